Source: an optimization exercise on an open RTL-to-GDS flow (aim: small area). Production flows keep margins and buffers that such runs may drop. Where RTL was checked, it was by simulation tests only, not by an equivalence proof against the original. Runs are listed by start time; runs that overlapped did not see each other's results, and the first one shown may already differ from the original design. Not every run is shown, and edits may drop behaviour that the tests do not exercise. For run 21, only the layout was checked, not whether the RTL still works. No driver is modelled on the clock port, so clocking that relies on it looks cheaper here than on a real chip.

--- design/flow/config.mk ---
export PLATFORM = sky130hd
export DESIGN_NAME = ddc_frontend
export DESIGN_NICKNAME = ddc_frontend
export VERILOG_FILES = /design/flow/design.v
export SDC_FILE = /design/flow/constraint.sdc
export NUM_CORES = 4
export LEC_CHECK = 0
export CAP_MARGIN = 20
export CORE_MARGIN = 2
export CORE_UTILIZATION = 40
export SLEW_MARGIN = 20
--- design/flow/constraint.sdc ---
create_clock -name core_clock -period 16.0 [get_ports {clock}]
set_input_delay 3.2000 -clock core_clock [delete_from_list [all_inputs] [get_ports {clock}]]
set_output_delay 3.2000 -clock core_clock [all_outputs]
set_load 0.01 [all_outputs]
--- design/flow/design.v ---
module cordic( clock, reset, frequency, in_data, out_data_I, out_data_Q );
parameter IN_WIDTH   = 12;  
parameter EXTRA_BITS = 5;   
localparam WR =  IN_WIDTH + EXTRA_BITS + 1;  
localparam OUT_WIDTH = WR;                   
localparam WZ =  IN_WIDTH + EXTRA_BITS - 1;  
localparam STG = IN_WIDTH + EXTRA_BITS - 2;  
localparam WO = OUT_WIDTH;
localparam WF = 32;  
localparam WP = WF;  
input clock;
input reset;
input signed [WF-1:0] frequency;
input signed [IN_WIDTH-1:0] in_data;
output signed [WO-1:0] out_data_I;
output signed [WO-1:0] out_data_Q;
localparam WT = 32;
wire signed [WT-1:0] atan_table [1:WT-1];
assign atan_table[01] = 32'b00100101110010000000101000111011;  
assign atan_table[02] = 32'b00010011111101100111000010110111;  
assign atan_table[03] = 32'b00001010001000100010001110101000;  
assign atan_table[04] = 32'b00000101000101100001101010000110;  
assign atan_table[05] = 32'b00000010100010111010111111000011;  
assign atan_table[06] = 32'b00000001010001011110110000111101;  
assign atan_table[07] = 32'b00000000101000101111100010101010;  
assign atan_table[08] = 32'b00000000010100010111110010100111;  
assign atan_table[09] = 32'b00000000001010001011111001011101;  
assign atan_table[10] = 32'b00000000000101000101111100110000;  
assign atan_table[11] = 32'b00000000000010100010111110011000;  
assign atan_table[12] = 32'b00000000000001010001011111001100;  
assign atan_table[13] = 32'b00000000000000101000101111100110;  
assign atan_table[14] = 32'b00000000000000010100010111110011;  
assign atan_table[15] = 32'b00000000000000001010001011111010;  
assign atan_table[16] = 32'b00000000000000000101000101111101;  
assign atan_table[17] = 32'b00000000000000000010100010111110;  
assign atan_table[18] = 32'b00000000000000000001010001011111;  
assign atan_table[19] = 32'b00000000000000000000101000110000;  
assign atan_table[20] = 32'b00000000000000000000010100011000;  
assign atan_table[21] = 32'b00000000000000000000001010001100;  
assign atan_table[22] = 32'b00000000000000000000000101000110;  
assign atan_table[23] = 32'b00000000000000000000000010100011;  
assign atan_table[24] = 32'b00000000000000000000000001010001;  
assign atan_table[25] = 32'b00000000000000000000000000101001;  
assign atan_table[26] = 32'b00000000000000000000000000010100;  
assign atan_table[27] = 32'b00000000000000000000000000001010;  
assign atan_table[28] = 32'b00000000000000000000000000000101;  
assign atan_table[29] = 32'b00000000000000000000000000000011;  
assign atan_table[30] = 32'b00000000000000000000000000000001;  
assign atan_table[31] = 32'b00000000000000000000000000000001;  
reg [WP-1:0] phase;
reg signed [WR-1:0] X [0:STG-1];
reg signed [WR-1:0] Y [0:STG-1];
reg signed [WZ-1:0] Z [0:STG-1];
wire signed [WR-1:0] in_data_ext = {in_data[IN_WIDTH-1], in_data, {EXTRA_BITS{1'b0}}};
wire [1:0] quadrant = phase[WP-1:WP-2];
always @(posedge clock)
  begin
  case (quadrant)
    0: begin X[0] <=  in_data_ext;   Y[0] <=  in_data_ext; end
    1: begin X[0] <= -in_data_ext;   Y[0] <=  in_data_ext; end
    2: begin X[0] <= -in_data_ext;   Y[0] <= -in_data_ext; end
    3: begin X[0] <=  in_data_ext;   Y[0] <= -in_data_ext; end
  endcase
  Z[0] <= {~phase[WP-3], ~phase[WP-3], phase[WP-4:WP-WZ-1]};
  if (reset) phase <= 0;
  else phase <= phase + frequency;
  end
genvar n;
generate
  for (n=0; n<=(STG-2); n=n+1)
    begin : stages
    wire signed [WR-1:0] X_shr = {{(n+1){X[n][WR-1]}}, X[n][WR-1:n+1]};
    wire signed [WR-1:0] Y_shr = {{(n+1){Y[n][WR-1]}}, Y[n][WR-1:n+1]};
    wire [WZ-2-n:0] atan = atan_table[n+1][WT-2-n:WT-WZ] + atan_table[n+1][WT-WZ-1];
    wire Z_sign = Z[n][WZ-1-n];
    always @(posedge clock)
      begin
      X[n+1] <= Z_sign ? X[n] + Y_shr + Y[n][n] : X[n] - Y_shr - Y[n][n];
      Y[n+1] <= Z_sign ? Y[n] - X_shr - X[n][n] : Y[n] + X_shr + X[n][n];
      if (n < STG-2)
        begin : angles
        Z[n+1][WZ-2-n:0] <= Z_sign ? Z[n][WZ-2-n:0] + atan : Z[n][WZ-2-n:0] - atan;
        end
      end
    end
endgenerate
generate
  if (OUT_WIDTH == WR)
    begin
    assign out_data_I = X[STG-1];
    assign out_data_Q = Y[STG-1];
    end
  else
    begin
    reg signed [WO-1:0] rounded_I;
    reg signed [WO-1:0] rounded_Q;
    always @(posedge clock)
      begin
      rounded_I <= X[STG-1][WR-1 : WR-WO] + X[STG-1][WR-1-WO];
      rounded_Q <= Y[STG-1][WR-1 : WR-WO] + Y[STG-1][WR-1-WO];
      end
    assign out_data_I = rounded_I;
    assign out_data_Q = rounded_Q;
    end
endgenerate
endmodule
module cic( clock, reset, in_strobe, out_strobe, in_data, out_data );
parameter STAGES = 3;
parameter DECIMATION = 16;  
parameter IN_WIDTH = 18;
parameter ACC_WIDTH = IN_WIDTH  + 12;
parameter OUT_WIDTH = IN_WIDTH  + 2;
input clock;
input reset;
input in_strobe;
output reg out_strobe;
input signed [IN_WIDTH-1:0] in_data;
output signed [OUT_WIDTH-1:0] out_data;
reg [15:0] sample_no;
always @(posedge clock)
  if (reset)
    begin
    sample_no <= 0;
    out_strobe <= 0;
    end
  else if (in_strobe)
    begin
    if (sample_no == (DECIMATION-1))
      begin
      sample_no <= 0;
      out_strobe <= 1;
      end
    else
      begin
      sample_no <= sample_no + 8'd1;
      out_strobe <= 0;
      end
    end
  else
    out_strobe <= 0;
wire signed [ACC_WIDTH-1:0] integrator_data [0:STAGES];
wire signed [ACC_WIDTH-1:0] comb_data [0:STAGES];
assign integrator_data[0] = in_data;
assign comb_data[0] = integrator_data[STAGES];
genvar i;
generate
  for (i=0; i<STAGES; i=i+1)
    begin : cic_stages
    cic_integrator #(ACC_WIDTH) cic_integrator_inst(
      .clock(clock),
      .strobe(in_strobe),
      .in_data(integrator_data[i]),
      .out_data(integrator_data[i+1])
      );
    cic_comb #(ACC_WIDTH) cic_comb_inst(
      .clock(clock),
      .strobe(out_strobe),
      .in_data(comb_data[i]),
      .out_data(comb_data[i+1])
      );
    end
endgenerate
assign out_data = comb_data[STAGES][ACC_WIDTH-1:ACC_WIDTH-OUT_WIDTH] +
  {{(OUT_WIDTH-1){1'b0}}, comb_data[STAGES][ACC_WIDTH-OUT_WIDTH-1]};
endmodule
module cic_comb( clock, strobe,  in_data,  out_data );
parameter WIDTH = 64;
input clock;
input strobe;
input signed [WIDTH-1:0] in_data;
output reg signed [WIDTH-1:0] out_data;
reg signed [WIDTH-1:0] prev_data;
always @(posedge clock)  
  if (strobe) 
    begin
    out_data <= in_data - prev_data;
    prev_data <= in_data;
    end
endmodule
module cic_integrator( clock, strobe, in_data,  out_data );
parameter WIDTH = 64;
input clock;
input strobe;
input signed [WIDTH-1:0] in_data;
output reg signed [WIDTH-1:0] out_data;
always @(posedge clock)
  if (strobe) out_data <= out_data + in_data;
endmodule
module varcic(decimation, clock, reset, in_strobe,  out_strobe, in_data, out_data );
  parameter STAGES = 5;
  parameter IN_WIDTH = 18;
  parameter ACC_WIDTH = 45;
  parameter OUT_WIDTH = 18;
  input [5:0] decimation; 
  input clock;
  input reset;
  input in_strobe;
  output reg out_strobe;
  input signed [IN_WIDTH-1:0] in_data;
  output reg signed [OUT_WIDTH-1:0] out_data;
reg [15:0] sample_no;
always @(posedge clock)
  if (reset)
    begin
    sample_no <= 0;
    out_strobe <= 0;
    end
  else if (in_strobe)
    begin
    if (sample_no == (decimation - 1))
      begin
      sample_no <= 0;
      out_strobe <= 1;
      end
    else
      begin
      sample_no <= sample_no + 8'd1;
      out_strobe <= 0;
      end
    end
  else
    out_strobe <= 0;
wire signed [ACC_WIDTH-1:0] integrator_data [0:STAGES];
wire signed [ACC_WIDTH-1:0] comb_data [0:STAGES];
assign integrator_data[0] = in_data;
assign comb_data[0] = integrator_data[STAGES];
genvar i;
generate
  for (i=0; i<STAGES; i=i+1)
    begin : cic_stages
    cic_integrator #(ACC_WIDTH) cic_integrator_inst(
      .clock(clock),
      .strobe(in_strobe),
      .in_data(integrator_data[i]),
      .out_data(integrator_data[i+1])
      );
    cic_comb #(ACC_WIDTH) cic_comb_inst(
      .clock(clock),
      .strobe(out_strobe),
      .in_data(comb_data[i]),
      .out_data(comb_data[i+1])
      );
    end
endgenerate
localparam GROWTH2  =  5;
localparam GROWTH4  = 10;
localparam GROWTH5  = 12;
localparam GROWTH8  = 15;
localparam GROWTH10 = 17;
localparam GROWTH20 = 22;
localparam GROWTH40 = 27;
localparam MSB2  =  (IN_WIDTH + GROWTH2)  - 1;            
localparam LSB2  =  (IN_WIDTH + GROWTH2)  - OUT_WIDTH;    
localparam MSB4  =  (IN_WIDTH + GROWTH4)  - 1;            
localparam LSB4  =  (IN_WIDTH + GROWTH4)  - OUT_WIDTH;    
localparam MSB5  =  (IN_WIDTH + GROWTH5)  - 1;            
localparam LSB5  =  (IN_WIDTH + GROWTH5)  - OUT_WIDTH;    
localparam MSB8  =  (IN_WIDTH + GROWTH8)  - 1;            
localparam LSB8  =  (IN_WIDTH + GROWTH8)  - OUT_WIDTH;    
localparam MSB10 =  (IN_WIDTH + GROWTH10) - 1;            
localparam LSB10 =  (IN_WIDTH + GROWTH10) - OUT_WIDTH;    
localparam MSB20 =  (IN_WIDTH + GROWTH20) - 1;    			 
localparam LSB20 =  (IN_WIDTH + GROWTH20) - OUT_WIDTH;    
localparam MSB40 =  (IN_WIDTH + GROWTH40) - 1;     		 
localparam LSB40 =  (IN_WIDTH + GROWTH40) - OUT_WIDTH;    
always @(posedge clock)
  case (decimation)
	   2: out_data <= comb_data[STAGES][MSB2:LSB2] 	 + comb_data[STAGES][LSB2-1];
	   4: out_data <= comb_data[STAGES][MSB4:LSB4]   + comb_data[STAGES][LSB4-1];
	   5: out_data <= comb_data[STAGES][MSB5:LSB5]   + comb_data[STAGES][LSB5-1];
	   8: out_data <= comb_data[STAGES][MSB8:LSB8]   + comb_data[STAGES][LSB8-1];
	  10: out_data <= comb_data[STAGES][MSB10:LSB10] + comb_data[STAGES][LSB10-1];
	  20: out_data <= comb_data[STAGES][MSB20:LSB20] + comb_data[STAGES][LSB20-1];
	  40: out_data <= comb_data[STAGES][MSB40:LSB40] + comb_data[STAGES][LSB40-1];
  endcase
endmodule
module ddc_frontend(
  input clock,                   
  input reset,                   
  input [31:0] frequency,        
  input signed [11:0] adc_data,  
  output out_strobe,             
  output signed [17:0] out_i,
  output signed [17:0] out_q
  );
    reg signed [11:0] temp_ADC;
    always @ (posedge clock) temp_ADC <= adc_data;
       localparam M2 = 32'd2345624805;   
       localparam M3 = 32'd16777216;    
       wire [63:0] ratio = frequency * M2 + M3;
       wire [31:0] rx_tune_phase = ratio[56:25];
wire signed [17:0] cordic_outdata_I;
wire signed [17:0] cordic_outdata_Q;
cordic rx_cordic (
    .clock(clock),
    .reset(reset),
    .in_data(temp_ADC),
    .frequency(rx_tune_phase),   
    .out_data_I(cordic_outdata_I),
    .out_data_Q(cordic_outdata_Q)
    );
wire cic_outstrobe_1;
wire signed [17:0] cic_outdata_I1;
wire signed [17:0] cic_outdata_Q1;
cic #(.STAGES(3), .DECIMATION(16), .IN_WIDTH(18), .ACC_WIDTH(27), .OUT_WIDTH(18))
  cic_inst_I1(
    .clock(clock),
    .reset(reset),
    .in_strobe(1'b1),
    .out_strobe(cic_outstrobe_1),
    .in_data(cordic_outdata_I),
    .out_data(cic_outdata_I1)
    );
cic #(.STAGES(3), .DECIMATION(16), .IN_WIDTH(18), .ACC_WIDTH(27), .OUT_WIDTH(18))
  cic_inst_Q1(
    .clock(clock),
    .reset(reset),
    .in_strobe(1'b1),
    .out_strobe(),
    .in_data(cordic_outdata_Q),
    .out_data(cic_outdata_Q1)
    );
varcic #(.STAGES(5), .IN_WIDTH(18), .ACC_WIDTH(45), .OUT_WIDTH(18))
  varcic_inst_I2(
    .clock(clock),
    .reset(reset),
    .in_strobe(cic_outstrobe_1),
    .decimation(6'd10),
    .out_strobe(out_strobe),
    .in_data(cic_outdata_I1),
    .out_data(out_i)
    );
varcic #(.STAGES(5), .IN_WIDTH(18), .ACC_WIDTH(45), .OUT_WIDTH(18))
  varcic_inst_Q2(
    .clock(clock),
    .reset(reset),
    .in_strobe(cic_outstrobe_1),
    .decimation(6'd10),
    .out_strobe(),
    .in_data(cic_outdata_Q1),
    .out_data(out_q)
    );
endmodule
--- design/flow/run.sh ---
#!/bin/bash
# synth_recipe.tcl (not shown) runs the flow's synth.tcl, then flattens the netlist and writes it again
# the make line also repeats each setting of config.mk as NAME=value (left out here)
make -C /OpenROAD-flow-scripts/flow DESIGN_CONFIG=/design/flow/config.mk WORK_HOME=/design/flow/orfs CLKGATE_MAP_FILE= SYNTH_SCRIPT=/design/flow/synth_recipe.tcl finish
==> results.yml, run 1 <==
layout:
  layout_common_cells: "inv_1 (3102), ha_1 (2790), a21oi_1 (1434), xnor2_1 (1333), edfxtp_1 (1326)"
  utilization_pct: 44.0
  layout_commonest_cell: "inv_1"
  drive_above_1_share_pct: 3.39
  finalNetCount: 22400
  fillers: 42800
  area_growth_pct: 9.64
synthesis:
  synth_area_sq_um: 178000
  yosys.area_share.adder_pct: 25.5
  synth.net_count: 22100
  synth_compound_gate_area_share_pct: 15.5
  syn_avg_cell_area_sq_um: 9.52
  synth_xor_area_share_pct: 8.93
  synthCells: 18700
  synth_ff_type: "edfxtp_1"
  yosys.area_share.simple_pct: 9.81
  synth_top_area_share_pct: 22.3
  synth_top_area_cell: "edfxtp_1"
  synth.distinct_cells: 95
  synth_top_family_by_area: "adder cells"
  synth_mux_area_share_pct: 0.459
  synth_area_leaders: "edfxtp_1 (22%), ha_1 (20%), dfxtp_1 (11%), xnor2_1 (6.5%), inv_1 (6.5%)"
  synth-seq-cells: 2281
  ys_warn_count: 11
  seq_area_frac_synth_pct: 33.0
  async_reset_ff_share_pct: 0
  synth_edf_count: 1326
sta:
  finalCriticalPeriod_ns: 13.54
  hold_viol: 0
  rsz0062_at_grt: "false"
  fin_crit_sh_pct: 84.6
  timing.fmax_mhz: 73.9
  setup_viol: 0
  maxSlewHeadroom_pct: 17.5
  finalMaxSlewViolations: 0
  worst_slew_pin_slew_ns: 1.24
  fin_ws_ns: 2.46
  fin_tns_setup_ns: 0
  skew_ns: 0.0741
setup_path:
  startpoint_type: "primary input"
  cp_slowest_stage_delay_ns: 0.91
  endpoint_kind: "register"
  cp_common_cell: "fa_1"
  worstSetupPathType: "primary input to register"
  path_max_fanout: 9
  cp.required_ns: 16.76
  timing.reg2reg.setup_slack_ns: 10.76
  arrival_ns: 14.30
  slowest_stage: "clkdlybuf4s50_1"
place:
  io_buffers: 82
  hpwl_mm: 289
  pre_cts_ws_ns: 1.60
  gp_congestion: 0.891
floorplan:
  initial_core_util_pct: 40.1
  dieHeight_um: 672
  rows: 245
  die_width_um: 672
  core-area_sq_um: 445000
  die_area_sq_um: 451000
  ios: 83
drt:
  drc: 0
  ant_nets: 0
  dr.first_iter.drc_count: 5481
  firstDrtPassIters: 5
  num_vias: 125000
  avgViaCountPerCell: 4.98
  route.detailed.wl_per_inst_um: 14.6
  routed_wl_mm: 367
cts:
  cts_tree: "yes"
  postCtsHoldBufs: 0
  cts.repair.resized: 0
  root_buffer: "clkbuf_16"
  htreeDepth: 5
  clk_transition_reported_paths_ns: 0.06
  clock_latency_ns: 0.93
  postCtsSetupBuffers: 0
  cts_sinks: 2281
  clk_path_buf_depth: 4
  cts_buffers: 281
global_routing:
  track_usage_pct: 16.0
  grt_overflow: 0
  grt_max_degree: 185
  grt_antenna_before_repair: 4
  grt_first_pass_wirelength_mm: 609
  grt_pass1_vias: 124000
hold_path:
  hold_path.class: "register to register"
flow_run:
  cap_violations: 0
run_status:
  status: "timing/DRC/antenna clean"
worst paths after layout:
check,end,depth (start not counted),startpoint
worst min-delay path,rx_cordic.Z[5][1]$_DFF_P_,0,rx_cordic.Z[4][1]$_DFF_P_
worst max register to register,register,19,register
worst max-delay path,rx_cordic.phase[29]$_SDFF_PP0_,41,frequency[16]
worst min register to register,rx_cordic.Z[5][1]$_DFF_P_,0,rx_cordic.Z[4][1]$_DFF_P_
cell usage after synthesis, drive strengths merged, types with 61 or more instances:
cell type / instances
a211oi: 94
a21boi: 103
a21o: 551
a21oi: 1437
a31oi: 129
and2: 61
and3: 156
clkbuf: 110
dfxtp: 955
edfxtp: 1326
fa: 525
ha: 2790
inv: 3102
nand2: 715
nand2b: 253
nand3: 299
nand4: 113
nor2: 1158
nor2b: 203
nor3: 301
o21a: 211
o21ai: 925
o21bai: 253
o31ai: 94
or3: 135
xnor2: 1334
xor2: 486
per-layer routing:
metal	up-vias	global-route usage [%]	routed length (um)
li1	65200	-	-
met1	58300	20.1	169000
met2	1237	28.9	179000
met3	482	1.88	10700
met4	0	3.84	8400
met5	-	0	0
logic make-up (layout without fill, tap and decap cells):
logic type / after synthesis / after routing
AOI/OAI and AO/OA: 4379 / 4379
xor gates and xnor gates: 1820 / 1820
adders and majority gates: 3315 / 3315
buffers and inverters: 3240 / 3741
DFF: 2281 / 2281
muxes: 77 / 77
other: 0 / 3
and+or+nand+nor: 3622 / 3622
final cells by class:
type	instances	area, sq um	share of cell area (%)
Multi-Input combinational cell	13200	107000	54.9
Tap cell	5928	7420	3.79
Sequential cell	2281	59000	30.1
Inverter	3106	11700	5.96
Clock buffer	373	7750	3.96
Timing Repair Buffer	135	1260	0.643
Clock inverter	127	1220	0.623
Antenna cell	3	7.51	0.00384
worst max-delay path, delay by kind of cell:
family | cells | cell delay, ns
adders and majority gates | 10 | 4.53
AOI/OAI and AO/OA | 15 | 3.72
buffers and inverters | 8 | 1.67
and+or+nand+nor | 6 | 0.64
muxes | 1 | 0.34
xor gates and xnor gates | 1 | 0.15
stage by stage:
stage	hold slack (ns)	cell area [sq um]	std cells
6_report	0.325	196000	25200
5_1_grt	0.330	196000	25200
4_1_cts	0.326	196000	25200
3_5_place_dp	0.312	187000	24700
3_3_place_gp	0.314	187000	24700
2_1_floorplan	0.310	178000	18700
sequential cells by signal, summed over array words and instances, names as in the netlist, 12 cells and up:
name / cells
varcic_inst_I2.cic_stages.cic_comb_inst.out_data: 159
rx_cordic.X: 256
varcic_inst_Q2.cic_stages.cic_comb_inst.prev_data: 175
temp_ADC: 12
cic_inst_Q1.cic_stages.cic_comb_inst.prev_data: 81
cic_inst_Q1.cic_stages.cic_integrator_inst.out_data: 81
varcic_inst_I2.cic_stages.cic_comb_inst.prev_data: 175
cic_inst_I1.cic_stages.cic_integrator_inst.out_data: 81
varcic_inst_Q2.out_data: 18
varcic_inst_Q2.cic_stages.cic_integrator_inst.out_data: 175
varcic_inst_I2.out_data: 18
varcic_inst_Q2.cic_stages.cic_comb_inst.out_data: 159
cic_inst_I1.cic_stages.cic_comb_inst.prev_data: 81
rx_cordic.Y: 259
cic_inst_I1.sample_no: 16
rx_cordic.Z: 130
varcic_inst_Q2.sample_no: 16
varcic_inst_I2.cic_stages.cic_integrator_inst.out_data: 175
varcic_inst_I2.sample_no: 16
rx_cordic.phase: 32
cic_inst_Q1.cic_stages.cic_comb_inst.out_data: 73
cic_inst_Q1.sample_no: 16
cic_inst_I1.cic_stages.cic_comb_inst.out_data: 73
Power of run 1 is left out: the tool's default activity adds up to more than one toggle a clock period on the data nets, which glitch-free logic cannot reach.
==> inputs of run 2 (changes only) <==
==> design/flow/design.v (replaced) <==
module rca #(parameter W = 8) (
  input  [W-1:0] a,
  input  [W-1:0] b,
  input          ci,
  output [W-1:0] s
  );
wire [W:0] c;
assign c[0] = ci;
genvar i;
generate
  for (i = 0; i < W; i = i + 1)
    begin : bits
    assign s[i]   = a[i] ^ b[i] ^ c[i];
    assign c[i+1] = (a[i] & b[i]) | (c[i] & (a[i] ^ b[i]));
    end
endgenerate
endmodule
module cordic_pipe #(parameter [13:0] CUT = 14'b00100100100100) (
  input         clock,
  input  [11:0] adc,
  input  [31:0] ph,
  output [17:0] xo,
  output [17:0] yo
  );
localparam [14*15-1:0] ATAN = {
  15'd1, 15'd3, 15'd5, 15'd10, 15'd20, 15'd41, 15'd81,
  15'd163, 15'd326, 15'd652, 15'd1302, 15'd2594, 15'd5110, 15'd9672};
wire [17:0] X [0:14];
wire [17:0] Y [0:14];
wire [15:0] Z [0:14];
wire [17:0] a  = {adc[11], adc, 5'b0};
wire [12:0] na13;
rca #(13) neg (.a(~{adc[11], adc}), .b(13'd0), .ci(1'b1), .s(na13));
wire [17:0] na = {na13, 5'b0};
assign X[0] = (ph[31] ^ ph[30]) ? na : a;
assign Y[0] = ph[31] ? na : a;
assign Z[0] = {~ph[29], ~ph[29], ph[28:15]};
genvar n;
generate
  for (n = 0; n < 14; n = n + 1)
    begin : stages
    wire d = Z[n][15-n];
    wire [17:0] ysh = {{(n+1){Y[n][17]}}, Y[n][17:n+1]};
    wire [17:0] xsh = {{(n+1){X[n][17]}}, X[n][17:n+1]};
    wire ry = Y[n][n];
    wire rx = X[n][n];
    wire [17:0] xn, yn;
    rca #(18) ax (.a(X[n]), .b(d ? ysh : ~ysh), .ci(d ? ry : ~ry), .s(xn));
    rca #(18) ay (.a(Y[n]), .b(d ? ~xsh : xsh), .ci(d ? ~rx : rx), .s(yn));
    wire [15:0] zn;
    if (n < 13)
      begin : zs
      wire [14-n:0] at = ATAN[n*15 +: 15-n];
      wire [14-n:0] zs = Z[n][14-n:0] + (d ? at : ~at + 1'b1);
      assign zn = zs;
      end
    else
      begin : zz
      assign zn = 16'd0;
      end
    if (CUT[n])
      begin : r
      reg [17:0] xr, yr;
      reg [14-n:0] zr;
      always @(posedge clock)
        begin
        xr <= xn;
        yr <= yn;
        zr <= zn[14-n:0];
        end
      assign X[n+1] = xr;
      assign Y[n+1] = yr;
      assign Z[n+1] = zr;
      end
    else
      begin : w
      assign X[n+1] = xn;
      assign Y[n+1] = yn;
      assign Z[n+1] = zn;
      end
    end
endgenerate
assign xo = X[14];
assign yo = Y[14];
endmodule
module csa_add #(parameter W = 16, parameter LOW = 8) (
  input  [W-1:0] a,
  input  [W-1:0] b,
  input          ci,
  output [W-1:0] s
  );
wire [LOW:0] cl;
wire [W-LOW:0] c0, c1;
wire [W-LOW-1:0] s0, s1;
assign cl[0] = ci;
assign c0[0] = 1'b0;
assign c1[0] = 1'b1;
genvar i;
generate
  for (i = 0; i < LOW; i = i + 1)
    begin : lo
    assign s[i]    = a[i] ^ b[i] ^ cl[i];
    assign cl[i+1] = (a[i] & b[i]) | (cl[i] & (a[i] ^ b[i]));
    end
  for (i = 0; i < W-LOW; i = i + 1)
    begin : hi
    assign s0[i]   = a[LOW+i] ^ b[LOW+i] ^ c0[i];
    assign c0[i+1] = (a[LOW+i] & b[LOW+i]) | (c0[i] & (a[LOW+i] ^ b[LOW+i]));
    assign s1[i]   = a[LOW+i] ^ b[LOW+i] ^ c1[i];
    assign c1[i+1] = (a[LOW+i] & b[LOW+i]) | (c1[i] & (a[LOW+i] ^ b[LOW+i]));
    assign s[LOW+i] = (cl[LOW] & s1[i]) | (~cl[LOW] & s0[i]);
    end
endgenerate
endmodule
module cic1 (
  input         clock,
  input         ev,
  input  [17:0] x,
  output reg [18:0] r1
  );
reg [26:0] i1, i2, i3;
reg [26:0] c0, c1, c2;
wire [26:0] s1, s2, s3;
rca #(27) ai1 (.a(i1), .b({{9{x[17]}}, x}), .ci(1'b0), .s(s1));
rca #(27) ai2 (.a(i2), .b(i1), .ci(1'b0), .s(s2));
rca #(27) ai3 (.a(i3), .b(i2), .ci(1'b0), .s(s3));
wire [26:0] a1, a2, a3;
rca #(27) ac1 (.a(i3), .b(~c0), .ci(1'b1), .s(a1));
rca #(27) ac2 (.a(a1), .b(~c1), .ci(1'b1), .s(a2));
rca #(27) ac3 (.a(a2), .b(~c2), .ci(1'b1), .s(a3));
always @(posedge clock)
  begin
  i1 <= s1;
  i2 <= s2;
  i3 <= s3;
  if (ev)
    begin
    c0 <= i3;
    c1 <= a1;
    c2 <= a2;
    r1 <= a3[26:8];
    end
  end
endmodule
module cic2 (
  input         clock,
  input  [3:0]  r10,        
  input         iact,       
  input         cact,       
  input  [18:0] xi,         
  input  [18:0] xq,
  output reg [17:0] out_i,
  output reg [17:0] out_q
  );
reg [349:0] ir;
reg [539:0] cr;
reg [34:0]  t;
wire [34:0] iw0 = ir[34:0];
wire [34:0] iw1 = ir[69:35];
wire sel_i = (r10 == 4'd4);
wire sel_q = (r10 == 4'd9);
wire [18:0] xs = sel_i ? xi : xq;
wire xu = xs[18] | (&xs[17:0]);
wire [34:0] xin = {{17{xu}}, xs[18:1]};
wire [34:0] op = (sel_i | sel_q) ? xin : iw1;
wire [34:0] iw;
csa_add #(35, 17) ai (.a(iw0), .b(iact ? op : 35'd0), .ci(iact & (sel_i | sel_q) & xs[0]), .s(iw));
always @(posedge clock)
  ir <= {iw, ir[349:35]};
wire [34:0] cw0 = cr[34:0];
wire [18:0] ow0 = cr[53:35];
wire [18:0] ow1 = cr[107:89];
wire first = (r10 == 4'd0) | (r10 == 4'd5);
wire last  = (r10 == 4'd4) | (r10 == 4'd9);
wire [34:0] src = first ? iw0 : t;
wire [34:0] dif;
csa_add #(35, 17) ac (.a(src), .b(~cw0), .ci(1'b1), .s(dif));
wire [34:0] cn = cact ? src : cw0;
wire [18:0] on = cact ? (last ? dif[34:16] : ow1) : ow0;
wire [17:0] rnd;
rca #(18) ar (.a(ow0[18:1]), .b(18'd0), .ci(ow0[0]), .s(rnd));
always @(posedge clock)
  begin
  cr <= {on, cn, cr[539:54]};
  t <= dif;
  if (cact & (r10 == 4'd0)) out_i <= rnd;
  if (cact & (r10 == 4'd5)) out_q <= rnd;
  end
endmodule
module nco_step(input [31:0] f, input [31:0] p, output [31:0] pn);
  wire w1 = f[22] ^ f[20];
  wire w2 = f[22] & f[20];
  wire w3 = f[23] ^ f[21];
  wire w4 = f[23] & f[21];
  wire w5 = f[24] ^ f[22] ^ ~f[19];
  wire w6 = (f[24] & f[22]) | (~f[19] & (f[24] ^ f[22]));
  wire w7 = f[25] ^ f[23] ^ ~f[20];
  wire w8 = (f[25] & f[23]) | (~f[20] & (f[25] ^ f[23]));
  wire w9 = f[26] ^ f[24] ^ ~f[21];
  wire w10 = (f[26] & f[24]) | (~f[21] & (f[26] ^ f[24]));
  wire w11 = f[18] ^ f[16];
  wire w12 = f[18] & f[16];
  wire w13 = f[27] ^ f[25] ^ ~f[22];
  wire w14 = (f[27] & f[25]) | (~f[22] & (f[27] ^ f[25]));
  wire w15 = f[19] ^ f[17];
  wire w16 = f[19] & f[17];
  wire w17 = f[28] ^ f[26] ^ ~f[23];
  wire w18 = (f[28] & f[26]) | (~f[23] & (f[28] ^ f[26]));
  wire w19 = f[20] ^ f[18] ^ ~f[15];
  wire w20 = (f[20] & f[18]) | (~f[15] & (f[20] ^ f[18]));
  wire w21 = f[29] ^ f[27] ^ ~f[24];
  wire w22 = (f[29] & f[27]) | (~f[24] & (f[29] ^ f[27]));
  wire w23 = f[21] ^ f[19] ^ ~f[16];
  wire w24 = (f[21] & f[19]) | (~f[16] & (f[21] ^ f[19]));
  wire w25 = f[30] ^ f[28] ^ ~f[25];
  wire w26 = (f[30] & f[28]) | (~f[25] & (f[30] ^ f[28]));
  wire w27 = f[22] ^ f[20] ^ ~f[17];
  wire w28 = (f[22] & f[20]) | (~f[17] & (f[22] ^ f[20]));
  wire w29 = f[31] ^ f[29] ^ ~f[26];
  wire w30 = (f[31] & f[29]) | (~f[26] & (f[31] ^ f[29]));
  wire w31 = f[23] ^ f[21] ^ ~f[18];
  wire w32 = (f[23] & f[21]) | (~f[18] & (f[23] ^ f[21]));
  wire w33 = f[30] ^ ~f[27] ^ f[24];
  wire w34 = (f[30] & ~f[27]) | (f[24] & (f[30] ^ ~f[27]));
  wire w35 = f[22] ^ ~f[19] ^ ~f[17];
  wire w36 = (f[22] & ~f[19]) | (~f[17] & (f[22] ^ ~f[19]));
  wire w37 = f[31] ^ ~f[28] ^ f[25];
  wire w38 = (f[31] & ~f[28]) | (f[25] & (f[31] ^ ~f[28]));
  wire w39 = f[23] ^ ~f[20] ^ ~f[18];
  wire w40 = (f[23] & ~f[20]) | (~f[18] & (f[23] ^ ~f[20]));
  wire w41 = ~f[29] ^ f[26] ^ f[24];
  wire w42 = (~f[29] & f[26]) | (f[24] & (~f[29] ^ f[26]));
  wire w43 = ~f[21] ^ ~f[19];
  wire w44 = ~f[21] & ~f[19];
  wire w45 = ~f[30] ^ f[27] ^ f[25];
  wire w46 = (~f[30] & f[27]) | (f[25] & (~f[30] ^ f[27]));
  wire w47 = ~f[22] ^ ~f[20];
  wire w48 = ~f[22] & ~f[20];
  wire w49 = ~f[31] ^ f[28] ^ f[26];
  wire w50 = (~f[31] & f[28]) | (f[26] & (~f[31] ^ f[28]));
  wire w51 = ~f[23] ^ ~f[21];
  wire w52 = ~f[23] & ~f[21];
  wire w53 = f[29] ^ f[27] ^ ~f[24];
  wire w54 = (f[29] & f[27]) | (~f[24] & (f[29] ^ f[27]));
  wire w55 = ~f[22] ^ f[17];
  wire w56 = ~f[22] & f[17];
  wire w57 = f[30] ^ f[28] ^ ~f[25];
  wire w58 = (f[30] & f[28]) | (~f[25] & (f[30] ^ f[28]));
  wire w59 = ~f[23] ^ f[18];
  wire w60 = ~f[23] & f[18];
  wire w61 = f[31] ^ f[29] ^ ~f[26];
  wire w62 = (f[31] & f[29]) | (~f[26] & (f[31] ^ f[29]));
  wire w63 = ~f[24] ^ f[19];
  wire w64 = ~f[24] & f[19];
  wire w65 = f[30] ^ ~f[27] ^ ~f[25];
  wire w66 = (f[30] & ~f[27]) | (~f[25] & (f[30] ^ ~f[27]));
  wire w67 = f[31] ^ ~f[28] ^ ~f[26];
  wire w68 = (f[31] & ~f[28]) | (~f[26] & (f[31] ^ ~f[28]));
  wire w69 = ~f[29] ^ ~f[27];
  wire w70 = ~f[29] & ~f[27];
  wire w71 = ~f[30] ^ ~f[28];
  wire w72 = ~f[30] & ~f[28];
  wire w73 = ~f[31] ^ ~f[29];
  wire w74 = ~f[31] & ~f[29];
  wire w75 = f[13] ^ f[11];
  wire w76 = f[13] & f[11];
  wire w77 = f[14] ^ f[12];
  wire w78 = f[14] & f[12];
  wire w79 = f[15] ^ f[13] ^ ~f[10];
  wire w80 = (f[15] & f[13]) | (~f[10] & (f[15] ^ f[13]));
  wire w81 = f[16] ^ f[14] ^ ~f[11];
  wire w82 = (f[16] & f[14]) | (~f[11] & (f[16] ^ f[14]));
  wire w83 = f[17] ^ f[15] ^ ~f[12];
  wire w84 = (f[17] & f[15]) | (~f[12] & (f[17] ^ f[15]));
  wire w85 = f[18] ^ f[16] ^ ~f[13];
  wire w86 = (f[18] & f[16]) | (~f[13] & (f[18] ^ f[16]));
  wire w87 = f[19] ^ f[17] ^ ~f[14];
  wire w88 = (f[19] & f[17]) | (~f[14] & (f[19] ^ f[17]));
  wire w89 = f[20] ^ f[18] ^ ~f[15];
  wire w90 = (f[20] & f[18]) | (~f[15] & (f[20] ^ f[18]));
  wire w91 = f[21] ^ f[19] ^ ~f[16];
  wire w92 = (f[21] & f[19]) | (~f[16] & (f[21] ^ f[19]));
  wire w93 = w1 ^ ~f[17] ^ f[14];
  wire w94 = (w1 & ~f[17]) | (f[14] & (w1 ^ ~f[17]));
  wire w95 = f[12] ^ ~f[9];
  wire w96 = f[12] & ~f[9];
  wire w97 = w3 ^ ~f[18] ^ f[15];
  wire w98 = (w3 & ~f[18]) | (f[15] & (w3 ^ ~f[18]));
  wire w99 = f[13] ^ ~f[10] ^ ~f[8];
  wire w100 = (f[13] & ~f[10]) | (~f[8] & (f[13] ^ ~f[10]));
  wire w101 = w5 ^ f[16] ^ f[14];
  wire w102 = (w5 & f[16]) | (f[14] & (w5 ^ f[16]));
  wire w103 = ~f[11] ^ ~f[9] ^ f[4];
  wire w104 = (~f[11] & ~f[9]) | (f[4] & (~f[11] ^ ~f[9]));
  wire w105 = w7 ^ f[17] ^ f[15];
  wire w106 = (w7 & f[17]) | (f[15] & (w7 ^ f[17]));
  wire w107 = ~f[12] ^ ~f[10] ^ f[5];
  wire w108 = (~f[12] & ~f[10]) | (f[5] & (~f[12] ^ ~f[10]));
  wire w109 = w9 ^ w11 ^ ~f[13];
  wire w110 = (w9 & w11) | (~f[13] & (w9 ^ w11));
  wire w111 = ~f[11] ^ f[6] ^ ~f[4];
  wire w112 = (~f[11] & f[6]) | (~f[4] & (~f[11] ^ f[6]));
  wire w113 = w13 ^ w15 ^ ~f[14];
  wire w114 = (w13 & w15) | (~f[14] & (w13 ^ w15));
  wire w115 = ~f[12] ^ f[7] ^ ~f[5];
  wire w116 = (~f[12] & f[7]) | (~f[5] & (~f[12] ^ f[7]));
  wire w117 = w17 ^ w19 ^ ~f[13];
  wire w118 = (w17 & w19) | (~f[13] & (w17 ^ w19));
  wire w119 = f[8] ^ ~f[6] ^ ~f[2];
  wire w120 = (f[8] & ~f[6]) | (~f[2] & (f[8] ^ ~f[6]));
  wire w121 = w21 ^ w23 ^ ~f[14];
  wire w122 = (w21 & w23) | (~f[14] & (w21 ^ w23));
  wire w123 = f[9] ^ ~f[7] ^ ~f[3];
  wire w124 = (f[9] & ~f[7]) | (~f[3] & (f[9] ^ ~f[7]));
  wire w125 = w25 ^ w27 ^ ~f[15];
  wire w126 = (w25 & w27) | (~f[15] & (w25 ^ w27));
  wire w127 = f[10] ^ ~f[8] ^ ~f[4];
  wire w128 = (f[10] & ~f[8]) | (~f[4] & (f[10] ^ ~f[8]));
  wire w129 = w29 ^ w31 ^ ~f[16];
  wire w130 = (w29 & w31) | (~f[16] & (w29 ^ w31));
  wire w131 = f[11] ^ ~f[9] ^ ~f[5];
  wire w132 = (f[11] & ~f[9]) | (~f[5] & (f[11] ^ ~f[9]));
  wire w133 = f[3] ^ f[0];
  wire w134 = f[3] & f[0];
  wire w135 = w33 ^ w35 ^ f[12];
  wire w136 = (w33 & w35) | (f[12] & (w33 ^ w35));
  wire w137 = ~f[10] ^ ~f[6] ^ f[4];
  wire w138 = (~f[10] & ~f[6]) | (f[4] & (~f[10] ^ ~f[6]));
  wire w139 = f[1] ^ p[7];
  wire w140 = f[1] & p[7];
  wire w141 = w37 ^ w39 ^ f[13];
  wire w142 = (w37 & w39) | (f[13] & (w37 ^ w39));
  wire w143 = ~f[11] ^ ~f[7] ^ f[5];
  wire w144 = (~f[11] & ~f[7]) | (f[5] & (~f[11] ^ ~f[7]));
  wire w145 = f[2] ^ p[8];
  wire w146 = f[2] & p[8];
  wire w147 = w41 ^ w43 ^ f[14];
  wire w148 = (w41 & w43) | (f[14] & (w41 ^ w43));
  wire w149 = ~f[12] ^ ~f[8] ^ f[6];
  wire w150 = (~f[12] & ~f[8]) | (f[6] & (~f[12] ^ ~f[8]));
  wire w151 = f[3] ^ p[9];
  wire w152 = f[3] & p[9];
  wire w153 = w45 ^ w47 ^ f[15];
  wire w154 = (w45 & w47) | (f[15] & (w45 ^ w47));
  wire w155 = ~f[13] ^ ~f[9] ^ f[7];
  wire w156 = (~f[13] & ~f[9]) | (f[7] & (~f[13] ^ ~f[9]));
  wire w157 = f[4] ^ p[10];
  wire w158 = f[4] & p[10];
  wire w159 = w49 ^ w51 ^ f[16];
  wire w160 = (w49 & w51) | (f[16] & (w49 ^ w51));
  wire w161 = ~f[14] ^ ~f[10] ^ f[8];
  wire w162 = (~f[14] & ~f[10]) | (f[8] & (~f[14] ^ ~f[10]));
  wire w163 = f[5] ^ p[11];
  wire w164 = f[5] & p[11];
  wire w165 = w53 ^ w55 ^ ~f[15];
  wire w166 = (w53 & w55) | (~f[15] & (w53 ^ w55));
  wire w167 = ~f[11] ^ f[9] ^ f[6];
  wire w168 = (~f[11] & f[9]) | (f[6] & (~f[11] ^ f[9]));
  wire w169 = p[12] ^ 1'b1;
  wire w170 = p[12] & 1'b1;
  wire w171 = w57 ^ w59 ^ ~f[16];
  wire w172 = (w57 & w59) | (~f[16] & (w57 ^ w59));
  wire w173 = ~f[12] ^ f[10] ^ f[7];
  wire w174 = (~f[12] & f[10]) | (f[7] & (~f[12] ^ f[10]));
  wire w175 = p[13] ^ 1'b1;
  wire w176 = p[13] & 1'b1;
  wire w177 = w61 ^ w63 ^ ~f[17];
  wire w178 = (w61 & w63) | (~f[17] & (w61 ^ w63));
  wire w179 = ~f[13] ^ f[11] ^ f[8];
  wire w180 = (~f[13] & f[11]) | (f[8] & (~f[13] ^ f[11]));
  wire w181 = p[14] ^ 1'b1;
  wire w182 = p[14] & 1'b1;
  wire w183 = w65 ^ f[20] ^ ~f[18];
  wire w184 = (w65 & f[20]) | (~f[18] & (w65 ^ f[20]));
  wire w185 = ~f[14] ^ f[12] ^ f[9];
  wire w186 = (~f[14] & f[12]) | (f[9] & (~f[14] ^ f[12]));
  wire w187 = p[15] ^ 1'b1;
  wire w188 = p[15] & 1'b1;
  wire w189 = w67 ^ f[21] ^ ~f[19];
  wire w190 = (w67 & f[21]) | (~f[19] & (w67 ^ f[21]));
  wire w191 = ~f[15] ^ f[13] ^ f[10];
  wire w192 = (~f[15] & f[13]) | (f[10] & (~f[15] ^ f[13]));
  wire w193 = w69 ^ f[22] ^ ~f[20];
  wire w194 = (w69 & f[22]) | (~f[20] & (w69 ^ f[22]));
  wire w195 = ~f[16] ^ f[14] ^ f[11];
  wire w196 = (~f[16] & f[14]) | (f[11] & (~f[16] ^ f[14]));
  wire w197 = w71 ^ f[23] ^ ~f[21];
  wire w198 = (w71 & f[23]) | (~f[21] & (w71 ^ f[23]));
  wire w199 = ~f[17] ^ f[15] ^ f[12];
  wire w200 = (~f[17] & f[15]) | (f[12] & (~f[17] ^ f[15]));
  wire w201 = w73 ^ f[24] ^ ~f[22];
  wire w202 = (w73 & f[24]) | (~f[22] & (w73 ^ f[24]));
  wire w203 = ~f[18] ^ f[16] ^ f[13];
  wire w204 = (~f[18] & f[16]) | (f[13] & (~f[18] ^ f[16]));
  wire w205 = ~f[30] ^ f[25] ^ ~f[23];
  wire w206 = (~f[30] & f[25]) | (~f[23] & (~f[30] ^ f[25]));
  wire w207 = ~f[19] ^ f[17];
  wire w208 = ~f[19] & f[17];
  wire w209 = ~f[31] ^ f[26] ^ ~f[24];
  wire w210 = (~f[31] & f[26]) | (~f[24] & (~f[31] ^ f[26]));
  wire w211 = ~f[20] ^ f[18];
  wire w212 = ~f[20] & f[18];
  wire w213 = f[27] ^ ~f[25] ^ ~f[21];
  wire w214 = (f[27] & ~f[25]) | (~f[21] & (f[27] ^ ~f[25]));
  wire w215 = f[28] ^ ~f[26] ^ ~f[22];
  wire w216 = (f[28] & ~f[26]) | (~f[22] & (f[28] ^ ~f[26]));
  wire w217 = f[29] ^ ~f[27] ^ ~f[23];
  wire w218 = (f[29] & ~f[27]) | (~f[23] & (f[29] ^ ~f[27]));
  wire w219 = f[30] ^ ~f[28] ^ ~f[24];
  wire w220 = (f[30] & ~f[28]) | (~f[24] & (f[30] ^ ~f[28]));
  wire w221 = f[31] ^ ~f[29] ^ ~f[25];
  wire w222 = (f[31] & ~f[29]) | (~f[25] & (f[31] ^ ~f[29]));
  wire w223 = ~f[30] ^ ~f[26];
  wire w224 = ~f[30] & ~f[26];
  wire w225 = ~f[31] ^ ~f[27];
  wire w226 = ~f[31] & ~f[27];
  wire w227 = f[10] ^ f[8];
  wire w228 = f[10] & f[8];
  wire w229 = f[11] ^ f[9] ^ ~f[6];
  wire w230 = (f[11] & f[9]) | (~f[6] & (f[11] ^ f[9]));
  wire w231 = f[12] ^ f[10] ^ ~f[7];
  wire w232 = (f[12] & f[10]) | (~f[7] & (f[12] ^ f[10]));
  wire w233 = w75 ^ ~f[8] ^ f[5];
  wire w234 = (w75 & ~f[8]) | (f[5] & (w75 ^ ~f[8]));
  wire w235 = w77 ^ ~f[9] ^ f[6];
  wire w236 = (w77 & ~f[9]) | (f[6] & (w77 ^ ~f[9]));
  wire w237 = w79 ^ f[7] ^ f[5];
  wire w238 = (w79 & f[7]) | (f[5] & (w79 ^ f[7]));
  wire w239 = ~f[2] ^ ~f[0];
  wire w240 = ~f[2] & ~f[0];
  wire w241 = w81 ^ f[8] ^ f[6];
  wire w242 = (w81 & f[8]) | (f[6] & (w81 ^ f[8]));
  wire w243 = ~f[3] ^ ~f[1];
  wire w244 = ~f[3] & ~f[1];
  wire w245 = w83 ^ f[9] ^ f[7];
  wire w246 = (w83 & f[9]) | (f[7] & (w83 ^ f[9]));
  wire w247 = ~f[4] ^ ~f[2];
  wire w248 = ~f[4] & ~f[2];
  wire w249 = w85 ^ f[10] ^ f[8];
  wire w250 = (w85 & f[10]) | (f[8] & (w85 ^ f[10]));
  wire w251 = ~f[5] ^ ~f[3];
  wire w252 = ~f[5] & ~f[3];
  wire w253 = w87 ^ f[11] ^ f[9];
  wire w254 = (w87 & f[11]) | (f[9] & (w87 ^ f[11]));
  wire w255 = ~f[6] ^ ~f[4];
  wire w256 = ~f[6] & ~f[4];
  wire w257 = w89 ^ f[12] ^ f[10];
  wire w258 = (w89 & f[12]) | (f[10] & (w89 ^ f[12]));
  wire w259 = ~f[7] ^ ~f[5] ^ f[0];
  wire w260 = (~f[7] & ~f[5]) | (f[0] & (~f[7] ^ ~f[5]));
  wire w261 = w91 ^ f[13] ^ f[11];
  wire w262 = (w91 & f[13]) | (f[11] & (w91 ^ f[13]));
  wire w263 = ~f[8] ^ ~f[6] ^ f[1];
  wire w264 = (~f[8] & ~f[6]) | (f[1] & (~f[8] ^ ~f[6]));
  wire w265 = w93 ^ w95 ^ ~f[7];
  wire w266 = (w93 & w95) | (~f[7] & (w93 ^ w95));
  wire w267 = f[2] ^ ~f[0] ^ 1'b1;
  wire w268 = (f[2] & ~f[0]) | (1'b1 & (f[2] ^ ~f[0]));
  wire w269 = w97 ^ w99 ^ f[3];
  wire w270 = (w97 & w99) | (f[3] & (w97 ^ w99));
  wire w271 = ~f[1] ^ w2 ^ w94;
  wire w272 = (~f[1] & w2) | (w94 & (~f[1] ^ w2));
  wire w273 = w101 ^ w103 ^ ~f[2];
  wire w274 = (w101 & w103) | (~f[2] & (w101 ^ w103));
  wire w275 = 1'b1 ^ w4 ^ w98;
  wire w276 = (1'b1 & w4) | (w98 & (1'b1 ^ w4));
  wire w277 = w105 ^ w107 ^ ~f[3];
  wire w278 = (w105 & w107) | (~f[3] & (w105 ^ w107));
  wire w279 = p[0] ^ w6 ^ w102;
  wire w280 = (p[0] & w6) | (w102 & (p[0] ^ w6));
  wire w281 = w109 ^ w111 ^ ~f[0];
  wire w282 = (w109 & w111) | (~f[0] & (w109 ^ w111));
  wire w283 = p[1] ^ 1'b1 ^ w8;
  wire w284 = (p[1] & 1'b1) | (w8 & (p[1] ^ 1'b1));
  wire w285 = w113 ^ w115 ^ ~f[1];
  wire w286 = (w113 & w115) | (~f[1] & (w113 ^ w115));
  wire w287 = p[2] ^ w10 ^ w12;
  wire w288 = (p[2] & w10) | (w12 & (p[2] ^ w10));
  wire w289 = w117 ^ w119 ^ f[0];
  wire w290 = (w117 & w119) | (f[0] & (w117 ^ w119));
  wire w291 = p[3] ^ w14 ^ w16;
  wire w292 = (p[3] & w14) | (w16 & (p[3] ^ w14));
  wire w293 = w121 ^ w123 ^ f[1];
  wire w294 = (w121 & w123) | (f[1] & (w121 ^ w123));
  wire w295 = p[4] ^ w18 ^ w20;
  wire w296 = (p[4] & w18) | (w20 & (p[4] ^ w18));
  wire w297 = w125 ^ w127 ^ f[2];
  wire w298 = (w125 & w127) | (f[2] & (w125 ^ w127));
  wire w299 = p[5] ^ w22 ^ w24;
  wire w300 = (p[5] & w22) | (w24 & (p[5] ^ w22));
  wire w301 = w129 ^ w131 ^ w133;
  wire w302 = (w129 & w131) | (w133 & (w129 ^ w131));
  wire w303 = p[6] ^ w26 ^ w28;
  wire w304 = (p[6] & w26) | (w28 & (p[6] ^ w26));
  wire w305 = w135 ^ w137 ^ w139;
  wire w306 = (w135 & w137) | (w139 & (w135 ^ w137));
  wire w307 = w30 ^ w32 ^ w130;
  wire w308 = (w30 & w32) | (w130 & (w30 ^ w32));
  wire w309 = w141 ^ w143 ^ w145;
  wire w310 = (w141 & w143) | (w145 & (w141 ^ w143));
  wire w311 = w34 ^ w36 ^ w136;
  wire w312 = (w34 & w36) | (w136 & (w34 ^ w36));
  wire w313 = w147 ^ w149 ^ w151;
  wire w314 = (w147 & w149) | (w151 & (w147 ^ w149));
  wire w315 = w38 ^ w40 ^ w142;
  wire w316 = (w38 & w40) | (w142 & (w38 ^ w40));
  wire w317 = w153 ^ w155 ^ w157;
  wire w318 = (w153 & w155) | (w157 & (w153 ^ w155));
  wire w319 = w42 ^ w44 ^ w148;
  wire w320 = (w42 & w44) | (w148 & (w42 ^ w44));
  wire w321 = w159 ^ w161 ^ w163;
  wire w322 = (w159 & w161) | (w163 & (w159 ^ w161));
  wire w323 = w46 ^ w48 ^ w154;
  wire w324 = (w46 & w48) | (w154 & (w46 ^ w48));
  wire w325 = w165 ^ w167 ^ w169;
  wire w326 = (w165 & w167) | (w169 & (w165 ^ w167));
  wire w327 = w50 ^ w52 ^ w160;
  wire w328 = (w50 & w52) | (w160 & (w50 ^ w52));
  wire w329 = w171 ^ w173 ^ w175;
  wire w330 = (w171 & w173) | (w175 & (w171 ^ w173));
  wire w331 = w54 ^ w56 ^ w166;
  wire w332 = (w54 & w56) | (w166 & (w54 ^ w56));
  wire w333 = w177 ^ w179 ^ w181;
  wire w334 = (w177 & w179) | (w181 & (w177 ^ w179));
  wire w335 = w58 ^ w60 ^ w172;
  wire w336 = (w58 & w60) | (w172 & (w58 ^ w60));
  wire w337 = w183 ^ w185 ^ w187;
  wire w338 = (w183 & w185) | (w187 & (w183 ^ w185));
  wire w339 = w62 ^ w64 ^ w178;
  wire w340 = (w62 & w64) | (w178 & (w62 ^ w64));
  wire w341 = w189 ^ w191 ^ p[16];
  wire w342 = (w189 & w191) | (p[16] & (w189 ^ w191));
  wire w343 = 1'b1 ^ w66 ^ w184;
  wire w344 = (1'b1 & w66) | (w184 & (1'b1 ^ w66));
  wire w345 = w193 ^ w195 ^ p[17];
  wire w346 = (w193 & w195) | (p[17] & (w193 ^ w195));
  wire w347 = 1'b1 ^ w68 ^ w190;
  wire w348 = (1'b1 & w68) | (w190 & (1'b1 ^ w68));
  wire w349 = w197 ^ w199 ^ p[18];
  wire w350 = (w197 & w199) | (p[18] & (w197 ^ w199));
  wire w351 = 1'b1 ^ w70 ^ w194;
  wire w352 = (1'b1 & w70) | (w194 & (1'b1 ^ w70));
  wire w353 = w201 ^ w203 ^ p[19];
  wire w354 = (w201 & w203) | (p[19] & (w201 ^ w203));
  wire w355 = 1'b1 ^ w72 ^ w198;
  wire w356 = (1'b1 & w72) | (w198 & (1'b1 ^ w72));
  wire w357 = w205 ^ w207 ^ f[14];
  wire w358 = (w205 & w207) | (f[14] & (w205 ^ w207));
  wire w359 = p[20] ^ w74 ^ w202;
  wire w360 = (p[20] & w74) | (w202 & (p[20] ^ w74));
  wire w361 = w209 ^ w211 ^ f[15];
  wire w362 = (w209 & w211) | (f[15] & (w209 ^ w211));
  wire w363 = p[21] ^ 1'b1 ^ w206;
  wire w364 = (p[21] & 1'b1) | (w206 & (p[21] ^ 1'b1));
  wire w365 = w213 ^ f[19] ^ f[16];
  wire w366 = (w213 & f[19]) | (f[16] & (w213 ^ f[19]));
  wire w367 = p[22] ^ w210;
  wire w368 = p[22] & w210;
  wire w369 = w215 ^ f[20] ^ f[17];
  wire w370 = (w215 & f[20]) | (f[17] & (w215 ^ f[20]));
  wire w371 = p[23] ^ 1'b1;
  wire w372 = p[23] & 1'b1;
  wire w373 = w217 ^ f[21] ^ f[18];
  wire w374 = (w217 & f[21]) | (f[18] & (w217 ^ f[21]));
  wire w375 = p[24] ^ 1'b1;
  wire w376 = p[24] & 1'b1;
  wire w377 = w219 ^ f[22] ^ f[19];
  wire w378 = (w219 & f[22]) | (f[19] & (w219 ^ f[22]));
  wire w379 = p[25] ^ 1'b1;
  wire w380 = p[25] & 1'b1;
  wire w381 = w221 ^ f[23] ^ f[20];
  wire w382 = (w221 & f[23]) | (f[20] & (w221 ^ f[23]));
  wire w383 = p[26] ^ 1'b1;
  wire w384 = p[26] & 1'b1;
  wire w385 = w223 ^ f[24] ^ f[21];
  wire w386 = (w223 & f[24]) | (f[21] & (w223 ^ f[24]));
  wire w387 = p[27] ^ 1'b1;
  wire w388 = p[27] & 1'b1;
  wire w389 = w225 ^ f[25] ^ f[22];
  wire w390 = (w225 & f[25]) | (f[22] & (w225 ^ f[25]));
  wire w391 = p[28] ^ 1'b1;
  wire w392 = p[28] & 1'b1;
  wire w393 = ~f[28] ^ f[26] ^ f[23];
  wire w394 = (~f[28] & f[26]) | (f[23] & (~f[28] ^ f[26]));
  wire w395 = ~f[29] ^ f[27] ^ f[24];
  wire w396 = (~f[29] & f[27]) | (f[24] & (~f[29] ^ f[27]));
  wire w397 = ~f[30] ^ f[28] ^ f[25];
  wire w398 = (~f[30] & f[28]) | (f[25] & (~f[30] ^ f[28]));
  wire w399 = f[5] ^ f[3];
  wire w400 = f[5] & f[3];
  wire w401 = f[6] ^ f[4];
  wire w402 = f[6] & f[4];
  wire w403 = f[7] ^ f[5];
  wire w404 = f[7] & f[5];
  wire w405 = f[8] ^ f[6] ^ ~f[3];
  wire w406 = (f[8] & f[6]) | (~f[3] & (f[8] ^ f[6]));
  wire w407 = f[9] ^ f[7] ^ ~f[4];
  wire w408 = (f[9] & f[7]) | (~f[4] & (f[9] ^ f[7]));
  wire w409 = w227 ^ ~f[5] ^ f[2];
  wire w410 = (w227 & ~f[5]) | (f[2] & (w227 ^ ~f[5]));
  wire w411 = w229 ^ f[3] ^ f[1];
  wire w412 = (w229 & f[3]) | (f[1] & (w229 ^ f[3]));
  wire w413 = w231 ^ f[4] ^ f[2];
  wire w414 = (w231 & f[4]) | (f[2] & (w231 ^ f[4]));
  wire w415 = w233 ^ f[3] ^ ~f[0];
  wire w416 = (w233 & f[3]) | (~f[0] & (w233 ^ f[3]));
  wire w417 = w235 ^ f[4] ^ ~f[1];
  wire w418 = (w235 & f[4]) | (~f[1] & (w235 ^ f[4]));
  wire w419 = w237 ^ w239 ^ 1'b1;
  wire w420 = (w237 & w239) | (1'b1 & (w237 ^ w239));
  wire w421 = w241 ^ w243 ^ w80;
  wire w422 = (w241 & w243) | (w80 & (w241 ^ w243));
  wire w423 = w245 ^ w247 ^ w82;
  wire w424 = (w245 & w247) | (w82 & (w245 ^ w247));
  wire w425 = w249 ^ w251 ^ w84;
  wire w426 = (w249 & w251) | (w84 & (w249 ^ w251));
  wire w427 = w253 ^ w255 ^ w86;
  wire w428 = (w253 & w255) | (w86 & (w253 ^ w255));
  wire w429 = w257 ^ w259 ^ w88;
  wire w430 = (w257 & w259) | (w88 & (w257 ^ w259));
  wire w431 = w261 ^ w263 ^ w90;
  wire w432 = (w261 & w263) | (w90 & (w261 ^ w263));
  wire w433 = w265 ^ w267 ^ w92;
  wire w434 = (w265 & w267) | (w92 & (w265 ^ w267));
  wire w435 = w269 ^ w271 ^ w96;
  wire w436 = (w269 & w271) | (w96 & (w269 ^ w271));
  wire w437 = w273 ^ w275 ^ w100;
  wire w438 = (w273 & w275) | (w100 & (w273 ^ w275));
  wire w439 = w277 ^ w279 ^ w104;
  wire w440 = (w277 & w279) | (w104 & (w277 ^ w279));
  wire w441 = w281 ^ w283 ^ w106;
  wire w442 = (w281 & w283) | (w106 & (w281 ^ w283));
  wire w443 = w108 ^ w278;
  wire w444 = w108 & w278;
  wire w445 = w285 ^ w287 ^ w110;
  wire w446 = (w285 & w287) | (w110 & (w285 ^ w287));
  wire w447 = w112 ^ w282 ^ w284;
  wire w448 = (w112 & w282) | (w284 & (w112 ^ w282));
  wire w449 = w289 ^ w291 ^ w114;
  wire w450 = (w289 & w291) | (w114 & (w289 ^ w291));
  wire w451 = w116 ^ w286 ^ w288;
  wire w452 = (w116 & w286) | (w288 & (w116 ^ w286));
  wire w453 = w293 ^ w295 ^ w118;
  wire w454 = (w293 & w295) | (w118 & (w293 ^ w295));
  wire w455 = w120 ^ w290 ^ w292;
  wire w456 = (w120 & w290) | (w292 & (w120 ^ w290));
  wire w457 = w297 ^ w299 ^ w122;
  wire w458 = (w297 & w299) | (w122 & (w297 ^ w299));
  wire w459 = w124 ^ w294 ^ w296;
  wire w460 = (w124 & w294) | (w296 & (w124 ^ w294));
  wire w461 = w301 ^ w303 ^ w126;
  wire w462 = (w301 & w303) | (w126 & (w301 ^ w303));
  wire w463 = w128 ^ w298 ^ w300;
  wire w464 = (w128 & w298) | (w300 & (w128 ^ w298));
  wire w465 = w305 ^ w307 ^ w132;
  wire w466 = (w305 & w307) | (w132 & (w305 ^ w307));
  wire w467 = w134 ^ w302 ^ w304;
  wire w468 = (w134 & w302) | (w304 & (w134 ^ w302));
  wire w469 = w309 ^ w311 ^ w138;
  wire w470 = (w309 & w311) | (w138 & (w309 ^ w311));
  wire w471 = w140 ^ w306 ^ w308;
  wire w472 = (w140 & w306) | (w308 & (w140 ^ w306));
  wire w473 = w313 ^ w315 ^ w144;
  wire w474 = (w313 & w315) | (w144 & (w313 ^ w315));
  wire w475 = w146 ^ w310 ^ w312;
  wire w476 = (w146 & w310) | (w312 & (w146 ^ w310));
  wire w477 = w317 ^ w319 ^ w150;
  wire w478 = (w317 & w319) | (w150 & (w317 ^ w319));
  wire w479 = w152 ^ w314 ^ w316;
  wire w480 = (w152 & w314) | (w316 & (w152 ^ w314));
  wire w481 = w321 ^ w323 ^ w156;
  wire w482 = (w321 & w323) | (w156 & (w321 ^ w323));
  wire w483 = w158 ^ w318 ^ w320;
  wire w484 = (w158 & w318) | (w320 & (w158 ^ w318));
  wire w485 = w325 ^ w327 ^ w162;
  wire w486 = (w325 & w327) | (w162 & (w325 ^ w327));
  wire w487 = w164 ^ w322 ^ w324;
  wire w488 = (w164 & w322) | (w324 & (w164 ^ w322));
  wire w489 = w329 ^ w331 ^ w168;
  wire w490 = (w329 & w331) | (w168 & (w329 ^ w331));
  wire w491 = w170 ^ w326 ^ w328;
  wire w492 = (w170 & w326) | (w328 & (w170 ^ w326));
  wire w493 = w333 ^ w335 ^ w174;
  wire w494 = (w333 & w335) | (w174 & (w333 ^ w335));
  wire w495 = w176 ^ w330 ^ w332;
  wire w496 = (w176 & w330) | (w332 & (w176 ^ w330));
  wire w497 = w337 ^ w339 ^ w180;
  wire w498 = (w337 & w339) | (w180 & (w337 ^ w339));
  wire w499 = w182 ^ w334 ^ w336;
  wire w500 = (w182 & w334) | (w336 & (w182 ^ w334));
  wire w501 = w341 ^ w343 ^ w186;
  wire w502 = (w341 & w343) | (w186 & (w341 ^ w343));
  wire w503 = w188 ^ w338 ^ w340;
  wire w504 = (w188 & w338) | (w340 & (w188 ^ w338));
  wire w505 = w345 ^ w347 ^ w192;
  wire w506 = (w345 & w347) | (w192 & (w345 ^ w347));
  wire w507 = w342 ^ w344;
  wire w508 = w342 & w344;
  wire w509 = w349 ^ w351 ^ w196;
  wire w510 = (w349 & w351) | (w196 & (w349 ^ w351));
  wire w511 = w346 ^ w348;
  wire w512 = w346 & w348;
  wire w513 = w353 ^ w355 ^ w200;
  wire w514 = (w353 & w355) | (w200 & (w353 ^ w355));
  wire w515 = w350 ^ w352;
  wire w516 = w350 & w352;
  wire w517 = w357 ^ w359 ^ w204;
  wire w518 = (w357 & w359) | (w204 & (w357 ^ w359));
  wire w519 = w354 ^ w356;
  wire w520 = w354 & w356;
  wire w521 = w361 ^ w363 ^ w208;
  wire w522 = (w361 & w363) | (w208 & (w361 ^ w363));
  wire w523 = w358 ^ w360;
  wire w524 = w358 & w360;
  wire w525 = w365 ^ w367 ^ w212;
  wire w526 = (w365 & w367) | (w212 & (w365 ^ w367));
  wire w527 = w362 ^ w364;
  wire w528 = w362 & w364;
  wire w529 = w369 ^ w371 ^ w214;
  wire w530 = (w369 & w371) | (w214 & (w369 ^ w371));
  wire w531 = w366 ^ w368;
  wire w532 = w366 & w368;
  wire w533 = w373 ^ w375 ^ w216;
  wire w534 = (w373 & w375) | (w216 & (w373 ^ w375));
  wire w535 = w370 ^ w372;
  wire w536 = w370 & w372;
  wire w537 = w377 ^ w379 ^ w218;
  wire w538 = (w377 & w379) | (w218 & (w377 ^ w379));
  wire w539 = w374 ^ w376;
  wire w540 = w374 & w376;
  wire w541 = w381 ^ w383 ^ w220;
  wire w542 = (w381 & w383) | (w220 & (w381 ^ w383));
  wire w543 = w378 ^ w380;
  wire w544 = w378 & w380;
  wire w545 = w385 ^ w387 ^ w222;
  wire w546 = (w385 & w387) | (w222 & (w385 ^ w387));
  wire w547 = w382 ^ w384;
  wire w548 = w382 & w384;
  wire w549 = w389 ^ w391 ^ w224;
  wire w550 = (w389 & w391) | (w224 & (w389 ^ w391));
  wire w551 = w386 ^ w388;
  wire w552 = w386 & w388;
  wire w553 = w393 ^ p[29] ^ w226;
  wire w554 = (w393 & p[29]) | (w226 & (w393 ^ p[29]));
  wire w555 = w390 ^ w392;
  wire w556 = w390 & w392;
  wire w557 = w395 ^ p[30] ^ 1'b1;
  wire w558 = (w395 & p[30]) | (1'b1 & (w395 ^ p[30]));
  wire w559 = w397 ^ p[31] ^ 1'b1;
  wire w560 = (w397 & p[31]) | (1'b1 & (w397 ^ p[31]));
  wire w561 = w399 ^ ~f[0];
  wire w562 = w399 & ~f[0];
  wire w563 = w401 ^ ~f[1] ^ w400;
  wire w564 = (w401 & ~f[1]) | (w400 & (w401 ^ ~f[1]));
  wire w565 = w403 ^ ~f[2] ^ w402;
  wire w566 = (w403 & ~f[2]) | (w402 & (w403 ^ ~f[2]));
  wire w567 = w405 ^ f[0] ^ w404;
  wire w568 = (w405 & f[0]) | (w404 & (w405 ^ f[0]));
  wire w569 = w407 ^ f[1] ^ w406;
  wire w570 = (w407 & f[1]) | (w406 & (w407 ^ f[1]));
  wire w571 = w409 ^ f[0] ^ w408;
  wire w572 = (w409 & f[0]) | (w408 & (w409 ^ f[0]));
  wire w573 = w411 ^ w228 ^ w410;
  wire w574 = (w411 & w228) | (w410 & (w411 ^ w228));
  wire w575 = w413 ^ w230 ^ w412;
  wire w576 = (w413 & w230) | (w412 & (w413 ^ w230));
  wire w577 = w415 ^ 1'b1 ^ w232;
  wire w578 = (w415 & 1'b1) | (w232 & (w415 ^ 1'b1));
  wire w579 = w417 ^ w76 ^ w234;
  wire w580 = (w417 & w76) | (w234 & (w417 ^ w76));
  wire w581 = w419 ^ w78 ^ w236;
  wire w582 = (w419 & w78) | (w236 & (w419 ^ w78));
  wire w583 = w421 ^ w238 ^ w240;
  wire w584 = (w421 & w238) | (w240 & (w421 ^ w238));
  wire w585 = w423 ^ w242 ^ w244;
  wire w586 = (w423 & w242) | (w244 & (w423 ^ w242));
  wire w587 = w425 ^ w246 ^ w248;
  wire w588 = (w425 & w246) | (w248 & (w425 ^ w246));
  wire w589 = w427 ^ w250 ^ w252;
  wire w590 = (w427 & w250) | (w252 & (w427 ^ w250));
  wire w591 = w429 ^ w254 ^ w256;
  wire w592 = (w429 & w254) | (w256 & (w429 ^ w254));
  wire w593 = w431 ^ w258 ^ w260;
  wire w594 = (w431 & w258) | (w260 & (w431 ^ w258));
  wire w595 = w433 ^ w262 ^ w264;
  wire w596 = (w433 & w262) | (w264 & (w433 ^ w262));
  wire w597 = w435 ^ w266 ^ w268;
  wire w598 = (w435 & w266) | (w268 & (w435 ^ w266));
  wire w599 = w437 ^ w270 ^ w272;
  wire w600 = (w437 & w270) | (w272 & (w437 ^ w270));
  wire w601 = w439 ^ w274 ^ w276;
  wire w602 = (w439 & w274) | (w276 & (w439 ^ w274));
  wire w603 = w441 ^ w443 ^ w280;
  wire w604 = (w441 & w443) | (w280 & (w441 ^ w443));
  wire w605 = w445 ^ w447 ^ w442;
  wire w606 = (w445 & w447) | (w442 & (w445 ^ w447));
  wire w607 = w449 ^ w451 ^ w446;
  wire w608 = (w449 & w451) | (w446 & (w449 ^ w451));
  wire w609 = w453 ^ w455 ^ w450;
  wire w610 = (w453 & w455) | (w450 & (w453 ^ w455));
  wire w611 = w457 ^ w459 ^ w454;
  wire w612 = (w457 & w459) | (w454 & (w457 ^ w459));
  wire w613 = w461 ^ w463 ^ w458;
  wire w614 = (w461 & w463) | (w458 & (w461 ^ w463));
  wire w615 = w465 ^ w467 ^ w462;
  wire w616 = (w465 & w467) | (w462 & (w465 ^ w467));
  wire w617 = w469 ^ w471 ^ w466;
  wire w618 = (w469 & w471) | (w466 & (w469 ^ w471));
  wire w619 = w473 ^ w475 ^ w470;
  wire w620 = (w473 & w475) | (w470 & (w473 ^ w475));
  wire w621 = w477 ^ w479 ^ w474;
  wire w622 = (w477 & w479) | (w474 & (w477 ^ w479));
  wire w623 = w481 ^ w483 ^ w478;
  wire w624 = (w481 & w483) | (w478 & (w481 ^ w483));
  wire w625 = w485 ^ w487 ^ w482;
  wire w626 = (w485 & w487) | (w482 & (w485 ^ w487));
  wire w627 = w489 ^ w491 ^ w486;
  wire w628 = (w489 & w491) | (w486 & (w489 ^ w491));
  wire w629 = w493 ^ w495 ^ w490;
  wire w630 = (w493 & w495) | (w490 & (w493 ^ w495));
  wire w631 = w497 ^ w499 ^ w494;
  wire w632 = (w497 & w499) | (w494 & (w497 ^ w499));
  wire w633 = w501 ^ w503 ^ w498;
  wire w634 = (w501 & w503) | (w498 & (w501 ^ w503));
  wire w635 = w505 ^ w507 ^ w502;
  wire w636 = (w505 & w507) | (w502 & (w505 ^ w507));
  wire w637 = w509 ^ w511 ^ w506;
  wire w638 = (w509 & w511) | (w506 & (w509 ^ w511));
  wire w639 = w513 ^ w515 ^ w510;
  wire w640 = (w513 & w515) | (w510 & (w513 ^ w515));
  wire w641 = w517 ^ w519 ^ w514;
  wire w642 = (w517 & w519) | (w514 & (w517 ^ w519));
  wire w643 = w521 ^ w523 ^ w518;
  wire w644 = (w521 & w523) | (w518 & (w521 ^ w523));
  wire w645 = w525 ^ w527 ^ w522;
  wire w646 = (w525 & w527) | (w522 & (w525 ^ w527));
  wire w647 = w529 ^ w531 ^ w526;
  wire w648 = (w529 & w531) | (w526 & (w529 ^ w531));
  wire w649 = w533 ^ w535 ^ w530;
  wire w650 = (w533 & w535) | (w530 & (w533 ^ w535));
  wire w651 = w537 ^ w539 ^ w534;
  wire w652 = (w537 & w539) | (w534 & (w537 ^ w539));
  wire w653 = w541 ^ w543 ^ w538;
  wire w654 = (w541 & w543) | (w538 & (w541 ^ w543));
  wire w655 = w545 ^ w547 ^ w542;
  wire w656 = (w545 & w547) | (w542 & (w545 ^ w547));
  wire w657 = w549 ^ w551 ^ w546;
  wire w658 = (w549 & w551) | (w546 & (w549 ^ w551));
  wire w659 = w553 ^ w555 ^ w550;
  wire w660 = (w553 & w555) | (w550 & (w553 ^ w555));
  wire w661 = w557 ^ w394 ^ w554;
  wire w662 = (w557 & w394) | (w554 & (w557 ^ w394));
  wire w663 = w559 ^ w396 ^ w558;
  wire w664 = (w559 & w396) | (w558 & (w559 ^ w396));
  wire w665 = w577 ^ w414;
  wire w666 = w577 & w414;
  wire w667 = w579 ^ w416 ^ w578;
  wire w668 = (w579 & w416) | (w578 & (w579 ^ w416));
  wire w669 = w581 ^ w418 ^ w580;
  wire w670 = (w581 & w418) | (w580 & (w581 ^ w418));
  wire w671 = w583 ^ w420 ^ w582;
  wire w672 = (w583 & w420) | (w582 & (w583 ^ w420));
  wire w673 = w585 ^ w422 ^ w584;
  wire w674 = (w585 & w422) | (w584 & (w585 ^ w422));
  wire w675 = w587 ^ w424 ^ w586;
  wire w676 = (w587 & w424) | (w586 & (w587 ^ w424));
  wire w677 = w589 ^ w426 ^ w588;
  wire w678 = (w589 & w426) | (w588 & (w589 ^ w426));
  wire w679 = w591 ^ w428 ^ w590;
  wire w680 = (w591 & w428) | (w590 & (w591 ^ w428));
  wire w681 = w593 ^ w430 ^ w592;
  wire w682 = (w593 & w430) | (w592 & (w593 ^ w430));
  wire w683 = w595 ^ w432 ^ w594;
  wire w684 = (w595 & w432) | (w594 & (w595 ^ w432));
  wire w685 = w597 ^ w434 ^ w596;
  wire w686 = (w597 & w434) | (w596 & (w597 ^ w434));
  wire w687 = w599 ^ w436 ^ w598;
  wire w688 = (w599 & w436) | (w598 & (w599 ^ w436));
  wire w689 = w601 ^ w438 ^ w600;
  wire w690 = (w601 & w438) | (w600 & (w601 ^ w438));
  wire w691 = w603 ^ w440 ^ w602;
  wire w692 = (w603 & w440) | (w602 & (w603 ^ w440));
  wire w693 = w605 ^ w444 ^ w604;
  wire w694 = (w605 & w444) | (w604 & (w605 ^ w444));
  wire w695 = w607 ^ w448 ^ w606;
  wire w696 = (w607 & w448) | (w606 & (w607 ^ w448));
  wire w697 = w609 ^ w452 ^ w608;
  wire w698 = (w609 & w452) | (w608 & (w609 ^ w452));
  wire w699 = w611 ^ w456 ^ w610;
  wire w700 = (w611 & w456) | (w610 & (w611 ^ w456));
  wire w701 = w613 ^ w460 ^ w612;
  wire w702 = (w613 & w460) | (w612 & (w613 ^ w460));
  wire w703 = w615 ^ w464 ^ w614;
  wire w704 = (w615 & w464) | (w614 & (w615 ^ w464));
  wire w705 = w617 ^ w468 ^ w616;
  wire w706 = (w617 & w468) | (w616 & (w617 ^ w468));
  wire w707 = w619 ^ w472 ^ w618;
  wire w708 = (w619 & w472) | (w618 & (w619 ^ w472));
  wire w709 = w621 ^ w476 ^ w620;
  wire w710 = (w621 & w476) | (w620 & (w621 ^ w476));
  wire w711 = w623 ^ w480 ^ w622;
  wire w712 = (w623 & w480) | (w622 & (w623 ^ w480));
  wire w713 = w625 ^ w484 ^ w624;
  wire w714 = (w625 & w484) | (w624 & (w625 ^ w484));
  wire w715 = w627 ^ w488 ^ w626;
  wire w716 = (w627 & w488) | (w626 & (w627 ^ w488));
  wire w717 = w629 ^ w492 ^ w628;
  wire w718 = (w629 & w492) | (w628 & (w629 ^ w492));
  wire w719 = w631 ^ w496 ^ w630;
  wire w720 = (w631 & w496) | (w630 & (w631 ^ w496));
  wire w721 = w633 ^ w500 ^ w632;
  wire w722 = (w633 & w500) | (w632 & (w633 ^ w500));
  wire w723 = w635 ^ w504 ^ w634;
  wire w724 = (w635 & w504) | (w634 & (w635 ^ w504));
  wire w725 = w637 ^ w508 ^ w636;
  wire w726 = (w637 & w508) | (w636 & (w637 ^ w508));
  wire w727 = w639 ^ w512 ^ w638;
  wire w728 = (w639 & w512) | (w638 & (w639 ^ w512));
  wire w729 = w641 ^ w516 ^ w640;
  wire w730 = (w641 & w516) | (w640 & (w641 ^ w516));
  wire w731 = w643 ^ w520 ^ w642;
  wire w732 = (w643 & w520) | (w642 & (w643 ^ w520));
  wire w733 = w645 ^ w524 ^ w644;
  wire w734 = (w645 & w524) | (w644 & (w645 ^ w524));
  wire w735 = w647 ^ w528 ^ w646;
  wire w736 = (w647 & w528) | (w646 & (w647 ^ w528));
  wire w737 = w649 ^ w532 ^ w648;
  wire w738 = (w649 & w532) | (w648 & (w649 ^ w532));
  wire w739 = w651 ^ w536 ^ w650;
  wire w740 = (w651 & w536) | (w650 & (w651 ^ w536));
  wire w741 = w653 ^ w540 ^ w652;
  wire w742 = (w653 & w540) | (w652 & (w653 ^ w540));
  wire w743 = w655 ^ w544 ^ w654;
  wire w744 = (w655 & w544) | (w654 & (w655 ^ w544));
  wire w745 = w657 ^ w548 ^ w656;
  wire w746 = (w657 & w548) | (w656 & (w657 ^ w548));
  wire w747 = w659 ^ w552 ^ w658;
  wire w748 = (w659 & w552) | (w658 & (w659 ^ w552));
  wire w749 = w661 ^ w556 ^ w660;
  wire w750 = (w661 & w556) | (w660 & (w661 ^ w556));
  wire w751 = w663 ^ w662;
  wire w752 = w663 & w662;
  wire w753 = (f[0] & 1'b0) | (1'b0 & (f[0] ^ 1'b0));
  wire w754 = (f[1] & 1'b0) | (w753 & (f[1] ^ 1'b0));
  wire w755 = (f[2] & f[0]) | (w754 & (f[2] ^ f[0]));
  wire w756 = (f[3] & f[1]) | (w755 & (f[3] ^ f[1]));
  wire w757 = (f[4] & f[2]) | (w756 & (f[4] ^ f[2]));
  wire w758 = (w561 & 1'b1) | (w757 & (w561 ^ 1'b1));
  wire w759 = (w563 & w562) | (w758 & (w563 ^ w562));
  wire w760 = (w565 & w564) | (w759 & (w565 ^ w564));
  wire w761 = (w567 & w566) | (w760 & (w567 ^ w566));
  wire w762 = (w569 & w568) | (w761 & (w569 ^ w568));
  wire w763 = (w571 & w570) | (w762 & (w571 ^ w570));
  wire w764 = (w573 & w572) | (w763 & (w573 ^ w572));
  wire w765 = (w575 & w574) | (w764 & (w575 ^ w574));
  wire w766 = (w665 & w576) | (1'b0 & (w665 ^ w576));
  wire w767 = (w667 & w666) | (w766 & (w667 ^ w666));
  wire w768 = (w669 & w668) | (w767 & (w669 ^ w668));
  wire w769 = (w671 & w670) | (w768 & (w671 ^ w670));
  wire w770 = (w673 & w672) | (w769 & (w673 ^ w672));
  wire w771 = (w675 & w674) | (w770 & (w675 ^ w674));
  wire w772 = (w677 & w676) | (w771 & (w677 ^ w676));
  wire w773 = (w679 & w678) | (w772 & (w679 ^ w678));
  wire w774 = (w681 & w680) | (w773 & (w681 ^ w680));
  wire w775 = (w683 & w682) | (w774 & (w683 ^ w682));
  wire w776 = (w685 & w684) | (w775 & (w685 ^ w684));
  wire w777 = (w687 & w686) | (w776 & (w687 ^ w686));
  wire w778 = (w665 & w576) | (1'b1 & (w665 ^ w576));
  wire w779 = (w667 & w666) | (w778 & (w667 ^ w666));
  wire w780 = (w669 & w668) | (w779 & (w669 ^ w668));
  wire w781 = (w671 & w670) | (w780 & (w671 ^ w670));
  wire w782 = (w673 & w672) | (w781 & (w673 ^ w672));
  wire w783 = (w675 & w674) | (w782 & (w675 ^ w674));
  wire w784 = (w677 & w676) | (w783 & (w677 ^ w676));
  wire w785 = (w679 & w678) | (w784 & (w679 ^ w678));
  wire w786 = (w681 & w680) | (w785 & (w681 ^ w680));
  wire w787 = (w683 & w682) | (w786 & (w683 ^ w682));
  wire w788 = (w685 & w684) | (w787 & (w685 ^ w684));
  wire w789 = (w687 & w686) | (w788 & (w687 ^ w686));
  wire w790 = (w765 & w789) | (~w765 & w777);
  wire w791 = w689 ^ w688 ^ 1'b0;
  wire w792 = (w689 & w688) | (1'b0 & (w689 ^ w688));
  wire w793 = w691 ^ w690 ^ w792;
  wire w794 = (w691 & w690) | (w792 & (w691 ^ w690));
  wire w795 = w693 ^ w692 ^ w794;
  wire w796 = (w693 & w692) | (w794 & (w693 ^ w692));
  wire w797 = w695 ^ w694 ^ w796;
  wire w798 = (w695 & w694) | (w796 & (w695 ^ w694));
  wire w799 = w697 ^ w696 ^ w798;
  wire w800 = (w697 & w696) | (w798 & (w697 ^ w696));
  wire w801 = w699 ^ w698 ^ w800;
  wire w802 = (w699 & w698) | (w800 & (w699 ^ w698));
  wire w803 = w701 ^ w700 ^ w802;
  wire w804 = (w701 & w700) | (w802 & (w701 ^ w700));
  wire w805 = w703 ^ w702 ^ w804;
  wire w806 = (w703 & w702) | (w804 & (w703 ^ w702));
  wire w807 = w705 ^ w704 ^ w806;
  wire w808 = (w705 & w704) | (w806 & (w705 ^ w704));
  wire w809 = w707 ^ w706 ^ w808;
  wire w810 = (w707 & w706) | (w808 & (w707 ^ w706));
  wire w811 = w709 ^ w708 ^ w810;
  wire w812 = (w709 & w708) | (w810 & (w709 ^ w708));
  wire w813 = w711 ^ w710 ^ w812;
  wire w814 = (w711 & w710) | (w812 & (w711 ^ w710));
  wire w815 = w713 ^ w712 ^ w814;
  wire w816 = (w713 & w712) | (w814 & (w713 ^ w712));
  wire w817 = w715 ^ w714 ^ w816;
  wire w818 = (w715 & w714) | (w816 & (w715 ^ w714));
  wire w819 = w717 ^ w716 ^ w818;
  wire w820 = (w717 & w716) | (w818 & (w717 ^ w716));
  wire w821 = w719 ^ w718 ^ w820;
  wire w822 = (w719 & w718) | (w820 & (w719 ^ w718));
  wire w823 = w689 ^ w688 ^ 1'b1;
  wire w824 = (w689 & w688) | (1'b1 & (w689 ^ w688));
  wire w825 = w691 ^ w690 ^ w824;
  wire w826 = (w691 & w690) | (w824 & (w691 ^ w690));
  wire w827 = w693 ^ w692 ^ w826;
  wire w828 = (w693 & w692) | (w826 & (w693 ^ w692));
  wire w829 = w695 ^ w694 ^ w828;
  wire w830 = (w695 & w694) | (w828 & (w695 ^ w694));
  wire w831 = w697 ^ w696 ^ w830;
  wire w832 = (w697 & w696) | (w830 & (w697 ^ w696));
  wire w833 = w699 ^ w698 ^ w832;
  wire w834 = (w699 & w698) | (w832 & (w699 ^ w698));
  wire w835 = w701 ^ w700 ^ w834;
  wire w836 = (w701 & w700) | (w834 & (w701 ^ w700));
  wire w837 = w703 ^ w702 ^ w836;
  wire w838 = (w703 & w702) | (w836 & (w703 ^ w702));
  wire w839 = w705 ^ w704 ^ w838;
  wire w840 = (w705 & w704) | (w838 & (w705 ^ w704));
  wire w841 = w707 ^ w706 ^ w840;
  wire w842 = (w707 & w706) | (w840 & (w707 ^ w706));
  wire w843 = w709 ^ w708 ^ w842;
  wire w844 = (w709 & w708) | (w842 & (w709 ^ w708));
  wire w845 = w711 ^ w710 ^ w844;
  wire w846 = (w711 & w710) | (w844 & (w711 ^ w710));
  wire w847 = w713 ^ w712 ^ w846;
  wire w848 = (w713 & w712) | (w846 & (w713 ^ w712));
  wire w849 = w715 ^ w714 ^ w848;
  wire w850 = (w715 & w714) | (w848 & (w715 ^ w714));
  wire w851 = w717 ^ w716 ^ w850;
  wire w852 = (w717 & w716) | (w850 & (w717 ^ w716));
  wire w853 = w719 ^ w718 ^ w852;
  wire w854 = (w719 & w718) | (w852 & (w719 ^ w718));
  wire w855 = (w790 & w854) | (~w790 & w822);
  wire w856 = w721 ^ w720 ^ 1'b0;
  wire w857 = (w721 & w720) | (1'b0 & (w721 ^ w720));
  wire w858 = w723 ^ w722 ^ w857;
  wire w859 = (w723 & w722) | (w857 & (w723 ^ w722));
  wire w860 = w725 ^ w724 ^ w859;
  wire w861 = (w725 & w724) | (w859 & (w725 ^ w724));
  wire w862 = w727 ^ w726 ^ w861;
  wire w863 = (w727 & w726) | (w861 & (w727 ^ w726));
  wire w864 = w729 ^ w728 ^ w863;
  wire w865 = (w729 & w728) | (w863 & (w729 ^ w728));
  wire w866 = w731 ^ w730 ^ w865;
  wire w867 = (w731 & w730) | (w865 & (w731 ^ w730));
  wire w868 = w733 ^ w732 ^ w867;
  wire w869 = (w733 & w732) | (w867 & (w733 ^ w732));
  wire w870 = w735 ^ w734 ^ w869;
  wire w871 = (w735 & w734) | (w869 & (w735 ^ w734));
  wire w872 = w737 ^ w736 ^ w871;
  wire w873 = (w737 & w736) | (w871 & (w737 ^ w736));
  wire w874 = w739 ^ w738 ^ w873;
  wire w875 = (w739 & w738) | (w873 & (w739 ^ w738));
  wire w876 = w741 ^ w740 ^ w875;
  wire w877 = (w741 & w740) | (w875 & (w741 ^ w740));
  wire w878 = w743 ^ w742 ^ w877;
  wire w879 = (w743 & w742) | (w877 & (w743 ^ w742));
  wire w880 = w745 ^ w744 ^ w879;
  wire w881 = (w745 & w744) | (w879 & (w745 ^ w744));
  wire w882 = w747 ^ w746 ^ w881;
  wire w883 = (w747 & w746) | (w881 & (w747 ^ w746));
  wire w884 = w749 ^ w748 ^ w883;
  wire w885 = (w749 & w748) | (w883 & (w749 ^ w748));
  wire w886 = w751 ^ w750 ^ w885;
  wire w887 = (w751 & w750) | (w885 & (w751 ^ w750));
  wire w888 = w721 ^ w720 ^ 1'b1;
  wire w889 = (w721 & w720) | (1'b1 & (w721 ^ w720));
  wire w890 = w723 ^ w722 ^ w889;
  wire w891 = (w723 & w722) | (w889 & (w723 ^ w722));
  wire w892 = w725 ^ w724 ^ w891;
  wire w893 = (w725 & w724) | (w891 & (w725 ^ w724));
  wire w894 = w727 ^ w726 ^ w893;
  wire w895 = (w727 & w726) | (w893 & (w727 ^ w726));
  wire w896 = w729 ^ w728 ^ w895;
  wire w897 = (w729 & w728) | (w895 & (w729 ^ w728));
  wire w898 = w731 ^ w730 ^ w897;
  wire w899 = (w731 & w730) | (w897 & (w731 ^ w730));
  wire w900 = w733 ^ w732 ^ w899;
  wire w901 = (w733 & w732) | (w899 & (w733 ^ w732));
  wire w902 = w735 ^ w734 ^ w901;
  wire w903 = (w735 & w734) | (w901 & (w735 ^ w734));
  wire w904 = w737 ^ w736 ^ w903;
  wire w905 = (w737 & w736) | (w903 & (w737 ^ w736));
  wire w906 = w739 ^ w738 ^ w905;
  wire w907 = (w739 & w738) | (w905 & (w739 ^ w738));
  wire w908 = w741 ^ w740 ^ w907;
  wire w909 = (w741 & w740) | (w907 & (w741 ^ w740));
  wire w910 = w743 ^ w742 ^ w909;
  wire w911 = (w743 & w742) | (w909 & (w743 ^ w742));
  wire w912 = w745 ^ w744 ^ w911;
  wire w913 = (w745 & w744) | (w911 & (w745 ^ w744));
  wire w914 = w747 ^ w746 ^ w913;
  wire w915 = (w747 & w746) | (w913 & (w747 ^ w746));
  wire w916 = w749 ^ w748 ^ w915;
  wire w917 = (w749 & w748) | (w915 & (w749 ^ w748));
  wire w918 = w751 ^ w750 ^ w917;
  wire w919 = (w751 & w750) | (w917 & (w751 ^ w750));
  wire w920 = (w855 & w919) | (~w855 & w887);
  assign pn[0] = ((w790 & w823) | (~w790 & w791));
  assign pn[1] = ((w790 & w825) | (~w790 & w793));
  assign pn[2] = ((w790 & w827) | (~w790 & w795));
  assign pn[3] = ((w790 & w829) | (~w790 & w797));
  assign pn[4] = ((w790 & w831) | (~w790 & w799));
  assign pn[5] = ((w790 & w833) | (~w790 & w801));
  assign pn[6] = ((w790 & w835) | (~w790 & w803));
  assign pn[7] = ((w790 & w837) | (~w790 & w805));
  assign pn[8] = ((w790 & w839) | (~w790 & w807));
  assign pn[9] = ((w790 & w841) | (~w790 & w809));
  assign pn[10] = ((w790 & w843) | (~w790 & w811));
  assign pn[11] = ((w790 & w845) | (~w790 & w813));
  assign pn[12] = ((w790 & w847) | (~w790 & w815));
  assign pn[13] = ((w790 & w849) | (~w790 & w817));
  assign pn[14] = ((w790 & w851) | (~w790 & w819));
  assign pn[15] = ((w790 & w853) | (~w790 & w821));
  assign pn[16] = ((w855 & w888) | (~w855 & w856));
  assign pn[17] = ((w855 & w890) | (~w855 & w858));
  assign pn[18] = ((w855 & w892) | (~w855 & w860));
  assign pn[19] = ((w855 & w894) | (~w855 & w862));
  assign pn[20] = ((w855 & w896) | (~w855 & w864));
  assign pn[21] = ((w855 & w898) | (~w855 & w866));
  assign pn[22] = ((w855 & w900) | (~w855 & w868));
  assign pn[23] = ((w855 & w902) | (~w855 & w870));
  assign pn[24] = ((w855 & w904) | (~w855 & w872));
  assign pn[25] = ((w855 & w906) | (~w855 & w874));
  assign pn[26] = ((w855 & w908) | (~w855 & w876));
  assign pn[27] = ((w855 & w910) | (~w855 & w878));
  assign pn[28] = ((w855 & w912) | (~w855 & w880));
  assign pn[29] = ((w855 & w914) | (~w855 & w882));
  assign pn[30] = ((w855 & w916) | (~w855 & w884));
  assign pn[31] = ((w855 & w918) | (~w855 & w886));
endmodule
module ddc_frontend(
  input clock,                   
  input reset,                   
  input [31:0] frequency,        
  input signed [11:0] adc_data,  
  output out_strobe,             
  output signed [17:0] out_i,
  output signed [17:0] out_q
  );
localparam [13:0] CUT = 14'b11010101001000;   
localparam integer L = 6;                     
localparam [3:0] R16 = (2 - L + 32) % 16;     
localparam integer Q1 = (R16 + 1 + L - 3) / 16;
localparam [3:0] RK = 4'd0;                   
localparam [3:0] KC = (RK + 7 + Q1) % 10;     
localparam [3:0] R16M = (R16 + 15) % 16;      
localparam [3:0] RKM  = (R16 == 0) ? (RK + 9) % 10 : RK;    
reg [3:0] c16;     
reg [3:0] k10;     
reg [3:0] r10;     
reg armed, strobe, iact_r, cact_r;
wire c16_wrap = (c16 == 4'd15);
wire ev1 = (c16 == 4'd3);
wire istart = (r10 == 4'd0) & (c16 <= 4'd9);
wire iact = istart | (iact_r & (r10 != 4'd0));
wire cstart = istart & (k10 == KC);
wire cact = cstart | (cact_r & (r10 != 4'd0));
always @(posedge clock)
  begin
  iact_r <= iact;
  cact_r <= cact;
  if (reset)
    begin
    c16 <= R16;
    k10 <= RK;
    r10 <= 4'd0;
    armed <= 1'b0;
    strobe <= 1'b0;
    end
  else
    begin
    c16 <= c16 + 4'd1;
    if (c16_wrap) k10 <= (k10 == 4'd9) ? 4'd0 : k10 + 4'd1;
    r10 <= (r10 == 4'd9) ? 4'd0 : r10 + 4'd1;
    if ((c16 == R16M) & (k10 == RKM)) armed <= 1'b1;
    strobe <= armed & (c16 == R16) & (k10 == RK);
    end
  end
assign out_strobe = strobe;
reg [11:0] adc_r;
reg [31:0] phase;
wire [31:0] phase_n;
nco_step nco (.f(frequency), .p(phase), .pn(phase_n));
always @(posedge clock)
  begin
  adc_r <= adc_data;
  phase <= reset ? 32'd0 : phase_n;
  end
wire [17:0] cordic_i, cordic_q;
cordic_pipe #(.CUT(CUT)) rx_cordic (
  .clock(clock), .adc(adc_r), .ph(phase), .xo(cordic_i), .yo(cordic_q));
wire [18:0] r1_i, r1_q;
cic1 cic1_i (.clock(clock), .ev(ev1), .x(cordic_i), .r1(r1_i));
cic1 cic1_q (.clock(clock), .ev(ev1), .x(cordic_q), .r1(r1_q));
cic2 cic2_iq (
  .clock(clock), .r10(r10), .iact(iact), .cact(cact),
  .xi(r1_i), .xq(r1_q), .out_i(out_i), .out_q(out_q));
endmodule
==> results.yml, run 2 <==
run_status:
  status: "timing/DRC/antenna clean"
synthesis:
  synthTopCellsByCount: "dfxtp_1 (1397), fa_1 (1198), inv_1 (955)"
  synth.net_count: 6824
  synth_area_sq_um: 74700
  synth_mux_area_share_pct: 1.53
  yosys.area_share.adder_pct: 36.2
  synth.distinct_cells: 56
  seq_area_frac_synth_pct: 46.9
  synth_compound_gate_area_share_pct: 2.52
  synthCells: 5335
  synth_edf_count: 236
  synth-seq-cells: 1633
  synth_area_leaders: "dfxtp_1 (37%), fa_1 (32%), edfxtp_1 (9.5%), inv_1 (4.8%), ha_1 (4.1%)"
  synth_top_area_share_pct: 37.4
  yosysMostFrequentCell: "dfxtp_1"
  syn_avg_cell_area_sq_um: 14.0
  synth_top_family_by_area: "adder cells"
  yosys.area_share.simple_pct: 1.96
  synth_top_area_cell: "dfxtp_1"
  async_reset_ff_share_pct: 0
  ys_warn_count: 4
  synth_ff_type: "dfxtp_1"
  synth_xor_area_share_pct: 5.61
layout:
  reg.largest.list: "cic2_iq.cr (540), cic2_iq.ir (350)"
  layout_commonest_cell: "dfxtp_1"
  largest_reg_flops: 540
  fillers: 16700
  drive_above_1_share_pct: 6.21
  finalNetCount: 7044
  regMostFlops: "cic2_iq.cr"
  area_growth_pct: 13.0
  layout_common_cells: "dfxtp_1 (1396), fa_1 (1198), inv_1 (955), xnor2_1 (332), ha_1 (245)"
drt:
  routed_wl_mm: 120
  dr.first_iter.drc_count: 1395
  firstDrtPassIters: 5
  route.detailed.wl_per_inst_um: 14.7
  ant_nets: 0
  avgViaCountPerCell: 4.25
  num_vias: 34700
  drc: 0
setup_path:
  cp-startpoint: "rx_cordic.stages[3].r.zr[11]$_DFF_P_"
  slowest_stage: "xnor2_1"
  cp.required_ns: 16.64
  worstSetupPathType: "register to register"
  endpoint_kind: "register"
  cp_common_cell: "fa_1"
  timing.reg2reg.setup_slack_ns: 1.35
  cp_slowest_stage_delay_ns: 0.79
  r2r-start: "rx_cordic.stages[3].r.zr[11]$_DFF_P_"
  arrival_ns: 15.29
  path_max_fanout: 10
  startpoint_type: "register"
cts:
  postCtsSetupBuffers: 0
  clock_latency_ns: 0.78
  root_buffer: "clkbuf_16"
  clk_transition_reported_paths_ns: 0.06
  cts_buffers: 162
  postCtsHoldBufs: 0
  cts.repair.resized: 0
  cts_sinks: 1633
  htreeDepth: 4
  cts_tree: "yes"
  clk_path_buf_depth: 3
sta:
  hold_viol: 0
  maxSlewHeadroom_pct: 25.6
  fin_crit_sh_pct: 91.5
  rsz0062_at_grt: "false"
  finalMaxSlewViolations: 0
  worst_slew_pin_slew_ns: 1.12
  timing.fmax_mhz: 68.3
  skew_ns: 0.0417
  setup_viol: 0
  fin_tns_setup_ns: 0
  finalCriticalPeriod_ns: 14.65
global_routing:
  track_usage_pct: 13.5
  grt_overflow: 0
  grt_antenna_before_repair: 3
  grt_pass1_vias: 39700
  grt_max_degree: 176
  grt_first_pass_wirelength_mm: 206
hold_path:
  hold_path.class: "register to register"
  hp-start: "cic2_iq.ir[341]$_DFF_P_"
floorplan:
  rows: 158
  initial_core_util_pct: 40.3
  die_area_sq_um: 190000
  die_width_um: 436
  dieHeight_um: 436
  ios: 83
  core-area_sq_um: 185000
place:
  io_buffers: 82
  hpwl_mm: 94.4
  gp_congestion: 0.871
flow_run:
  cap_violations: 0
[run 2: cell count changes in the layout (fill, tap and decap cells not counted), sizes merged, moves of 527 or more]
cell,delta
nor2,-998
inv,-2150
nand2,-621
a21o,-527
ha,-2545
edfxtp,-1090
o21ai,-890
a21oi,-1317
xnor2,-988
fa,+673
[run 2: worst paths after layout]
kind	endpoint	cells after the start
setup / recovery	rx_cordic.stages[6].r.xr[17]$_DFF_P_	39
hold / removal	cic2_iq.ir[306]$_DFF_P_	0
setup reg to reg	rx_cordic.stages[6].r.xr[17]$_DFF_P_	39
hold reg to reg	cic2_iq.ir[306]$_DFF_P_	0
[run 2: worst max-delay path: cells and delay by family, from the launching register on]
family,cells,cell delay [ns]
buf+inv,4,0.32
xor+xnor,4,1.31
flops,1,0.47
fa+ha+maj,31,12.44
[run 2: routing by layer]
layer  wire (um)  vias to the layer above  track usage (%)
li1            -                    16700                -
met1       55900                    17400             18.2
met2       57800                      372             22.3
met3        4330                      166             2.60
met4        2350                        0             3.56
met5           0                        -                0
[run 2: kinds of logic after synthesis]
family | count (synthesis)
compound gates | 297
simple gates | 336
fa+ha+maj | 1443
xor+xnor | 475
mux | 112
buf+inv | 1039
flops | 1633
[run 2: cell type report]
class	count	area, sq um	share of cell area (%)
Inverter	957	3590	4.26
Multi-Input combinational cell	2663	35900	42.5
Tap cell	2480	3100	3.68
Clock inverter	57	733	0.869
Sequential cell	1633	35100	41.6
Antenna cell	2	5.00	0.00593
Clock buffer	238	4730	5.61
Timing Repair Buffer	138	1250	1.48
[run 2: through the flow]
step / setup slack [ns] / instance area (sq um) / util [%] / instances / hold slack (ns)
detailed placement: 0.988 / 78900 / 42.5 / 7871 / 0.312
floorplan: 0.965 / 74700 / - / 5335 / 0.310
global placement: 1.14 / 78900 / 42.5 / 7871 / 0.310
CTS: 1.20 / 84300 / 45.5 / 8166 / 0.292
global route: 0.637 / 84400 / 45.5 / 8167 / 0.297
finish: 1.35 / 84400 / 45.5 / 8168 / 0.292
Power of run 2 is left out for the same reason.
==> inputs of run 3 (changes only) <==
--- a/design/flow/design.v
+++ b/design/flow/design.v
@@ -119,13 +119,12 @@
   output reg [18:0] r1
   );
-reg [26:0] i1, i2, i3;
-reg [26:0] c0, c1, c2;
-wire [26:0] s1, s2, s3;
+reg [26:0] i1, i2, acc;
+reg [26:0] c1, c2;
+wire [26:0] s1, s2, sa;
 rca #(27) ai1 (.a(i1), .b({{9{x[17]}}, x}), .ci(1'b0), .s(s1));
 rca #(27) ai2 (.a(i2), .b(i1), .ci(1'b0), .s(s2));
-rca #(27) ai3 (.a(i3), .b(i2), .ci(1'b0), .s(s3));
-wire [26:0] a1, a2, a3;
-rca #(27) ac1 (.a(i3), .b(~c0), .ci(1'b1), .s(a1));
-rca #(27) ac2 (.a(a1), .b(~c1), .ci(1'b1), .s(a2));
+rca #(27) ai3 (.a(ev ? 27'd0 : acc), .b(i2), .ci(1'b0), .s(sa));
+wire [26:0] a2, a3;
+rca #(27) ac2 (.a(acc), .b(~c1), .ci(1'b1), .s(a2));
 rca #(27) ac3 (.a(a2), .b(~c2), .ci(1'b1), .s(a3));
 always @(posedge clock)
@@ -133,9 +132,8 @@
   i1 <= s1;
   i2 <= s2;
-  i3 <= s3;
+  acc <= sa;
   if (ev)
     begin
-    c0 <= i3;
-    c1 <= a1;
+    c1 <= acc;
     c2 <= a2;
     r1 <= a3[26:8];
@@ -154,5 +152,6 @@
   );
 reg [349:0] ir;
-reg [539:0] cr;
+reg [279:0] cr;
+reg [179:0] orr;
 reg [34:0]  t;
 wire [34:0] iw0 = ir[34:0];
@@ -160,4 +159,5 @@
 wire sel_i = (r10 == 4'd4);
 wire sel_q = (r10 == 4'd9);
+wire dump = cact & ((r10 == 4'd0) | (r10 == 4'd5));
 wire [18:0] xs = sel_i ? xi : xq;
 wire xu = xs[18] | (&xs[17:0]);
@@ -165,25 +165,27 @@
 wire [34:0] op = (sel_i | sel_q) ? xin : iw1;
 wire [34:0] iw;
-csa_add #(35, 17) ai (.a(iw0), .b(iact ? op : 35'd0), .ci(iact & (sel_i | sel_q) & xs[0]), .s(iw));
+csa_add #(35, 17) ai (.a(dump ? 35'd0 : iw0), .b(iact ? op : 35'd0),
+  .ci(iact & (sel_i | sel_q) & xs[0]), .s(iw));
 always @(posedge clock)
   ir <= {iw, ir[349:35]};
+wire cstep = cact & ~r10[3];                  
 wire [34:0] cw0 = cr[34:0];
-wire [18:0] ow0 = cr[53:35];
-wire [18:0] ow1 = cr[107:89];
-wire first = (r10 == 4'd0) | (r10 == 4'd5);
-wire last  = (r10 == 4'd4) | (r10 == 4'd9);
-wire [34:0] src = first ? iw0 : t;
+wire [34:0] src = (r10 == 4'd0) ? iw0 : (r10 == 4'd4) ? iw1 : t;
 wire [34:0] dif;
-csa_add #(35, 17) ac (.a(src), .b(~cw0), .ci(1'b1), .s(dif));
-wire [34:0] cn = cact ? src : cw0;
-wire [18:0] on = cact ? (last ? dif[34:16] : ow1) : ow0;
+csa_add #(35, 17) ac (.a(src), .b(cstep ? ~cw0 : 35'd0), .ci(cstep), .s(dif));
+wire [34:0] cn = cstep ? src : cw0;
 wire [17:0] rnd;
-rca #(18) ar (.a(ow0[18:1]), .b(18'd0), .ci(ow0[0]), .s(rnd));
+rca #(18) ar (.a(t[34:17]), .b(18'd0), .ci(t[16]), .s(rnd));
+wire [17:0] ow0 = orr[17:0];
+wire [17:0] ow1 = orr[35:18];
+wire olast = (r10 == 4'd4) | (r10 == 4'd9);
+wire [17:0] on = cact ? (olast ? rnd : ow1) : ow0;
 always @(posedge clock)
   begin
-  cr <= {on, cn, cr[539:54]};
+  cr <= {cn, cr[279:35]};
+  orr <= {on, orr[179:18]};
   t <= dif;
-  if (cact & (r10 == 4'd0)) out_i <= rnd;
-  if (cact & (r10 == 4'd5)) out_q <= rnd;
+  if (cact & (r10 == 4'd0)) out_i <= ow0;
+  if (cact & (r10 == 4'd5)) out_q <= ow0;
   end
 endmodule
--- a/design/flow/config.mk
+++ b/design/flow/config.mk
@@ -6,6 +6,10 @@
 export NUM_CORES = 4
 export LEC_CHECK = 0
+export ABC_AREA = 1
 export CAP_MARGIN = 20
 export CORE_MARGIN = 2
 export CORE_UTILIZATION = 40
+export CTS_BUF_LIST = sky130_fd_sc_hd__clkbuf_8
+export CTS_CLUSTER_DIAMETER = 60
+export CTS_CLUSTER_SIZE = 16
 export SLEW_MARGIN = 20
==> results.yml, run 3 <==
run_status:
  status: "timing/DRC/antenna clean"
sta:
  fin_crit_sh_pct: 94.0
  worst_slew_pin_slew_ns: 0.990
  fin_tns_setup_ns: 0
  timing.fmax_mhz: 66.5
  hold_viol: 0
  skew_ns: 0.0700
  finalCriticalPeriod_ns: 15.03
  maxSlewHeadroom_pct: 33.9
  rsz0062_at_grt: "false"
  setup_viol: 0
  finalMaxSlewViolations: 0
flow_run:
  cap_violations: 0
setup_path:
  worstSetupPathType: "register to register"
  cp_common_cell: "fa_1"
  slowest_stage: "fa_1"
  path_max_fanout: 25
  cp.required_ns: 16.75
  arrival_ns: 15.78
  startpoint_type: "register"
  cp_slowest_stage_delay_ns: 0.49
  endpoint_kind: "register"
floorplan:
  die_area_sq_um: 182000
  dieHeight_um: 427
  core-area_sq_um: 178000
  ios: 83
  initial_core_util_pct: 40.2
  rows: 155
  die_width_um: 427
synthesis:
  synth_ff_type: "dfxtp_1"
  yosys.area_share.adder_pct: 36.4
  yosys.area_share.simple_pct: 4.65
  seq_area_frac_synth_pct: 44.5
  synth_edf_count: 182
  synth_xor_area_share_pct: 5.85
  synth_area_sq_um: 71600
  synth.net_count: 7070
  synth_compound_gate_area_share_pct: 2.56
  synth_top_family_by_area: "adder cells"
  async_reset_ff_share_pct: 0
  ys_warn_count: 4
  synth_top_area_share_pct: 36.8
  synthTopCellsByCount: "dfxtp_1 (1317), fa_1 (1149), inv_1 (992)"
  syn_avg_cell_area_sq_um: 12.7
  synth.distinct_cells: 59
  synthCells: 5633
  yosysMostFrequentCell: "dfxtp_1"
  synth_area_leaders: "dfxtp_1 (37%), fa_1 (32%), edfxtp_1 (7.6%), inv_1 (5.2%), ha_1 (4.2%)"
  synth_mux_area_share_pct: 0.210
  synth_top_area_cell: "dfxtp_1"
  synth-seq-cells: 1499
global_routing:
  grt_overflow: 0
  grt_antenna_before_repair: 2
  grt_pass1_vias: 39100
  grt_first_pass_wirelength_mm: 207
  grt_max_degree: 69
  track_usage_pct: 14.3
layout:
  regArea_sq_um: 31800
  layout_common_cells: "dfxtp_1 (1316), fa_1 (1149), inv_1 (1016), nand2_1 (480), xor2_1 (290)"
  drive_above_1_share_pct: 4.56
  fillers: 16400
  multiInputGateArea_sq_um: 35600
  largest_reg_flops: 350
  reg.largest.list: "cic2_iq.ir (350), cic2_iq.cr (280), cic2_iq.orr (180)"
  layout_commonest_cell: "dfxtp_1"
  area_growth_pct: 8.74
  finalNetCount: 7217
  regMostFlops: "cic2_iq.ir"
drt:
  firstDrtPassIters: 5
  avgViaCountPerCell: 4.32
  ant_nets: 0
  routed_wl_mm: 123
  drc: 0
  dr.first_iter.drc_count: 1475
  route.detailed.wl_per_inst_um: 15.0
  num_vias: 35500
place:
  gp_congestion: 0.893
  hpwl_mm: 97.5
  io_buffers: 82
cts:
  htreeDepth: 3
  cts_tree: "yes"
  cts_buffers: 120
  clk_transition_reported_paths_ns: 0.10
  clock_latency_ns: 0.91
  clk_path_buf_depth: 3
  cts_sinks: 1499
  root_buffer: "clkbuf_8"
hold_path:
  hold_path.class: "register to register"
[run 3: changes by cell type in the layout (fill, tap and decap cells not counted), moves of 49 or more]
cell | before | now
edfxtp_1 | 236 | 182
dfxtp_1 | 1396 | 1316
xnor2_1 | 332 | 158
nand2_1 | 94 | 480
inv_1 | 955 | 1016
fa_1 | 1198 | 1149
mux2i_1 | 93 | 15
nor2_1 | 160 | 245
clkbuf_16 | 169 | 0
xor2_1 | 125 | 290
clkbuf_8 | 24 | 127
o21ai_0 | 33 | 115
[run 3: critical path: cells and delay by family, from the launching register on]
family / cells / cell delay [ns]
adders and majority gates: 32 / 13.06
xor gates and xnor gates: 4 / 0.92
buffers and inverters: 2 / 0.49
DFF: 1 / 0.46
[run 3: metrics by stage]
step / utilization [%] / std cells / instance area (sq um) / setup WS, ns / hold WS, ns
6_report: 43.7 / 8207 / 77800 / 0.967 / 0.286
3_5_place_dp: 42.3 / 8013 / 75300 / 0.570 / 0.312
3_3_place_gp: 42.3 / 8013 / 75300 / 0.760 / 0.310
4_1_cts: 43.7 / 8206 / 77800 / 0.576 / 0.277
2_1_floorplan: - / 5633 / 71600 / 0.672 / 0.310
5_1_grt: 43.7 / 8207 / 77800 / 0.319 / 0.281
[run 3: kinds of logic (layout without fill, tap and decap cells)]
| family | count (synthesis) | count (layout) |
|---|---|---|
| multiplexers | 15 | 15 |
| adder cells (fa/ha/maj) | 1391 | 1391 |
| XOR/XNOR | 466 | 466 |
| AND/OR/NAND/NOR | 826 | 826 |
| other | 0 | 1 |
| AO/OA/AOI/OAI | 332 | 332 |
| buffers and inverters | 1104 | 1322 |
| flip-flops | 1499 | 1499 |
[run 3: metal layers]
layer / GRT usage, % / up-vias / routed length (um)
li1: - / 17100 / -
met1: 18.4 / 17700 / 53700
met2: 25.2 / 466 / 62400
met3: 2.12 / 202 / 3990
met4: 3.89 / 0 / 3180
met5: 0 / - / 0
[run 3: timing repair]
| item | CTS | global route |
|---|---|---|
| setup endpoints to repair | 0 | 2 |
| resized for setup | 0 | 2 |
| hold buffers | 0 | 0 |
| setup buffers | 0 | 0 |
[run 3: path summary, 6_finish.rpt]
| path | startpoint | cells past startpoint | slack [ns] | end |
|---|---|---|---|---|
| max | rx_cordic.stages[3].r.zr[11]$_DFF_P_ | 38 | 0.97 | rx_cordic.stages[6].r.yr[17]$_DFF_P_ |
| min | cic2_iq.cr[53]$_DFF_P_ | 0 | 0.29 | cic2_iq.cr[18]$_DFF_P_ |
| max reg2reg | rx_cordic.stages[3].r.zr[11]$_DFF_P_ | 38 | 0.97 | rx_cordic.stages[6].r.yr[17]$_DFF_P_ |
| min reg2reg | cic2_iq.cr[53]$_DFF_P_ | 0 | 0.29 | cic2_iq.cr[18]$_DFF_P_ |
[run 3: final cells by class]
type / count / area share, %
antenna: 1 / 0.00322
clock buffer: 127 / 2.25
clock inverter: 66 / 0.944
inverter: 1004 / 4.85
multi-input combinational: 3030 / 45.8
sequential: 1499 / 40.9
tap: 2355 / 3.79
timing repair buffer: 125 / 1.47
Power of run 3 is left out for the same reason.
==> inputs of run 4 (changes only) <==
--- a/design/flow/config.mk
+++ b/design/flow/config.mk
@@ -10,6 +10,3 @@
 export CORE_MARGIN = 2
 export CORE_UTILIZATION = 40
-export CTS_BUF_LIST = sky130_fd_sc_hd__clkbuf_8
-export CTS_CLUSTER_DIAMETER = 60
-export CTS_CLUSTER_SIZE = 16
 export SLEW_MARGIN = 20
==> results.yml, run 4 <==
run_status:
  status: "timing/DRC/antenna clean"
layout:
  fillers: 16100
  drive_above_1_share_pct: 5.96
  layout_commonest_cell: "dfxtp_1"
  finalNetCount: 7249
  layout_common_cells: "dfxtp_1 (1316), fa_1 (1149), inv_1 (991), nand2_1 (480), xor2_1 (290)"
  reg.largest.list: "cic2_iq.ir (350), cic2_iq.cr (280), cic2_iq.orr (180)"
  multiInputGateArea_sq_um: 35600
  largest_reg_flops: 350
  regMostFlops: "cic2_iq.ir"
  area_growth_pct: 13.0
  antenna_cells: 0
  regArea_sq_um: 31800
cts:
  postCtsSetupBuffers: 0
  clk_transition_reported_paths_ns: 0.06
  cts.repair.resized: 0
  cts_tree: "yes"
  clk_path_buf_depth: 3
  htreeDepth: 4
  cts_sinks: 1499
  postCtsHoldBufs: 0
  root_buffer: "clkbuf_16"
  clock_latency_ns: 0.80
  cts_buffers: 152
drt:
  drc: 0
  routed_wl_mm: 125
  firstDrtPassIters: 5
  dr.first_iter.drc_count: 1404
  num_vias: 35900
  avgViaCountPerCell: 4.33
  ant_nets: 0
  route.detailed.wl_per_inst_um: 15.1
sta:
  finalCriticalPeriod_ns: 15.03
  worst_slew_pin_slew_ns: 0.990
  rsz0062_at_grt: "false"
  fin_tns_setup_ns: 0
  setup_viol: 0
  timing.fmax_mhz: 66.5
  maxSlewHeadroom_pct: 33.9
  finalMaxSlewViolations: 0
  fin_crit_sh_pct: 93.9
  skew_ns: 0.0881
  hold_viol: 0
floorplan:
  initial_core_util_pct: 40.2
  rows: 155
  die_width_um: 427
  dieHeight_um: 427
  die_area_sq_um: 182000
  core-area_sq_um: 178000
  ios: 83
place:
  gp_congestion: 0.893
  hpwl_mm: 97.5
  io_buffers: 82
global_routing:
  grt_first_pass_wirelength_mm: 210
  grt_overflow: 0
  grt_max_degree: 69
  grt_antenna_before_repair: 0
  grt_pass1_vias: 39700
  track_usage_pct: 14.5
synthesis:
  async_reset_ff_share_pct: 0
  seq_area_frac_synth_pct: 44.5
  synth.distinct_cells: 59
  synth_edf_count: 182
  synth.net_count: 7070
  synth_area_leaders: "dfxtp_1 (37%), fa_1 (32%), edfxtp_1 (7.6%), inv_1 (5.2%), ha_1 (4.2%)"
  syn_avg_cell_area_sq_um: 12.7
  synth_ff_type: "dfxtp_1"
  yosysMostFrequentCell: "dfxtp_1"
  synth-seq-cells: 1499
  synthTopCellsByCount: "dfxtp_1 (1317), fa_1 (1149), inv_1 (992)"
  ys_warn_count: 4
  synth_area_sq_um: 71600
  synth_top_area_share_pct: 36.8
  synth_top_area_cell: "dfxtp_1"
  synthCells: 5633
flow_run:
  cap_violations: 0
setup_path:
  cp.required_ns: 16.62
  endpoint_kind: "register"
  path_max_fanout: 10
  cp_common_cell: "fa_1"
  slowest_stage: "xor2_2"
  arrival_ns: 15.66
  worstSetupPathType: "register to register"
  crit_buf_inv: 4
  cp_slowest_stage_delay_ns: 0.55
  startpoint_type: "register"
  crit_family: "adder cells"
hold_path:
  hold_path.class: "register to register"
-- run 4: cell counts after synthesis --
Identical to the previous run, type by type.
-- run 4: worst paths after layout --
path                                                to  slack [ns]  cells past startpoint                            startpoint
hold / removal                 cic2_iq.cr[119]$_DFF_P_        0.26                      0               cic2_iq.cr[154]$_DFF_P_
hold reg to reg                cic2_iq.cr[119]$_DFF_P_        0.26                      0               cic2_iq.cr[154]$_DFF_P_
setup / recovery  rx_cordic.stages[6].r.xr[17]$_DFF_P_        0.97                     40  rx_cordic.stages[3].r.zr[11]$_DFF_P_
setup reg to reg  rx_cordic.stages[6].r.xr[17]$_DFF_P_        0.97                     40  rx_cordic.stages[3].r.zr[11]$_DFF_P_
-- run 4: layer usage --
| layer | global-route usage [%] | wire length (um) | up-vias |
|---|---|---|---|
| met4 | 4.07 | 3120 | 0 |
| met1 | 18.5 | 54600 | 17900 |
| met3 | 2.43 | 4170 | 221 |
| met2 | 25.4 | 63200 | 516 |
| met5 | 0 | 0 | - |
| li1 | - | - | 17300 |
-- run 4: final cells by class --
class,instances,area share (%)
clock buffer,208,5.49
timing repair buffer,125,1.41
clock inverter,72,1.32
tap,2355,3.65
inverter,1004,4.67
sequential,1499,39.4
multi-input combinational,3030,44.1
-- run 4: through the flow --
step / worst slack (ns) / instances / area (sq um) / utilization [%] / hold WS [ns]
after floorplan: 0.672 / 5633 / 71600 / - / 0.310
after CTS: 0.571 / 8293 / 80800 / 45.4 / 0.250
after global placement: 0.760 / 8013 / 75300 / 42.3 / 0.310
after detailed placement: 0.570 / 8013 / 75300 / 42.3 / 0.312
final: 0.969 / 8293 / 80800 / 45.4 / 0.256
after global routing: 0.291 / 8293 / 80800 / 45.4 / 0.251
-- run 4: cells by family after synthesis --
group           after synthesis  synth area share (%)
fa+ha+maj                  1391                  36.4
simple gates                826                  4.65
buf+inv                    1104                  5.88
xor+xnor                    466                  5.85
compound gates              332                  2.56
flops                      1499                  44.5
mux                          15                 0.210
-- run 4: worst reg2reg max path: cells and delay by family (launching register included) --
family,cells,cell delay (ns)
XOR/XNOR,5,1.50
flip-flops,1,0.45
buffers and inverters,4,0.34
adder cells (fa/ha/maj),31,12.66
Power of run 4 is left out for the same reason.
==> inputs of run 5 (changes only) <==
--- a/design/flow/design.v
+++ b/design/flow/design.v
@@ -1153,6 +1153,6 @@
   output signed [17:0] out_q
   );
-localparam [13:0] CUT = 14'b11010101001000;   
-localparam integer L = 6;                     
+localparam [13:0] CUT = 14'b01010101001000;   
+localparam integer L = 5;                     
 localparam [3:0] R16 = (2 - L + 32) % 16;     
 localparam integer Q1 = (R16 + 1 + L - 3) / 16;
--- a/design/flow/config.mk
+++ b/design/flow/config.mk
@@ -6,7 +6,9 @@
 export NUM_CORES = 4
 export LEC_CHECK = 0
-export ABC_AREA = 1
 export CAP_MARGIN = 20
 export CORE_MARGIN = 2
 export CORE_UTILIZATION = 40
+export CTS_BUF_LIST = sky130_fd_sc_hd__clkbuf_8
+export CTS_CLUSTER_DIAMETER = 60
+export CTS_CLUSTER_SIZE = 16
 export SLEW_MARGIN = 20
==> results.yml, run 5 <==
place:
  io_buffers: 82
  hpwl_mm: 91.9
  gp_congestion: 0.839
setup_path:
  cp.depth: 38
  slowest_stage: "xnor2_1"
  arrival_ns: 15.61
  timing.reg2reg.setup_slack_ns: 1.13
  path_max_fanout: 32
  cp-startpoint: "rx_cordic.stages[3].r.zr[11]$_DFF_P_"
  startpoint_type: "register"
  crit_buf_inv: 4
  cp_slowest_stage_delay_ns: 0.81
  cp_common_cell: "fa_1"
  endpoint_kind: "register"
  crit_family: "adder cells"
  rr_worst_depth: 38
  cp.required_ns: 16.74
  worstSetupPathType: "register to register"
  reg2reg_to: "rx_cordic.stages[6].r.xr[17]$_DFF_P_"
  endpoint: "rx_cordic.stages[6].r.xr[17]$_DFF_P_"
  r2r-start: "rx_cordic.stages[3].r.zr[11]$_DFF_P_"
sta:
  setup_viol: 0
  timing.fmax_mhz: 67.3
  fin_crit_sh_pct: 92.9
  maxSlewHeadroom_pct: 31.3
  fin_tns_setup_ns: 0
  rsz0062_at_grt: "false"
  finalCriticalPeriod_ns: 14.87
  finalMaxSlewViolations: 0
  skew_ns: 0.0468
  worst_slew_pin_slew_ns: 1.03
  hold_viol: 0
floorplan:
  dieHeight_um: 424
  ios: 83
  die_width_um: 424
  core-area_sq_um: 176000
  initial_core_util_pct: 40.1
  die_area_sq_um: 179000
  rows: 154
hold_path:
  hold_path.class: "register to register"
synthesis:
  seq_area_frac_synth_pct: 44.2
  synth.distinct_cells: 55
  synthCells: 5169
  synth_area_leaders: "dfxtp_1 (36%), fa_1 (33%), edfxtp_1 (7.8%), inv_1 (4.6%), ha_1 (4.3%)"
  synthTopCellsByCount: "dfxtp_1 (1281), fa_1 (1149), inv_1 (865)"
  yosysMostFrequentCell: "dfxtp_1"
  syn_avg_cell_area_sq_um: 13.6
  synth_edf_count: 182
  synth.net_count: 6606
  synth_area_sq_um: 70400
  ys_warn_count: 4
  async_reset_ff_share_pct: 0
  synth_ff_type: "dfxtp_1"
  synth_top_area_share_pct: 36.4
  synth-seq-cells: 1463
  synth_top_area_cell: "dfxtp_1"
drt:
  routed_wl_mm: 116
  firstDrtPassIters: 7
  num_vias: 33600
  avgViaCountPerCell: 4.34
  route.detailed.wl_per_inst_um: 15.0
  ant_nets: 0
  dr.first_iter.drc_count: 1196
  drc: 0
layout:
  finalNetCount: 6762
  drive_above_1_share_pct: 5.51
  reg.largest.list: "cic2_iq.ir (350), cic2_iq.cr (280), cic2_iq.orr (180)"
  area_growth_pct: 8.85
  layout_commonest_cell: "dfxtp_1"
  regMostFlops: "cic2_iq.ir"
  fillers: 15900
  largest_reg_flops: 350
  layout_common_cells: "dfxtp_1 (1280), fa_1 (1148), inv_1 (890), xnor2_1 (315), ha_1 (242)"
cts:
  postCtsHoldBufs: 0
  clock_latency_ns: 0.88
  cts_buffers: 116
  cts.repair.resized: 0
  root_buffer: "clkbuf_8"
  postCtsSetupBuffers: 0
  cts_sinks: 1463
  htreeDepth: 3
  clk_transition_reported_paths_ns: 0.10
  cts_tree: "yes"
  clk_path_buf_depth: 3
global_routing:
  met3_usage_pct: 2.39
  grt-busiest-layer: "met2"
  grt_pass1_vias: 37700
  track_usage_pct: 13.7
  grt_first_pass_wirelength_mm: 198
  grtUsageMet2_pct: 22.8
  met1_usage_pct: 18.6
  grt_antenna_before_repair: 3
  grt_max_degree: 56
  grt_overflow: 0
flow_run:
  cap_violations: 0
run_status:
  status: "timing/DRC/antenna clean"
==> run 5: kinds of logic (layout without fill, tap and decap cells) <==
| group | Yosys count | after routing | synth area share (%) |
|---|---|---|---|
| XOR/XNOR | 472 | 472 | 5.92 |
| flip-flops | 1463 | 1463 | 44.2 |
| adder cells (fa/ha/maj) | 1391 | 1391 | 37.0 |
| buffers and inverters | 963 | 1184 | 5.16 |
| multiplexers | 168 | 168 | 2.47 |
| AO/OA/AOI/OAI | 296 | 296 | 2.54 |
| other | 0 | 2 | 0 |
| AND/OR/NAND/NOR | 416 | 416 | 2.77 |
==> run 5: final cells by class <==
class / instances / area, sq um / share of cell area (%)
Antenna cell: 2 / 5.00 / 0.00653
Clock buffer: 123 / 1690 / 2.21
Clock inverter: 60 / 543 / 0.708
Inverter: 866 / 3260 / 4.25
Multi-Input combinational cell: 2743 / 35900 / 46.8
Sequential cell: 1463 / 31100 / 40.6
Tap cell: 2340 / 2930 / 3.82
Timing Repair Buffer: 135 / 1210 / 1.58
==> run 5: worst min path at each step <==
stage,cells past startpoint,end,from
global route,0,cic2_iq.ir[112]$_DFF_P_,cic2_iq.ir[147]$_DFF_P_
detailed placement,0,cic2_iq.ir[58]$_DFF_P_,cic2_iq.ir[93]$_DFF_P_
finish,0,cic2_iq.ir[84]$_DFF_P_,cic2_iq.ir[119]$_DFF_P_
CTS,0,cic2_iq.orr[88]$_DFF_P_,cic2_iq.orr[106]$_DFF_P_
floorplan,0,cic2_iq.cr[0]$_DFF_P_,cic2_iq.cr[35]$_DFF_P_
global placement,0,cic2_iq.cr[17]$_DFF_P_,cic2_iq.cr[52]$_DFF_P_
==> run 5: metal layers <==
metal	vias up	wire length, um
li1	16000	-
met3	169	3670
met1	17000	54600
met2	322	55200
met5	-	0
met4	0	2840
==> run 5: through the flow <==
step           util (%)  hold slack (ns)  setup slack (ns)  std cells  area, sq um
3_3_place_gp       42.4            0.310              1.21       7547        74400
5_1_grt            43.7            0.319             0.408       7732        76700
2_1_floorplan         -            0.310             0.532       5169        70400
4_1_cts            43.6            0.314              1.00       7730        76600
3_5_place_dp       42.4            0.312             0.997       7547        74400
6_report           43.7            0.312              1.13       7732        76700
Power of run 5 is left out for the same reason.
==> inputs of run 6 (changes only) <==
--- a/design/flow/config.mk
+++ b/design/flow/config.mk
@@ -10,5 +10,5 @@
 export CORE_UTILIZATION = 40
 export CTS_BUF_LIST = sky130_fd_sc_hd__clkbuf_8
-export CTS_CLUSTER_DIAMETER = 60
-export CTS_CLUSTER_SIZE = 16
+export CTS_CLUSTER_DIAMETER = 35
+export CTS_CLUSTER_SIZE = 20
 export SLEW_MARGIN = 20
==> results.yml, run 6 <==
run_status:
  status: "timing/DRC/antenna clean"
layout:
  area_growth_pct: 12.6
  regArea_sq_um: 31100
  regMostFlops: "cic2_iq.ir"
  finalNetCount: 6847
  fillers: 15700
  multiInputGateArea_sq_um: 35900
  layout_commonest_cell: "dfxtp_1"
  drive_above_1_share_pct: 9.11
  fin_area_sq_um: 79300
  largest_reg_flops: 350
  reg.largest.list: "cic2_iq.ir (350), cic2_iq.cr (280), cic2_iq.orr (180)"
  layout_common_cells: "dfxtp_1 (1280), fa_1 (1148), inv_1 (876), xnor2_1 (315), ha_1 (242)"
flow_run:
  cap_violations: 0
place:
  gp_congestion: 0.839
  hpwl_mm: 91.9
  pre_cts_ws_ns: 0.997
  place_area_sq_um: 74400
  io_buffers: 82
cts:
  cts_buffers: 201
  cts.repair.resized: 0
  postCtsSetupBuffers: 0
  htreeDepth: 4
  clk_transition_reported_paths_ns: 0.09
  clk_path_buf_depth: 3
  clock_latency_ns: 0.96
  cts_tree: "yes"
  root_buffer: "clkbuf_8"
  postCtsHoldBufs: 0
  cts_sinks: 1463
synthesis:
  synthTopCellsByCount: "dfxtp_1 (1281), fa_1 (1149), inv_1 (865)"
  synth.net_count: 6606
  ys_warn_count: 4
  synth_top_area_cell: "dfxtp_1"
  yosysMostFrequentCell: "dfxtp_1"
  synth_top_area_share_pct: 36.4
  syn_avg_cell_area_sq_um: 13.6
  async_reset_ff_share_pct: 0
  synth_area_leaders: "dfxtp_1 (36%), fa_1 (33%), edfxtp_1 (7.8%), inv_1 (4.6%), ha_1 (4.3%)"
  synth-seq-cells: 1463
  synth_edf_count: 182
  synth.distinct_cells: 55
  synth_ff_type: "dfxtp_1"
  seq_area_frac_synth_pct: 44.2
  synthCells: 5169
  synth_area_sq_um: 70400
global_routing:
  track_usage_pct: 13.9
  grt_antenna_before_repair: 4
  grt_pass1_vias: 38600
  grt_max_degree: 56
  grt_overflow: 0
  grt_first_pass_wirelength_mm: 200
drt:
  dr.first_iter.drc_count: 1195
  ant_nets: 0
  avgViaCountPerCell: 4.31
  num_vias: 34200
  firstDrtPassIters: 6
  drc: 0
  routed_wl_mm: 118
  route.detailed.wl_per_inst_um: 14.8
sta:
  hold_viol: 0
  fin_tns_setup_ns: 0
  rsz0062_at_grt: "false"
  fin_ws_ns: 1.15
  worst_slew_pin_slew_ns: 1.03
  fin_crit_sh_pct: 92.8
  setup_viol: 0
  finalMaxSlewViolations: 0
  skew_ns: 0.0692
  timing.fmax_mhz: 67.3
  finalCriticalPeriod_ns: 14.85
  maxSlewHeadroom_pct: 31.3
setup_path:
  cp_common_cell: "fa_1"
  cp_slowest_stage_delay_ns: 0.81
  r2r-start: "rx_cordic.stages[3].r.zr[11]$_DFF_P_"
  slowest_stage: "xnor2_1"
  path_max_fanout: 32
  cp.required_ns: 16.77
  endpoint_kind: "register"
  worstSetupPathType: "register to register"
  arrival_ns: 15.62
  rr_worst_depth: 38
  reg2reg_to: "rx_cordic.stages[6].r.xr[17]$_DFF_P_"
  timing.reg2reg.setup_slack_ns: 1.15
  startpoint_type: "register"
floorplan:
  initial_core_util_pct: 40.1
  dieHeight_um: 424
  die_width_um: 424
  core-area_sq_um: 176000
  ios: 83
  rows: 154
  die_area_sq_um: 179000
hold_path:
  min_path_cells: 0
  hold_path.class: "register to register"
  hp-start: "cic2_iq.ir[283]$_DFF_P_"
  min_to: "cic2_iq.ir[248]$_DFF_P_"
[run 6: changes by cell type in the layout (fill, tap and decap cells not counted), sizes merged]
cell / previous run / this run
bufinv: 2 / 14
clkbuf: 123 / 223
clkinv: 14 / 52
clkinvlp: 2 / 12
diode: 2 / 6
inv: 908 / 946
[run 6: metal layers]
| layer | vias up | part of all wire [%] | track usage (%) |
|---|---|---|---|
| met5 | - | 0 | 0 |
| met4 | 0 | 2.4 | 4.28 |
| met3 | 208 | 3.8 | 2.93 |
| met2 | 392 | 48 | 22.9 |
| met1 | 17200 | 46 | 18.5 |
| li1 | 16300 | - | - |
[run 6: worst max-delay path by stage]
| stage | start | end |
|---|---|---|
| 2_1_floorplan | phase[29]$_SDFF_PP0_ | rx_cordic.stages[3].r.yr[17]$_DFF_P_ |
| 3_3_place_gp | rx_cordic.stages[3].r.zr[11]$_DFF_P_ | rx_cordic.stages[6].r.xr[17]$_DFF_P_ |
| 3_5_place_dp | rx_cordic.stages[3].r.zr[11]$_DFF_P_ | rx_cordic.stages[6].r.xr[17]$_DFF_P_ |
| 4_1_cts | rx_cordic.stages[3].r.zr[11]$_DFF_P_ | rx_cordic.stages[6].r.xr[17]$_DFF_P_ |
| 5_1_grt | phase[29]$_SDFF_PP0_ | rx_cordic.stages[3].r.yr[17]$_DFF_P_ |
| 6_report | rx_cordic.stages[3].r.zr[11]$_DFF_P_ | rx_cordic.stages[6].r.xr[17]$_DFF_P_ |
[run 6: logic make-up after synthesis]
| logic type | after synthesis | share of synthesized area (%) |
|---|---|---|
| adders and majority gates | 1391 | 37.0 |
| buffers and inverters | 963 | 5.16 |
| xor gates and xnor gates | 472 | 5.92 |
| and+or+nand+nor | 416 | 2.77 |
| muxes | 168 | 2.47 |
| DFF | 1463 | 44.2 |
| AOI/OAI and AO/OA | 296 | 2.54 |
[run 6: stage by stage]
stage	util (%)	cells	hold slack, ns
6_report	45.2	7934	0.276
5_1_grt	45.2	7932	0.294
2_1_floorplan	-	5169	0.310
4_1_cts	45.2	7928	0.288
3_5_place_dp	42.4	7547	0.312
3_3_place_gp	42.4	7547	0.310
[run 6: layout make-up]
class | count | share of cell area [%]
Clock inverter | 158 | 2.28
Multi-Input combinational cell | 2743 | 45.3
Sequential cell | 1463 | 39.2
Antenna cell | 6 | 0.0189
Inverter | 866 | 4.10
Timing Repair Buffer | 135 | 1.53
Clock buffer | 223 | 3.87
Tap cell | 2340 | 3.69
[run 6: worst max-delay path, delay by kind of cell, from the launching register on]
| kind | cells | cell delay, ns |
|---|---|---|
| adders and majority gates | 30 | 12.43 |
| DFF | 1 | 0.35 |
| xor gates and xnor gates | 4 | 1.25 |
| buffers and inverters | 4 | 0.68 |
Power of run 6 is left out for the same reason.
==> inputs of run 7 (changes only) <==
--- a/design/flow/config.mk
+++ b/design/flow/config.mk
@@ -9,6 +9,6 @@
 export CORE_MARGIN = 2
 export CORE_UTILIZATION = 40
-export CTS_BUF_LIST = sky130_fd_sc_hd__clkbuf_8
-export CTS_CLUSTER_DIAMETER = 35
-export CTS_CLUSTER_SIZE = 20
+export CTS_BUF_LIST = sky130_fd_sc_hd__clkbuf_4
+export CTS_CLUSTER_DIAMETER = 40
+export CTS_CLUSTER_SIZE = 10
 export SLEW_MARGIN = 20
==> results.yml, run 7 <==
place:
  hpwl_mm: 91.9
  io_buffers: 82
  gp_congestion: 0.839
layout:
  largest_reg_flops: 350
  finalNetCount: 6840
  drive_above_1_share_pct: 7.86
  layout_commonest_cell: "dfxtp_1"
  reg.largest.list: "cic2_iq.ir (350), cic2_iq.cr (280), cic2_iq.orr (180)"
  layout_common_cells: "dfxtp_1 (1280), fa_1 (1148), inv_1 (864), xnor2_1 (315), ha_1 (242)"
  regMostFlops: "cic2_iq.ir"
  area_growth_pct: 9.14
cts:
  postCtsSetupBuffers: 0
  postCtsHoldBufs: 0
  clock_latency_ns: 1.21
  cts_sinks: 1463
  htreeDepth: 4
  cts_tree: "yes"
  clk_transition_reported_paths_ns: 0.10
  clk_path_buf_depth: 3
  root_buffer: "clkbuf_4"
  cts.repair.resized: 0
  cts_buffers: 194
drt:
  route.detailed.wl_per_inst_um: 14.9
  ant_nets: 0
  drc: 0
  routed_wl_mm: 117
  firstDrtPassIters: 7
  dr.first_iter.drc_count: 1162
  num_vias: 34200
  avgViaCountPerCell: 4.35
sta:
  setup_viol: 0
  finalCriticalPeriod_ns: 14.85
  skew_ns: 0.0884
  finalMaxSlewViolations: 0
  worst_slew_pin_slew_ns: 1.04
  maxSlewHeadroom_pct: 30.2
  fin_crit_sh_pct: 92.8
  timing.fmax_mhz: 67.3
  hold_viol: 0
  rsz0062_at_grt: "false"
  fin_tns_setup_ns: 0
floorplan:
  die_area_sq_um: 179000
  initial_core_util_pct: 40.1
  rows: 154
  core-area_sq_um: 176000
  dieHeight_um: 424
  ios: 83
  die_width_um: 424
synthesis:
  synth.distinct_cells: 55
  synth_compound_gate_area_share_pct: 2.54
  seq_area_frac_synth_pct: 44.2
  synth_top_area_share_pct: 36.4
  yosys.area_share.simple_pct: 2.77
  synth_area_sq_um: 70400
  synthTopCellsByCount: "dfxtp_1 (1281), fa_1 (1149), inv_1 (865)"
  synthCells: 5169
  synth_ff_type: "dfxtp_1"
  yosys.area_share.adder_pct: 37.0
  synth_mux_area_share_pct: 2.47
  synth_edf_count: 182
  synth-seq-cells: 1463
  synth_area_leaders: "dfxtp_1 (36%), fa_1 (33%), edfxtp_1 (7.8%), inv_1 (4.6%), ha_1 (4.3%)"
  syn_avg_cell_area_sq_um: 13.6
  ys_warn_count: 4
  synth_top_family_by_area: "adder cells"
  async_reset_ff_share_pct: 0
  yosysMostFrequentCell: "dfxtp_1"
  synth_top_area_cell: "dfxtp_1"
  synth_xor_area_share_pct: 5.92
  synth.net_count: 6606
flow_run:
  cap_violations: 0
global_routing:
  grt_max_degree: 56
  grt_overflow: 0
  grt_antenna_before_repair: 5
  grt_first_pass_wirelength_mm: 199
  track_usage_pct: 13.9
  grt_pass1_vias: 38500
setup_path:
  endpoint_kind: "register"
  crit_family: "adder cells"
  cp_slowest_stage_delay_ns: 0.81
  cp.required_ns: 17.05
  startpoint_type: "register"
  worstSetupPathType: "register to register"
  cp_common_cell: "fa_1"
  path_max_fanout: 32
  slowest_stage: "xnor2_1"
  crit_buf_inv: 4
  arrival_ns: 15.90
run_status:
  status: "timing/DRC/antenna clean"
hold_path:
  hold_path.class: "register to register"
## run 7: cell counts after synthesis
No cell type changed its count.
## run 7: cell families (layout without fill, tap and decap cells)
| group | count (synthesis) | in the layout |
|---|---|---|
| compound gates | 296 | 296 |
| flops | 1463 | 1463 |
| buf+inv | 963 | 1306 |
| mux | 168 | 168 |
| fa+ha+maj | 1391 | 1391 |
| other cells | 0 | 11 |
| xor+xnor | 472 | 472 |
| simple gates | 416 | 416 |
## run 7: through the flow
stage	worst slack, ns	hold slack, ns	area (sq um)	util, %	instances
finish	1.15	0.288	76900	43.8	7863
global route	0.372	0.284	76900	43.8	7861
CTS	1.03	0.271	76800	43.8	7852
detailed placement	0.997	0.312	74400	42.4	7547
global placement	1.21	0.310	74400	42.4	7547
floorplan	0.532	0.310	70400	-	5169
## run 7: final timing paths
kind | from | to | slack, ns | depth (start not counted)
worst min-delay path | cic2_iq.ir[86]$_DFF_P_ | cic2_iq.ir[51]$_DFF_P_ | 0.29 | 0
worst max register to register | rx_cordic.stages[3].r.zr[11]$_DFF_P_ | rx_cordic.stages[6].r.xr[17]$_DFF_P_ | 1.15 | 38
worst min register to register | cic2_iq.ir[86]$_DFF_P_ | cic2_iq.ir[51]$_DFF_P_ | 0.29 | 0
worst max-delay path | rx_cordic.stages[3].r.zr[11]$_DFF_P_ | rx_cordic.stages[6].r.xr[17]$_DFF_P_ | 1.15 | 38
## run 7: metal layers
layer  up-vias  global-route usage [%]  part of all wire [%]
li1      16300                       -                     -
met1     17200                    18.3                    46
met2       416                    22.9                    47
met3       230                    2.87                   3.8
met4         4                    4.13                   2.4
met5         -                       0                 0.021
## run 7: layout make-up
class                           instances  area (sq um)
Fill cell                           16000         98700
Multi-Input combinational cell       2743         35900
Sequential cell                      1463         31100
Inverter                              866          3260
Tap cell                             2340          2930
Clock buffer                          240          1800
Timing Repair Buffer                  135          1210
Clock inverter                         65           616
Antenna cell                           11          27.5
Power of run 7 is left out for the same reason.
==> inputs of run 8 (changes only) <==
==> design/flow/flow/run.sh (new file) <==
#!/bin/bash
# Standard layout, with one netlist step between synthesis and floorplan: inverters
# around full adders are removed by flipping adders (a full adder commutes with
# complementing all its pins) and xor/xnor gates; registers are untouched.
set -euo pipefail
R=orfs/results/${FLOW_PLATFORM:-sky130hd}/ddc_frontend/base
bash standard.sh synth > synth.log 2>&1
cp "$R/1_2_yosys.v" "$R/1_2_yosys.std.v"
if python3 flow/invopt.py "$R/1_2_yosys.std.v" invopt.v > invopt.log 2>&1 &&
   python3 flow/simeq.py "$R/1_2_yosys.std.v" invopt.v > simeq.log 2>&1 &&
   grep -q ", 0 differ" simeq.log; then
  cp invopt.v "$R/1_2_yosys.v"
  echo "netlist step applied" >> invopt.log
else
  echo "netlist step skipped" >> invopt.log
fi
rm -f "$R/1_synth.odb" "$R/1_synth.sdc"
bash standard.sh > layout.log 2>&1
==> design/flow/flow/invopt.py (new file) <==
#!/usr/bin/env python3
"""Removes inverters around sky130 full adders in a Yosys netlist.

A full adder commutes with complementing all its pins: FA(~a,~b,~c) = (~cout, ~sum).
Each inverter chain is collapsed to a base signal and a polarity; each full adder may be
flipped (fed the complements of its inputs, giving the complements of its outputs); a local
search picks the flips that need the fewest inverters; the netlist is written back with one
inverter per base signal and polarity that some pin needs and its driver does not give.
Usage: invopt.py IN.v OUT.v"""
import re, sys, collections

src = re.sub(r"\(\*.*?\*\)", "", open(sys.argv[1]).read())
INV = "sky130_fd_sc_hd__inv_1"
FA = "sky130_fd_sc_hd__fa_1"
OUTPINS = {"X", "Y", "Q", "Q_N", "SUM", "COUT", "HI", "LO"}

# split the module body into statements
m = re.search(r"module\s+(\S+)\s*\((.*?)\);(.*)endmodule", src, re.S)
top, ports, body = m.group(1), m.group(2), m.group(3)
stmts = [s.strip() for s in re.split(r";\s*\n", body) if s.strip()]
decls, cells, assigns = [], [], []
cell_re = re.compile(r"^(sky130_fd_sc_hd__\w+)\s+(\S+)\s*\((.*)\)$", re.S)
pin_re = re.compile(r"\.(\w+)\((.*?)\)\s*(?:,|$)", re.S)
for s in stmts:
    if s.startswith(("wire", "input", "output", "reg")):
        decls.append(s)
    elif s.startswith("assign"):
        assigns.append(s)
    else:
        mm = cell_re.match(s)
        if not mm:
            raise SystemExit("cannot parse: " + s[:200])
        pins = [(p, n.strip()) for p, n in pin_re.findall(mm.group(3))]
        cells.append([mm.group(1), mm.group(2), pins])

def norm(n):
    return re.sub(r"\s+", "", n)

# inverter collapse: net -> (base, pol)
inv_of = {}
for typ, name, pins in cells:
    if typ == INV:
        d = dict(pins)
        inv_of[norm(d["Y"])] = norm(d["A"])
def base(n):
    p = 0
    n = norm(n)
    while n in inv_of:
        n = inv_of[n]; p ^= 1
    return n, p

XORS = {"sky130_fd_sc_hd__xor2_1": "sky130_fd_sc_hd__xnor2_1", "sky130_fd_sc_hd__xnor2_1": "sky130_fd_sc_hd__xor2_1",
        "sky130_fd_sc_hd__xor2_2": "sky130_fd_sc_hd__xnor2_2", "sky130_fd_sc_hd__xnor2_2": "sky130_fd_sc_hd__xor2_2"}
fas = [c for c in cells if c[0] == FA or c[0] in XORS]
others = [c for c in cells if c[0] not in (FA, INV) and c[0] not in XORS]
OUTP = {"SUM", "COUT", "X", "Y"}
INP = {"A", "B", "CIN"}
# producers: base net -> fa index (if driven by a FA output)
prod = {}
for i, (typ, name, pins) in enumerate(fas):
    for p, n in pins:
        if p in OUTP:
            prod[norm(n)] = i
# consumers: list of (base, pol, fa index or None)
cons = collections.defaultdict(list)   # base -> list of (pol, fa or None)
isx = [c[0] in XORS for c in fas]
for i, (typ, name, pins) in enumerate(fas):
    for p, n in pins:
        if p in INP:
            b, pol = base(n)
            cons[b].append((pol, -1 if isx[i] else i))
for typ, name, pins in others:
    for p, n in pins:
        if p not in OUTPINS:
            if n.startswith("1'") or n == "":
                continue
            b, pol = base(n)
            cons[b].append((pol, None))
# nets used by assigns / ports: need their own polarity as they are
outs_needed = set()
for a in assigns:
    mm = re.match(r"assign\s+(.*?)\s*=\s*(.*)$", a, re.S)
    for side in (mm.group(2),):
        b, pol = base(side)
        cons[b].append((pol, None))
portnames = set()
for d in decls:
    if d.startswith("output"):
        nm = d.split()[-1]
        portnames.add(nm)
for pn in portnames:
    b, pol = base(pn)
    if b != norm(pn) or pol:
        cons[b].append((pol, None))

flip = [0] * len(fas)
fa_inputs = collections.defaultdict(list)
for b, lst in cons.items():
    for pol, i in lst:
        if i is not None and i >= 0:
            fa_inputs[i].append(b)
fa_outputs = collections.defaultdict(list)
for b, i in prod.items():
    fa_outputs[i].append(b)

def cost_of(b):
    q = flip[prod[b]] if b in prod else 0
    need = set()
    for pol, i in cons.get(b, []):
        if i == -1:
            continue
        need.add(pol ^ (flip[i] if i is not None else 0))
    return 1 if (1 - q) in need else 0

def local(i):
    bs = set(fa_inputs[i]) | set(fa_outputs[i])
    return sum(cost_of(b) for b in bs)

total0 = sum(cost_of(b) for b in set(cons) | set(prod))
improved = True
passes = 0
while improved and passes < 50:
    improved = False; passes += 1
    for i in range(len(fas)):
        before = local(i)
        flip[i] ^= 1
        after = local(i)
        if after < before:
            improved = True
        else:
            flip[i] ^= 1
import random, math
random.seed(1)
allb = list(set(cons) | set(prod))
cur = sum(cost_of(b) for b in allb)
best = cur; bestflip = flip[:]
T = 2.0
N = len(fas)
for it in range(400000):
    i = random.randrange(N)
    before = local(i)
    flip[i] ^= 1
    d = local(i) - before
    if d <= 0 or random.random() < math.exp(-d / T):
        cur += d
        if cur < best:
            best = cur; bestflip = flip[:]
    else:
        flip[i] ^= 1
    T = max(0.05, 2.0 * (1 - it / 350000.0))
flip[:] = bestflip
improved = True
while improved:
    improved = False
    for i in range(len(fas)):
        before = local(i)
        flip[i] ^= 1
        if local(i) < before:
            improved = True
        else:
            flip[i] ^= 1
total1 = sum(cost_of(b) for b in set(cons) | set(prod))
ninv = sum(1 for c in cells if c[0] == INV)
sys.stderr.write("inverters: %d in netlist, %d needed before, %d after, %d full adders flipped\n"
                 % (ninv, total0, total1, sum(flip)))

# rebuild: for each base b, net for polarity q (native) is b itself when not flipped;
# a flipped FA drives a fresh net carrying ~b, and b (the original name) becomes an
# inverter output if positive polarity is needed.
fresh = [0]
def newnet(hint):
    fresh[0] += 1
    return "_invopt_%d_" % fresh[0]
native = {}          # base -> (net, pol)
for b in set(cons) | set(prod):
    if b in prod and flip[prod[b]]:
        native[b] = (newnet(b), 1)
    else:
        native[b] = (b, 0)
other_net = {}       # base -> net of the other polarity
new_invs = []
def net_for(b, pol):
    n, q = native[b]
    if pol == q:
        return n
    if b not in other_net:
        if q == 1:
            o = b                      # original name carries the positive value
        else:
            o = newnet(b)
        other_net[b] = o
        new_invs.append((n, o))
    return other_net[b]
# rewrite pins
out_cells = []
for typ, name, pins in cells:
    if typ == INV:
        continue
    np_ = []
    if typ == FA:
        i = fas.index([typ, name, pins]) if False else None
    for p, n in pins:
        np_.append([p, n])
    out_cells.append([typ, name, np_])
fa_index = {id(c): k for k, c in enumerate(fas)}
fa_by_name = {c[1]: k for k, c in enumerate(fas)}
for c in out_cells:
    typ, name, pins = c
    if typ == FA:
        k = fa_by_name[name]
        for pp in pins:
            p, n = pp
            if p in ("A", "B", "CIN"):
                b, pol = base(n)
                pp[1] = net_for(b, pol ^ flip[k])
            else:
                b = norm(n)
                pp[1] = native[b][0]
    elif typ in XORS:
        k = fa_by_name[name]
        t = flip[k]
        for pp in pins:
            p, n = pp
            if p in INP:
                b, pol = base(n)
                nn, q = native[b]
                if q != pol:
                    t ^= 1
                pp[1] = nn
            else:
                pp[1] = native[norm(n)][0]
        if t:
            c[0] = XORS[typ]
            for pp in pins:
                if pp[0] in ("X", "Y"):
                    pp[0] = "Y" if "xnor" in c[0] else "X"
    else:
        for pp in pins:
            p, n = pp
            if p not in OUTPINS and not n.startswith("1'") and n != "":
                b, pol = base(n)
                pp[1] = net_for(b, pol)
new_assigns = []
for a in assigns:
    mm = re.match(r"assign\s+(.*?)\s*=\s*(.*)$", a, re.S)
    b, pol = base(mm.group(2))
    new_assigns.append("assign %s = %s" % (mm.group(1), net_for(b, pol)))
# ports driven through inverters in the original: make sure the port net exists with its value
for pn in portnames:
    b, pol = base(pn)
    if b != norm(pn) or pol:
        n = net_for(b, pol)
        if n != norm(pn):
            new_assigns.append("assign %s = %s" % (pn, n))
# drop declarations of nets that no longer exist? keep all; add new ones
newdecls = ["wire %s" % n for n in sorted(set([native[b][0] for b in native if native[b][1]] + list(other_net.values()))) if n.startswith("_invopt_")]
o = ["module %s(%s);" % (top, ports)]
for d in decls + newdecls:
    o.append("  " + d + ";")
k = 0
for a, y in new_invs:
    k += 1
    o.append("  %s _invopt_inv_%d_ (.A(%s), .Y(%s));" % (INV, k, a, y))
for typ, name, pins in out_cells:
    o.append("  %s %s (%s);" % (typ, name, ", ".join(".%s(%s)" % (p, n) for p, n in pins)))
for a in new_assigns:
    o.append("  " + a + ";")
o.append("endmodule")
text = "\n".join(o) + "\n"
text = re.sub(r"(\\[^\s,;()]+)", r"\1 ", text)
open(sys.argv[2], "w").write(text)
sys.stderr.write("wrote %d inverters\n" % len(new_invs))
if len(sys.argv) > 3:  # category report
    cat = collections.Counter()
    for b in set(cons) | set(prod):
        if cost_of(b):
            drv = ("FA" if not isx[prod[b]] else "X") if b in prod else "other"
            kinds = collections.Counter()
            for pol, i in cons.get(b, []):
                if i is None: kinds["other"] += 1
                elif i >= 0: kinds["FA"] += 1
            cat[(drv, tuple(sorted(kinds)))] += 1
    for k, v in cat.most_common(): sys.stderr.write("%d %s\n" % (v, k))
==> design/flow/flow/simeq.py (new file) <==
#!/usr/bin/env python3
"""Random-vector combinational equivalence of two sky130 netlists with the same flops/ports:
flop outputs and inputs are free variables, flop D/DE pins and outputs are compared."""
import re, sys, random, collections
LIB = "/OpenROAD-flow-scripts/flow/platforms/sky130hd/lib/sky130_fd_sc_hd__tt_025C_1v80.lib"
lib = open(LIB).read()
funcs = {}
for blk in re.split(r"\n\s*cell\s*\(", lib)[1:]:
    name = re.match(r'\s*"?(\w+)"?', blk).group(1)
    f = {}
    for pm in re.finditer(r'pin\s*\(\s*"?(\w+)"?\s*\)\s*\{(.*?)\n\s{8}\}', blk, re.S):
        fm = re.search(r'function\s*:\s*"([^"]*)"', pm.group(2))
        dm = re.search(r'direction\s*:\s*"?(\w+)', pm.group(2))
        if fm and dm and dm.group(1) == "output":
            f[pm.group(1)] = fm.group(1)
    funcs[name] = f
def pyexpr(e):
    e = e.replace("!", "~").replace("*", "&").replace("+", "|").replace("^", "^")
    e = re.sub(r"\b([A-Z][A-Z0-9_]*)\b", r"v['\1']", e)
    return e
def load(fn):
    src = re.sub(r"\(\*.*?\*\)", "", open(fn).read())
    body = re.search(r"module\s+\S+\s*\(.*?\);(.*)endmodule", src, re.S).group(1)
    cells, assigns = [], []
    for s in re.split(r";\s*\n", body):
        s = s.strip()
        if not s or s.startswith(("wire", "input", "output", "reg")):
            continue
        if s.startswith("assign"):
            m = re.match(r"assign\s+(.*?)\s*=\s*(.*)$", s, re.S)
            assigns.append((re.sub(r"\s+", "", m.group(1)), re.sub(r"\s+", "", m.group(2))))
            continue
        m = re.match(r"^(sky130_fd_sc_hd__\w+)\s+(\S+)\s*\((.*)\)$", s, re.S)
        pins = {p: re.sub(r"\s+", "", n) for p, n in re.findall(r"\.(\w+)\((.*?)\)\s*(?:,|$)", m.group(3), re.S)}
        cells.append((m.group(1), m.group(2), pins))
    return cells, assigns
SEQ = ("df", "edf", "sdf", "dlx", "dlclkp", "sdlclkp")
def is_seq(t):
    t = t.replace("sky130_fd_sc_hd__", "")
    return t.startswith(SEQ)
def evaluate(cells, assigns, free, W):
    val = dict(free)
    val["1'b0"] = 0; val["1'b1"] = (1 << W) - 1
    drv = {}
    for c in cells:
        if is_seq(c[0]):
            continue
        for p, n in c[2].items():
            if p in funcs[c[0]]:
                drv[n] = (c, p)
    for a, b in assigns:
        drv[a] = ("assign", b)
    mask = (1 << W) - 1
    sys.setrecursionlimit(100000)
    def get(n):
        if n in val:
            return val[n]
        if n not in drv:
            raise KeyError(n)
        c, p = drv[n]
        if c == "assign":
            r = get(p)
        else:
            v = {q: get(m) for q, m in c[2].items() if q not in funcs[c[0]]}
            r = eval(pyexpr(funcs[c[0]][p])) & mask
        val[n] = r
        return r
    return get
def main():
    A = load(sys.argv[1]); B = load(sys.argv[2])
    W = 256
    random.seed(5)
    # free: all flop Q outputs and primary inputs (any net not driven in A)
    drivenA = set()
    for c in A[0]:
        if not is_seq(c[0]):
            for p, n in c[2].items():
                if p in funcs[c[0]]:
                    drivenA.add(n)
    for a, b in A[1]:
        drivenA.add(a)
    free = {}
    checks = []
    for c in A[0]:
        if is_seq(c[0]):
            for p, n in c[2].items():
                if p in ("Q", "Q_N"):
                    free[n] = random.getrandbits(W)
                elif p != "CLK":
                    checks.append(n)
    allnets = set()
    for c in A[0]:
        for p, n in c[2].items():
            allnets.add(n)
    for n in allnets:
        if n not in drivenA and n not in free and not n.startswith("1'"):
            free[n] = random.getrandbits(W)
    outs = [a for a, b in A[1]]
    for c in A[0]:
        pass
    ga = evaluate(A[0], A[1], free, W); gb = evaluate(B[0], B[1], free, W)
    # outputs: port nets = nets named like out_* plus flop inputs
    ports = re.findall(r"output\s+(?:\[\d+:\d+\]\s*)?(\w+)", open(sys.argv[1]).read())
    for n in list(allnets):
        if any(n == p or n.startswith(p + "[") for p in ports):
            checks.append(n)
    bad = 0
    seqB = {c[1]: c for c in B[0] if is_seq(c[0])}
    pairs = []
    for c in A[0]:
        if is_seq(c[0]):
            cb = seqB[c[1]]
            assert cb[0] == c[0]
            for p, n in c[2].items():
                if p not in ("Q", "Q_N", "CLK"):
                    pairs.append((n, cb[2][p]))
    for n in allnets:
        if any(n == p or n.startswith(p + "[") for p in ports):
            pairs.append((n, n))
    for a, b in A[1]:
        pairs.append((a, a))
    for na, nb in pairs:
        if na.startswith("1'") and nb == na:
            continue
        if ga(na) != gb(nb):
            bad += 1
            if bad < 5: print("DIFF", na, nb)
    print("checked", len(pairs), "pins,", bad, "differ")
main()
==> design/flow/standard.sh (new file) <==
#!/bin/bash
# synth_recipe.tcl (not shown) runs the flow's synth.tcl, then flattens the netlist and writes it again
# the make line also repeats each setting of config.mk as NAME=value (left out here)
make -C /OpenROAD-flow-scripts/flow DESIGN_CONFIG=/design/flow/config.mk WORK_HOME=/design/flow/orfs CLKGATE_MAP_FILE= SYNTH_SCRIPT=/design/flow/synth_recipe.tcl "${@:-finish}"
--- a/design/flow/config.mk
+++ b/design/flow/config.mk
@@ -9,6 +9,6 @@
 export CORE_MARGIN = 2
 export CORE_UTILIZATION = 40
-export CTS_BUF_LIST = sky130_fd_sc_hd__clkbuf_4
-export CTS_CLUSTER_DIAMETER = 40
-export CTS_CLUSTER_SIZE = 10
+export CTS_BUF_LIST = sky130_fd_sc_hd__clkbuf_8
+export CTS_CLUSTER_DIAMETER = 60
+export CTS_CLUSTER_SIZE = 16
 export SLEW_MARGIN = 20
removed: design/flow/run.sh
==> results.yml, run 8 <==
layout:
  layout_common_cells: "dfxtp_1 (1280), fa_1 (1149), inv_1 (339), ha_1 (242), xnor2_1 (239)"
  regMostFlops: "cic2_iq.ir"
  largest_reg_flops: 350
  area_growth_pct: 8.86
  finalNetCount: 6209
  layout_commonest_cell: "dfxtp_1"
  reg.largest.list: "cic2_iq.ir (350), cic2_iq.cr (280), cic2_iq.orr (180)"
  drive_above_1_share_pct: 6.02
cts:
  htreeDepth: 3
  clock_latency_ns: 0.89
  cts_buffers: 114
  cts_tree: "yes"
  cts_sinks: 1463
  clk_transition_reported_paths_ns: 0.10
  cts.repair.resized: 0
  clk_path_buf_depth: 3
  postCtsSetupBuffers: 0
  root_buffer: "clkbuf_8"
  postCtsHoldBufs: 0
setup_path:
  r2r-start: "rx_cordic.stages[3].r.zr[11]$_DFF_P_"
  slowest_stage: "xor2_1"
  endpoint_kind: "register"
  rr_worst_depth: 35
  worstSetupPathType: "register to register"
  path_max_fanout: 24
  reg2reg_to: "rx_cordic.stages[6].r.xr[17]$_DFF_P_"
  timing.reg2reg.setup_slack_ns: 0.76
  startpoint_type: "register"
  cp_slowest_stage_delay_ns: 0.79
  arrival_ns: 15.99
  endpoint: "rx_cordic.stages[6].r.xr[17]$_DFF_P_"
  cp-startpoint: "rx_cordic.stages[3].r.zr[11]$_DFF_P_"
  cp_common_cell: "fa_1"
  cp.required_ns: 16.75
sta:
  finalCriticalPeriod_ns: 15.24
  skew_ns: 0.0491
  setup_viol: 0
  fin_crit_sh_pct: 95.3
  hold_viol: 0
  maxSlewHeadroom_pct: 30.5
  fin_tns_setup_ns: 0
  timing.fmax_mhz: 65.6
  finalMaxSlewViolations: 0
  rsz0062_at_grt: "false"
  worst_slew_pin_slew_ns: 1.04
global_routing:
  grt_antenna_before_repair: 2
  grt_max_degree: 52
  grt_pass1_vias: 35600
  grt_first_pass_wirelength_mm: 191
  track_usage_pct: 13.8
  grt_overflow: 0
drt:
  dr.first_iter.drc_count: 1326
  num_vias: 31600
  avgViaCountPerCell: 4.47
  ant_nets: 0
  firstDrtPassIters: 5
  route.detailed.wl_per_inst_um: 16.2
  routed_wl_mm: 114
  drc: 0
floorplan:
  ios: 83
  die_area_sq_um: 174000
  initial_core_util_pct: 40.3
  dieHeight_um: 417
  rows: 151
  die_width_um: 417
  core-area_sq_um: 170000
synthesis:
  ys_warn_count: 4
  synth.net_count: 6054
  synthCells: 4617
  synth_area_sq_um: 68400
  syn_avg_cell_area_sq_um: 14.8
place:
  gp_congestion: 0.845
  io_buffers: 82
  hpwl_mm: 89.8
hold_path:
  hold_path.class: "register to register"
  min_path_cells: 0
run_status:
  status: "timing/DRC/antenna clean"
flow_run:
  cap_violations: 0
==> run 8: cell count changes in the layout (fill, tap and decap cells not counted), moves of 4 or more <==
cell / before / now
clkinv_1: 13 / 1
clkinv_8: 2 / 8
clkbuf_4: 240 / 0
xnor2_1: 315 / 239
xor2_2: 3 / 7
xor2_1: 136 / 213
inv_1: 864 / 339
diode_2: 11 / 2
xnor2_2: 13 / 8
clkinv_2: 12 / 6
inv_6: 16 / 6
clkbuf_8: 0 / 118
==> run 8: final cells by class <==
cell class	instances	area, sq um
fill	15200	95200
multi-input combinational	2743	35900
sequential	1463	31100
tap	2218	2780
clock buffer	118	1620
timing repair buffer	136	1220
inverter	314	1180
clock inverter	62	591
antenna	2	5.00
==> run 8: worst min path at each step <==
stage               slack [ns]                 endpoint                    start
floorplan                 0.31    cic2_iq.cr[0]$_DFF_P_   cic2_iq.cr[35]$_DFF_P_
global placement          0.31  cic2_iq.ir[263]$_DFF_P_  cic2_iq.ir[298]$_DFF_P_
detailed placement        0.31  cic2_iq.cr[242]$_DFF_P_  cic2_iq.cr[277]$_DFF_P_
CTS                       0.28  cic2_iq.orr[29]$_DFF_P_  cic2_iq.orr[47]$_DFF_P_
global route              0.27  cic2_iq.orr[29]$_DFF_P_  cic2_iq.orr[47]$_DFF_P_
finish                    0.30  cic2_iq.orr[29]$_DFF_P_  cic2_iq.orr[47]$_DFF_P_
==> run 8: worst max-delay path: cells and delay by family, from the launching register on <==
family	cells	cell delay [ns]
buf+inv	1	0.42
xor+xnor	4	1.30
fa+ha+maj	30	12.91
flops	1	0.50
==> run 8: routing by layer <==
metal  vias up  global-route usage [%]  part of all wire, %
met5         -                       0                    0
met2       321                    22.4                   47
met3       156                    2.42                  3.6
met1     16200                    19.3                   47
li1      14900                       -                    -
met4         0                    3.46                  2.2
==> run 8: per-stage QoR <==
stage                     setup WS (ns)  instances  util, %  hold WS (ns)  cell area [sq um]
after floorplan                   0.417       4617        -         0.310              68400
final                             0.758       7056     43.9         0.295              74400
after detailed placement          0.648       6874     42.5         0.312              72200
after CTS                         0.671       7054     43.8         0.282              74400
after global routing             0.0239       7056     43.9         0.273              74400
after global placement            0.734       6874     42.5         0.309              72200
Power of run 8 is left out for the same reason.
==> inputs of run 9 (changes only) <==
--- a/design/flow/flow/run.sh
+++ b/design/flow/flow/run.sh
@@ -16,3 +16,3 @@
 fi
 rm -f "$R/1_synth.odb" "$R/1_synth.sdc"
-bash standard.sh > layout.log 2>&1
+BUFFER_PORTS_ARGS="-buffer_cell sky130_fd_sc_hd__buf_1" bash standard.sh > layout.log 2>&1
==> results.yml, run 9 <==
floorplan:
  die_width_um: 417
  die_area_sq_um: 174000
  rows: 151
  initial_core_util_pct: 40.3
  ios: 83
  core-area_sq_um: 170000
  dieHeight_um: 417
sta:
  fin_crit_sh_pct: 95.1
  fin_tns_setup_ns: 0
  finalMaxSlewViolations: 0
  maxSlewHeadroom_pct: 33.4
  timing.fmax_mhz: 65.7
  hold_viol: 0
  finalCriticalPeriod_ns: 15.22
  worst_slew_pin_slew_ns: 0.999
  rsz0062_at_grt: "false"
  setup_viol: 0
  skew_ns: 0.0556
layout:
  reg.largest.list: "cic2_iq.ir (350), cic2_iq.cr (280), cic2_iq.orr (180)"
  drive_above_1_share_pct: 6.31
  area_growth_pct: 8.29
  layout_commonest_cell: "dfxtp_1"
  largest_reg_flops: 350
  layout_common_cells: "dfxtp_1 (1280), fa_1 (1149), inv_1 (340), ha_1 (242), xnor2_1 (239)"
  regMostFlops: "cic2_iq.ir"
  fillers: 15300
  finalNetCount: 6226
cts:
  postCtsSetupBuffers: 0
  root_buffer: "clkbuf_8"
  clk_path_buf_depth: 3
  cts_tree: "yes"
  postCtsHoldBufs: 0
  clock_latency_ns: 0.85
  cts.repair.resized: 0
  cts_buffers: 114
  clk_transition_reported_paths_ns: 0.09
  htreeDepth: 3
  cts_sinks: 1463
global_routing:
  grt_antenna_before_repair: 2
  grt_pass1_vias: 35800
  grt_first_pass_wirelength_mm: 192
  track_usage_pct: 13.9
  grt_max_degree: 119
  grt_overflow: 0
hold_path:
  min_path_cells: 0
  hp-start: "cic2_iq.cr[131]$_DFF_P_"
  hold_path.class: "register to register"
place:
  hpwl_mm: 90.6
  gp_congestion: 0.859
  io_buffers: 82
setup_path:
  endpoint_kind: "register"
  rr_worst_depth: 35
  timing.reg2reg.setup_slack_ns: 0.78
  slowest_stage: "xor2_1"
  arrival_ns: 15.94
  cp.required_ns: 16.72
  cp_slowest_stage_delay_ns: 0.74
  worstSetupPathType: "register to register"
  cp_common_cell: "fa_1"
  r2r-start: "rx_cordic.stages[3].r.zr[11]$_DFF_P_"
  cp-startpoint: "rx_cordic.stages[3].r.zr[11]$_DFF_P_"
  cp.depth: 35
  path_max_fanout: 24
  crit_family: "adder cells"
  crit_buf_inv: 1
  startpoint_type: "register"
drt:
  drc: 0
  route.detailed.wl_per_inst_um: 16.1
  routed_wl_mm: 114
  firstDrtPassIters: 7
  num_vias: 31700
  avgViaCountPerCell: 4.48
  dr.first_iter.drc_count: 1427
  ant_nets: 0
synthesis:
  syn_avg_cell_area_sq_um: 14.8
  synth.net_count: 6054
  synthCells: 4617
  synth_area_sq_um: 68400
  ys_warn_count: 4
run_status:
  status: "timing/DRC/antenna clean"
flow_run:
  cap_violations: 0
run 9: cell count changes in the layout (fill, tap and decap cells not counted), moves of 2 or more:
cell	delta
buf_1	+81
buf_4	+15
clkbuf_8	+2
clkdlybuf4s50_1	-81
clkinv_2	-3
inv_16	-2
inv_6	-4
inv_8	+4
run 9: final cells by class:
cell class                      count  area, sq um  share of cell area [%]
Sequential cell                  1463        31100                    42.0
Inverter                          314         1180                    1.60
Antenna cell                        2         5.00                 0.00676
Clock buffer                      120         1650                    2.23
Multi-Input combinational cell   2743        35900                    48.5
Tap cell                         2218         2780                    3.75
Clock inverter                     59          543                   0.734
Timing Repair Buffer              153          855                    1.15
run 9: worst reg2reg max path: cells and delay by family, from the launching register on:
kind                       cells  cell delay, ns
buffers and inverters          1            0.41
DFF                            1            0.49
adders and majority gates     30           12.95
xor gates and xnor gates       4            1.26
run 9: metrics by stage:
step                      instance area (sq um)  hold slack [ns]  utilization, %  cells  setup slack (ns)
after floorplan                           68400            0.310               -   4617             0.417
after global placement                    71800            0.310            42.3   6891             0.663
after detailed placement                  71800            0.312            42.3   6891             0.670
after CTS                                 74000            0.278            43.6   7070             0.652
after global routing                      74000            0.282            43.6   7072             0.131
final                                     74000            0.296            43.6   7072             0.782
run 9: final timing paths:
kind,end
max reg2reg,rx_cordic.stages[6].r.xr[17]$_DFF_P_
min reg2reg,cic2_iq.cr[96]$_DFF_P_
min,cic2_iq.cr[96]$_DFF_P_
max,rx_cordic.stages[6].r.xr[17]$_DFF_P_
run 9: routing by layer:
layer | wire length [um] | share of wire, % | GRT usage (%) | vias to the layer above
met5 | 0 | 0 | 0 | -
met4 | 2120 | 1.9 | 3.29 | 0
met3 | 3940 | 3.5 | 2.51 | 132
met2 | 54400 | 48 | 22.6 | 350
met1 | 53700 | 47 | 19.3 | 16200
li1 | - | - | - | 15000
Power of run 9 is left out for the same reason.
==> inputs of run 10 (changes only) <==
--- a/design/flow/flow/invopt.py
+++ b/design/flow/flow/invopt.py
@@ -65,4 +65,12 @@
 cons = collections.defaultdict(list)   # base -> list of (pol, fa or None)
 isx = [c[0] in XORS for c in fas]
+HA = "sky130_fd_sc_hd__ha_1"
+has = [c for c in cells if c[0] == HA]
+ha_sum, ha_cout = {}, {}
+for j, (typ, name, pins) in enumerate(has):
+    d = dict(pins)
+    ha_sum[norm(d["SUM"])] = j
+    ha_cout[norm(d["COUT"])] = j
+hsplit = [0] * len(has)
 for i, (typ, name, pins) in enumerate(fas):
     for p, n in pins:
@@ -106,4 +114,6 @@
 def cost_of(b):
     q = flip[prod[b]] if b in prod else 0
+    if b in ha_cout:
+        q = hsplit[ha_cout[b]]
     need = set()
     for pol, i in cons.get(b, []):
@@ -111,4 +121,6 @@
             continue
         need.add(pol ^ (flip[i] if i is not None else 0))
+    if b in ha_sum and hsplit[ha_sum[b]]:
+        return 1 if len(need) == 2 else 0
     return 1 if (1 - q) in need else 0
 
@@ -160,8 +172,27 @@
         else:
             flip[i] ^= 1
+for rnd in range(3):
+    for j, (typ, name, pins) in enumerate(has):
+        d = dict(pins)
+        bs = [norm(d["SUM"]), norm(d["COUT"])]
+        before = sum(cost_of(b) for b in bs)
+        hsplit[j] ^= 1
+        if sum(cost_of(b) for b in bs) < before:
+            continue
+        hsplit[j] ^= 1
+    improved = True
+    while improved:
+        improved = False
+        for i in range(len(fas)):
+            before = local(i)
+            flip[i] ^= 1
+            if local(i) < before:
+                improved = True
+            else:
+                flip[i] ^= 1
 total1 = sum(cost_of(b) for b in set(cons) | set(prod))
 ninv = sum(1 for c in cells if c[0] == INV)
-sys.stderr.write("inverters: %d in netlist, %d needed before, %d after, %d full adders flipped\n"
-                 % (ninv, total0, total1, sum(flip)))
+sys.stderr.write("inverters: %d in netlist, %d needed before, %d after, %d full adders flipped, %d half adders split\n"
+                 % (ninv, total0, total1, sum(flip), sum(hsplit)))
 
 # rebuild: for each base b, net for polarity q (native) is b itself when not flipped;
@@ -172,8 +203,19 @@
     fresh[0] += 1
     return "_invopt_%d_" % fresh[0]
+def need_of(b):
+    need = set()
+    for pol, i in cons.get(b, []):
+        if i == -1:
+            continue
+        need.add(pol ^ (flip[i] if i is not None else 0))
+    return need
 native = {}          # base -> (net, pol)
-for b in set(cons) | set(prod):
+for b in set(cons) | set(prod) | set(ha_sum) | set(ha_cout):
     if b in prod and flip[prod[b]]:
         native[b] = (newnet(b), 1)
+    elif b in ha_cout and hsplit[ha_cout[b]]:
+        native[b] = (newnet(b), 1)
+    elif b in ha_sum and hsplit[ha_sum[b]] and need_of(b) == {1}:
+        native[b] = (newnet(b), 1)
     else:
         native[b] = (b, 0)
@@ -241,4 +283,6 @@
                 b, pol = base(n)
                 pp[1] = net_for(b, pol)
+            elif typ == HA and p in ("SUM", "COUT"):
+                pp[1] = native[norm(n)][0]
 new_assigns = []
 for a in assigns:
@@ -262,4 +306,18 @@
     k += 1
     o.append("  %s _invopt_inv_%d_ (.A(%s), .Y(%s));" % (INV, k, a, y))
+split_cells = []
+for c in out_cells:
+    typ, name, pins = c
+    if typ == HA:
+        d = dict((p, n) for p, n in pins)
+        j = ha_cout.get(norm(dict(has[[h[1] for h in has].index(name)][2])["COUT"]))
+        if hsplit[j]:
+            sb = norm(dict(has[j][2])["SUM"])
+            xt = "sky130_fd_sc_hd__xnor2_1" if native[sb][1] else "sky130_fd_sc_hd__xor2_1"
+            xp = "Y" if "xnor" in xt else "X"
+            split_cells.append((xt, "_invopt_hx_%d_" % j, [("A", d["A"]), ("B", d["B"]), (xp, d["SUM"])]))
+            split_cells.append(("sky130_fd_sc_hd__nand2_1", "_invopt_hn_%d_" % j, [("A", d["A"]), ("B", d["B"]), ("Y", d["COUT"])]))
+            c[0] = None
+out_cells = [c for c in out_cells if c[0] is not None] + split_cells
 for typ, name, pins in out_cells:
     o.append("  %s %s (%s);" % (typ, name, ", ".join(".%s(%s)" % (p, n) for p, n in pins)))
@@ -271,5 +329,5 @@
 open(sys.argv[2], "w").write(text)
 sys.stderr.write("wrote %d inverters\n" % len(new_invs))
-if len(sys.argv) > 3:  # category report
+if len(sys.argv) > 3:
     cat = collections.Counter()
     for b in set(cons) | set(prod):
--- a/design/flow/config.mk
+++ b/design/flow/config.mk
@@ -12,3 +12,4 @@
 export CTS_CLUSTER_DIAMETER = 60
 export CTS_CLUSTER_SIZE = 16
+export GPL_TIMING_DRIVEN = 0
 export SLEW_MARGIN = 20
==> results.yml, run 10 <==
sta:
  maxSlewHeadroom_pct: 29.0
  fin_crit_sh_pct: 96.3
  fin_ws_ns: 0.593
  skew_ns: 0.0804
  finalCriticalPeriod_ns: 15.41
  fin_hold_ws_ns: 0.284
  setup_viol: 0
  hold_viol: 0
  worst_slew_pin_slew_ns: 1.07
  finalMaxSlewViolations: 0
  timing.fmax_mhz: 64.9
layout:
  largest_reg_flops: 350
  layout_commonest_cell: "dfxtp_1"
  utilization_pct: 43.7
  layout_common_cells: "dfxtp_1 (1279), fa_1 (1149), inv_1 (297), xnor2_1 (250), xor2_1 (220)"
  reg.largest.list: "cic2_iq.ir (350), cic2_iq.cr (280), cic2_iq.orr (180)"
  area_growth_pct: 8.57
  finalNetCount: 6227
  final_cells: 7101
  regMostFlops: "cic2_iq.ir"
  fillers: 15300
  drive_above_1_share_pct: 5.88
global_routing:
  grt_max_degree: 85
  track_usage_pct: 14.4
  grt_antenna_before_repair: 3
  grt_pass1_vias: 36100
  grt_overflow: 0
  grt_first_pass_wirelength_mm: 196
setup_path:
  worstSetupPathType: "register to register"
  cp_slowest_stage_delay_ns: 0.66
  slowest_stage: "fa_1"
  path_max_fanout: 10
  timing.reg2reg.setup_slack_ns: 0.59
  cp.required_ns: 16.68
  cp_common_cell: "fa_1"
  endpoint_kind: "register"
  crit_family: "adder cells"
  startpoint_type: "register"
  crit_buf_inv: 1
  arrival_ns: 16.09
drt:
  ant_nets: 0
  num_vias: 32100
  drc: 0
  firstDrtPassIters: 5
  route.detailed.wl_per_inst_um: 16.8
  avgViaCountPerCell: 4.52
  dr.first_iter.drc_count: 1495
  routed_wl_mm: 119
synthesis:
  ys_warn_count: 4
  syn_avg_cell_area_sq_um: 14.8
  synth.net_count: 6007
  synth_area_sq_um: 68200
  synthCells: 4598
floorplan:
  initial_core_util_pct: 40.3
  rows: 151
  ios: 83
  core-area_sq_um: 169000
  die_width_um: 417
  dieHeight_um: 417
  die_area_sq_um: 174000
cts:
  clk_path_buf_depth: 3
  cts_buffers: 115
  clock_latency_ns: 0.87
  root_buffer: "clkbuf_8"
  clk_transition_reported_paths_ns: 0.09
  postCtsHoldBufs: 0
  htreeDepth: 3
  cts_tree: "yes"
  cts_sinks: 1463
place:
  pre_cts_ws_ns: -2.42
  gp_congestion: 0.865
  hpwl_mm: 96.1
  io_buffers: 81
  place_inst: 6910
hold_path:
  hold_path.class: "register to register"
run_status:
  status: "timing/DRC/antenna clean"
flow_run:
  cap_violations: 0
-- run 10: path summary, 6_finish.rpt --
path / cells after the start / from / endpoint
max reg2reg: 37 / rx_cordic.stages[3].r.zr[11]$_DFF_P_ / rx_cordic.stages[6].r.xr[17]$_DFF_P_
max: 37 / rx_cordic.stages[3].r.zr[11]$_DFF_P_ / rx_cordic.stages[6].r.xr[17]$_DFF_P_
min reg2reg: 0 / cic2_iq.orr[126]$_DFF_P_ / cic2_iq.orr[108]$_DFF_P_
min: 0 / cic2_iq.orr[126]$_DFF_P_ / cic2_iq.orr[108]$_DFF_P_
-- run 10: routing by layer --
metal | wire length [um] | GRT usage (%) | up-vias
met1 | 54800 | 19.8 | 16400
met5 | 0 | 0 | -
met4 | 2760 | 3.62 | 0
met2 | 56400 | 23.6 | 452
met3 | 5170 | 2.76 | 170
li1 | - | - | 15000
-- run 10: cell type report --
type	instances	area, sq um	share of cell area [%]
tap	2218	2780	3.75
multi-input combinational	2762	35900	48.5
sequential	1463	31100	42.0
timing repair buffer	103	554	0.749
inverter	276	1050	1.42
clock inverter	58	517	0.698
antenna	2	5.00	0.00676
clock buffer	122	1680	2.27
buffer	97	440	0.595
-- run 10: timing repair --
action,in CTS,in global routing
resized for setup,22,28
buffers inserted,1,8
setup endpoints to repair,19,11
pin swaps,1,4
-- run 10: metrics by stage --
step / instance area, sq um / setup TNS, ns
2_1_floorplan: 68200 / 0
3_3_place_gp: 71200 / -26.54
3_5_place_dp: 71600 / -20.20
4_1_cts: 73900 / 0
5_1_grt: 74000 / -0.0521
6_report: 74000 / 0
Power of run 10 is left out for the same reason.
==> inputs of run 11 (changes only) <==
--- a/design/flow/config.mk
+++ b/design/flow/config.mk
@@ -12,4 +12,3 @@
 export CTS_CLUSTER_DIAMETER = 60
 export CTS_CLUSTER_SIZE = 16
-export GPL_TIMING_DRIVEN = 0
 export SLEW_MARGIN = 20
==> results.yml, run 11 <==
synthesis:
  synth_area_sq_um: 68200
  syn_avg_cell_area_sq_um: 14.8
  synthCells: 4598
  ys_warn_count: 4
  synth.net_count: 6007
hold_path:
  min_to: "cic2_iq.ir[86]$_DFF_P_"
  hp-start: "cic2_iq.ir[121]$_DFF_P_"
  hold_path.class: "register to register"
  min_path_cells: 0
setup_path:
  path_max_fanout: 24
  cp_slowest_stage_delay_ns: 0.82
  arrival_ns: 15.93
  reg2reg_to: "rx_cordic.stages[6].r.xr[17]$_DFF_P_"
  cp.required_ns: 16.72
  slowest_stage: "xor2_1"
  rr_worst_depth: 35
  startpoint_type: "register"
  endpoint_kind: "register"
  cp_common_cell: "fa_1"
  timing.reg2reg.setup_slack_ns: 0.78
  r2r-start: "rx_cordic.stages[3].r.zr[11]$_DFF_P_"
  worstSetupPathType: "register to register"
cts:
  root_buffer: "clkbuf_8"
  postCtsSetupBuffers: 0
  cts_tree: "yes"
  cts.repair.resized: 0
  clock_latency_ns: 0.88
  htreeDepth: 3
  cts_sinks: 1463
  clk_path_buf_depth: 3
  clk_transition_reported_paths_ns: 0.10
  cts_buffers: 116
  postCtsHoldBufs: 0
layout:
  drive_above_1_share_pct: 6.37
  fillers: 15300
  largest_reg_flops: 350
  finalNetCount: 6177
  layout_commonest_cell: "dfxtp_1"
  regMostFlops: "cic2_iq.ir"
  layout_common_cells: "dfxtp_1 (1280), fa_1 (1149), inv_1 (298), xnor2_1 (252), xor2_1 (224)"
  utilization_pct: 43.6
  reg.largest.list: "cic2_iq.ir (350), cic2_iq.cr (280), cic2_iq.orr (180)"
  area_growth_pct: 8.34
drt:
  num_vias: 31700
  avgViaCountPerCell: 4.49
  ant_nets: 0
  dr.first_iter.drc_count: 1278
  drc: 0
  routed_wl_mm: 113
  firstDrtPassIters: 8
  route.detailed.wl_per_inst_um: 16.1
floorplan:
  die_width_um: 417
  initial_core_util_pct: 40.3
  dieHeight_um: 417
  die_area_sq_um: 174000
  rows: 151
  ios: 83
  core-area_sq_um: 169000
global_routing:
  grt_overflow: 0
  grt_pass1_vias: 35700
  grt_first_pass_wirelength_mm: 191
  grt_antenna_before_repair: 2
  grt_max_degree: 54
  track_usage_pct: 13.8
sta:
  timing.fmax_mhz: 65.7
  skew_ns: 0.0505
  worst_slew_pin_slew_ns: 1.06
  setup_viol: 0
  finalCriticalPeriod_ns: 15.22
  finalMaxSlewViolations: 0
  fin_tns_setup_ns: 0
  fin_crit_sh_pct: 95.1
  maxSlewHeadroom_pct: 29.4
  fin_ws_ns: 0.783
  rsz0062_at_grt: "false"
  hold_viol: 0
place:
  gp_congestion: 0.843
  hpwl_mm: 88.8
  pre_cts_ws_ns: 0.710
  io_buffers: 82
flow_run:
  cap_violations: 0
run_status:
  status: "timing/DRC/antenna clean"
-- run 11: critical path: cells and delay by family, from the launching register on --
family	cells	cell delay (ns)
xor+xnor	4	1.33
fa+ha+maj	30	12.86
buf+inv	1	0.41
flops	1	0.49
-- run 11: worst max path at each step --
stage,slack (ns),start,endpoint
3_3_place_gp,0.80,rx_cordic.stages[3].r.zr[11]$_DFF_P_,rx_cordic.stages[6].r.xr[17]$_DFF_P_
4_1_cts,0.73,rx_cordic.stages[3].r.zr[11]$_DFF_P_,rx_cordic.stages[6].r.xr[17]$_DFF_P_
5_1_grt,0.1,phase[29]$_SDFF_PP0_,rx_cordic.stages[3].r.xr[17]$_DFF_P_
3_5_place_dp,0.71,rx_cordic.stages[3].r.zr[11]$_DFF_P_,rx_cordic.stages[6].r.xr[17]$_DFF_P_
2_1_floorplan,0.42,phase[29]$_SDFF_PP0_,rx_cordic.stages[3].r.xr[17]$_DFF_P_
6_report,0.78,rx_cordic.stages[3].r.zr[11]$_DFF_P_,rx_cordic.stages[6].r.xr[17]$_DFF_P_
-- run 11: final cells by class --
class	instances	area [sq um]	area share, %
multi-input cells	2762	35800	48.5
flip-flops and latches	1463	31100	42.1
well taps	2218	2780	3.76
clock buffers	120	1650	2.24
inverters	276	1040	1.41
repair buffers	149	812	1.10
clock inverters	63	593	0.803
diodes	4	10.0	0.0136
-- run 11: routing by layer --
metal	track usage (%)	up-vias	part of all wire (%)	wire length, um
li1	-	14900	-	-
met4	3.14	0	2.0	2310
met2	22.8	380	48	54000
met1	19.1	16200	47	53000
met5	0	-	0	0
met3	2.32	162	3.5	3990
-- run 11: per-stage QoR --
stage,cells,hold slack (ns),area (sq um)
floorplan,4598,0.310,68200
global placement,6868,0.310,71600
detailed placement,6868,0.312,71600
CTS,7051,0.304,73800
global route,7054,0.305,73800
finish,7055,0.306,73800
Power of run 11 is left out for the same reason.
==> inputs of run 12 (changes only) <==
--- a/design/flow/config.mk
+++ b/design/flow/config.mk
@@ -8,5 +8,5 @@
 export CAP_MARGIN = 20
 export CORE_MARGIN = 2
-export CORE_UTILIZATION = 40
+export CORE_UTILIZATION = 60
 export CTS_BUF_LIST = sky130_fd_sc_hd__clkbuf_8
 export CTS_CLUSTER_DIAMETER = 60
==> results.yml, run 12 <==
cts:
  cts_buffers: 119
  htreeDepth: 3
  postCtsSetupBuffers: 0
  cts_sinks: 1463
  cts.repair.resized: 0
  postCtsHoldBufs: 0
  cts_tree: "yes"
  clk_path_buf_depth: 3
  clock_latency_ns: 0.85
  clk_transition_reported_paths_ns: 0.10
  root_buffer: "clkbuf_8"
drt:
  drc: 0
  avgViaCountPerCell: 5.01
  routed_wl_mm: 113
  num_vias: 31800
  dr.first_iter.drc_count: 1400
  ant_nets: 0
  route.detailed.wl_per_inst_um: 17.8
  firstDrtPassIters: 5
floorplan:
  die_area_sq_um: 116000
  rows: 123
  ios: 83
  dieHeight_um: 341
  core-area_sq_um: 113000
  die_width_um: 341
  initial_core_util_pct: 60.5
global_routing:
  grt_max_degree: 66
  grt_antenna_before_repair: 2
  grt_overflow: 0
  grt_first_pass_wirelength_mm: 190
  grt_pass1_vias: 35700
  track_usage_pct: 20.9
setup_path:
  endpoint_kind: "register"
  worstSetupPathType: "register to register"
  startpoint_type: "register"
  slowest_stage: "xor2_1"
  arrival_ns: 15.94
  cp_common_cell: "fa_1"
  cp_slowest_stage_delay_ns: 0.79
  cp.required_ns: 16.71
  path_max_fanout: 26
sta:
  fin_hold_ws_ns: 0.308
  timing.fmax_mhz: 65.6
  setup_viol: 0
  finalMaxSlewViolations: 0
  maxSlewHeadroom_pct: 29.3
  fin_ws_ns: 0.767
  fin_tns_setup_ns: 0
  hold_viol: 0
  finalCriticalPeriod_ns: 15.23
  skew_ns: 0.0705
  worst_slew_pin_slew_ns: 1.06
  fin_crit_sh_pct: 95.2
  rsz0062_at_grt: "false"
place:
  gp_congestion: 0.854
  pre_cts_ws_ns: 0.708
  place_area_sq_um: 70700
  hpwl_mm: 88.1
  io_buffers: 82
layout:
  area_growth_pct: 7.23
  finalNetCount: 6181
  layout_commonest_cell: "dfxtp_1"
  layout_common_cells: "dfxtp_1 (1280), fa_1 (1149), inv_1 (299), xnor2_1 (252), xor2_1 (224)"
  fin_area_sq_um: 73100
  largest_reg_flops: 350
  drive_above_1_share_pct: 6.57
  reg.largest.list: "cic2_iq.ir (350), cic2_iq.cr (280), cic2_iq.orr (180)"
  regMostFlops: "cic2_iq.ir"
synthesis:
  synth.net_count: 6007
  synth_area_sq_um: 68200
  syn_avg_cell_area_sq_um: 14.8
  ys_warn_count: 4
  synthCells: 4598
run_status:
  status: "timing/DRC/antenna clean"
flow_run:
  cap_violations: 0
hold_path:
  hold_path.class: "register to register"
-- run 12: worst max-delay path, delay by kind of cell, from the launching register on --
family,cells,cell delay [ns]
adders and majority gates,30,12.93
xor gates and xnor gates,4,1.30
DFF,1,0.45
buffers and inverters,1,0.42
-- run 12: layout make-up --
| type | instances | area (sq um) |
|---|---|---|
| inverter | 276 | 1040 |
| antenna | 1 | 2.50 |
| multi-input combinational | 2762 | 35800 |
| tap | 1500 | 1880 |
| timing repair buffer | 150 | 823 |
| fill | 8372 | 39600 |
| clock inverter | 67 | 658 |
| clock buffer | 125 | 1720 |
| sequential | 1463 | 31100 |
-- run 12: worst paths after layout --
check / startpoint / endpoint / slack, ns / depth (start not counted)
setup / recovery: rx_cordic.stages[3].r.zr[11]$_DFF_P_ / rx_cordic.stages[6].r.xr[17]$_DFF_P_ / 0.77 / 35
setup reg to reg: rx_cordic.stages[3].r.zr[11]$_DFF_P_ / rx_cordic.stages[6].r.xr[17]$_DFF_P_ / 0.77 / 35
hold / removal: cic2_iq.ir[296]$_DFF_P_ / cic2_iq.ir[261]$_DFF_P_ / 0.31 / 0
hold reg to reg: cic2_iq.ir[296]$_DFF_P_ / cic2_iq.ir[261]$_DFF_P_ / 0.31 / 0
-- run 12: metal layers --
metal / up-vias / routed length [um] / GRT usage (%)
met5: - / 0 / 0
met4: 0 / 2470 / 5.01
met3: 140 / 3960 / 3.33
met2: 407 / 55000 / 34.5
met1: 16300 / 51500 / 29.4
li1: 14900 / - / -
-- run 12: per-stage QoR --
step / std cells / utilization [%]
after floorplan: 4598 / -
after global placement: 6150 / 62.7
after detailed placement: 6150 / 62.7
after CTS: 6342 / 64.8
after global routing: 6344 / 64.9
final: 6344 / 64.9
Power of run 12 is left out for the same reason.
==> inputs of run 13 (changes only) <==
--- a/design/flow/config.mk
+++ b/design/flow/config.mk
@@ -8,7 +8,7 @@
 export CAP_MARGIN = 20
 export CORE_MARGIN = 2
-export CORE_UTILIZATION = 60
+export CORE_UTILIZATION = 40
 export CTS_BUF_LIST = sky130_fd_sc_hd__clkbuf_8
 export CTS_CLUSTER_DIAMETER = 60
-export CTS_CLUSTER_SIZE = 16
+export CTS_CLUSTER_SIZE = 18
 export SLEW_MARGIN = 20
==> results.yml, run 13 <==
layout:
  reg.largest.list: "cic2_iq.ir (350), cic2_iq.cr (280), cic2_iq.orr (180)"
  area_growth_pct: 8.40
  largest_reg_flops: 350
  layout_commonest_cell: "dfxtp_1"
  regMostFlops: "cic2_iq.ir"
  drive_above_1_share_pct: 6.44
  layout_common_cells: "dfxtp_1 (1280), fa_1 (1149), inv_1 (295), xnor2_1 (252), xor2_1 (223)"
  finalNetCount: 6171
floorplan:
  dieHeight_um: 417
  die_area_sq_um: 174000
  ios: 83
  core-area_sq_um: 169000
  rows: 151
  initial_core_util_pct: 40.3
  die_width_um: 417
drt:
  routed_wl_mm: 112
  num_vias: 31700
  ant_nets: 0
  drc: 0
  route.detailed.wl_per_inst_um: 15.9
  dr.first_iter.drc_count: 1362
  firstDrtPassIters: 5
  avgViaCountPerCell: 4.49
setup_path:
  arrival_ns: 15.88
  crit_buf_inv: 1
  startpoint_type: "register"
  worstSetupPathType: "register to register"
  endpoint_kind: "register"
  slowest_stage: "xor2_1"
  path_max_fanout: 25
  cp.required_ns: 16.71
  cp_common_cell: "fa_1"
  cp_slowest_stage_delay_ns: 0.69
  crit_family: "adder cells"
cts:
  clk_transition_reported_paths_ns: 0.10
  clk_path_buf_depth: 3
  cts.repair.resized: 0
  cts_sinks: 1463
  cts_buffers: 110
  root_buffer: "clkbuf_8"
  clock_latency_ns: 0.85
  postCtsSetupBuffers: 0
  postCtsHoldBufs: 0
  cts_tree: "yes"
  htreeDepth: 3
run_status:
  status: "timing/DRC/antenna clean"
sta:
  finalMaxSlewViolations: 0
  timing.fmax_mhz: 66.0
  maxSlewHeadroom_pct: 33.1
  setup_viol: 0
  hold_viol: 0
  fin_tns_setup_ns: 0
  worst_slew_pin_slew_ns: 0.998
  skew_ns: 0.0529
  fin_crit_sh_pct: 94.8
  finalCriticalPeriod_ns: 15.16
  rsz0062_at_grt: "false"
synthesis:
  ys_warn_count: 4
  syn_avg_cell_area_sq_um: 14.8
  synth.net_count: 6007
  synthCells: 4598
  synth_area_sq_um: 68200
flow_run:
  cap_violations: 0
global_routing:
  track_usage_pct: 13.7
  grt_pass1_vias: 35800
  grt_max_degree: 58
  grt_first_pass_wirelength_mm: 190
  grt_antenna_before_repair: 2
  grt_overflow: 0
hold_path:
  hold_path.class: "register to register"
place:
  io_buffers: 82
  gp_congestion: 0.853
  hpwl_mm: 88.4
run 13: layer usage:
| layer | global-route usage (%) | vias up | part of all wire (%) |
|---|---|---|---|
| met4 | 3.30 | 0 | 2.1 |
| met5 | 0 | - | 0 |
| met1 | 19.0 | 16200 | 47 |
| met2 | 22.2 | 365 | 47 |
| met3 | 2.45 | 162 | 3.6 |
| li1 | - | 14900 | - |
run 13: layout make-up:
cell class	instances	area, sq um
clock inverters	64	656
fillers	15300	95400
flip-flops and latches	1463	31100
multi-input cells	2762	35900
inverters	276	1040
diodes	4	10.0
well taps	2218	2780
clock buffers	117	1610
repair buffers	149	812
run 13: worst paths after layout:
path	from	endpoint	slack (ns)	depth (start not counted)
min	cic2_iq.orr[64]$_DFF_P_	cic2_iq.orr[46]$_DFF_P_	0.31	0
max reg2reg	rx_cordic.stages[3].r.zr[11]$_DFF_P_	rx_cordic.stages[6].r.yr[17]$_DFF_P_	0.84	36
min reg2reg	cic2_iq.orr[64]$_DFF_P_	cic2_iq.orr[46]$_DFF_P_	0.31	0
max	rx_cordic.stages[3].r.zr[11]$_DFF_P_	rx_cordic.stages[6].r.yr[17]$_DFF_P_	0.84	36
run 13: metrics by stage:
| step | instance area, sq um | worst slack, ns | hold slack (ns) | util, % | cells |
|---|---|---|---|---|---|
| 6_report | 73900 | 0.838 | 0.308 | 43.6 | 7053 |
| 4_1_cts | 73800 | 0.745 | 0.285 | 43.6 | 7049 |
| 5_1_grt | 73900 | 0.158 | 0.292 | 43.6 | 7053 |
| 3_3_place_gp | 71600 | 0.794 | 0.310 | 42.3 | 6868 |
| 3_5_place_dp | 71600 | 0.756 | 0.312 | 42.3 | 6868 |
| 2_1_floorplan | 68200 | 0.417 | 0.310 | - | 4598 |
Power of run 13 is left out for the same reason.
==> inputs of run 14 (changes only) <==
--- a/design/flow/flow/run.sh
+++ b/design/flow/flow/run.sh
@@ -16,3 +16,7 @@
 fi
 rm -f "$R/1_synth.odb" "$R/1_synth.sdc"
-BUFFER_PORTS_ARGS="-buffer_cell sky130_fd_sc_hd__buf_1" bash standard.sh > layout.log 2>&1
+# ports buffered with the smallest buffer; the clock tree built as the standard flow
+# builds it from config.mk's settings, without dummy loads
+export BUFFER_PORTS_ARGS="-buffer_cell sky130_fd_sc_hd__buf_1"
+export CTS_ARGS="-sink_clustering_enable -repair_clock_nets -sink_clustering_size 16 -sink_clustering_max_diameter 60 -buf_list sky130_fd_sc_hd__clkbuf_8 -dont_use_dummy_load"
+bash standard.sh > layout.log 2>&1
--- a/design/flow/config.mk
+++ b/design/flow/config.mk
@@ -6,9 +6,9 @@
 export NUM_CORES = 4
 export LEC_CHECK = 0
-export CAP_MARGIN = 20
+export CAP_MARGIN = 0
 export CORE_MARGIN = 2
 export CORE_UTILIZATION = 40
 export CTS_BUF_LIST = sky130_fd_sc_hd__clkbuf_8
 export CTS_CLUSTER_DIAMETER = 60
-export CTS_CLUSTER_SIZE = 18
-export SLEW_MARGIN = 20
+export CTS_CLUSTER_SIZE = 16
+export SLEW_MARGIN = 0
==> results.yml, run 14 <==
layout:
  reg.largest.list: "cic2_iq.ir (350), cic2_iq.cr (280), cic2_iq.orr (180)"
  regMostFlops: "cic2_iq.ir"
  layout_commonest_cell: "dfxtp_1"
  layout_common_cells: "dfxtp_1 (1280), fa_1 (1149), inv_1 (274), xnor2_1 (252), xor2_1 (224)"
  finalNetCount: 6175
  area_growth_pct: 7.29
  largest_reg_flops: 350
  drive_above_1_share_pct: 5.52
cts:
  postCtsHoldBufs: 0
  cts_buffers: 113
  clock_latency_ns: 0.87
  htreeDepth: 3
  clk_transition_reported_paths_ns: 0.09
  root_buffer: "clkbuf_8"
  postCtsSetupBuffers: 0
  cts_tree: "yes"
  cts_sinks: 1463
  cts.repair.resized: 0
  clk_path_buf_depth: 3
global_routing:
  track_usage_pct: 13.7
  grt_max_degree: 60
  grt_overflow: 0
  grt_pass1_vias: 35400
  grt_antenna_before_repair: 4
  grt_first_pass_wirelength_mm: 189
setup_path:
  cp_slowest_stage_delay_ns: 0.77
  path_max_fanout: 26
  startpoint_type: "register"
  timing.reg2reg.setup_slack_ns: 0.80
  endpoint_kind: "register"
  worstSetupPathType: "register to register"
  cp_common_cell: "fa_1"
  arrival_ns: 15.81
  cp.required_ns: 16.61
  slowest_stage: "xor2_1"
synthesis:
  syn_avg_cell_area_sq_um: 14.8
  synth_area_sq_um: 68200
  ys_warn_count: 4
  synthCells: 4598
  synth.net_count: 6007
hold_path:
  hold_path.class: "register to register"
sta:
  timing.fmax_mhz: 65.8
  fin_tns_setup_ns: 0
  maxSlewHeadroom_pct: 15.1
  finalCriticalPeriod_ns: 15.20
  setup_viol: 0
  skew_ns: 0.108
  rsz0062_at_grt: "false"
  hold_viol: 0
  fin_crit_sh_pct: 95.0
  worst_slew_pin_slew_ns: 1.27
  finalMaxSlewViolations: 0
place:
  hpwl_mm: 88.5
  io_buffers: 82
  gp_congestion: 0.842
drt:
  firstDrtPassIters: 5
  routed_wl_mm: 112
  num_vias: 31500
  drc: 0
  dr.first_iter.drc_count: 1276
  ant_nets: 0
  route.detailed.wl_per_inst_um: 16.1
  avgViaCountPerCell: 4.51
floorplan:
  rows: 151
  die_width_um: 417
  core-area_sq_um: 169000
  ios: 83
  die_area_sq_um: 174000
  initial_core_util_pct: 40.3
  dieHeight_um: 417
run_status:
  status: "timing/DRC/antenna clean"
flow_run:
  cap_violations: 0
[run 14: path summary, 6_finish.rpt]
| check | from | cells past startpoint | endpoint |
|---|---|---|---|
| setup / recovery | rx_cordic.stages[3].r.zr[11]$_DFF_P_ | 35 | rx_cordic.stages[6].r.xr[17]$_DFF_P_ |
| hold / removal | cic2_iq.orr[89]$_DFF_P_ | 0 | cic2_iq.orr[71]$_DFF_P_ |
| setup reg to reg | rx_cordic.stages[3].r.zr[11]$_DFF_P_ | 35 | rx_cordic.stages[6].r.xr[17]$_DFF_P_ |
| hold reg to reg | cic2_iq.orr[89]$_DFF_P_ | 0 | cic2_iq.orr[71]$_DFF_P_ |
[run 14: area by class of cell]
type	count	area [sq um]
sequential	1463	31100
fill	15300	96200
antenna	2	5.00
timing repair buffer	150	820
clock buffer	113	1560
multi-input combinational	2762	35800
tap	2218	2780
inverter	276	1040
[run 14: worst max-delay path: cells and delay by family (launching register included)]
family                     cells  cell delay, ns
xor gates and xnor gates       4            1.26
DFF                            1            0.47
buffers and inverters          1            0.42
adders and majority gates     30           12.88
[run 14: per-stage QoR]
stage          area (sq um)  hold WS (ns)  util, %  setup slack, ns  instances
2_1_floorplan         68200         0.310        -            0.417       4598
3_3_place_gp          71600         0.310     42.3            0.777       6869
3_5_place_dp          71600         0.312     42.3            0.720       6869
4_1_cts               73100         0.251     43.2            0.644       6982
5_1_grt               73100         0.254     43.2          0.00598       6984
6_report              73100         0.256     43.2            0.800       6984
[run 14: metal layers]
| layer | track usage (%) | wire length (um) | vias up |
|---|---|---|---|
| met5 | 0 | 21 | - |
| met4 | 3.40 | 2550 | 4 |
| met3 | 2.37 | 3820 | 158 |
| met2 | 21.9 | 52400 | 363 |
| met1 | 19.3 | 53600 | 16100 |
| li1 | - | - | 14800 |
Power of run 14 is left out for the same reason.
==> inputs of run 15 (changes only) <==
--- a/design/flow/config.mk
+++ b/design/flow/config.mk
@@ -6,5 +6,5 @@
 export NUM_CORES = 4
 export LEC_CHECK = 0
-export CAP_MARGIN = 0
+export CAP_MARGIN = 20
 export CORE_MARGIN = 2
 export CORE_UTILIZATION = 40
@@ -12,3 +12,3 @@
 export CTS_CLUSTER_DIAMETER = 60
 export CTS_CLUSTER_SIZE = 16
-export SLEW_MARGIN = 0
+export SLEW_MARGIN = 20
==> results.yml, run 15 <==
sta:
  worst_slew_pin_slew_ns: 1.01
  maxSlewHeadroom_pct: 32.8
  setup_viol: 0
  timing.fmax_mhz: 65.4
  hold_viol: 0
  fin_tns_setup_ns: 0
  skew_ns: 0.115
  finalMaxSlewViolations: 0
  rsz0062_at_grt: "false"
  fin_crit_sh_pct: 95.6
  finalCriticalPeriod_ns: 15.29
drt:
  drc: 0
  avgViaCountPerCell: 4.51
  firstDrtPassIters: 5
  route.detailed.wl_per_inst_um: 16.0
  routed_wl_mm: 112
  ant_nets: 0
  dr.first_iter.drc_count: 1189
  num_vias: 31500
setup_path:
  slowest_stage: "xor2_1"
  cp-startpoint: "rx_cordic.stages[3].r.zr[11]$_DFF_P_"
  endpoint_kind: "register"
  arrival_ns: 15.93
  r2r-start: "rx_cordic.stages[3].r.zr[11]$_DFF_P_"
  startpoint_type: "register"
  worstSetupPathType: "register to register"
  cp.required_ns: 16.64
  cp_slowest_stage_delay_ns: 0.82
  path_max_fanout: 24
  cp_common_cell: "fa_1"
place:
  hpwl_mm: 88.3
  io_buffers: 82
  gp_congestion: 0.835
floorplan:
  die_width_um: 417
  initial_core_util_pct: 40.3
  rows: 151
  core-area_sq_um: 169000
  die_area_sq_um: 174000
  ios: 83
  dieHeight_um: 417
layout:
  regMostFlops: "cic2_iq.ir"
  area_growth_pct: 7.37
  layout_commonest_cell: "dfxtp_1"
  largest_reg_flops: 350
  drive_above_1_share_pct: 5.58
  finalNetCount: 6177
  reg.largest.list: "cic2_iq.ir (350), cic2_iq.cr (280), cic2_iq.orr (180)"
  layout_common_cells: "dfxtp_1 (1280), fa_1 (1149), inv_1 (274), xnor2_1 (252), xor2_1 (224)"
global_routing:
  grt-busiest-layer: "met2"
  track_usage_pct: 13.7
  grt_antenna_before_repair: 2
  grtUsageMet2_pct: 22.7
  met3_usage_pct: 2.34
  met1_usage_pct: 19.0
  grt_overflow: 0
  grt_first_pass_wirelength_mm: 190
  grt_max_degree: 58
  grt_pass1_vias: 35600
cts:
  postCtsHoldBufs: 0
  clk_path_buf_depth: 3
  cts_tree: "yes"
  cts.repair.resized: 0
  htreeDepth: 3
  root_buffer: "clkbuf_8"
  cts_sinks: 1463
  postCtsSetupBuffers: 0
  clock_latency_ns: 0.86
  cts_buffers: 115
  clk_transition_reported_paths_ns: 0.10
synthesis:
  synth.net_count: 6007
  synth_area_sq_um: 68200
  syn_avg_cell_area_sq_um: 14.8
  synthCells: 4598
  ys_warn_count: 4
hold_path:
  hp-start: "cic2_iq.ir[96]$_DFF_P_"
  hold_path.class: "register to register"
flow_run:
  cap_violations: 0
run_status:
  status: "timing/DRC/antenna clean"
## run 15: per-stage QoR
stage	utilization, %	hold slack, ns	cell area, sq um	worst slack [ns]	std cells
2_1_floorplan	-	0.310	68200	0.417	4598
3_3_place_gp	42.3	0.310	71600	0.745	6868
3_5_place_dp	42.3	0.312	71600	0.564	6868
4_1_cts	43.2	0.232	73100	0.591	6983
5_1_grt	43.2	0.252	73200	0.0891	6986
6_report	43.2	0.252	73200	0.707	6987
## run 15: cell type report
class	count	area [sq um]
Sequential cell	1463	31100
Clock buffer	115	1580
Inverter	276	1040
Antenna cell	3	7.51
Tap cell	2218	2780
Fill cell	15300	96100
Multi-Input combinational cell	2762	35800
Timing Repair Buffer	150	823
## run 15: worst paths after layout
| path | slack (ns) | depth (start not counted) | to |
|---|---|---|---|
| max | 0.71 | 35 | rx_cordic.stages[6].r.xr[17]$_DFF_P_ |
| min | 0.25 | 0 | cic2_iq.ir[61]$_DFF_P_ |
| max reg2reg | 0.71 | 35 | rx_cordic.stages[6].r.xr[17]$_DFF_P_ |
| min reg2reg | 0.25 | 0 | cic2_iq.ir[61]$_DFF_P_ |
## run 15: routing by layer
| layer | share of wire (%) | vias to the layer above |
|---|---|---|
| li1 | - | 14900 |
| met5 | 0 | - |
| met3 | 3.7 | 140 |
| met2 | 48 | 372 |
| met1 | 47 | 16100 |
| met4 | 1.8 | 0 |
## run 15: critical path: cells and delay by family (launching register included)
family	cells	cell delay (ns)
flip-flops	1	0.49
buffers and inverters	1	0.41
adder cells (fa/ha/maj)	30	12.98
XOR/XNOR	4	1.34
Power of run 15 is left out for the same reason.
==> inputs of run 16 (changes only) <==
--- a/design/flow/flow/run.sh
+++ b/design/flow/flow/run.sh
@@ -19,4 +19,4 @@
 # builds it from config.mk's settings, without dummy loads
 export BUFFER_PORTS_ARGS="-buffer_cell sky130_fd_sc_hd__buf_1"
-export CTS_ARGS="-sink_clustering_enable -repair_clock_nets -sink_clustering_size 16 -sink_clustering_max_diameter 60 -buf_list sky130_fd_sc_hd__clkbuf_8 -dont_use_dummy_load"
+export CTS_ARGS="-sink_clustering_enable -repair_clock_nets -sink_clustering_size 30 -sink_clustering_max_diameter 80 -buf_list sky130_fd_sc_hd__clkbuf_16 -dont_use_dummy_load"
 bash standard.sh > layout.log 2>&1
==> results.yml, run 16 <==
sta:
  finalCriticalPeriod_ns: 15.18
  setup_viol: 0
  skew_ns: 0.0802
  timing.fmax_mhz: 65.9
  fin_crit_sh_pct: 94.9
  maxSlewHeadroom_pct: 30.2
  fin_tns_setup_ns: 0
  hold_viol: 0
  rsz0062_at_grt: "false"
  finalMaxSlewViolations: 0
  worst_slew_pin_slew_ns: 1.05
flow_run:
  cap_violations: 0
layout:
  finalNetCount: 6133
  area_growth_pct: 7.66
  drive_above_1_share_pct: 4.68
  fin_area_sq_um: 73400
  reg.largest.list: "cic2_iq.ir (350), cic2_iq.cr (280), cic2_iq.orr (180)"
  regMostFlops: "cic2_iq.ir"
  layout_commonest_cell: "dfxtp_1"
  largest_reg_flops: 350
  layout_common_cells: "dfxtp_1 (1280), fa_1 (1149), inv_1 (274), xnor2_1 (252), xor2_1 (224)"
global_routing:
  grt_pass1_vias: 35000
  grt_antenna_before_repair: 1
  grt_first_pass_wirelength_mm: 188
  track_usage_pct: 13.6
  grt_overflow: 0
  grt_max_degree: 60
drt:
  avgViaCountPerCell: 4.49
  firstDrtPassIters: 5
  num_vias: 31100
  drc: 0
  wl_met1_mm: 52.4
  dr_wl_met3_mm: 3.79
  route.detailed.wl_per_inst_um: 16.0
  routed_wl_mm: 111
  ant_nets: 0
  maxUsedRoutingLayer: "met4"
  wl_met2_mm: 53.1
  dr.first_iter.drc_count: 1389
synthesis:
  ys_warn_count: 4
  syn_avg_cell_area_sq_um: 14.8
  synth_area_sq_um: 68200
  synth.net_count: 6007
  synthCells: 4598
floorplan:
  ios: 83
  dieHeight_um: 417
  die_area_sq_um: 174000
  core-area_sq_um: 169000
  rows: 151
  initial_core_util_pct: 40.3
  die_width_um: 417
cts:
  postCtsHoldBufs: 0
  htreeDepth: 3
  cts_tree: "yes"
  clk_path_buf_depth: 3
  postCtsSetupBuffers: 0
  cts_sinks: 1463
  clock_latency_ns: 0.71
  clk_transition_reported_paths_ns: 0.11
  cts_buffers: 71
  root_buffer: "clkbuf_16"
  cts.repair.resized: 0
run_status:
  status: "timing/DRC/antenna clean"
setup_path:
  startpoint_type: "register"
  cp_common_cell: "fa_1"
  timing.reg2reg.setup_slack_ns: 0.82
  cp_slowest_stage_delay_ns: 0.81
  rr_worst_depth: 35
  arrival_ns: 15.70
  path_max_fanout: 24
  worstSetupPathType: "register to register"
  slowest_stage: "xor2_1"
  endpoint_kind: "register"
  cp.required_ns: 16.52
place:
  io_buffers: 82
  place_area_sq_um: 71600
  gp_congestion: 0.842
  hpwl_mm: 88.1
hold_path:
  hold_path.class: "register to register"
  min_path_cells: 0
## run 16: cell count changes in the layout (fill, tap and decap cells not counted), sizes merged
cell    previous run  this run
clkbuf           116        72
diode              3         1
## run 16: worst max-delay path, delay by kind of cell (launching register included)
family | cells | cell delay, ns
flops | 1 | 0.48
xor+xnor | 4 | 1.32
fa+ha+maj | 30 | 12.88
buf+inv | 1 | 0.41
## run 16: per-stage QoR
step	setup WS [ns]	utilization, %	instances	hold WS (ns)
after detailed placement	0.674	42.3	6868	0.312
after floorplan	0.417	-	4598	0.310
after CTS	0.712	43.3	6939	0.288
after global placement	0.800	42.3	6868	0.310
final	0.819	43.3	6941	0.296
after global routing	0.142	43.3	6941	0.301
## run 16: path summary, 6_finish.rpt
kind                                        start                                   end
min                       cic2_iq.ir[273]$_DFF_P_               cic2_iq.ir[238]$_DFF_P_
max          rx_cordic.stages[3].r.zr[11]$_DFF_P_  rx_cordic.stages[6].r.xr[17]$_DFF_P_
max reg2reg  rx_cordic.stages[3].r.zr[11]$_DFF_P_  rx_cordic.stages[6].r.xr[17]$_DFF_P_
min reg2reg               cic2_iq.ir[273]$_DFF_P_               cic2_iq.ir[238]$_DFF_P_
## run 16: area by class of cell
cell class                      instances  area [sq um]
Fill cell                           15300         95900
Multi-Input combinational cell       2762         35800
Sequential cell                      1463         31100
Tap cell                             2218          2780
Clock buffer                           71          1780
Inverter                              276          1040
Timing Repair Buffer                  150           823
Antenna cell                            1          2.50
## run 16: per-layer routing
layer / global-route usage (%) / vias up
met5: 0 / -
met1: 19.1 / 16000
li1: - / 14800
met4: 2.68 / 0
met3: 2.35 / 106
met2: 22.2 / 283
Power of run 16 is left out for the same reason.
==> inputs of run 17 (changes only) <==
--- a/design/flow/flow/run.sh
+++ b/design/flow/flow/run.sh
@@ -19,4 +19,4 @@
 # builds it from config.mk's settings, without dummy loads
 export BUFFER_PORTS_ARGS="-buffer_cell sky130_fd_sc_hd__buf_1"
-export CTS_ARGS="-sink_clustering_enable -repair_clock_nets -sink_clustering_size 30 -sink_clustering_max_diameter 80 -buf_list sky130_fd_sc_hd__clkbuf_16 -dont_use_dummy_load"
+export CTS_ARGS='-sink_clustering_enable -repair_clock_nets -sink_clustering_size 24 -sink_clustering_max_diameter 60 -buf_list {sky130_fd_sc_hd__clkbuf_8 sky130_fd_sc_hd__clkbuf_16} -dont_use_dummy_load'
 bash standard.sh > layout.log 2>&1
==> results.yml, run 17 <==
run_status:
  status: "timing/DRC/antenna clean"
layout:
  area_growth_pct: 8.55
  regMostFlops: "cic2_iq.ir"
  multiInputGateArea_sq_um: 35800
  layout_common_cells: "dfxtp_1 (1280), fa_1 (1149), inv_1 (274), xnor2_1 (252), xor2_1 (223)"
  reg.largest.list: "cic2_iq.ir (350), cic2_iq.cr (280), cic2_iq.orr (180)"
  finalNetCount: 6158
  final_cells: 6966
  regArea_sq_um: 31100
  largest_reg_flops: 350
  drive_above_1_share_pct: 5.20
  layout_commonest_cell: "dfxtp_1"
  fillers: 15200
place:
  io_buffers: 82
  place_inst: 6868
  gp_congestion: 0.836
  hpwl_mm: 88.8
synthesis:
  synthCells: 4598
  synth_area_sq_um: 68200
  ys_warn_count: 4
  synth.net_count: 6007
  syn_avg_cell_area_sq_um: 14.8
setup_path:
  cp_common_cell: "fa_1"
  rr_worst_depth: 35
  arrival_ns: 15.73
  cp_slowest_stage_delay_ns: 0.78
  startpoint_type: "register"
  endpoint_kind: "register"
  path_max_fanout: 24
  worstSetupPathType: "register to register"
  r2r-start: "rx_cordic.stages[3].r.zr[11]$_DFF_P_"
  slowest_stage: "xor2_1"
  timing.reg2reg.setup_slack_ns: 0.78
  cp.required_ns: 16.51
  reg2reg_to: "rx_cordic.stages[6].r.xr[17]$_DFF_P_"
global_routing:
  grt_first_pass_wirelength_mm: 189
  grt_pass1_vias: 35400
  grt_max_degree: 54
  grt_antenna_before_repair: 1
  track_usage_pct: 13.7
  grt_overflow: 0
sta:
  skew_ns: 0.115
  rsz0062_at_grt: "false"
  maxSlewHeadroom_pct: 30.5
  finalMaxSlewViolations: 0
  hold_viol: 0
  finalCriticalPeriod_ns: 15.22
  worst_slew_pin_slew_ns: 1.04
  timing.fmax_mhz: 65.7
  fin_tns_setup_ns: 0
  setup_viol: 0
  fin_crit_sh_pct: 95.2
cts:
  cts_buffers: 95
  postCtsSetupBuffers: 0
  htreeDepth: 3
  clock_latency_ns: 0.75
  cts_tree: "yes"
  clk_transition_reported_paths_ns: 0.08
  cts_sinks: 1463
  root_buffer: "clkbuf_16"
  clk_path_buf_depth: 3
floorplan:
  dieHeight_um: 417
  die_width_um: 417
  initial_core_util_pct: 40.3
  rows: 151
  die_area_sq_um: 174000
  core-area_sq_um: 169000
  ios: 83
drt:
  dr.first_iter.drc_count: 1506
  route.detailed.wl_per_inst_um: 16.2
  ant_nets: 0
  drc: 0
  routed_wl_mm: 113
  avgViaCountPerCell: 4.52
  num_vias: 31500
  firstDrtPassIters: 5
hold_path:
  hp-start: "cic2_iq.orr[139]$_DFF_P_"
  min_path_cells: 0
  hold_path.class: "register to register"
  min_to: "cic2_iq.orr[121]$_DFF_P_"
flow_run:
  cap_violations: 0
==> run 17: final cells by class <==
type / instances / share of cell area (%)
Timing Repair Buffer: 151 / 1.13
Antenna cell: 1 / 0.00338
Tap cell: 2218 / 3.75
Multi-Input combinational cell: 2762 / 48.4
Sequential cell: 1463 / 42.1
Inverter: 276 / 1.41
Clock buffer: 95 / 3.21
==> run 17: timing repair <==
| item | CTS | global route |
|---|---|---|
| endpoints found under the setup margin | 0 | 1 |
| hold endpoints to repair | 0 | 0 |
| hold buffers | 0 | 0 |
| gates resized for setup | 0 | 1 |
==> run 17: worst max path at each step <==
stage	from	cells past startpoint	end
floorplan	phase[29]$_SDFF_PP0_	53	rx_cordic.stages[3].r.xr[17]$_DFF_P_
global placement	rx_cordic.stages[3].r.zr[11]$_DFF_P_	35	rx_cordic.stages[6].r.xr[17]$_DFF_P_
detailed placement	rx_cordic.stages[3].r.zr[11]$_DFF_P_	35	rx_cordic.stages[6].r.xr[17]$_DFF_P_
CTS	rx_cordic.stages[3].r.zr[11]$_DFF_P_	35	rx_cordic.stages[6].r.xr[17]$_DFF_P_
global route	phase[29]$_SDFF_PP0_	48	rx_cordic.stages[3].r.xr[17]$_DFF_P_
finish	rx_cordic.stages[3].r.zr[11]$_DFF_P_	35	rx_cordic.stages[6].r.xr[17]$_DFF_P_
==> run 17: metal layers <==
layer | track usage [%] | routed length (um) | vias to the layer above
li1 | - | - | 14800
met1 | 18.9 | 52200 | 16200
met2 | 22.7 | 54000 | 391
met3 | 2.28 | 4140 | 133
met4 | 3.02 | 2250 | 0
met5 | 0 | 0 | -
==> run 17: worst max-delay path: cells and delay by family, from the launching register on <==
kind / cells / cell delay, ns
XOR/XNOR: 4 / 1.28
adder cells (fa/ha/maj): 30 / 12.89
buffers and inverters: 1 / 0.41
flip-flops: 1 / 0.49
==> run 17: stage by stage <==
step                utilization (%)  worst slack [ns]  hold slack, ns  area [sq um]
finish                         43.7             0.775           0.291         74000
global route                   43.7            0.0421           0.296         74000
CTS                            43.7             0.632           0.289         73900
detailed placement             42.3             0.642           0.312         71600
global placement               42.3             0.828           0.310         71600
floorplan                         -             0.417           0.310         68200
Power of run 17 is left out for the same reason.
==> inputs of run 18 (changes only) <==
--- a/design/flow/flow/run.sh
+++ b/design/flow/flow/run.sh
@@ -19,4 +19,6 @@
 # builds it from config.mk's settings, without dummy loads
 export BUFFER_PORTS_ARGS="-buffer_cell sky130_fd_sc_hd__buf_1"
-export CTS_ARGS='-sink_clustering_enable -repair_clock_nets -sink_clustering_size 24 -sink_clustering_max_diameter 60 -buf_list {sky130_fd_sc_hd__clkbuf_8 sky130_fd_sc_hd__clkbuf_16} -dont_use_dummy_load'
+export CTS_ARGS="-sink_clustering_enable -repair_clock_nets -sink_clustering_size 16 -sink_clustering_max_diameter 60 -buf_list sky130_fd_sc_hd__clkbuf_8 -dont_use_dummy_load"
+# cells on paths with slack downsized after clock tree synthesis
+export POST_CTS_TCL="$(pwd)/flow/post_cts.tcl"
 bash standard.sh > layout.log 2>&1
==> design/flow/flow/post_cts.tcl (new file) <==
# After clock tree synthesis: downsize cells on paths that keep a slack margin, then
# legalize the placement again.
log_cmd estimate_parasitics -placement
log_cmd repair_timing -recover_power 100 -slack_margin 0.8
log_cmd detailed_placement
log_cmd check_placement -verbose
log_cmd estimate_parasitics -placement
report_worst_slack
==> results.yml, run 18 <==
run_status:
  status: "timing/DRC/antenna clean"
drt:
  dr.first_iter.drc_count: 1354
  drc: 0
  ant_nets: 0
  num_vias: 31800
  firstDrtPassIters: 4
  avgViaCountPerCell: 4.54
  routed_wl_mm: 114
  route.detailed.wl_per_inst_um: 16.2
hold_path:
  hold_path.class: "register to register"
  min_to: "cic2_iq.ir[166]$_DFF_P_"
  hp-start: "cic2_iq.ir[201]$_DFF_P_"
  min_path_cells: 0
global_routing:
  grtUsageMet2_pct: 22.6
  met1_usage_pct: 19.2
  grt_overflow: 0
  track_usage_pct: 13.9
  met3_usage_pct: 2.62
  grt_first_pass_wirelength_mm: 192
  grt-busiest-layer: "met2"
  grt_max_degree: 54
  grt_antenna_before_repair: 1
  grt_pass1_vias: 36000
layout:
  finalNetCount: 6195
  drive_above_1_share_pct: 5.77
  layout_common_cells: "dfxtp_1 (1281), fa_1 (1149), inv_1 (274), xnor2_1 (253), xor2_1 (222)"
  utilization_pct: 43.3
  final_cells: 7003
  regMostFlops: "cic2_iq.ir"
  largest_reg_flops: 350
  area_growth_pct: 7.67
  reg.largest.list: "cic2_iq.ir (350), cic2_iq.cr (280), cic2_iq.orr (180)"
  layout_commonest_cell: "dfxtp_1"
sta:
  maxSlewHeadroom_pct: 30.5
  worst_slew_pin_slew_ns: 1.04
  fin_crit_sh_pct: 94.8
  hold_viol: 0
  skew_ns: 0.127
  fin_tns_setup_ns: 0
  timing.fmax_mhz: 65.9
  finalCriticalPeriod_ns: 15.17
  rsz0062_at_grt: "false"
  finalMaxSlewViolations: 0
  setup_viol: 0
place:
  gp_congestion: 0.848
  io_buffers: 82
  place_inst: 6872
  hpwl_mm: 89.9
synthesis:
  synth.net_count: 6007
  ys_warn_count: 4
  synthCells: 4598
  syn_avg_cell_area_sq_um: 14.8
  synth_area_sq_um: 68200
setup_path:
  arrival_ns: 15.81
  worstSetupPathType: "register to register"
  cp_common_cell: "fa_1"
  r2r-start: "rx_cordic.stages[3].r.zr[11]$_DFF_P_"
  path_max_fanout: 31
  cp.required_ns: 16.64
  timing.reg2reg.setup_slack_ns: 0.83
  startpoint_type: "register"
  endpoint_kind: "register"
  slowest_stage: "xor2_1"
  reg2reg_to: "rx_cordic.stages[6].r.xr[17]$_DFF_P_"
  cp_slowest_stage_delay_ns: 0.80
  rr_worst_depth: 35
floorplan:
  ios: 83
  die_area_sq_um: 174000
  rows: 151
  die_width_um: 417
  dieHeight_um: 417
  initial_core_util_pct: 40.3
  core-area_sq_um: 169000
cts:
  cts_tree: "yes"
  clock_latency_ns: 0.88
  cts_sinks: 1463
  clk_transition_reported_paths_ns: 0.09
flow_run:
  cap_violations: 0
-- run 18: area by class of cell --
class                           instances  area, sq um
Fill cell                           15300        95900
Multi-Input combinational cell       2762        35800
Sequential cell                      1463        31100
Tap cell                             2218         2780
Clock buffer                          111         1530
Timing Repair Buffer                  172         1100
Inverter                              276         1040
Antenna cell                            1         2.50
-- run 18: metrics by stage --
| step | instance area, sq um | hold WS [ns] | setup slack [ns] |
|---|---|---|---|
| final | 73400 | 0.250 | 0.831 |
| after global routing | 73400 | 0.270 | 0.0422 |
| after detailed placement | 71600 | 0.312 | 0.779 |
| after global placement | 71600 | 0.310 | 0.875 |
| after floorplan | 68200 | 0.310 | 0.417 |
-- run 18: critical path, delay by kind of cell, from the launching register on --
family / cells / cell delay (ns)
XOR/XNOR: 4 / 1.32
adder cells (fa/ha/maj): 30 / 12.87
buffers and inverters: 1 / 0.46
flip-flops: 1 / 0.42
-- run 18: worst max-delay path by stage --
stage / to / from / slack (ns) / cells past startpoint
6_report: rx_cordic.stages[6].r.xr[17]$_DFF_P_ / rx_cordic.stages[3].r.zr[11]$_DFF_P_ / 0.83 / 35
2_1_floorplan: rx_cordic.stages[3].r.xr[17]$_DFF_P_ / phase[29]$_SDFF_PP0_ / 0.42 / 53
5_1_grt: rx_cordic.stages[3].r.xr[17]$_DFF_P_ / phase[29]$_SDFF_PP0_ / 0.04 / 48
3_3_place_gp: rx_cordic.stages[6].r.xr[17]$_DFF_P_ / rx_cordic.stages[3].r.zr[11]$_DFF_P_ / 0.87 / 35
3_5_place_dp: rx_cordic.stages[6].r.xr[17]$_DFF_P_ / rx_cordic.stages[3].r.zr[11]$_DFF_P_ / 0.78 / 35
-- run 18: routing by layer --
metal | vias up | part of all wire [%]
met2 | 366 | 47
li1 | 14900 | -
met4 | 0 | 2.0
met1 | 16400 | 47
met5 | - | 0
met3 | 146 | 3.9
Power of run 18 is left out for the same reason.
==> inputs of run 19 (changes only) <==
--- a/design/flow/flow/run.sh
+++ b/design/flow/flow/run.sh
@@ -20,5 +20,5 @@
 export BUFFER_PORTS_ARGS="-buffer_cell sky130_fd_sc_hd__buf_1"
 export CTS_ARGS="-sink_clustering_enable -repair_clock_nets -sink_clustering_size 16 -sink_clustering_max_diameter 60 -buf_list sky130_fd_sc_hd__clkbuf_8 -dont_use_dummy_load"
-# cells on paths with slack downsized after clock tree synthesis
-export POST_CTS_TCL="$(pwd)/flow/post_cts.tcl"
+# synthesis buffers removed before the (not timing-driven) global placement
+export PRE_GLOBAL_PLACE_TCL="$(pwd)/flow/pre_gpl.tcl"
 bash standard.sh > layout.log 2>&1
==> design/flow/flow/pre_gpl.tcl (new file) <==
# Global placement runs without timing-driven buffering; remove the synthesis
# buffers first, as the timing-driven mode would (port buffers are added after).
log_cmd remove_buffers
--- a/design/flow/config.mk
+++ b/design/flow/config.mk
@@ -12,3 +12,4 @@
 export CTS_CLUSTER_DIAMETER = 60
 export CTS_CLUSTER_SIZE = 16
+export GPL_TIMING_DRIVEN = 0
 export SLEW_MARGIN = 20
removed: design/flow/flow/post_cts.tcl
==> results.yml, run 19 <==
layout:
  finalNetCount: 6160
  layout_common_cells: "dfxtp_1 (1277), fa_1 (1147), inv_1 (273), xnor2_1 (248), xor2_1 (220)"
  drive_above_1_share_pct: 5.62
  fillers: 15200
  regMostFlops: "cic2_iq.ir"
  final_cells: 6970
  reg.largest.list: "cic2_iq.ir (350), cic2_iq.cr (280), cic2_iq.orr (180)"
  area_growth_pct: 8.05
  largest_reg_flops: 350
  utilization_pct: 43.5
  regArea_sq_um: 31100
  layout_commonest_cell: "dfxtp_1"
  multiInputGateArea_sq_um: 36000
global_routing:
  grt_pass1_vias: 35400
  track_usage_pct: 13.3
  grt_first_pass_wirelength_mm: 186
  grtUsageMet2_pct: 22.1
  met3_usage_pct: 2.20
  met1_usage_pct: 18.3
  grt_overflow: 0
  grt_max_degree: 98
  grt-busiest-layer: "met2"
  grt_antenna_before_repair: 2
run_status:
  status: "timing/DRC/antenna clean"
setup_path:
  cp_common_cell: "fa_1"
  endpoint_kind: "register"
  cp.required_ns: 16.66
  slowest_stage: "fa_1"
  rr_worst_depth: 37
  worstSetupPathType: "register to register"
  arrival_ns: 16.00
  startpoint_type: "register"
  path_max_fanout: 20
  cp_slowest_stage_delay_ns: 0.65
flow_run:
  cap_violations: 0
synthesis:
  ys_warn_count: 4
  synth.net_count: 6007
  synthCells: 4598
  syn_avg_cell_area_sq_um: 14.8
  synth_area_sq_um: 68200
drt:
  dr.first_iter.drc_count: 1217
  routed_wl_mm: 109
  ant_nets: 0
  firstDrtPassIters: 4
  route.detailed.wl_per_inst_um: 15.7
  num_vias: 31300
  drc: 0
  avgViaCountPerCell: 4.48
floorplan:
  dieHeight_um: 417
  core-area_sq_um: 169000
  initial_core_util_pct: 40.3
  rows: 151
  die_width_um: 417
  die_area_sq_um: 174000
  ios: 83
place:
  pre_cts_ws_ns: -0.991
  place_inst: 6849
  gp_congestion: 0.848
  io_buffers: 82
  hpwl_mm: 87.0
cts:
  clk_path_buf_depth: 3
  htreeDepth: 3
  cts_tree: "yes"
  cts_buffers: 114
  clock_latency_ns: 0.89
  clk_transition_reported_paths_ns: 0.10
  root_buffer: "clkbuf_8"
  cts_sinks: 1463
sta:
  finalCriticalPeriod_ns: 15.34
  setup_viol: 0
  worst_slew_pin_slew_ns: 1.05
  skew_ns: 0.140
  rsz0062_at_grt: "false"
  maxSlewHeadroom_pct: 29.7
  fin_hold_ws_ns: 0.260
  hold_viol: 0
  fin_crit_sh_pct: 95.9
  fin_ws_ns: 0.657
  timing.fmax_mhz: 65.2
  finalMaxSlewViolations: 0
hold_path:
  min_path_cells: 0
  hold_path.class: "register to register"
[run 19: cell count changes in the layout (fill, tap and decap cells not counted), sizes merged]
cell,change
clkbuf,-22
buf,-13
diode,+2
inv,+2
clkinv,-1
clkinvlp,-1
[run 19: stage by stage]
| step | area [sq um] | TNS (ns) |
|---|---|---|
| final | 73600 | 0 |
| after global routing | 73600 | 0 |
| after CTS | 73600 | 0 |
| after detailed placement | 72000 | -4.59 |
| after global placement | 70900 | -663.18 |
| after floorplan | 68200 | 0 |
[run 19: area by class of cell]
cell class                      count  share of cell area [%]
Tap cell                         2218                    3.77
Antenna cell                        3                  0.0102
Multi-Input combinational cell   2762                    48.8
Inverter                          276                    1.42
Timing Repair Buffer              134                    1.58
Clock buffer                      114                    2.13
Sequential cell                  1463                    42.3
[run 19: path summary, 6_finish.rpt]
path | slack (ns) | endpoint | from
worst max-delay path | 0.66 | rx_cordic.stages[6].r.xr[17]$_DFF_P_ | rx_cordic.stages[3].r.zr[11]$_DFF_P_
worst min-delay path | 0.26 | cic2_iq.ir[130]$_DFF_P_ | cic2_iq.ir[165]$_DFF_P_
worst max register to register | 0.66 | rx_cordic.stages[6].r.xr[17]$_DFF_P_ | rx_cordic.stages[3].r.zr[11]$_DFF_P_
worst min register to register | 0.26 | cic2_iq.ir[130]$_DFF_P_ | cic2_iq.ir[165]$_DFF_P_
[run 19: critical path: cells and delay by family (launching register included)]
family | cells | cell delay (ns)
flops | 1 | 0.57
fa+ha+maj | 32 | 14.00
buf+inv | 1 | 0.21
xor+xnor | 4 | 0.52
[run 19: what timing repair did]
action,CTS,global route
endpoints found under the setup margin,8,8
gates resized for setup,2,5
pin swaps,0,1
hold endpoints to repair,0,0
setup buffers,0,4
hold buffers,0,0
[run 19: metal layers]
layer / vias up / wire [um]
met5: - / 0
met4: 0 / 2580
met3: 166 / 3410
met2: 324 / 52300
met1: 15900 / 51000
li1: 14800 / -
Power of run 19 is left out for the same reason.
==> inputs of run 20 (changes only) <==
--- a/design/flow/design.v
+++ b/design/flow/design.v
@@ -165,5 +165,5 @@
 wire [34:0] op = (sel_i | sel_q) ? xin : iw1;
 wire [34:0] iw;
-csa_add #(35, 17) ai (.a(dump ? 35'd0 : iw0), .b(iact ? op : 35'd0),
+csa_add #(35, 24) ai (.a(dump ? 35'd0 : iw0), .b(iact ? op : 35'd0),
   .ci(iact & (sel_i | sel_q) & xs[0]), .s(iw));
 always @(posedge clock)
@@ -173,5 +173,5 @@
 wire [34:0] src = (r10 == 4'd0) ? iw0 : (r10 == 4'd4) ? iw1 : t;
 wire [34:0] dif;
-csa_add #(35, 17) ac (.a(src), .b(cstep ? ~cw0 : 35'd0), .ci(cstep), .s(dif));
+csa_add #(35, 27) ac (.a(src), .b(cstep ? ~cw0 : 35'd0), .ci(cstep), .s(dif));
 wire [34:0] cn = cstep ? src : cw0;
 wire [17:0] rnd;
--- a/design/flow/flow/run.sh
+++ b/design/flow/flow/run.sh
@@ -20,5 +20,3 @@
 export BUFFER_PORTS_ARGS="-buffer_cell sky130_fd_sc_hd__buf_1"
 export CTS_ARGS="-sink_clustering_enable -repair_clock_nets -sink_clustering_size 16 -sink_clustering_max_diameter 60 -buf_list sky130_fd_sc_hd__clkbuf_8 -dont_use_dummy_load"
-# synthesis buffers removed before the (not timing-driven) global placement
-export PRE_GLOBAL_PLACE_TCL="$(pwd)/flow/pre_gpl.tcl"
 bash standard.sh > layout.log 2>&1
--- a/design/flow/config.mk
+++ b/design/flow/config.mk
@@ -12,4 +12,3 @@
 export CTS_CLUSTER_DIAMETER = 60
 export CTS_CLUSTER_SIZE = 16
-export GPL_TIMING_DRIVEN = 0
 export SLEW_MARGIN = 20
removed: design/flow/flow/pre_gpl.tcl
==> results.yml, run 20 <==
sta:
  finalCriticalPeriod_ns: 15.09
  setup_viol: 0
  fin_tns_setup_ns: 0
  fin_crit_sh_pct: 94.3
  finalMaxSlewViolations: 0
  maxSlewHeadroom_pct: 26.7
  skew_ns: 0.170
  worst_slew_pin_slew_ns: 1.10
  rsz0062_at_grt: "false"
  hold_viol: 0
  timing.fmax_mhz: 66.3
cts:
  htreeDepth: 3
  postCtsHoldBufs: 0
  clk_transition_reported_paths_ns: 0.11
  clock_latency_ns: 0.91
  postCtsSetupBuffers: 0
  cts_tree: "yes"
  root_buffer: "clkbuf_8"
  cts_buffers: 120
  cts.repair.resized: 0
  clk_path_buf_depth: 3
  cts_sinks: 1463
layout:
  area_growth_pct: 7.59
  multiInputGateArea_sq_um: 35400
  finalNetCount: 6152
  utilization_pct: 43.2
  regArea_sq_um: 31100
  fillers: 15200
  drive_above_1_share_pct: 5.55
  layout_common_cells: "dfxtp_1 (1279), fa_1 (1132), inv_1 (271), xnor2_1 (258), ha_1 (217)"
  reg.largest.list: "cic2_iq.ir (350), cic2_iq.cr (280), cic2_iq.orr (180)"
  regMostFlops: "cic2_iq.ir"
  largest_reg_flops: 350
  layout_commonest_cell: "dfxtp_1"
synthesis:
  synth.net_count: 5968
  synth_area_sq_um: 67700
  synthCells: 4573
  ys_warn_count: 4
  syn_avg_cell_area_sq_um: 14.8
global_routing:
  met1_usage_pct: 19.4
  grt_pass1_vias: 35100
  grt_overflow: 0
  grt-busiest-layer: "met2"
  grt_antenna_before_repair: 3
  met3_usage_pct: 2.67
  grt_first_pass_wirelength_mm: 189
  grt_max_degree: 103
  track_usage_pct: 13.8
  grtUsageMet2_pct: 22.1
drt:
  route.detailed.wl_per_inst_um: 16.2
  num_vias: 31400
  drc: 0
  avgViaCountPerCell: 4.50
  dr.first_iter.drc_count: 1309
  routed_wl_mm: 113
  firstDrtPassIters: 4
  ant_nets: 0
setup_path:
  path_max_fanout: 26
  cp_common_cell: "fa_1"
  endpoint_kind: "register"
  cp.required_ns: 16.61
  startpoint_type: "register"
  cp_slowest_stage_delay_ns: 0.53
  slowest_stage: "fa_1"
  worstSetupPathType: "register to register"
  r2r-start: "rx_cordic.stages[3].r.zr[11]$_DFF_P_"
  arrival_ns: 15.70
  cp-startpoint: "rx_cordic.stages[3].r.zr[11]$_DFF_P_"
hold_path:
  hp-start: "cic2_iq.ir[117]$_DFF_P_"
  hold_path.class: "register to register"
place:
  io_buffers: 82
  hpwl_mm: 89.1
  gp_congestion: 0.859
run_status:
  status: "timing/DRC/antenna clean"
floorplan:
  die_width_um: 415
  dieHeight_um: 415
  ios: 83
  rows: 151
  core-area_sq_um: 169000
  die_area_sq_um: 173000
  initial_core_util_pct: 40.1
flow_run:
  cap_violations: 0
-- run 20: worst paths after layout --
| check | slack (ns) | end | depth (start not counted) |
|---|---|---|---|
| worst max register to register | 0.91 | rx_cordic.stages[6].r.yr[17]$_DFF_P_ | 36 |
| worst min register to register | 0.16 | cic2_iq.ir[82]$_DFF_P_ | 0 |
| worst min-delay path | 0.16 | cic2_iq.ir[82]$_DFF_P_ | 0 |
| worst max-delay path | 0.91 | rx_cordic.stages[6].r.yr[17]$_DFF_P_ | 36 |
-- run 20: area by class of cell --
class / instances / area share [%]
timing repair buffer: 155 / 1.18
antenna: 4 / 0.0137
inverter: 274 / 1.42
sequential: 1463 / 42.7
clock buffer: 120 / 2.27
tap: 2218 / 3.81
multi-input combinational: 2743 / 48.6
-- run 20: per-layer routing --
metal  wire length (um)  share of wire [%]  vias to the layer above
li1                   -                  -                    14800
met1              53500                 47                    16100
met2              52700                 47                      360
met3               4380                3.9                      152
met4               2330                2.1                        2
met5                  9             0.0080                        -
-- run 20: worst max-delay path, delay by kind of cell (launching register included) --
family / cells / cell delay (ns)
buffers and inverters: 1 / 0.41
flip-flops: 1 / 0.45
XOR/XNOR: 4 / 0.95
adder cells (fa/ha/maj): 31 / 13.15
-- run 20: per-stage QoR --
step	worst slack (ns)	std cells	hold WS, ns	instance area (sq um)
2_1_floorplan	0.596	4573	0.310	67700
3_3_place_gp	0.922	6852	0.309	71200
3_5_place_dp	0.832	6852	0.312	71200
4_1_cts	0.799	6972	0.142	72800
5_1_grt	0.252	6977	0.148	72900
6_report	0.910	6977	0.158	72900
Power of run 20 is left out for the same reason.
==> inputs of run 21 (changes only) <==
--- a/design/flow/design.v
+++ b/design/flow/design.v
@@ -16,5 +16,6 @@
 endgenerate
 endmodule
-module cordic_pipe #(parameter [13:0] CUT = 14'b00100100100100) (
+module cordic_pipe #(parameter [13:0] CUT = 14'b00100100100100,
+  parameter [13:0] ZFAST = 14'b11111111111111) (
   input         clock,
   input  [11:0] adc,
@@ -52,5 +53,13 @@
       begin : zs
       wire [14-n:0] at = ATAN[n*15 +: 15-n];
-      wire [14-n:0] zs = Z[n][14-n:0] + (d ? at : ~at + 1'b1);
+      wire [14-n:0] zs;
+      if (ZFAST[n])
+        begin : f
+        assign zs = Z[n][14-n:0] + (d ? at : ~at + 1'b1);
+        end
+      else
+        begin : r
+        rca #(15-n) az (.a(Z[n][14-n:0]), .b(d ? at : ~at), .ci(~d), .s(zs));
+        end
       assign zn = zs;
       end
@@ -1203,5 +1212,5 @@
   end
 wire [17:0] cordic_i, cordic_q;
-cordic_pipe #(.CUT(CUT)) rx_cordic (
+cordic_pipe #(.CUT(CUT), .ZFAST(14'b00000000110111)) rx_cordic (
   .clock(clock), .adc(adc_r), .ph(phase), .xo(cordic_i), .yo(cordic_q));
 wire [18:0] r1_i, r1_q;
==> results.yml, run 21 <==
setup_path:
  cp_slowest_stage_delay_ns: 0.80
  cp-startpoint: "rx_cordic.stages[3].r.zr[11]$_DFF_P_"
  cp.required_ns: 16.63
  path_max_fanout: 14
  arrival_ns: 15.75
  slowest_stage: "xor2_1"
  endpoint_kind: "register"
  worstSetupPathType: "register to register"
  startpoint_type: "register"
  rr_worst_depth: 35
  r2r-start: "rx_cordic.stages[3].r.zr[11]$_DFF_P_"
  cp_common_cell: "fa_1"
  reg2reg_to: "rx_cordic.stages[6].r.xr[17]$_DFF_P_"
  endpoint: "rx_cordic.stages[6].r.xr[17]$_DFF_P_"
  timing.reg2reg.setup_slack_ns: 0.88
place:
  gp_congestion: 0.866
  io_buffers: 82
  hpwl_mm: 89.0
  place_inst: 6766
  place_area_sq_um: 71200
layout:
  layout_commonest_cell: "dfxtp_1"
  reg.largest.list: "cic2_iq.ir (350), cic2_iq.cr (280), cic2_iq.orr (180)"
  regMostFlops: "cic2_iq.ir"
  finalNetCount: 6072
  area_growth_pct: 7.43
  drive_above_1_share_pct: 6.17
  layout_common_cells: "dfxtp_1 (1279), fa_1 (1164), inv_1 (261), xnor2_1 (226), xor2_1 (207)"
  utilization_pct: 43.1
  fin_area_sq_um: 72800
  final_cells: 6885
  largest_reg_flops: 350
cts:
  clk_path_buf_depth: 3
  root_buffer: "clkbuf_8"
  cts.repair.resized: 0
  cts_tree: "yes"
  htreeDepth: 3
  clk_transition_reported_paths_ns: 0.09
  clock_latency_ns: 0.88
  cts_sinks: 1463
  postCtsHoldBufs: 0
  cts_buffers: 117
  postCtsSetupBuffers: 0
global_routing:
  grt_first_pass_wirelength_mm: 189
  grt_max_degree: 91
  grt_antenna_before_repair: 2
  grt_overflow: 0
  track_usage_pct: 13.8
  grt_pass1_vias: 34900
drt:
  dr.first_iter.drc_count: 1172
  route.detailed.wl_per_inst_um: 16.4
  num_vias: 30900
  drc: 0
  avgViaCountPerCell: 4.49
  firstDrtPassIters: 5
  ant_nets: 0
  routed_wl_mm: 113
sta:
  fin_tns_setup_ns: 0
  worst_slew_pin_slew_ns: 1.00
  maxSlewHeadroom_pct: 32.7
  timing.fmax_mhz: 66.1
  finalMaxSlewViolations: 0
  skew_ns: 0.123
  fin_crit_sh_pct: 94.5
  hold_viol: 0
  setup_viol: 0
  rsz0062_at_grt: "false"
  finalCriticalPeriod_ns: 15.12
synthesis:
  synth_area_sq_um: 67800
  synth.net_count: 5887
  syn_avg_cell_area_sq_um: 15.1
  ys_warn_count: 4
  synthCells: 4482
flow_run:
  cap_violations: 0
floorplan:
  dieHeight_um: 416
  die_width_um: 416
  core-area_sq_um: 169000
  ios: 83
  rows: 151
  initial_core_util_pct: 40.1
  die_area_sq_um: 173000
run_status:
  status: "timing/DRC/antenna clean"
hold_path:
  hold_path.class: "register to register"
==> run 21: cell types whose count changed in the layout (fill, tap and decap cells not counted), moves of 11 or more <==
cell	delta
fa_1	+32
xnor2_1	-32
a21oi_1	-28
ha_1	-22
nor2_1	-20
xnor2_2	+15
a21o_1	-14
o21ai_0	-12
o21bai_1	-11
==> run 21: per-stage QoR <==
step	worst slack, ns	hold WS [ns]
CTS	0.705	0.230
finish	0.876	0.216
global route	0.171	0.218
detailed placement	0.754	0.312
floorplan	0.658	0.310
global placement	0.823	0.310
==> run 21: worst min-delay path by stage <==
stage | from | to | slack (ns) | depth (start not counted)
2_1_floorplan | cic2_iq.cr[35]$_DFF_P_ | cic2_iq.cr[0]$_DFF_P_ | 0.31 | 0
3_3_place_gp | cic2_iq.orr[111]$_DFF_P_ | cic2_iq.orr[93]$_DFF_P_ | 0.31 | 0
3_5_place_dp | cic2_iq.cr[58]$_DFF_P_ | cic2_iq.cr[23]$_DFF_P_ | 0.31 | 0
4_1_cts | cic2_iq.cr[180]$_DFF_P_ | cic2_iq.cr[145]$_DFF_P_ | 0.23 | 0
5_1_grt | cic2_iq.cr[180]$_DFF_P_ | cic2_iq.cr[145]$_DFF_P_ | 0.22 | 0
6_report | cic2_iq.ir[107]$_DFF_P_ | cic2_iq.ir[72]$_DFF_P_ | 0.22 | 0
==> run 21: worst max-delay path, delay by kind of cell, from the launching register on <==
family / cells / cell delay, ns
adder cells (fa/ha/maj): 31 / 13.14
XOR/XNOR: 4 / 1.27
flip-flops: 1 / 0.55
==> run 21: area by class of cell <==
| cell class | count | area, sq um |
|---|---|---|
| sequential | 1463 | 31100 |
| tap | 2218 | 2780 |
| timing repair buffer | 157 | 872 |
| inverter | 266 | 1000 |
| clock buffer | 117 | 1610 |
| antenna | 2 | 5.00 |
| fill | 15300 | 96100 |
| multi-input combinational | 2662 | 35400 |
==> run 21: routing by layer <==
metal | GRT usage [%] | routed length, um
met5 | 0 | 0
met4 | 3.44 | 2630
met3 | 2.61 | 4340
met2 | 22.1 | 52700
met1 | 19.4 | 52900
Power of run 21 is left out for the same reason.
==> inputs of run 22 (changes only) <==
--- a/design/flow/design.v
+++ b/design/flow/design.v
@@ -16,6 +16,5 @@
 endgenerate
 endmodule
-module cordic_pipe #(parameter [13:0] CUT = 14'b00100100100100,
-  parameter [13:0] ZFAST = 14'b11111111111111) (
+module cordic_pipe #(parameter [13:0] CUT = 14'b00100100100100) (
   input         clock,
   input  [11:0] adc,
@@ -53,13 +52,5 @@
       begin : zs
       wire [14-n:0] at = ATAN[n*15 +: 15-n];
-      wire [14-n:0] zs;
-      if (ZFAST[n])
-        begin : f
-        assign zs = Z[n][14-n:0] + (d ? at : ~at + 1'b1);
-        end
-      else
-        begin : r
-        rca #(15-n) az (.a(Z[n][14-n:0]), .b(d ? at : ~at), .ci(~d), .s(zs));
-        end
+      wire [14-n:0] zs = Z[n][14-n:0] + (d ? at : ~at + 1'b1);
       assign zn = zs;
       end
@@ -1212,5 +1203,5 @@
   end
 wire [17:0] cordic_i, cordic_q;
-cordic_pipe #(.CUT(CUT), .ZFAST(14'b00000000110111)) rx_cordic (
+cordic_pipe #(.CUT(CUT)) rx_cordic (
   .clock(clock), .adc(adc_r), .ph(phase), .xo(cordic_i), .yo(cordic_q));
 wire [18:0] r1_i, r1_q;
--- a/design/flow/flow/run.sh
+++ b/design/flow/flow/run.sh
@@ -19,4 +19,4 @@
 # builds it from config.mk's settings, without dummy loads
 export BUFFER_PORTS_ARGS="-buffer_cell sky130_fd_sc_hd__buf_1"
-export CTS_ARGS="-sink_clustering_enable -repair_clock_nets -sink_clustering_size 16 -sink_clustering_max_diameter 60 -buf_list sky130_fd_sc_hd__clkbuf_8 -dont_use_dummy_load"
+export CTS_ARGS="-sink_clustering_enable -repair_clock_nets -sink_clustering_size 20 -sink_clustering_max_diameter 50 -buf_list sky130_fd_sc_hd__clkbuf_8 -dont_use_dummy_load"
 bash standard.sh > layout.log 2>&1
--- a/design/flow/config.mk
+++ b/design/flow/config.mk
@@ -10,5 +10,5 @@
 export CORE_UTILIZATION = 40
 export CTS_BUF_LIST = sky130_fd_sc_hd__clkbuf_8
-export CTS_CLUSTER_DIAMETER = 60
-export CTS_CLUSTER_SIZE = 16
+export CTS_CLUSTER_DIAMETER = 50
+export CTS_CLUSTER_SIZE = 20
 export SLEW_MARGIN = 20
==> results.yml, run 22 <==
global_routing:
  grt_max_degree: 75
  track_usage_pct: 13.7
  grt_first_pass_wirelength_mm: 187
  grt_pass1_vias: 35100
  grt_overflow: 0
  grt_antenna_before_repair: 2
run_status:
  status: "timing/DRC/antenna clean"
drt:
  drc: 0
  routed_wl_mm: 112
  avgViaCountPerCell: 4.50
  num_vias: 31400
  ant_nets: 0
  firstDrtPassIters: 5
  dr.first_iter.drc_count: 1318
  route.detailed.wl_per_inst_um: 16.0
layout:
  finalNetCount: 6151
  utilization_pct: 43.2
  largest_reg_flops: 350
  area_growth_pct: 7.55
  fillers: 15200
  layout_common_cells: "dfxtp_1 (1279), fa_1 (1132), inv_1 (271), xnor2_1 (258), ha_1 (217)"
  layout_commonest_cell: "dfxtp_1"
  drive_above_1_share_pct: 5.53
  regMostFlops: "cic2_iq.ir"
  reg.largest.list: "cic2_iq.ir (350), cic2_iq.cr (280), cic2_iq.orr (180)"
cts:
  cts.repair.resized: 0
  cts_tree: "yes"
  cts_sinks: 1463
  root_buffer: "clkbuf_8"
  clk_path_buf_depth: 3
  postCtsHoldBufs: 0
  clk_transition_reported_paths_ns: 0.10
  cts_buffers: 119
  clock_latency_ns: 0.93
  postCtsSetupBuffers: 0
  htreeDepth: 3
floorplan:
  rows: 151
  die_width_um: 415
  ios: 83
  dieHeight_um: 415
  initial_core_util_pct: 40.1
  die_area_sq_um: 173000
  core-area_sq_um: 169000
setup_path:
  arrival_ns: 15.68
  timing.reg2reg.setup_slack_ns: 0.92
  reg2reg_to: "rx_cordic.stages[6].r.xr[17]$_DFF_P_"
  path_max_fanout: 26
  crit_buf_inv: 1
  worstSetupPathType: "register to register"
  crit_family: "adder cells"
  cp.required_ns: 16.61
  slowest_stage: "fa_1"
  r2r-start: "rx_cordic.stages[3].r.zr[11]$_DFF_P_"
  rr_worst_depth: 37
  cp_common_cell: "fa_1"
  endpoint_kind: "register"
  cp.depth: 37
  startpoint_type: "register"
  cp-startpoint: "rx_cordic.stages[3].r.zr[11]$_DFF_P_"
  endpoint: "rx_cordic.stages[6].r.xr[17]$_DFF_P_"
  cp_slowest_stage_delay_ns: 0.62
place:
  pre_cts_ws_ns: 0.714
  hpwl_mm: 88.9
  gp_congestion: 0.864
  io_buffers: 82
sta:
  finalMaxSlewViolations: 0
  hold_viol: 0
  fin_crit_sh_pct: 94.2
  timing.fmax_mhz: 66.3
  fin_ws_ns: 0.924
  setup_viol: 0
  worst_slew_pin_slew_ns: 0.983
  finalCriticalPeriod_ns: 15.08
  rsz0062_at_grt: "false"
  maxSlewHeadroom_pct: 34.4
  fin_tns_setup_ns: 0
  skew_ns: 0.210
flow_run:
  cap_violations: 0
synthesis:
  ys_warn_count: 4
  synth_area_sq_um: 67700
  syn_avg_cell_area_sq_um: 14.8
  synthCells: 4573
  synth.net_count: 5968
hold_path:
  hold_path.class: "register to register"
  min_path_cells: 0
run 22: changes by cell type in the layout (fill, tap and decap cells not counted), moves of 12 or more:
cell,before,now
fa_1,1164,1132
xnor2_1,226,258
a21oi_1,65,93
ha_1,195,217
nor2_1,132,152
xnor2_2,21,6
a21o_1,16,30
o21ai_0,68,80
run 22: metal layers:
metal | up-vias | track usage [%] | wire length [um] | part of all wire [%]
li1 | 14800 | - | - | -
met1 | 16000 | 19.2 | 53000 | 47
met2 | 381 | 21.9 | 52000 | 46
met3 | 155 | 2.65 | 4500 | 4.0
met4 | 2 | 3.30 | 2280 | 2.0
met5 | - | 0.417 | 99 | 0.088
run 22: stage by stage:
stage | instances | hold slack [ns] | area [sq um]
after floorplan | 4573 | 0.310 | 67700
after global placement | 6853 | 0.310 | 71200
after detailed placement | 6853 | 0.312 | 71200
after CTS | 6972 | 0.159 | 72800
after global routing | 6974 | 0.169 | 72800
final | 6974 | 0.169 | 72800
run 22: worst min-delay path by stage:
stage	start	endpoint	slack, ns
3_5_place_dp	cic2_iq.cr[49]$_DFF_P_	cic2_iq.cr[14]$_DFF_P_	0.31
5_1_grt	cic2_iq.ir[141]$_DFF_P_	cic2_iq.ir[106]$_DFF_P_	0.17
6_report	cic2_iq.ir[141]$_DFF_P_	cic2_iq.ir[106]$_DFF_P_	0.17
4_1_cts	cic2_iq.ir[141]$_DFF_P_	cic2_iq.ir[106]$_DFF_P_	0.16
3_3_place_gp	cic2_iq.ir[230]$_DFF_P_	cic2_iq.ir[195]$_DFF_P_	0.31
2_1_floorplan	cic2_iq.cr[35]$_DFF_P_	cic2_iq.cr[0]$_DFF_P_	0.31
run 22: area by class of cell:
cell class	count	area (sq um)	area share (%)
antenna	2	5.00	0.00687
clock buffer	119	1640	2.25
inverter	274	1030	1.42
multi-input combinational	2743	35400	48.6
sequential	1463	31100	42.7
tap	2218	2780	3.81
timing repair buffer	155	857	1.18
run 22: worst reg2reg max path, delay by kind of cell, from the launching register on:
family / cells / cell delay (ns)
adders and majority gates: 31 / 12.53
xor gates and xnor gates: 5 / 1.53
DFF: 1 / 0.44
buffers and inverters: 1 / 0.42
Power of run 22 is left out for the same reason.

[static timing again, ports no longer ideal]
No port has a modelled driver above. Below, the same layouts with a new extraction and two added sets of constraints.
Step 1 (the two cells are an assumption about what drives the block):
set clk [get_ports {clock}]
set_driving_cell -lib_cell sky130_fd_sc_hd__clkbuf_16 $clk
set_driving_cell -lib_cell sky130_fd_sc_hd__buf_2 [delete_from_list [all_inputs] $clk]
Step 2 also shifts input and output timing later by t, the mid clock arrival at the registers, as if the neighbouring blocks saw the same clock.
Three values: ideal, step 1, step 2; two values: the first two.
| run | t (ns) | setup WS [ns] | worst setup path after step 2 | worst slew at a driven data input, ns |
|---|---|---|---|---|
| run 1 | 0.991 | 2.459 / 2.550 / 1.559 | input to register | 0.07 |
| run 2 | 0.835 | 1.355 / 1.355 / 1.085 | input to register | 0.04 |
| run 3 | 0.938 | 0.967 / 0.967 / 0.967 | register to register | 0.10 |
| run 4 | 0.826 | 0.969 / 0.969 / 0.969 | register to register | 0.10 |
| run 5 | 0.933 | 1.131 / 1.131 / 1.131 | register to register | 0.08 |
| run 6 | 0.985 | 1.150 / 1.150 / 1.150 | register to register | 0.08 |
| run 7 | 1.230 | 1.150 / 1.150 / 1.150 | register to register | 0.08 |
| run 8 | 0.940 | 0.758 / 0.758 / 0.758 | register to register | 0.08 |
| run 9 | 0.910 | 0.782 / 0.782 / 0.782 | register to register | 0.06 |
| run 10 | 0.904 | 0.593 / 0.593 / 0.593 | register to register | 0.04 |
| run 11 | 0.922 | 0.783 / 0.783 / 0.783 | register to register | 0.06 |
| run 12 | 0.883 | 0.767 / 0.767 / 0.767 | register to register | 0.04 |
| run 13 | 0.906 | 0.838 / 0.838 / 0.838 | register to register | 0.05 |
| run 14 | 0.869 | 0.800 / 0.800 / 0.800 | register to register | 0.05 |
| run 15 | 0.856 | 0.707 / 0.707 / 0.707 | register to register | 0.05 |
| run 16 | 0.726 | 0.819 / 0.819 / 0.819 | register to register | 0.05 |
| run 17 | 0.758 | 0.775 / 0.775 / 0.775 | register to register | 0.05 |
| run 18 | 0.875 | 0.831 / 0.831 / 0.831 | register to register | 0.05 |
| run 19 | 0.878 | 0.657 / 0.657 / 0.657 | register to register | 0.05 |
| run 20 | 0.889 | 0.910 / 0.910 / 0.910 | register to register | 0.05 |
| run 21 | 0.873 | 0.876 / 0.876 / 0.876 | register to register | 0.06 |
| run 22 | 0.894 | 0.924 / 0.924 / 0.924 | register to register | 0.05 |
After both steps setup and hold are still met in every run listed. For run 1, which loses most, drivers alone change the setup slack by +0.091 ns; drivers and shift together by -0.900 ns.
